Background: an optimization exercise with open tools, aiming at a short achievable clock period and few clock cycles. Do not read the settings as production practice. RTL that was checked went through simulation tests only; none was proved equivalent to the original. The runs stand in the order in which they began. Some may have run side by side, so a run need not build on the results above it, and the first need not be the original design. Not every run is shown, and edits may drop behaviour that the tests do not exercise. The RTL of runs 3, 7 to 10 and 12 to 14 was laid out without a check of its function. Power and IR drop assume default switching activity.

==> flow/design.v <==
module fp_add (
  input logic         clk,
  input logic         rst,
  input logic         in_vld,
  input logic [31:0]  a,
  input logic [31:0]  b,
  output logic        sum_vld,
  output logic [31:0] sum
);
  localparam OVFL_BIT_POS     = 24;
  localparam IMPLICIT_BIT_POS = 23;
  localparam PIPELINE_DLY     = 7;
  logic a_sign_q;
  logic a_sign_q2;
  logic b_sign_q;
  logic b_sign_q2;
  logic [7:0] a_exp;
  logic [7:0] b_exp;
  logic [7:0] exp_norm;
  logic [7:0] exp_norm_q;
  logic [7:0] exp_norm_q2;
  logic [7:0] exp_norm_q3;
  logic [7:0] exp_norm_q4;
  logic [7:0] exp_norm_adj;
  logic a_exp_larger;
  logic [7:0] exp_diff;
  logic [22:0] a_mant_q;
  logic [22:0] b_mant_q;
  logic [23:0] a_mant_norm;
  logic [23:0] b_mant_norm;
  logic [22:0] sum_mant_adj;
  logic signed [24:0] a_mant_norm_signed;
  logic signed [24:0] b_mant_norm_signed;
  logic signed [25:0] sum_mant_signed;
  logic        [24:0] sum_mant_unsigned;
  logic [PIPELINE_DLY-1:0] sum_vld_sr;
  logic final_sign;
  logic final_sign_q;
  logic imp_bit;
  logic [4:0] mant_msb;
  assign a_exp = a[30:23];
  assign b_exp = b[30:23];
  always_ff @(posedge clk) begin
    if (rst) begin
      sum_vld_sr <= '0;
    end else begin
      sum_vld_sr <= {sum_vld_sr[$size(sum_vld_sr)-2:0], in_vld};
    end
  end
  assign sum_vld = sum_vld_sr[$size(sum_vld_sr)-1];
  always_ff @(posedge clk) begin
    a_sign_q <= a[31];
    b_sign_q <= b[31];
    a_mant_q <= a[22:0];
    b_mant_q <= b[22:0];
    if (a_exp >= b_exp) begin
      a_exp_larger <= 1;
      exp_norm     <= a_exp;
      exp_diff     <= a_exp - b_exp;
    end else begin
      a_exp_larger <= 0;
      exp_norm     <= b_exp;
      exp_diff     <= b_exp - a_exp;
    end
    a_sign_q2   <= a_sign_q;
    b_sign_q2   <= b_sign_q;
    exp_norm_q  <= exp_norm;
    a_mant_norm <= (a_exp_larger ) ? {1'b1, a_mant_q} : {1'b1, a_mant_q} >> exp_diff;
    b_mant_norm <= (!a_exp_larger) ? {1'b1, b_mant_q} : {1'b1, b_mant_q} >> exp_diff;
    exp_norm_q2        <= exp_norm_q;
    a_mant_norm_signed <= a_sign_q2 ? -a_mant_norm : a_mant_norm;
    b_mant_norm_signed <= b_sign_q2 ? -b_mant_norm : b_mant_norm;
    exp_norm_q3     <= exp_norm_q2;
    final_sign      <= sum_mant_signed[$size(sum_mant_signed)-1];
    sum_mant_signed <= a_mant_norm_signed + b_mant_norm_signed;
    final_sign_q      <= final_sign;
    exp_norm_q4       <= exp_norm_q3;
    sum_mant_unsigned <= sum_mant_signed[$size(sum_mant_signed)-1] ? -sum_mant_signed : sum_mant_signed[$size(sum_mant_signed)-2:0];
    if (!sum_mant_unsigned[OVFL_BIT_POS] && !sum_mant_unsigned[IMPLICIT_BIT_POS]) begin
      if (sum_mant_unsigned[$size(sum_mant_adj)-1:0] == '0) begin
        sum_mant_adj <= '0;
        exp_norm_adj <= '0;
      end else begin
        sum_mant_adj <= sum_mant_unsigned[$size(sum_mant_adj)-1:0] << ($size(sum_mant_adj) - mant_msb);
        exp_norm_adj <= exp_norm_q4 - ($size(sum_mant_adj) - mant_msb);
      end
    end else if (sum_mant_unsigned[OVFL_BIT_POS]) begin
      exp_norm_adj <= exp_norm_q4 + 1;
      sum_mant_adj <= sum_mant_unsigned[OVFL_BIT_POS-1:1];
    end else begin
      exp_norm_adj <= exp_norm_q4;
      sum_mant_adj <= sum_mant_unsigned[$size(sum_mant_adj)-1:0];
    end
    sum <= {final_sign_q, exp_norm_adj, sum_mant_adj};
  end
  always_comb begin
    mant_msb = 0;
    for (int i = 0; i < $size(sum_mant_adj); i++) begin
      if (sum_mant_unsigned[i]) begin
        mant_msb = i;
      end
    end
  end
endmodule
==> flow/run.sh <==
#!/bin/bash
# synth_recipe.tcl (not shown) runs the flow's synth.tcl, then flattens the netlist and writes it again
# the make line also repeats each setting of config.mk as NAME=value (left out here)
make -C /OpenROAD-flow-scripts/flow DESIGN_CONFIG=/design/flow/config.mk WORK_HOME=/design/flow/orfs CLKGATE_MAP_FILE= SYNTH_SCRIPT=/design/flow/synth_recipe.tcl finish
==> flow/config.mk <==
export PLATFORM = sky130hd
export DESIGN_NAME = fp_add
export DESIGN_NICKNAME = fp_add
export VERILOG_FILES = /design/flow/design.v
export SDC_FILE = /design/flow/constraint.sdc
export NUM_CORES = 4
export LEC_CHECK = 0
export CAP_MARGIN = 20
export CORE_MARGIN = 2
export CORE_UTILIZATION = 40
export PLACE_DENSITY = 0.6
export SLEW_MARGIN = 20
==> flow/constraint.sdc <==
create_clock -name core_clock -period 10.0 [get_ports {clk}]
set_input_delay 2.0000 -clock core_clock [delete_from_list [all_inputs] [get_ports {clk}]]
set_output_delay 2.0000 -clock core_clock [all_outputs]
set_load 0.01 [all_outputs]
==> impl_summary.log, run 1 <==
[metrics] status: complete, no violations
[metrics] Critical R2R Capture: sum_mant_adj[10]
[metrics] worst slack at placement: 4570 ps
[metrics] number of primary I/O pins: 100
[metrics] Critical path buffers and inverters: 2
[metrics] Required @ worst endpoint: 10470 ps
[metrics] number of clock buffers inserted by TritonCTS: 35
[metrics] Max Clk Rate: 0.205 GHz
[metrics] sequential fraction of design power: 35.1%
[metrics] detailed-routing iteration count for the pre-antenna-repair pass: 7
[metrics] fraction of final layout cells sized beyond drive strength 1: 8.93%
[metrics] part of the power in combinational logic: 39.7%
[metrics] sum of negative setup slack: 0 ps
[metrics] Site Rows: 70
[metrics] number of buffers on the longest clock path: 3
[metrics] crit path capture: exp_diff[7]
[metrics] path category of the worst min-delay check: register to register
[metrics] Reg2Reg Launch Point: sum_mant_unsigned[16]
[metrics] remaining global-route overflow: 0
[metrics] cell count after synthesis: 1573
[metrics] number of nets with antenna violations after routing: 0
[metrics] post-DR vias/cell: 5.49
[metrics] floorplan die area: 38500 sq um
[metrics] area share of and/or/nand/nor cells after synthesis: 13.4%
[metrics] post-DP HPWL: 27.1 mm
[metrics] die width: 196 um
[metrics] number of flops mapped to enable cells by yosys: 0
[metrics] number of antenna diodes: 0
[metrics] initial cell density of the core: 40.5%
[metrics] biggest fanout along the worst timing path: 26
[metrics] number of violations of the max-capacitance limit: 0
[metrics] number of setup buffers added after CTS: 0
[metrics] async set or reset register ratio after synthesis: 0%
[metrics] area grow syn2layout: 17.5%
[metrics] kind of critical path: input port to register
[metrics] number of synthesized register bits: 320
[metrics] wire length of the first global-routing pass: 58.8 mm
[metrics] endpoint kind of the worst setup timing path: register
[metrics] Cell Pwr Density: 323 nW/um^2
[metrics] Synth Area in Compound Gates: 19.7%
[metrics] proportion of synthesized area in mux cells: 8.13%
[metrics] sequential-to-total area share from yosys stat: 43.3%
[metrics] clock insertion delay at the later pin of the skew report: 550 ps
[metrics] Post-Route Skew: 30.7 ps
[metrics] primary flip-flop cell chosen by synthesis mapping: dfxtp_1
[metrics] count of cell types in the netlist: 76
[metrics] R2R cell count: 10
[metrics] Leak Pwr: 6.82 nW
[metrics] CTS root buffer: clkbuf_16
[metrics] number of violations reported at the end of detailed-routing iteration 0: 1123
[metrics] layout net count: 1755
[metrics] detail-routed net length per standard cell: 17.2 um
[metrics] arithmetic-cell share of the synthesized area counting full adders, half adders and majority gates: 5.02%
[metrics] net switching share of the total power: 37.8%
[metrics] Placed Cells incl. Taps: 2062
[metrics] total of buffers placed on input and output ports: 99
[metrics] average footprint of a synthesized cell: 9.41 sq um
[metrics] final cell count without fillers: 2125
[metrics] Floorplan Core Area: 36500 sq um
[metrics] slew at the pin closest to its max-slew limit: 1030 ps
[metrics] cell type contributing the most total cell area after synthesis: dfxtp_1
[metrics] Final Max Slew Viols: 0
[metrics] minimum setup slack in the final design: 5130 ps
[metrics] post-route clock period utilization: 48.7%
[metrics] Worst path max stage delay: 550 ps
[metrics] GP Congestion: 0.931
[metrics] largest family of logic cells by synthesized area: compound AO/OA/AOI/OAI gates
[metrics] area share of the leading cell type in the synthesized netlist: 43.3%
[metrics] Via Count: 11700
[metrics] endpoints failing hold: 0
[metrics] sw power: 2.13 mW
[metrics] internal power: 3.50 mW
[metrics] final critical path time including I/O delays and setup: 4870 ps
[metrics] clock-pin slew reported for the worst setup and hold paths after clock tree synthesis: 60 ps
[metrics] source of the critical timing path: a[23]
[metrics] H-tree levels: 2
[metrics] standard cell with the maximum stage delay on the critical path: a31o_2
[metrics] RSZ-0062 raised after global routing: false
[metrics] total track usage: 18.8%
[metrics] initial antenna violation count: 0
[metrics] reg2reg setup slack: 5970 ps
[metrics] Resized Gates After CTS: 0
[metrics] number of hold-repair buffers added at the cts stage: 0
[metrics] total setup violations reported at the end of the flow: 0
[metrics] cell family contributing the most delay on the critical path: compound AO/OA/AOI/OAI gates
[metrics] XOR/XNOR Fraction of Synth Area: 6.04%
[metrics] Filler Cells Inserted: 3483
[metrics] number of global-route vias before repair: 11200
[metrics] number of cells on the critical path: 12
[metrics] TritonCTS clock tree: built
[metrics] cell types with the largest area share after synthesis: dfxtp_1, mux4_2, xnor2_1, ha_1, nand2_1
[metrics] largest net degree at the start of global routing: 58
[metrics] number of warnings issued by yosys: 1
[metrics] DRC violation count after routing: 0
[metrics] critical path arrival: 5340 ps
[metrics] Slew headroom: 31.5%
[metrics] vertical die dimension: 196 um
[metrics] netlist area before placement: 14800 sq um
[metrics] ordered cell list for the critical path: clkdlybuf4s50_1, inv_1, ha_1, fa_1, o31ai_1, o22a_1, a31o_2, mux2_2, a2bb2oi_1, nand3b_1, a21oi_1, xnor2_1
[metrics] clock network power share: 25.2%
[metrics] Final Routed Wirelength: 36.6 mm
[metrics] kind of start point of the critical path: input port
[metrics] number of clock sinks seen by CTS: 320
[metrics] worst voltage drop across the vdd grid: 0.132 mV
## metrics by stage
step	utilization [%]	total power [mW]	cell area [sq um]	hold WS [ps]
final	47.6	5.62	17400	315
after CTS	47.6	5.65	17400	322
after global routing	47.6	5.98	17400	327
after floorplan	-	3.54	14800	310
after global placement	44.1	4.21	16100	310
after detailed placement	44.1	4.20	16100	312
## cells in the mapped netlist, drive strengths merged, types with 30 or more instances
master	number
mux4	36
inv	75
o21ai	120
nor2	97
xnor2	87
ha	53
clkbuf	63
nand2	157
dfxtp	320
a21oi	65
nand3	50
o22ai	30
## state kept, by name, indices dropped and copies added, names as in the netlist, 23 cells and up
signal,flops
sum,32
sum_mant_signed,26
a_mant_norm_signed,25
b_mant_norm_signed,25
sum_mant_unsigned,25
a_mant_norm,24
b_mant_norm,24
a_mant_q,23
b_mant_q,23
sum_mant_adj,23
## power by group through the flow
stage	Combinational (mW)	Clock (mW)	Sequential, mW
2_1_floorplan	1.68	0	1.86
3_3_place_gp	2.20	0	2.00
3_5_place_dp	2.20	0	2.00
4_1_cts	2.21	1.46	1.98
5_1_grt	2.45	1.51	2.02
6_report	2.23	1.42	1.98
## worst register-to-register path: stages (launching register included)
cell,delay (ps)
dfxtp_1,410
nor4_2,500
nand2_1,180
a21oi_1,610
ha_1,270
buf_4,260
clkinv_1,380
nand4_1,470
nor2_1,220
a222oi_1,480
o21ai_1,130
## placed cells by master (no fill, tap or decap), drive strengths merged, types with 18 or more instances in the layout
| cell | instances |
|---|---|
| dfxtp | 320 |
| clkbuf | 47 |
| o31ai | 25 |
| nor2 | 97 |
| xnor2 | 87 |
| inv | 78 |
| nor2b | 18 |
| nor3 | 19 |
| nand3 | 50 |
| a21oi | 65 |
| o22ai | 30 |
| mux4 | 36 |
| mux2i | 28 |
| a211oi | 19 |
| nand2 | 157 |
| clkdlybuf4s50 | 99 |
| o21ai | 120 |
| a22oi | 20 |
| ha | 53 |
## final cells by class
cell class	instances	area, sq um	share of cell area (%)
clock inverters	16	330	1.90
clock buffers	47	961	5.53
well taps	468	586	3.37
flip-flops and latches	320	6410	36.9
inverters	76	285	1.64
multi-input cells	1087	7730	44.5
repair buffers	111	1080	6.22
## cells by family after synthesis
family,count (synthesis)
multiplexers,74
XOR/XNOR,102
AND/OR/NAND/NOR,426
buffers and inverters,166
AO/OA/AOI/OAI,428
adder cells (fa/ha/maj),57
flip-flops,320
## routing by layer
metal / vias up / wire (um) / GRT usage [%] / part of all wire (%)
li1: 5790 / - / - / -
met1: 5429 / 16500 / 25.5 / 45
met2: 370 / 16700 / 29.8 / 46
met3: 79 / 2180 / 3.34 / 6.0
met4: 0 / 1140 / 7.63 / 3.1
met5: - / 0 / 0 / 0
## worst min-delay path by stage
| stage | startpoint | end | depth (start not counted) | slack [ps] |
|---|---|---|---|---|
| after floorplan | a_sign_q | a_sign_q2 | 0 | 310 |
| after global placement | exp_norm_q3[3] | exp_norm_q4[3] | 0 | 310 |
| after detailed placement | b_sign_q | b_sign_q2 | 0 | 310 |
| after CTS | b_sign_q | b_sign_q2 | 0 | 320 |
| after global routing | exp_norm_adj[0] | sum[23] | 0 | 330 |
| final | exp_norm_adj[1] | sum[24] | 0 | 320 |
==> run 2: changes to the inputs <==
==> flow/design.v (replaced) <==
module fp_add (
  input  logic        clk,
  input  logic        rst,
  input  logic        in_vld,
  input  logic [31:0] a,
  input  logic [31:0] b,
  output logic        sum_vld,
  output logic [31:0] sum
);
  function automatic logic [4:0] lzc24(input logic [23:0] x);
    logic [31:0] p;
    logic [15:0] c1, v1;
    logic [15:0] c2;
    logic [7:0]  v2;
    logic [11:0] c3;
    logic [3:0]  v3;
    logic [7:0]  c4;
    logic [1:0]  v4;
    p = {x, 8'h80};
    for (int i = 0; i < 16; i++) begin
      v1[i] = p[2*i+1] | p[2*i];
      c1[i] = ~p[2*i+1];
    end
    for (int i = 0; i < 8; i++) begin
      v2[i] = v1[2*i+1] | v1[2*i];
      c2[2*i +: 2] = v1[2*i+1] ? {1'b0, c1[2*i+1]} : {1'b1, c1[2*i]};
    end
    for (int i = 0; i < 4; i++) begin
      v3[i] = v2[2*i+1] | v2[2*i];
      c3[3*i +: 3] = v2[2*i+1] ? {1'b0, c2[2*(2*i+1) +: 2]} : {1'b1, c2[2*(2*i) +: 2]};
    end
    for (int i = 0; i < 2; i++) begin
      v4[i] = v3[2*i+1] | v3[2*i];
      c4[4*i +: 4] = v3[2*i+1] ? {1'b0, c3[3*(2*i+1) +: 3]} : {1'b1, c3[3*(2*i) +: 3]};
    end
    lzc24 = v4[1] ? {1'b0, c4[7:4]} : {1'b1, c4[3:0]};
  endfunction
  logic        sa, sb, eff_sub;
  logic [7:0]  ea, eb;
  logic [23:0] ma, mb;
  logic [8:0]  dab, dba;
  logic        a_ge;
  assign sa = a[31];
  assign sb = b[31];
  assign ea = a[30:23];
  assign eb = b[30:23];
  assign ma = {1'b1, a[22:0]};
  assign mb = {1'b1, b[22:0]};
  assign eff_sub = sa ^ sb;
  assign dab = {1'b0, ea} - {1'b0, eb};
  assign dba = {1'b0, eb} - {1'b0, ea};
  assign a_ge = ~dab[8];
  logic [23:0] b_sh, a_sh;
  assign b_sh = (dab[7:5] != 3'd0 || dab[4:3] == 2'b11) ? 24'd0 : (mb >> dab[4:0]);
  assign a_sh = (dba[7:5] != 3'd0 || dba[4:3] == 2'b11) ? 24'd0 : (ma >> dba[4:0]);
  logic        e_eq, a_p1, b_p1, close;
  logic [24:0] d_ab, d_ba;
  logic [23:0] d1a, d1b;
  logic [4:0]  lz_ab, lz_ba, lz_1a, lz_1b;
  assign e_eq = (ea == eb);
  assign a_p1 = (dab == 9'd1);
  assign b_p1 = (dba == 9'd1);
  assign close = eff_sub & (e_eq | a_p1 | b_p1);
  assign d_ab = {1'b0, ma} - {1'b0, mb};
  assign d_ba = {1'b0, mb} - {1'b0, ma};
  assign d1a  = ma - {1'b0, mb[23:1]};
  assign d1b  = mb - {1'b0, ma[23:1]};
  assign lz_ab = lzc24(d_ab[23:0]);
  assign lz_ba = lzc24(d_ba[23:0]);
  assign lz_1a = lzc24(d1a);
  assign lz_1b = lzc24(d1b);
  logic        vld_q, close_q, eff_sub_q, f_s_q, c_s_q, c_zero_q;
  logic [23:0] f_big_q, f_sml_q, c_u_q;
  logic [7:0]  f_e_q, f_ep_q, f_em_q, c_e_q;
  logic [4:0]  c_lz_q;
  always_ff @(posedge clk) begin
    vld_q     <= in_vld & ~rst;
    close_q   <= close;
    eff_sub_q <= eff_sub;
    f_big_q   <= a_ge ? ma : mb;
    f_sml_q   <= a_ge ? b_sh : a_sh;
    f_s_q     <= a_ge ? sa : sb;
    f_e_q     <= a_ge ? ea : eb;
    f_ep_q    <= a_ge ? ea + 8'd1 : eb + 8'd1;
    f_em_q    <= a_ge ? ea - 8'd1 : eb - 8'd1;
    if (a_p1) begin
      c_u_q <= d1a;  c_lz_q <= lz_1a; c_e_q <= ea; c_s_q <= sa; c_zero_q <= 1'b0;
    end else if (b_p1) begin
      c_u_q <= d1b;  c_lz_q <= lz_1b; c_e_q <= eb; c_s_q <= sb; c_zero_q <= 1'b0;
    end else if (!d_ab[24]) begin
      c_u_q <= d_ab[23:0]; c_lz_q <= lz_ab; c_e_q <= ea; c_s_q <= sa; c_zero_q <= (d_ab[23:0] == 24'd0);
    end else begin
      c_u_q <= d_ba[23:0]; c_lz_q <= lz_ba; c_e_q <= ea; c_s_q <= sb; c_zero_q <= 1'b0;
    end
  end
  assign sum_vld = vld_q;
  logic [24:0] f_add;
  logic [23:0] f_sub;
  logic [22:0] f_mant;
  logic [7:0]  f_exp;
  assign f_add = {1'b0, f_big_q} + {1'b0, f_sml_q};
  assign f_sub = f_big_q - f_sml_q;
  always_comb begin
    if (!eff_sub_q) begin
      if (f_add[24]) begin f_mant = f_add[23:1]; f_exp = f_ep_q; end
      else           begin f_mant = f_add[22:0]; f_exp = f_e_q;  end
    end else begin
      if (f_sub[23]) begin f_mant = f_sub[22:0];         f_exp = f_e_q;  end
      else           begin f_mant = {f_sub[21:0], 1'b0}; f_exp = f_em_q; end
    end
  end
  logic [23:0] c_n;
  logic [31:0] c_res, f_res;
  assign c_n   = c_u_q << c_lz_q;
  assign c_res = c_zero_q ? 32'd0 : {c_s_q, c_e_q - {3'd0, c_lz_q}, c_n[22:0]};
  assign f_res = {f_s_q, f_exp, f_mant};
  assign sum = close_q ? c_res : f_res;
endmodule
--- a/flow/config.mk
+++ b/flow/config.mk
@@ -10,3 +10,4 @@
 export CORE_UTILIZATION = 40
 export PLACE_DENSITY = 0.6
+export SETUP_SLACK_MARGIN = 5
 export SLEW_MARGIN = 20
==> run 2 against run 1 <==
Net effect:
- still clean on timing, DRC and antenna
- wire length is 130% higher
- cell area is 36% higher
- non-clock buffer count is 217 higher
- first-iteration DRC count is 81% higher
- utilization is 7.1 points higher
- power is 42% lower
- synthesized cell count is 57% higher
- area after synthesis is 18% higher
- sequential share of layout area is 27 points lower
- fmax is 16% lower
- clock power is 75% lower
==> impl_summary.log, run 2 <==
[metrics] status: complete, no violations
[metrics] slew at the pin closest to its max-slew limit: 1200 ps
[metrics] number of flops mapped to enable cells by yosys: 0
[metrics] H-tree levels: 3
[metrics] number of buffers on the longest clock path: 2
[metrics] Floorplan Core Area: 43200 sq um
[metrics] final core utilization: 54.7%
[metrics] vertical die dimension: 213 um
[metrics] number of violations of the max-capacitance limit: 0
[metrics] Max Clk Rate: 0.173 GHz
[metrics] FF/Latch Area: 2260 sq um
[metrics] path category of the worst min-delay check: input port to register
[metrics] kind of start point of the critical path: register
[metrics] net switching share of the total power: 50.4%
[metrics] standard cell with the maximum stage delay on the critical path: or3_4
[metrics] RSZ-0062 raised after global routing: true
[metrics] count of cell types in the netlist: 92
[metrics] Final Max Slew Viols: 0
[metrics] cell types with the largest area share after synthesis: dfxtp_1, ha_1, mux2i_1, a21oi_1, nand2_1
[metrics] number of synthesized register bits: 112
[metrics] biggest fanout along the worst timing path: 3
[metrics] crit path capture: sum[17]
[metrics] number of global-route vias before repair: 19600
[metrics] ordered cell list for the critical path: inv_2, ha_4, or3_4, or3_4, o31ai_4, o41ai_4, buf_4, o31ai_4, a21oi_1, o21bai_1, xor2_2, nor3_4, a311oi_2, o21ai_1, buf_2
[metrics] part of the power in combinational logic: 71.7%
[metrics] detail-routed net length per standard cell: 25.9 um
[metrics] DRC violation count after routing: 0
[metrics] number of hold-repair buffers added at the cts stage: 0
[metrics] Filler Cells Inserted: 4146
[metrics] primary flip-flop cell chosen by synthesis mapping: dfxtp_1
[metrics] Cell Pwr Density: 138 nW/um^2
[metrics] internal power: 1.61 mW
[metrics] largest net degree at the start of global routing: 65
[metrics] number of antenna diodes: 0
[metrics] number of primary I/O pins: 100
[metrics] remaining global-route overflow: 0
[metrics] largest register by flop count: f_sml_q
[metrics] clock-pin slew reported for the worst setup and hold paths after clock tree synthesis: 80 ps
[metrics] worst slack at placement: 2910 ps
[metrics] endpoint kind of the worst setup timing path: primary output
[metrics] average footprint of a synthesized cell: 7.09 sq um
[metrics] total of buffers placed on input and output ports: 99
[metrics] Slew headroom: 20.3%
[metrics] most used cells in the layout excluding fill and tap cells: nand2_1, buf_4, nor2_1
[metrics] cell type contributing the most total cell area after synthesis: dfxtp_1
[metrics] number of clock buffers inserted by TritonCTS: 9
[metrics] sequential fraction of design power: 17.4%
[metrics] total track usage: 35.3%
[metrics] number of clock sinks seen by CTS: 112
[metrics] worst voltage drop across the vdd grid: 0.0907 mV
[metrics] critical path arrival: 3780 ps
[metrics] Leak Pwr: 9.63 nW
[metrics] endpoints failing hold: 0
[metrics] Via Count: 20700
[metrics] area share of the leading cell type in the synthesized netlist: 12.8%
[metrics] minimum setup slack in the final design: 4220 ps
[metrics] kind of critical path: register to primary output
[metrics] detailed-routing iteration count for the pre-antenna-repair pass: 9
[metrics] GP Congestion: 1.08
[metrics] sequential-to-total area share from yosys stat: 12.8%
[metrics] total setup violations reported at the end of the flow: 0
[metrics] number of nets with antenna violations after routing: 0
[metrics] largest registers in the final layout: f_sml_q: 24 flops, c_u_q: 23 flops, f_big_q: 23 flops
[metrics] area grow syn2layout: 35.1%
[metrics] floorplan die area: 45400 sq um
[metrics] post-DP HPWL: 63.1 mm
[metrics] clock network power share: 10.9%
[metrics] Required @ worst endpoint: 8000 ps
[metrics] number of violations reported at the end of detailed-routing iteration 0: 2037
[metrics] flip-flop count of the largest register, all copies and words added: 24
[metrics] fraction of final layout cells sized beyond drive strength 1: 28.4%
[metrics] most common library cell in the layout ignoring fill and taps: nand2_1
[metrics] number of warnings issued by yosys: 1
[metrics] die width: 213 um
[metrics] initial antenna violation count: 0
[metrics] source of the critical timing path: f_sml_q[9]
[metrics] sum of negative setup slack: 0 ps
[metrics] post-route clock period utilization: 57.8%
[metrics] multi-input logic area: 16800 sq um
[metrics] Final Routed Wirelength: 84.6 mm
[metrics] netlist area before placement: 17500 sq um
[metrics] post-DR vias/cell: 6.34
[metrics] cell count after synthesis: 2468
[metrics] TritonCTS clock tree: built
[metrics] final critical path time including I/O delays and setup: 5780 ps
[metrics] Site Rows: 76
[metrics] CTS root buffer: clkbuf_16
[metrics] async set or reset register ratio after synthesis: 0%
[metrics] Worst path max stage delay: 380 ps
[metrics] initial cell density of the core: 40.5%
[metrics] most common cell in the synthesized netlist: nand2_1
[metrics] layout net count: 2908
[metrics] wire length of the first global-routing pass: 121 mm
[metrics] most numerous cell types in the synthesized netlist: nand2_1, a21oi_1, o21ai_0, nor2_1, ha_1
[metrics] sw power: 1.64 mW
==> run 2: cell types whose count changed after synthesis, sizes merged, moves of 81 or more <==
cell / change
nor2: +99
a21oi: +143
o21ai: +90
dfxtp: -208
nand2: +120
ha: +106
mux2i: +81
==> run 2: how the worst min path moves through the flow <==
| stage | startpoint | slack, ps | depth (start not counted) | end |
|---|---|---|---|---|
| after global routing | b[2] | 1950 | 3 | f_big_q[2] |
| after detailed placement | rst | 2550 | 2 | vld_q |
| final | a[23] | 1940 | 3 | c_e_q[0] |
| after CTS | b[0] | 1910 | 3 | f_big_q[0] |
| after global placement | rst | 2540 | 2 | vld_q |
| after floorplan | rst | 2070 | 1 | vld_q |
==> run 2: critical path, delay by kind of cell, from the launching register on <==
kind	cells	cell delay [ps]
buffers and inverters	3	440
adders and majority gates	1	230
DFF	1	330
AOI/OAI and AO/OA	7	1360
and+or+nand+nor	3	790
xor gates and xnor gates	1	270
==> run 2: repair_timing <==
| item | in CTS | in global routing |
|---|---|---|
| endpoints found under the setup margin | 107 | 79 |
| setup buffers | 128 | 71 |
| endpoints found under the hold margin | 0 | 0 |
| pin swaps | 120 | 107 |
| gates cloned | 9 | 5 |
| gates resized for setup | 707 | 227 |
==> run 2: area by class of cell <==
type	count	area share, %
clock inverter	6	0.228
sequential	112	9.58
inverter	154	2.70
clock buffer	9	0.953
tap	585	3.10
timing repair buffer	328	12.5
multi-input combinational	2068	70.9
==> run 2: per-stage QoR <==
| step | hold slack [ps] | cell area [sq um] | power [mW] | instances |
|---|---|---|---|---|
| after floorplan | 2070 | 17700 | 1.81 | 2468 |
| after global placement | 2540 | 19100 | 2.44 | 3034 |
| after detailed placement | 2550 | 19100 | 2.45 | 3034 |
| after CTS | 1910 | 22100 | 3.01 | 3186 |
| after global routing | 1950 | 23600 | 3.40 | 3262 |
| final | 1940 | 23600 | 3.25 | 3262 |
==> run 2: power by group through the flow <==
stage / clock [mW] / combinational [mW] / sequential (mW)
global placement: 0 / 1.87 / 0.566
CTS: 0.358 / 2.09 / 0.562
global route: 0.377 / 2.45 / 0.573
finish: 0.354 / 2.33 / 0.566
detailed placement: 0 / 1.88 / 0.569
floorplan: 0 / 1.26 / 0.549
==> run 2: kinds of logic (layout without fill, tap and decap cells) <==
| group | count (synthesis) | in the layout | share of synthesized area, % |
|---|---|---|---|
| flops | 112 | 112 | 12.8 |
| fa+ha+maj | 168 | 168 | 12.4 |
| mux | 142 | 142 | 9.54 |
| buf+inv | 290 | 497 | 6.39 |
| xor+xnor | 150 | 150 | 7.51 |
| simple gates | 797 | 797 | 21.6 |
| compound gates | 809 | 811 | 29.8 |
==> run 2: metal layers <==
layer | track usage [%] | share of wire [%] | vias up
li1 | - | - | 9397
met1 | 42.1 | 39 | 9884
met2 | 61.0 | 47 | 1052
met3 | 3.16 | 5.6 | 337
met4 | 22.4 | 7.7 | 0
met5 | 0 | 0 | -
Testbench counts for the RTL of run 2, summed over its fixed seeds: cycles 80,000.
==> run 3: changes to the inputs <==
==> flow/design.v (replaced) <==
module fp_add (
  input  logic        clk,
  input  logic        rst,
  input  logic        in_vld,
  input  logic [31:0] a,
  input  logic [31:0] b,
  output logic        sum_vld,
  output logic [31:0] sum
);
  localparam int K = 2;
  function automatic logic [4:0] lzc24(input logic [23:0] x);
    logic [31:0] p;
    logic [15:0] c1, v1;
    logic [15:0] c2;
    logic [7:0]  v2;
    logic [11:0] c3;
    logic [3:0]  v3;
    logic [7:0]  c4;
    logic [1:0]  v4;
    p = {x, 8'h80};
    for (int i = 0; i < 16; i++) begin
      v1[i] = p[2*i+1] | p[2*i];
      c1[i] = ~p[2*i+1];
    end
    for (int i = 0; i < 8; i++) begin
      v2[i] = v1[2*i+1] | v1[2*i];
      c2[2*i +: 2] = v1[2*i+1] ? {1'b0, c1[2*i+1]} : {1'b1, c1[2*i]};
    end
    for (int i = 0; i < 4; i++) begin
      v3[i] = v2[2*i+1] | v2[2*i];
      c3[3*i +: 3] = v2[2*i+1] ? {1'b0, c2[2*(2*i+1) +: 2]} : {1'b1, c2[2*(2*i) +: 2]};
    end
    for (int i = 0; i < 2; i++) begin
      v4[i] = v3[2*i+1] | v3[2*i];
      c4[4*i +: 4] = v3[2*i+1] ? {1'b0, c3[3*(2*i+1) +: 3]} : {1'b1, c3[3*(2*i) +: 3]};
    end
    lzc24 = v4[1] ? {1'b0, c4[7:4]} : {1'b1, c4[3:0]};
  endfunction
  function automatic logic [23:0] lza(input logic [23:0] x, input logic [23:0] y);
    lza = (x ^ y) & ~({~x[22:0], 1'b0} & {y[22:0], 1'b0});
  endfunction
  function automatic logic [47:0] ks(input logic [23:0] g, input logic [23:0] p,
                                     input int lo, input int hi);
    logic [23:0] gn, pn;
    for (int l = 0; l < 5; l++) begin
      if (l >= lo && l < hi) begin
        for (int i = 0; i < 24; i++) begin
          if (i >= (1 << l)) begin
            gn[i] = g[i] | (p[i] & g[i - (1 << l)]);
            pn[i] = p[i] & p[i - (1 << l)];
          end else begin
            gn[i] = g[i];
            pn[i] = p[i];
          end
        end
        g = gn;
        p = pn;
      end
    end
    ks = {g, p};
  endfunction
  logic        sa, sb, eff_sub;
  logic [7:0]  ea, eb;
  logic [23:0] ma, mb, ma1, mb1;
  logic [8:0]  dab, dba;
  logic        a_ge;
  assign sa  = a[31];
  assign sb  = b[31];
  assign ea  = a[30:23];
  assign eb  = b[30:23];
  assign ma  = {1'b1, a[22:0]};
  assign mb  = {1'b1, b[22:0]};
  assign ma1 = {1'b0, ma[23:1]};
  assign mb1 = {1'b0, mb[23:1]};
  assign eff_sub = sa ^ sb;
  assign dab = {1'b0, ea} - {1'b0, eb};
  assign dba = {1'b0, eb} - {1'b0, ea};
  assign a_ge = ~dab[8];
  logic [7:0] nea, neb;
  logic       e_eq, a_p1, b_p1, close;
  assign nea  = ~ea;
  assign neb  = ~eb;
  assign e_eq = (ea == eb);
  assign a_p1 = ((ea[7:1] ^ neb[7:1]) == (ea[6:0] | neb[6:0])) & ~(ea[0] ^ neb[0]) & (eb != 8'hff);
  assign b_p1 = ((eb[7:1] ^ nea[7:1]) == (eb[6:0] | nea[6:0])) & ~(eb[0] ^ nea[0]) & (ea != 8'hff);
  assign close = eff_sub & (e_eq | a_p1 | b_p1);
  logic [23:0] b_sh, a_sh, f_b, f_s;
  assign b_sh = (dab[7:5] != 3'd0 || dab[4:3] == 2'b11) ? 24'd0 : (mb >> dab[4:0]);
  assign a_sh = (dba[7:5] != 3'd0 || dba[4:3] == 2'b11) ? 24'd0 : (ma >> dba[4:0]);
  assign f_b  = a_ge ? ma : mb;
  assign f_s  = a_ge ? b_sh : a_sh;
  logic [23:0] ap, ag, sp, sg;
  logic [47:0] ak, sk;
  assign ap = f_b ^ f_s;
  assign ag = f_b & f_s;
  assign sp = ~(f_b ^ f_s);
  assign sg = {f_b[23:1] & ~f_s[23:1], f_b[0] | ~f_s[0]};
  assign ak = ks(ag, ap, 0, K);
  assign sk = ks(sg, {sp[23:1], 1'b0}, 0, K);
  logic        m_eq;
  logic [24:0] d_ab;
  logic [23:0] d_ba, d1a, d1b;
  logic [4:0]  lz_ab, lz_ba, lz_1a, lz_1b;
  assign m_eq  = (a[22:0] == b[22:0]);
  assign d_ab  = {1'b0, ma} - {1'b0, mb};
  assign d_ba  = mb - ma;
  assign d1a   = ma - mb1;
  assign d1b   = mb - ma1;
  assign lz_ab = lzc24(lza(ma, mb));
  assign lz_ba = lzc24(lza(mb, ma));
  assign lz_1a = lzc24(lza(ma, mb1));
  assign lz_1b = lzc24(lza(mb, ma1));
  logic [23:0] c_u;
  logic [4:0]  c_lz;
  logic [7:0]  c_e;
  logic        c_s;
  always_comb begin
    if (a_p1) begin
      c_u = d1a;        c_lz = lz_1a; c_e = ea; c_s = sa;
    end else if (b_p1) begin
      c_u = d1b;        c_lz = lz_1b; c_e = eb; c_s = sb;
    end else if (!d_ab[24]) begin
      c_u = d_ab[23:0]; c_lz = lz_ab; c_e = ea; c_s = sa;
    end else begin
      c_u = d_ba;       c_lz = lz_ba; c_e = ea; c_s = sb;
    end
  end
  logic        vld_q, close_q, eff_sub_q, f_s_q, c_s_q, c_zero_q;
  logic [23:0] ap_q, ag_q, a0_q, sp_q, sg_q, s0_q, c_u_q;
  logic [7:0]  f_e_q, f_ep_q, f_em_q, c_e0_q, c_e1_q;
  logic [2:0]  c_lz_q;
  always_ff @(posedge clk) begin
    vld_q     <= in_vld & ~rst;
    close_q   <= close;
    eff_sub_q <= eff_sub;
    {ag_q, ap_q} <= ak;
    {sg_q, sp_q} <= sk;
    a0_q      <= ap;
    s0_q      <= sp;
    f_s_q     <= a_ge ? sa : sb;
    f_e_q     <= a_ge ? ea : eb;
    f_ep_q    <= a_ge ? ea + 8'd1 : eb + 8'd1;
    f_em_q    <= a_ge ? ea - 8'd1 : eb - 8'd1;
    c_zero_q  <= e_eq & m_eq;
    c_s_q     <= c_s;
    c_u_q     <= c_u << {c_lz[4:3], 3'd0};
    c_lz_q    <= c_lz[2:0];
    c_e0_q    <= c_e - {3'd0, c_lz};
    c_e1_q    <= c_e - {3'd0, c_lz} - 8'd1;
  end
  assign sum_vld = vld_q;
  logic [47:0] af, sf;
  logic [24:0] f_add;
  logic [23:0] f_sub;
  assign af    = ks(ag_q, ap_q, K, 5);
  assign sf    = ks(sg_q, sp_q, K, 5);
  assign f_add = {af[47], a0_q ^ {af[46:24], 1'b0}};
  assign f_sub = s0_q ^ {sf[46:24], 1'b1};
  logic [22:0] f_mant;
  logic [7:0]  f_exp;
  always_comb begin
    if (!eff_sub_q) begin
      if (f_add[24]) begin f_mant = f_add[23:1]; f_exp = f_ep_q; end
      else           begin f_mant = f_add[22:0]; f_exp = f_e_q;  end
    end else begin
      if (f_sub[23]) begin f_mant = f_sub[22:0];         f_exp = f_e_q;  end
      else           begin f_mant = {f_sub[21:0], 1'b0}; f_exp = f_em_q; end
    end
  end
  logic [23:0] c_n;
  logic [31:0] c_res, f_res;
  assign c_n   = c_u_q << c_lz_q;
  assign c_res = c_zero_q ? 32'd0 :
                 c_n[23]  ? {c_s_q, c_e0_q, c_n[22:0]} : {c_s_q, c_e1_q, c_n[21:0], 1'b0};
  assign f_res = {f_s_q, f_exp, f_mant};
  assign sum = close_q ? c_res : f_res;
endmodule
==> run 3 against run 2 <==
Net effect:
- critical path depth up 2
- clock power rose to 2.6 times the previous value
- power up 47%
- fmax up 3.8%
- first-iteration DRC count up 32%
- wire length up 12%
- sequential power up 87%
==> impl_summary.log, run 3 <==
[metrics] status: complete, no violations
[metrics] Slew headroom: 20.3%
[metrics] number of nets with antenna violations after routing: 0
[metrics] die width: 227 um
[metrics] initial antenna violation count: 5
[metrics] clock-pin slew reported for the worst setup and hold paths after clock tree synthesis: 50 ps
[metrics] Worst path max stage delay: 470 ps
[metrics] Via Count: 21900
[metrics] global routing met2 resource utilization: 55.0%
[metrics] slew at the pin closest to its max-slew limit: 1190 ps
[metrics] area of placed instances: 21700 sq um
[metrics] RSZ-0062 raised after global routing: true
[metrics] number of violations of the max-capacitance limit: 0
[metrics] primary flip-flop cell chosen by synthesis mapping: dfxtp_1
[metrics] vertical die dimension: 227 um
[metrics] Filler Cells Inserted: 4591
[metrics] post-route clock period utilization: 55.7%
[metrics] internal power: 2.64 mW
[metrics] wire length of the first global-routing pass: 135 mm
[metrics] path category of the worst min-delay check: input port to register
[metrics] remaining global-route overflow: 0
[metrics] kind of start point of the critical path: input port
[metrics] count of cell types in the netlist: 86
[metrics] area grow syn2layout: 36.0%
[metrics] worst voltage drop across the vdd grid: 0.146 mV
[metrics] number of flops mapped to enable cells by yosys: 0
[metrics] endpoints failing hold: 0
[metrics] most used cells in the layout excluding fill and tap cells: nand2_1, nor2_1, a21oi_1
[metrics] net switching share of the total power: 44.6%
[metrics] Required @ worst endpoint: 10470 ps
[metrics] met1 track utilization from global routing: 48.0%
[metrics] average footprint of a synthesized cell: 7.55 sq um
[metrics] detail-routed net length per standard cell: 26.9 um
[metrics] kind of critical path: input port to register
[metrics] most numerous cell types in the synthesized netlist: a21oi_1, nand2_1, nor2_1, dfxtp_1, ha_1
[metrics] critical path arrival: 6040 ps
[metrics] cell count after synthesis: 2640
[metrics] biggest fanout along the worst timing path: 8
[metrics] minimum setup slack in the final design: 4430 ps
[metrics] number of synthesized register bits: 206
[metrics] Placed Cells incl. Taps: 3270
[metrics] worst slack at placement: 2450 ps
[metrics] netlist area before placement: 19900 sq um
[metrics] Final Routed Wirelength: 94.3 mm
[metrics] Final Max Slew Viols: 0
[metrics] endpoint of the worst hold path: f_em_q[0]
[metrics] detailed-routing iteration count for the pre-antenna-repair pass: 8
[metrics] cell types with the largest area share after synthesis: dfxtp_1, ha_1, a21oi_1, mux2i_1, o21ai_0
[metrics] standard cell with the maximum stage delay on the critical path: ha_1
[metrics] number of buffers on the longest clock path: 3
[metrics] total of buffers placed on input and output ports: 99
[metrics] ordered cell list for the critical path: buf_4, inv_4, ha_1, o22ai_1, nor2_1, o211ai_1, a31oi_1, a21o_1, ha_2, fa_2, inv_2, a21o_1, maj3_2, xor2_4, nor3b_2, nor3b_2, xor2_1
[metrics] final core utilization: 55.3%
[metrics] largest net degree at the start of global routing: 64
[metrics] sequential-to-total area share from yosys stat: 20.7%
[metrics] final cell count without fillers: 3512
[metrics] number of global-route vias before repair: 20400
[metrics] Site Rows: 81
[metrics] Critical path buffers and inverters: 3
[metrics] initial cell density of the core: 40.6%
[metrics] total setup violations reported at the end of the flow: 0
[metrics] fraction of final layout cells sized beyond drive strength 1: 31.4%
[metrics] sw power: 2.13 mW
[metrics] cell family contributing the most delay on the critical path: adder cells
[metrics] clock network power share: 19.2%
[metrics] floorplan die area: 51600 sq um
[metrics] area share of the leading cell type in the synthesized netlist: 20.7%
[metrics] post-DR vias/cell: 6.24
[metrics] Leak Pwr: 11.1 nW
[metrics] number of warnings issued by yosys: 1
[metrics] Post-Layout Inst Area: 27100 sq um
[metrics] layout net count: 3113
[metrics] GP Congestion: 1.03
[metrics] startpoint of the lowest-slack hold path: a[23]
[metrics] H-tree levels: 1
[metrics] number of clock sinks seen by CTS: 206
[metrics] post-DP HPWL: 70.2 mm
[metrics] cell type contributing the most total cell area after synthesis: dfxtp_1
[metrics] Floorplan Core Area: 49100 sq um
[metrics] busiest grt layer: met2
[metrics] sequential fraction of design power: 22.2%
[metrics] number of violations reported at the end of detailed-routing iteration 0: 2696
[metrics] number of hold-repair buffers added at the cts stage: 0
[metrics] endpoint kind of the worst setup timing path: register
[metrics] Cell Pwr Density: 176 nW/um^2
[metrics] fraction of met3 tracks used by global routing: 5.99%
[metrics] DRC violation count after routing: 0
[metrics] part of the power in combinational logic: 58.6%
[metrics] sum of negative setup slack: 0 ps
[metrics] Max Clk Rate: 0.180 GHz
[metrics] number of clock buffers inserted by TritonCTS: 24
[metrics] final critical path time including I/O delays and setup: 5570 ps
[metrics] CTS root buffer: clkbuf_16
[metrics] number of primary I/O pins: 100
[metrics] async set or reset register ratio after synthesis: 0%
[metrics] TritonCTS clock tree: built
[metrics] worst hold path depth: 2
[metrics] total track usage: 35.1%
[metrics] most common cell in the synthesized netlist: a21oi_1
## run 3: cell type report
| class | count | area, sq um | share of cell area, % |
|---|---|---|---|
| diodes | 3 | 7.51 | 0.0277 |
| clock buffers | 35 | 702 | 2.59 |
| clock inverters | 8 | 111 | 0.411 |
| inverters | 177 | 741 | 2.73 |
| multi-input cells | 2108 | 17600 | 65.0 |
| flip-flops and latches | 206 | 4130 | 15.2 |
| well taps | 664 | 831 | 3.06 |
| repair buffers | 311 | 2960 | 10.9 |
## run 3: kinds of logic after synthesis
kind of cell / share of synthesized area (%)
fa+ha+maj: 14.5
flops: 20.7
buf+inv: 6.45
simple gates: 17.4
mux: 8.64
xor+xnor: 6.22
compound gates: 26.2
## run 3: repair_timing
item | CTS | global route
pin swaps | 134 | 118
endpoints found under the setup margin | 224 | 129
setup buffers | 113 | 68
gates resized for setup | 945 | 257
cloned | 12 | 3
## run 3: worst max-delay path by stage
stage | cells past startpoint | to | slack [ps] | start
floorplan | 24 | c_e1_q[7] | 4190 | a[0]
global placement | 19 | c_e1_q[7] | 2530 | a[3]
detailed placement | 19 | c_e1_q[7] | 2450 | a[3]
CTS | 23 | c_e1_q[7] | 4610 | a[3]
global route | 24 | c_e1_q[7] | 4370 | a[0]
finish | 17 | c_e1_q[7] | 4430 | a[7]
## run 3: power by group through the flow
stage | combinational, mW | sequential (mW) | clock [mW]
after global placement | 2.12 | 1.06 | 0
after detailed placement | 2.11 | 1.07 | 0
after global routing | 2.93 | 1.07 | 0.954
final | 2.79 | 1.06 | 0.917
after CTS | 2.47 | 1.05 | 0.922
after floorplan | 1.39 | 1.04 | 0
## run 3: per-stage QoR
step                      hold slack (ps)  power (mW)
after CTS                            1780        4.44
after global placement               2540        3.18
final                                1790        4.77
after floorplan                      2070        2.43
after detailed placement             2550        3.18
after global routing                 1800        4.95
## run 3: layer usage
metal / up-vias / part of all wire, %
met5: - / 0
met4: 0 / 4.6
met3: 239 / 9.3
met2: 1214 / 44
met1: 10600 / 43
li1: 9844 / -
==> run 4: changes to the inputs <==
--- a/flow/design.v
+++ b/flow/design.v
@@ -9,4 +9,61 @@
 );
   localparam int K = 2;
+  logic        close, eff_sub, f_s, c_zero, c_s;
+  logic [23:0] ap, ag, a0, sp, sg, s0, c_u;
+  logic [7:0]  f_e, f_ep, f_em, c_e;
+  logic [4:0]  c_lz;
+  fp_add_s1 #(.K(K)) s1 (
+    .a(a), .b(b), .close(close), .eff_sub(eff_sub),
+    .ap(ap), .ag(ag), .a0(a0), .sp(sp), .sg(sg), .s0(s0),
+    .f_s(f_s), .f_e(f_e), .f_ep(f_ep), .f_em(f_em),
+    .c_zero(c_zero), .c_s(c_s), .c_u(c_u), .c_lz(c_lz), .c_e(c_e)
+  );
+  logic        vld_q, close_q, eff_sub_q, f_s_q, c_s_q, c_zero_q;
+  logic [23:0] ap_q, ag_q, a0_q, sp_q, sg_q, s0_q, c_u_q;
+  logic [7:0]  f_e_q, f_ep_q, f_em_q, c_e_q;
+  logic [4:0]  c_lz_q;
+  always_ff @(posedge clk) begin
+    vld_q     <= in_vld & ~rst;
+    close_q   <= close;
+    eff_sub_q <= eff_sub;
+    ap_q      <= ap;
+    ag_q      <= ag;
+    a0_q      <= a0;
+    sp_q      <= sp;
+    sg_q      <= sg;
+    s0_q      <= s0;
+    f_s_q     <= f_s;
+    f_e_q     <= f_e;
+    f_ep_q    <= f_ep;
+    f_em_q    <= f_em;
+    c_zero_q  <= c_zero;
+    c_s_q     <= c_s;
+    c_u_q     <= c_u;
+    c_lz_q    <= c_lz;
+    c_e_q     <= c_e;
+  end
+  assign sum_vld = vld_q;
+  fp_add_s2 #(.K(K)) s2 (
+    .close(close_q), .eff_sub(eff_sub_q),
+    .ap(ap_q), .ag(ag_q), .a0(a0_q), .sp(sp_q), .sg(sg_q), .s0(s0_q),
+    .f_s(f_s_q), .f_e(f_e_q), .f_ep(f_ep_q), .f_em(f_em_q),
+    .c_zero(c_zero_q), .c_s(c_s_q), .c_u(c_u_q), .c_lz(c_lz_q), .c_e(c_e_q),
+    .sum(sum)
+  );
+endmodule
+module fp_add_s1 #(parameter int K = 2) (
+  input  logic [31:0] a,
+  input  logic [31:0] b,
+  output logic        close,
+  output logic        eff_sub,
+  output logic [23:0] ap, ag, a0, sp, sg, s0,
+  output logic        f_s,
+  output logic [7:0]  f_e, f_ep, f_em,
+  output logic        c_zero,
+  output logic        c_s,
+  output logic [23:0] c_u,
+  output logic [4:0]  c_lz,
+  output logic [7:0]  c_e
+);
   function automatic logic [4:0] lzc24(input logic [23:0] x);
     logic [31:0] p;
@@ -60,5 +117,5 @@
     ks = {g, p};
   endfunction
-  logic        sa, sb, eff_sub;
+  logic        sa, sb;
   logic [7:0]  ea, eb;
   logic [23:0] ma, mb, ma1, mb1;
@@ -78,5 +135,5 @@
   assign a_ge = ~dab[8];
   logic [7:0] nea, neb;
-  logic       e_eq, a_p1, b_p1, close;
+  logic       e_eq, a_p1, b_p1;
   assign nea  = ~ea;
   assign neb  = ~eb;
@@ -85,17 +142,22 @@
   assign b_p1 = ((eb[7:1] ^ nea[7:1]) == (eb[6:0] | nea[6:0])) & ~(eb[0] ^ nea[0]) & (ea != 8'hff);
   assign close = eff_sub & (e_eq | a_p1 | b_p1);
-  logic [23:0] b_sh, a_sh, f_b, f_s;
+  logic [23:0] b_sh, a_sh, f_b, f_m;
   assign b_sh = (dab[7:5] != 3'd0 || dab[4:3] == 2'b11) ? 24'd0 : (mb >> dab[4:0]);
   assign a_sh = (dba[7:5] != 3'd0 || dba[4:3] == 2'b11) ? 24'd0 : (ma >> dba[4:0]);
   assign f_b  = a_ge ? ma : mb;
-  assign f_s  = a_ge ? b_sh : a_sh;
-  logic [23:0] ap, ag, sp, sg;
-  logic [47:0] ak, sk;
-  assign ap = f_b ^ f_s;
-  assign ag = f_b & f_s;
-  assign sp = ~(f_b ^ f_s);
-  assign sg = {f_b[23:1] & ~f_s[23:1], f_b[0] | ~f_s[0]};
-  assign ak = ks(ag, ap, 0, K);
-  assign sk = ks(sg, {sp[23:1], 1'b0}, 0, K);
+  assign f_m  = a_ge ? b_sh : a_sh;
+  logic [23:0] pa, ga, ps, gs;
+  assign pa = f_b ^ f_m;
+  assign ga = f_b & f_m;
+  assign ps = ~(f_b ^ f_m);
+  assign gs = {f_b[23:1] & ~f_m[23:1], f_b[0] | ~f_m[0]};
+  assign {ag, ap} = ks(ga, pa, 0, K);
+  assign {sg, sp} = ks(gs, {ps[23:1], 1'b0}, 0, K);
+  assign a0 = pa;
+  assign s0 = ps;
+  assign f_s  = a_ge ? sa : sb;
+  assign f_e  = a_ge ? ea : eb;
+  assign f_ep = a_ge ? ea + 8'd1 : eb + 8'd1;
+  assign f_em = a_ge ? ea - 8'd1 : eb - 8'd1;
   logic        m_eq;
   logic [24:0] d_ab;
@@ -111,8 +173,5 @@
   assign lz_1a = lzc24(lza(ma, mb1));
   assign lz_1b = lzc24(lza(mb, ma1));
-  logic [23:0] c_u;
-  logic [4:0]  c_lz;
-  logic [7:0]  c_e;
-  logic        c_s;
+  assign c_zero = e_eq & m_eq;
   always_comb begin
     if (a_p1) begin
@@ -126,52 +185,65 @@
     end
   end
-  logic        vld_q, close_q, eff_sub_q, f_s_q, c_s_q, c_zero_q;
-  logic [23:0] ap_q, ag_q, a0_q, sp_q, sg_q, s0_q, c_u_q;
-  logic [7:0]  f_e_q, f_ep_q, f_em_q, c_e0_q, c_e1_q;
-  logic [2:0]  c_lz_q;
-  always_ff @(posedge clk) begin
-    vld_q     <= in_vld & ~rst;
-    close_q   <= close;
-    eff_sub_q <= eff_sub;
-    {ag_q, ap_q} <= ak;
-    {sg_q, sp_q} <= sk;
-    a0_q      <= ap;
-    s0_q      <= sp;
-    f_s_q     <= a_ge ? sa : sb;
-    f_e_q     <= a_ge ? ea : eb;
-    f_ep_q    <= a_ge ? ea + 8'd1 : eb + 8'd1;
-    f_em_q    <= a_ge ? ea - 8'd1 : eb - 8'd1;
-    c_zero_q  <= e_eq & m_eq;
-    c_s_q     <= c_s;
-    c_u_q     <= c_u << {c_lz[4:3], 3'd0};
-    c_lz_q    <= c_lz[2:0];
-    c_e0_q    <= c_e - {3'd0, c_lz};
-    c_e1_q    <= c_e - {3'd0, c_lz} - 8'd1;
-  end
-  assign sum_vld = vld_q;
+endmodule
+module fp_add_s2 #(parameter int K = 2) (
+  input  logic        close,
+  input  logic        eff_sub,
+  input  logic [23:0] ap, ag, a0, sp, sg, s0,
+  input  logic        f_s,
+  input  logic [7:0]  f_e, f_ep, f_em,
+  input  logic        c_zero,
+  input  logic        c_s,
+  input  logic [23:0] c_u,
+  input  logic [4:0]  c_lz,
+  input  logic [7:0]  c_e,
+  output logic [31:0] sum
+);
+  function automatic logic [47:0] ks(input logic [23:0] g, input logic [23:0] p,
+                                     input int lo, input int hi);
+    logic [23:0] gn, pn;
+    for (int l = 0; l < 5; l++) begin
+      if (l >= lo && l < hi) begin
+        for (int i = 0; i < 24; i++) begin
+          if (i >= (1 << l)) begin
+            gn[i] = g[i] | (p[i] & g[i - (1 << l)]);
+            pn[i] = p[i] & p[i - (1 << l)];
+          end else begin
+            gn[i] = g[i];
+            pn[i] = p[i];
+          end
+        end
+        g = gn;
+        p = pn;
+      end
+    end
+    ks = {g, p};
+  endfunction
   logic [47:0] af, sf;
   logic [24:0] f_add;
   logic [23:0] f_sub;
-  assign af    = ks(ag_q, ap_q, K, 5);
-  assign sf    = ks(sg_q, sp_q, K, 5);
-  assign f_add = {af[47], a0_q ^ {af[46:24], 1'b0}};
-  assign f_sub = s0_q ^ {sf[46:24], 1'b1};
+  assign af    = ks(ag, ap, K, 5);
+  assign sf    = ks(sg, sp, K, 5);
+  assign f_add = {af[47], a0 ^ {af[46:24], 1'b0}};
+  assign f_sub = s0 ^ {sf[46:24], 1'b1};
   logic [22:0] f_mant;
   logic [7:0]  f_exp;
   always_comb begin
-    if (!eff_sub_q) begin
-      if (f_add[24]) begin f_mant = f_add[23:1]; f_exp = f_ep_q; end
-      else           begin f_mant = f_add[22:0]; f_exp = f_e_q;  end
+    if (!eff_sub) begin
+      if (f_add[24]) begin f_mant = f_add[23:1]; f_exp = f_ep; end
+      else           begin f_mant = f_add[22:0]; f_exp = f_e;  end
     end else begin
-      if (f_sub[23]) begin f_mant = f_sub[22:0];         f_exp = f_e_q;  end
-      else           begin f_mant = {f_sub[21:0], 1'b0}; f_exp = f_em_q; end
+      if (f_sub[23]) begin f_mant = f_sub[22:0];         f_exp = f_e;  end
+      else           begin f_mant = {f_sub[21:0], 1'b0}; f_exp = f_em; end
     end
   end
   logic [23:0] c_n;
+  logic [7:0]  c_e0, c_e1;
   logic [31:0] c_res, f_res;
-  assign c_n   = c_u_q << c_lz_q;
-  assign c_res = c_zero_q ? 32'd0 :
-                 c_n[23]  ? {c_s_q, c_e0_q, c_n[22:0]} : {c_s_q, c_e1_q, c_n[21:0], 1'b0};
-  assign f_res = {f_s_q, f_exp, f_mant};
-  assign sum = close_q ? c_res : f_res;
+  assign c_n   = c_u << c_lz;
+  assign c_e0  = c_e - {3'd0, c_lz};
+  assign c_e1  = c_e - {3'd0, c_lz} - 8'd1;
+  assign c_res = c_zero ? 32'd0 :
+                 c_n[23] ? {c_s, c_e0, c_n[22:0]} : {c_s, c_e1, c_n[21:0], 1'b0};
+  assign f_res = {f_s, f_exp, f_mant};
+  assign sum = close ? c_res : f_res;
 endmodule
==> run 4 against run 3 <==
Net effect:
- clock-buffer cell count down 16
- wire length decreased by 12%
- area after synthesis shrank 1.8%
- via count shrank 5.7%
- largest power group unchanged
==> impl_summary.log, run 4 <==
[metrics] final critical path time including I/O delays and setup: 5460 ps
[metrics] number of clock buffers inserted by TritonCTS: 17
[metrics] CTS root buffer: clkbuf_16
[metrics] critical path arrival: 3460 ps
[metrics] GP Congestion: 0.985
[metrics] post-route clock period utilization: 54.6%
[metrics] most common library cell in the layout ignoring fill and taps: nand2_1
[metrics] number of buffers on the longest clock path: 2
[metrics] count of cell types in the netlist: 75
[metrics] detailed-routing iteration count for the pre-antenna-repair pass: 5
[metrics] Final Routed Wirelength: 83.2 mm
[metrics] TritonCTS clock tree: built
[metrics] vertical die dimension: 225 um
[metrics] detail-routed net length per standard cell: 25.0 um
[metrics] most numerous cell types in the synthesized netlist: nand2_1, a21oi_1, nor2_1, ha_1, dfxtp_1
[metrics] Cell Pwr Density: 173 nW/um^2
[metrics] H-tree levels: 4
[metrics] number of synthesized register bits: 200
[metrics] initial antenna violation count: 0
[metrics] worst voltage drop across the vdd grid: 0.150 mV
[metrics] Max Clk Rate: 0.183 GHz
[metrics] initial cell density of the core: 40.2%
[metrics] Floorplan Core Area: 48600 sq um
[metrics] sequential-to-total area share from yosys stat: 20.5%
[metrics] RSZ-0062 raised after global routing: true
[metrics] number of clock sinks seen by CTS: 200
[metrics] endpoints failing hold: 0
[metrics] largest net degree at the start of global routing: 40
[metrics] cell type contributing the most total cell area after synthesis: dfxtp_1
[metrics] area share of the leading cell type in the synthesized netlist: 20.5%
[metrics] clock-pin slew reported for the worst setup and hold paths after clock tree synthesis: 70 ps
[metrics] post-DR vias/cell: 6.20
[metrics] sum of negative setup slack: 0 ps
[metrics] layout net count: 2984
[metrics] path category of the worst min-delay check: input port to register
[metrics] post-DP HPWL: 61.0 mm
[metrics] Site Rows: 81
[metrics] slew at the pin closest to its max-slew limit: 978 ps
[metrics] kind of critical path: register to primary output
[metrics] cell types with the largest area share after synthesis: dfxtp_1, ha_1, a21oi_1, nand2_1, mux4_2
[metrics] die width: 225 um
[metrics] status: complete, no violations
[metrics] number of primary I/O pins: 100
[metrics] primary flip-flop cell chosen by synthesis mapping: dfxtp_1
[metrics] most used cells in the layout excluding fill and tap cells: nand2_1, nor2_1, dfxtp_1
[metrics] area grow syn2layout: 26.5%
[metrics] total of buffers placed on input and output ports: 99
[metrics] DRC violation count after routing: 0
[metrics] worst hold path depth: 3
[metrics] worst slack at placement: 2800 ps
[metrics] Via Count: 20700
[metrics] floorplan die area: 50700 sq um
[metrics] Required @ worst endpoint: 8000 ps
[metrics] Final Max Slew Viols: 0
[metrics] total setup violations reported at the end of the flow: 0
[metrics] kind of start point of the critical path: register
[metrics] Leak Pwr: 10.5 nW
[metrics] biggest fanout along the worst timing path: 7
[metrics] average footprint of a synthesized cell: 7.74 sq um
[metrics] cell count after synthesis: 2528
[metrics] crit path capture: sum[27]
[metrics] minimum setup slack in the final design: 4540 ps
[metrics] netlist area before placement: 19600 sq um
[metrics] endpoint kind of the worst setup timing path: primary output
[metrics] async set or reset register ratio after synthesis: 0%
[metrics] number of violations reported at the end of detailed-routing iteration 0: 1639
[metrics] number of nets with antenna violations after routing: 0
[metrics] total track usage: 31.8%
[metrics] number of violations of the max-capacitance limit: 0
[metrics] fraction of final layout cells sized beyond drive strength 1: 23.3%
[metrics] remaining global-route overflow: 0
[metrics] Slew headroom: 34.3%
[metrics] wire length of the first global-routing pass: 122 mm
[metrics] number of flops mapped to enable cells by yosys: 0
[metrics] most common cell in the synthesized netlist: nand2_1
[metrics] source of the critical timing path: c_lz_q[0]
[metrics] number of warnings issued by yosys: 3
[metrics] number of global-route vias before repair: 20100
[metrics] final-layout worst hold slack: 1830 ps
run 4: cell count changes after synthesis, sizes merged, moves of 14 or more:
| cell | change |
|---|---|
| a21oi | -35 |
| buf | -15 |
| clkbuf | +14 |
| inv | -23 |
| mux2 | -16 |
| mux4 | +26 |
| nand2 | +14 |
| nor2 | -21 |
| o21ai | -20 |
run 4: final cells by class:
type	count	area [sq um]
Tap cell	622	778
Multi-Input combinational cell	2024	16000
Fill cell	4657	23900
Clock buffer	19	443
Inverter	151	601
Timing Repair Buffer	302	2710
Sequential cell	200	4010
Clock inverter	13	155
Antenna cell	2	5.00
run 4: metal layers:
metal	wire length, um	global-route usage [%]
met5	0	0
met4	5160	17.4
met3	6010	3.29
met2	38400	52.6
met1	33600	40.6
run 4: logic make-up after synthesis:
family / count (synthesis) / synth area share, %
fa+ha+maj: 221 / 14.8
simple gates: 717 / 16.5
buf+inv: 304 / 6.05
compound gates: 800 / 25.5
mux: 148 / 10.4
xor+xnor: 138 / 6.21
flops: 200 / 20.5
run 4: what timing repair did:
item,CTS,global route
hold buffers,0,0
resized for setup,485,211
pin swaps,69,42
setup endpoints to repair,208,129
setup buffers,121,38
gates cloned,9,2
endpoints found under the hold margin,0,0
run 4: how the worst min path moves through the flow:
stage | startpoint | to | slack (ps)
CTS | b[23] | c_e_q[0] | 1810
floorplan | rst | vld_q | 2070
global placement | rst | vld_q | 2550
global route | b[23] | c_e_q[0] | 1860
finish | b[23] | c_e_q[0] | 1830
detailed placement | rst | vld_q | 2550
run 4: power by group:
group          switching (mW)  total, mW  internal, mW  leakage, nW
combinational            1.49       2.59          1.10         8.56
clock                   0.323      0.705         0.382        0.289
sequential             0.0733      0.999         0.926         1.66
total                    1.89       4.29          2.40         10.5
run 4: metrics by stage:
stage / util (%) / instances / total power [mW] / instance area (sq um)
3_5_place_dp: 43.4 / 3129 / 3.00 / 21100
3_3_place_gp: 43.4 / 3129 / 2.98 / 21100
6_report: 50.9 / 3333 / 4.29 / 24700
5_1_grt: 50.9 / 3331 / 4.48 / 24700
4_1_cts: 49.3 / 3291 / 4.10 / 24000
2_1_floorplan: - / 2528 / 2.33 / 19700
run 4: critical path, cell delays in order (launching register included):
cell	delay [ps]
dfxtp_2	350
buf_12	130
mux4_2	540
mux4_2	550
nand2_1	100
o31a_1	190
buf_4	150
buf_6	100
nand3_4	80
or3_4	370
a21oi_4	180
a21o_1	140
buf_2	130
Testbench counts for the RTL of run 4, summed over its fixed seeds: cycles 80,000.
==> run 5: changes to the inputs <==
==> flow/flow/run.sh (new file) <==
#!/bin/bash
# Standard layout with two changes: the port buffers are a plain buffer cell
# (sky130_fd_sc_hd__buf_4) instead of the delay cell buffer_ports picks by
# default, and synthesis leaves adders to abc as plain gates instead of
# mapping them to the library's half- and full-adder cells. The make output
# is kept in flow.log.
set -euo pipefail
export BUFFER_PORTS_ARGS="-buffer_cell sky130_fd_sc_hd__buf_4"
export ADDER_MAP_FILE=
bash standard.sh > flow.log 2>&1
==> flow/standard.sh (new file) <==
#!/bin/bash
# synth_recipe.tcl (not shown) runs the flow's synth.tcl, then flattens the netlist and writes it again
# the make line also repeats each setting of config.mk as NAME=value (left out here)
make -C /OpenROAD-flow-scripts/flow DESIGN_CONFIG=/design/flow/config.mk WORK_HOME=/design/flow/orfs CLKGATE_MAP_FILE= SYNTH_SCRIPT=/design/flow/synth_recipe.tcl "${@:-finish}"
--- a/flow/config.mk
+++ b/flow/config.mk
@@ -12,2 +12,3 @@
 export SETUP_SLACK_MARGIN = 5
 export SLEW_MARGIN = 20
+export SYNTH_HIERARCHICAL = 1
removed: flow/run.sh
==> run 5 against run 4 <==
Net effect:
- clock-buffer cell count increased by 6
- clock power increased by 28%
- area after synthesis increased by 5.3%
- non-clock buffer count decreased by 38
- synthesized cell count increased by 8.4%
- wire length increased by 10%
- sequential power about the same
- via count increased by 10%
- sequential share of layout area decreased by 0.64 points
- still clean
==> impl_summary.log, run 5 <==
[metrics] status: complete, no violations
[metrics] number of hold-repair buffers added at the cts stage: 0
[metrics] most used cells in the layout excluding fill and tap cells: nand2_1, nor2_1, buf_4
[metrics] vertical die dimension: 231 um
[metrics] sum of negative setup slack: 0 ps
[metrics] worst hold path depth: 2
[metrics] total track usage: 32.4%
[metrics] endpoint kind of the worst setup timing path: primary output
[metrics] Leak Pwr: 10.1 nW
[metrics] wire length of the first global-routing pass: 133 mm
[metrics] initial antenna violation count: 0
[metrics] cell count after synthesis: 2741
[metrics] Max Clk Rate: 0.189 GHz
[metrics] startpoint of the lowest-slack hold path: rst
[metrics] post-DR vias/cell: 6.41
[metrics] GP Congestion: 0.976
[metrics] Cell Pwr Density: 167 nW/um^2
[metrics] layout net count: 2922
[metrics] path category of the worst min-delay check: input port to register
[metrics] number of clock buffers inserted by TritonCTS: 23
[metrics] number of buffers on the longest clock path: 3
[metrics] post-route clock period utilization: 53.0%
[metrics] CTS root buffer: clkbuf_16
[metrics] number of violations of the max-capacitance limit: 0
[metrics] number of warnings issued by yosys: 9
[metrics] detail-routed net length per standard cell: 25.8 um
[metrics] number of global-route vias before repair: 20700
[metrics] TritonCTS clock tree: built
[metrics] endpoints failing hold: 0
[metrics] source of the critical timing path: c_lz_q[0]
[metrics] kind of critical path: register to primary output
[metrics] endpoint of the worst hold path: vld_q
[metrics] slew at the pin closest to its max-slew limit: 1080 ps
[metrics] RSZ-0062 raised after global routing: true
[metrics] Final Max Slew Viols: 0
[metrics] post-DP HPWL: 68.1 mm
[metrics] most common library cell in the layout ignoring fill and taps: nand2_1
[metrics] average footprint of a synthesized cell: 7.52 sq um
[metrics] initial cell density of the core: 40.3%
[metrics] netlist area before placement: 20600 sq um
[metrics] Floorplan Core Area: 51100 sq um
[metrics] clock-pin slew reported for the worst setup and hold paths after clock tree synthesis: 70 ps
[metrics] kind of start point of the critical path: register
[metrics] number of violations reported at the end of detailed-routing iteration 0: 2765
[metrics] H-tree levels: 1
[metrics] Required @ worst endpoint: 8000 ps
[metrics] final-layout worst hold slack: 1620 ps
[metrics] fraction of final layout cells sized beyond drive strength 1: 25.7%
[metrics] final critical path time including I/O delays and setup: 5300 ps
[metrics] number of primary I/O pins: 100
[metrics] number of nets with antenna violations after routing: 0
[metrics] area grow syn2layout: 25.8%
[metrics] Site Rows: 83
[metrics] total setup violations reported at the end of the flow: 0
[metrics] worst voltage drop across the vdd grid: 0.111 mV
[metrics] number of clock sinks seen by CTS: 201
[metrics] critical path arrival: 3300 ps
[metrics] biggest fanout along the worst timing path: 6
[metrics] floorplan die area: 53300 sq um
[metrics] DRC violation count after routing: 0
[metrics] Final Routed Wirelength: 91.6 mm
[metrics] Via Count: 22800
[metrics] largest net degree at the start of global routing: 66
[metrics] detailed-routing iteration count for the pre-antenna-repair pass: 5
[metrics] total of buffers placed on input and output ports: 99
[metrics] Slew headroom: 27.4%
[metrics] die width: 231 um
[metrics] remaining global-route overflow: 0
[metrics] Design Power: 4.31 mW
[run 5: stage by stage]
stage               utilization [%]  instances  worst slack (ps)  instance area [sq um]
finish                         50.7       3553              4700                  25900
global route                   50.7       3552              4650                  25900
CTS                            47.5       3473              4710                  24300
detailed placement             42.4       3356              3710                  21600
global placement               42.4       3356              3650                  21600
floorplan                         -       2741              4980                  20700
[run 5: worst max-delay path, cell delays in order (launching register included)]
cell and delay [ps]:
dfxtp_4 410, mux4_2 560, mux4_2 540, a22oi_4 190
buf_12 160, a221oi_4 80, nor3_2 230, xor2_2 250
a22o_1 200, buf_4 140
[run 5: power breakdown]
| part | internal (mW) | switching, mW | total, mW |
|---|---|---|---|
| logic | 1.02 | 1.39 | 2.41 |
| clock network | 0.520 | 0.383 | 0.903 |
| registers | 0.911 | 0.0865 | 0.998 |
[run 5: final cells by class]
cell class                      instances  area (sq um)
Sequential cell                       201          4030
Clock buffer                           25           593
Timing Repair Buffer                  264          2470
Multi-Input combinational cell       2248         17200
Fill cell                            4888         25200
Inverter                              117           490
Clock inverter                         17           215
Tap cell                              680           851
Antenna cell                            1          2.50
[run 5: how the worst max path moves through the flow]
| stage | slack (ps) | endpoint |
|---|---|---|
| final | 4700 | sum[29] |
| after detailed placement | 3710 | ag_q[3] |
| after floorplan | 4980 | ag_q[16] |
| after global routing | 4650 | sum[30] |
| after CTS | 4710 | sum[29] |
| after global placement | 3650 | c_lz_q[1] |
[run 5: what timing repair did]
action / CTS / global route
resized for setup: 205 / 200
pin swaps: 51 / 89
buffers inserted: 68 / 75
gates cloned: 7 / 4
endpoints found under the setup margin: 186 / 130
[run 5: layer usage]
metal	part of all wire (%)	global-route usage [%]
met1	43	45.4
met2	43	49.2
met3	10	6.47
met4	4.1	11.1
met5	0	0
==> run 6: changes to the inputs <==
==> flow/run.sh (new file) <==
#!/bin/bash
# synth_recipe.tcl (not shown) runs the flow's synth.tcl, then flattens the netlist and writes it again
# the make line also repeats each setting of config.mk as NAME=value (left out here)
make -C /OpenROAD-flow-scripts/flow DESIGN_CONFIG=/design/flow/config.mk WORK_HOME=/design/flow/orfs CLKGATE_MAP_FILE= SYNTH_SCRIPT=/design/flow/synth_recipe.tcl finish
removed: flow/flow/run.sh
removed: flow/standard.sh
==> run 6 against run 5 <==
Net effect:
- still clean on timing, DRC and antenna
- hold slack gained 190 ps
- die area decreased by 0.45%
- clock power grew 6.5%
- largest power group unchanged
==> impl_summary.log, run 6 <==
[metrics] status: complete, no violations
[metrics] total of buffers placed on input and output ports: 99
[metrics] number of warnings issued by yosys: 9
[metrics] number of hold-repair buffers added at the cts stage: 0
[metrics] GP Congestion: 0.976
[metrics] FF/Latch Area: 4040 sq um
[metrics] detail-routed net length per standard cell: 25.2 um
[metrics] Filler Cells Inserted: 4732
[metrics] layout net count: 3094
[metrics] kind of start point of the critical path: register
[metrics] endpoints failing hold: 0
[metrics] critical path arrival: 3240 ps
[metrics] largest net degree at the start of global routing: 38
[metrics] Site Rows: 82
[metrics] wire length of the first global-routing pass: 128 mm
[metrics] post-DR vias/cell: 6.35
[metrics] multi-input logic area: 17000 sq um
[metrics] initial antenna violation count: 1
[metrics] RSZ-0062 raised after global routing: true
[metrics] Via Count: 22200
[metrics] DRC violation count after routing: 0
[metrics] number of primary I/O pins: 100
[metrics] number of buffers on the longest clock path: 3
[metrics] startpoint of the lowest-slack hold path: b[30]
[metrics] area grow syn2layout: 27.4%
[metrics] Leak Pwr: 10.7 nW
[metrics] initial cell density of the core: 40.7%
[metrics] crit path capture: sum[17]
[metrics] final core utilization: 51.9%
[metrics] slew at the pin closest to its max-slew limit: 926 ps
[metrics] floorplan die area: 53100 sq um
[metrics] most used cells in the layout excluding fill and tap cells: nand2_1, nor2_1, dfxtp_1
[metrics] vertical die dimension: 230 um
[metrics] Max Clk Rate: 0.191 GHz
[metrics] Floorplan Core Area: 50400 sq um
[metrics] average footprint of a synthesized cell: 7.76 sq um
[metrics] path category of the worst min-delay check: input port to register
[metrics] total track usage: 31.2%
[metrics] Slew headroom: 38.3%
[metrics] kind of critical path: register to primary output
[metrics] endpoint kind of the worst setup timing path: primary output
[metrics] most common library cell in the layout ignoring fill and taps: nand2_1
[metrics] number of clock buffers inserted by TritonCTS: 23
[metrics] fraction of final layout cells sized beyond drive strength 1: 23.2%
[metrics] number of clock sinks seen by CTS: 201
[metrics] CTS root buffer: clkbuf_16
[metrics] total setup violations reported at the end of the flow: 0
[metrics] netlist area before placement: 20500 sq um
[metrics] TritonCTS clock tree: built
[metrics] Final Routed Wirelength: 88.0 mm
[metrics] detailed-routing iteration count for the pre-antenna-repair pass: 6
[metrics] source of the critical timing path: c_lz_q[0]
[metrics] clock-pin slew reported for the worst setup and hold paths after clock tree synthesis: 70 ps
[metrics] Cell Pwr Density: 182 nW/um^2
[metrics] Final Max Slew Viols: 0
[metrics] number of violations of the max-capacitance limit: 0
[metrics] biggest fanout along the worst timing path: 8
[metrics] Required @ worst endpoint: 8000 ps
[metrics] H-tree levels: 1
[metrics] die width: 230 um
[metrics] number of violations reported at the end of detailed-routing iteration 0: 2503
[metrics] remaining global-route overflow: 0
[metrics] final critical path time including I/O delays and setup: 5240 ps
[metrics] post-DP HPWL: 64.5 mm
[metrics] worst voltage drop across the vdd grid: 0.139 mV
[metrics] sum of negative setup slack: 0 ps
[metrics] number of global-route vias before repair: 20700
[metrics] post-route clock period utilization: 52.4%
[metrics] cell count after synthesis: 2644
[metrics] number of nets with antenna violations after routing: 0
==> run 6: layout make-up <==
cell class | count | area share, %
inverter | 156 | 2.38
tap | 672 | 3.22
antenna | 3 | 0.0287
timing repair buffer | 289 | 10.5
clock inverter | 17 | 0.982
sequential | 201 | 15.5
multi-input combinational | 2133 | 65.0
clock buffer | 25 | 2.31
timing repair inverter | 2 | 0.0479
==> run 6: timing repair <==
action | CTS | global route
setup buffers | 95 | 52
gates resized for setup | 388 | 231
setup endpoints to repair | 203 | 138
endpoints found under the hold margin | 0 | 0
gates cloned | 10 | 3
pin swaps | 54 | 54
==> run 6: worst max-delay path, stage by stage (launching register included) <==
cell and delay [ps]:
dfxtp_4 380, buf_12 140, mux4_2 530, mux2_2 290, a222oi_1 410, o21ai_1 170
buf_4 170, o211ai_1 320, o211ai_1 140, buf_2 170
==> run 6: worst min-delay path by stage <==
stage / to / cells after the start
after global routing: f_em_q[0] / 2
after CTS: c_e_q[1] / 3
after floorplan: vld_q / 1
after detailed placement: vld_q / 2
after global placement: vld_q / 2
final: c_e_q[7] / 3
==> run 6: stage by stage <==
stage	instances	total power, mW	cell area [sq um]	hold WS (ps)	setup WS, ps
2_1_floorplan	2644	2.41	20600	2060	4970
3_3_place_gp	3293	3.06	22100	2560	3100
5_1_grt	3495	4.94	26100	1840	4630
3_5_place_dp	3293	3.08	22100	2570	2980
4_1_cts	3440	4.42	25000	1850	4810
6_report	3498	4.75	26100	1810	4760
==> run 6: routing by layer <==
layer | track usage, % | share of wire [%]
met1 | 43.6 | 43
met2 | 48.3 | 44
met3 | 5.34 | 10
met4 | 10.8 | 3.6
met5 | 0 | 0
==> run 6: where the power goes <==
group	total, mW	switching [mW]	internal [mW]	leakage [nW]
Clock	0.962	0.387	0.575	0.418
Sequential	1.05	0.115	0.935	1.67
Combinational	2.74	1.55	1.19	8.61
==> run 7: changes to the inputs <==
==> flow/design.v (replaced) <==
module fp_add (
  input  logic        clk,
  input  logic        rst,
  input  logic        in_vld,
  input  logic [31:0] a,
  input  logic [31:0] b,
  output logic        sum_vld,
  output logic [31:0] sum
);
  localparam int K = 2;
  logic        sa, sb, eff_sub;
  logic [23:0] ma, mb;
  assign sa = a[31];
  assign sb = b[31];
  assign ma = {1'b1, a[22:0]};
  assign mb = {1'b1, b[22:0]};
  assign eff_sub = sa ^ sb;
  logic [8:0] dab, dba;
  logic       a_ge, e_eq, a_p1, b_p1;
  fp_add_exp ex (.ea(a[30:23]), .eb(b[30:23]), .dab(dab), .dba(dba), .a_ge(a_ge),
                 .e_eq(e_eq), .a_p1(a_p1), .b_p1(b_p1));
  logic [23:0] ap, ag, a0, sp, sg, s0;
  fp_add_far1 #(.K(K)) f1 (.ma(ma), .mb(mb), .dab(dab), .dba(dba), .a_ge(a_ge),
                           .ap(ap), .ag(ag), .a0(a0), .sp(sp), .sg(sg), .s0(s0));
  logic        c_zero, c_s;
  logic [23:0] c_u;
  logic [4:0]  c_lz;
  logic [7:0]  c_e;
  fp_add_close1 c1 (.sa(sa), .sb(sb), .ea(a[30:23]), .eb(b[30:23]), .ma(ma), .mb(mb),
                    .e_eq(e_eq), .a_p1(a_p1), .b_p1(b_p1),
                    .c_zero(c_zero), .c_s(c_s), .c_u(c_u), .c_lz(c_lz), .c_e(c_e));
  logic close;
  assign close = eff_sub & (e_eq | a_p1 | b_p1);
  logic        vld_q, c_sel_q, fa_sel_q, fs_sel_q, f_s_q, c_s_q;
  logic [23:0] ap_q, ag_q, a0_q, sp_q, sg_q, s0_q, c_u_q;
  logic [7:0]  f_e_q, f_ep_q, f_em_q, c_e_q;
  logic [4:0]  c_lz_q;
  always_ff @(posedge clk) begin
    vld_q    <= in_vld & ~rst;
    c_sel_q  <= close & ~c_zero;
    fa_sel_q <= ~close & ~eff_sub;
    fs_sel_q <= ~close & eff_sub;
    ap_q     <= ap;
    ag_q     <= ag;
    a0_q     <= a0;
    sp_q     <= sp;
    sg_q     <= sg;
    s0_q     <= s0;
    f_s_q    <= a_ge ? sa : sb;
    f_e_q    <= a_ge ? a[30:23] : b[30:23];
    f_ep_q   <= a_ge ? a[30:23] + 8'd1 : b[30:23] + 8'd1;
    f_em_q   <= a_ge ? a[30:23] - 8'd1 : b[30:23] - 8'd1;
    c_s_q    <= c_s;
    c_u_q    <= c_u;
    c_lz_q   <= c_lz;
    c_e_q    <= c_e;
  end
  assign sum_vld = vld_q;
  logic [30:0] fa_r, fs_r, c_r;
  fp_add_far2 #(.K(K)) f2 (.ap(ap_q), .ag(ag_q), .a0(a0_q), .sp(sp_q), .sg(sg_q), .s0(s0_q),
                           .f_e(f_e_q), .f_ep(f_ep_q), .f_em(f_em_q), .fa_r(fa_r), .fs_r(fs_r));
  fp_add_close2 c2 (.c_u(c_u_q), .c_lz(c_lz_q), .c_e(c_e_q), .c_r(c_r));
  assign sum = ({32{c_sel_q}}  & {c_s_q, c_r}) |
               ({32{fa_sel_q}} & {f_s_q, fa_r}) |
               ({32{fs_sel_q}} & {f_s_q, fs_r});
endmodule
module fp_add_exp (
  input  logic [7:0] ea,
  input  logic [7:0] eb,
  output logic [8:0] dab,
  output logic [8:0] dba,
  output logic       a_ge,
  output logic       e_eq,
  output logic       a_p1,
  output logic       b_p1
);
  logic [7:0] nea, neb;
  assign nea  = ~ea;
  assign neb  = ~eb;
  assign dab  = {1'b0, ea} - {1'b0, eb};
  assign dba  = {1'b0, eb} - {1'b0, ea};
  assign a_ge = ~dab[8];
  assign e_eq = (ea == eb);
  assign a_p1 = ((ea[7:1] ^ neb[7:1]) == (ea[6:0] | neb[6:0])) & ~(ea[0] ^ neb[0]) & (eb != 8'hff);
  assign b_p1 = ((eb[7:1] ^ nea[7:1]) == (eb[6:0] | nea[6:0])) & ~(eb[0] ^ nea[0]) & (ea != 8'hff);
endmodule
module fp_add_far1 #(parameter int K = 2) (
  input  logic [23:0] ma,
  input  logic [23:0] mb,
  input  logic [8:0]  dab,
  input  logic [8:0]  dba,
  input  logic        a_ge,
  output logic [23:0] ap, ag, a0, sp, sg, s0
);
  function automatic logic [47:0] ks(input logic [23:0] g, input logic [23:0] p,
                                     input int lo, input int hi);
    logic [23:0] gn, pn;
    for (int l = 0; l < 5; l++) begin
      if (l >= lo && l < hi) begin
        for (int i = 0; i < 24; i++) begin
          if (i >= (1 << l)) begin
            gn[i] = g[i] | (p[i] & g[i - (1 << l)]);
            pn[i] = p[i] & p[i - (1 << l)];
          end else begin
            gn[i] = g[i];
            pn[i] = p[i];
          end
        end
        g = gn;
        p = pn;
      end
    end
    ks = {g, p};
  endfunction
  logic [23:0] b_sh, a_sh, f_b, f_m;
  assign b_sh = (dab[7:5] != 3'd0 || dab[4:3] == 2'b11) ? 24'd0 : (mb >> dab[4:0]);
  assign a_sh = (dba[7:5] != 3'd0 || dba[4:3] == 2'b11) ? 24'd0 : (ma >> dba[4:0]);
  assign f_b  = a_ge ? ma : mb;
  assign f_m  = a_ge ? b_sh : a_sh;
  logic [23:0] pa, ga, ps, gs;
  assign pa = f_b ^ f_m;
  assign ga = f_b & f_m;
  assign ps = ~(f_b ^ f_m);
  assign gs = {f_b[23:1] & ~f_m[23:1], f_b[0] | ~f_m[0]};
  assign {ag, ap} = ks(ga, pa, 0, K);
  assign {sg, sp} = ks(gs, {ps[23:1], 1'b0}, 0, K);
  assign a0 = pa;
  assign s0 = ps;
endmodule
module fp_add_far2 #(parameter int K = 2) (
  input  logic [23:0] ap, ag, a0, sp, sg, s0,
  input  logic [7:0]  f_e, f_ep, f_em,
  output logic [30:0] fa_r,
  output logic [30:0] fs_r
);
  function automatic logic [47:0] ks(input logic [23:0] g, input logic [23:0] p,
                                     input int lo, input int hi);
    logic [23:0] gn, pn;
    for (int l = 0; l < 5; l++) begin
      if (l >= lo && l < hi) begin
        for (int i = 0; i < 24; i++) begin
          if (i >= (1 << l)) begin
            gn[i] = g[i] | (p[i] & g[i - (1 << l)]);
            pn[i] = p[i] & p[i - (1 << l)];
          end else begin
            gn[i] = g[i];
            pn[i] = p[i];
          end
        end
        g = gn;
        p = pn;
      end
    end
    ks = {g, p};
  endfunction
  logic [47:0] af, sf;
  logic [24:0] f_add;
  logic [23:0] f_sub;
  assign af    = ks(ag, ap, K, 5);
  assign sf    = ks(sg, sp, K, 5);
  assign f_add = {af[47], a0 ^ {af[46:24], 1'b0}};
  assign f_sub = s0 ^ {sf[46:24], 1'b1};
  assign fa_r  = f_add[24] ? {f_ep, f_add[23:1]} : {f_e, f_add[22:0]};
  assign fs_r  = f_sub[23] ? {f_e, f_sub[22:0]} : {f_em, f_sub[21:0], 1'b0};
endmodule
module fp_add_close1 (
  input  logic        sa,
  input  logic        sb,
  input  logic [7:0]  ea,
  input  logic [7:0]  eb,
  input  logic [23:0] ma,
  input  logic [23:0] mb,
  input  logic        e_eq,
  input  logic        a_p1,
  input  logic        b_p1,
  output logic        c_zero,
  output logic        c_s,
  output logic [23:0] c_u,
  output logic [4:0]  c_lz,
  output logic [7:0]  c_e
);
  function automatic logic [4:0] lzc24(input logic [23:0] x);
    logic [31:0] p;
    logic [15:0] c1, v1;
    logic [15:0] c2;
    logic [7:0]  v2;
    logic [11:0] c3;
    logic [3:0]  v3;
    logic [7:0]  c4;
    logic [1:0]  v4;
    p = {x, 8'h80};
    for (int i = 0; i < 16; i++) begin
      v1[i] = p[2*i+1] | p[2*i];
      c1[i] = ~p[2*i+1];
    end
    for (int i = 0; i < 8; i++) begin
      v2[i] = v1[2*i+1] | v1[2*i];
      c2[2*i +: 2] = v1[2*i+1] ? {1'b0, c1[2*i+1]} : {1'b1, c1[2*i]};
    end
    for (int i = 0; i < 4; i++) begin
      v3[i] = v2[2*i+1] | v2[2*i];
      c3[3*i +: 3] = v2[2*i+1] ? {1'b0, c2[2*(2*i+1) +: 2]} : {1'b1, c2[2*(2*i) +: 2]};
    end
    for (int i = 0; i < 2; i++) begin
      v4[i] = v3[2*i+1] | v3[2*i];
      c4[4*i +: 4] = v3[2*i+1] ? {1'b0, c3[3*(2*i+1) +: 3]} : {1'b1, c3[3*(2*i) +: 3]};
    end
    lzc24 = v4[1] ? {1'b0, c4[7:4]} : {1'b1, c4[3:0]};
  endfunction
  function automatic logic [23:0] lza(input logic [23:0] x, input logic [23:0] y);
    lza = (x ^ y) & ~({~x[22:0], 1'b0} & {y[22:0], 1'b0});
  endfunction
  logic [23:0] ma1, mb1, d_ba, d1a, d1b;
  logic [24:0] d_ab;
  logic [4:0]  lz_ab, lz_ba, lz_1a, lz_1b;
  assign ma1   = {1'b0, ma[23:1]};
  assign mb1   = {1'b0, mb[23:1]};
  assign c_zero = e_eq & (ma == mb);
  assign d_ab  = {1'b0, ma} - {1'b0, mb};
  assign d_ba  = mb - ma;
  assign d1a   = ma - mb1;
  assign d1b   = mb - ma1;
  assign lz_ab = lzc24(lza(ma, mb));
  assign lz_ba = lzc24(lza(mb, ma));
  assign lz_1a = lzc24(lza(ma, mb1));
  assign lz_1b = lzc24(lza(mb, ma1));
  logic [23:0] u;
  logic [4:0]  lz;
  always_comb begin
    if (a_p1) begin
      u = d1a;        lz = lz_1a; c_e = ea; c_s = sa;
    end else if (b_p1) begin
      u = d1b;        lz = lz_1b; c_e = eb; c_s = sb;
    end else if (!d_ab[24]) begin
      u = d_ab[23:0]; lz = lz_ab; c_e = ea; c_s = sa;
    end else begin
      u = d_ba;       lz = lz_ba; c_e = ea; c_s = sb;
    end
  end
  assign c_u  = u << {lz[4:3], 3'd0};
  assign c_lz = lz;
endmodule
module fp_add_close2 (
  input  logic [23:0] c_u,
  input  logic [4:0]  c_lz,
  input  logic [7:0]  c_e,
  output logic [30:0] c_r
);
  logic [23:0] n;
  logic [7:0]  e0, e1;
  assign n   = c_u << c_lz[2:0];
  assign e0  = c_e - {3'd0, c_lz};
  assign e1  = c_e - {3'd0, c_lz} - 8'd1;
  assign c_r = n[23] ? {e0, n[22:0]} : {e1, n[21:0], 1'b0};
endmodule
==> run 7 against run 6 <==
Net effect:
- area after synthesis grew 6.4%
- via count grew 4.8%
- sequential power shrank 4%
- combinational power grew 7.7%
- hold slack lost 51 ps
- global-route usage grew 3.1 points
- sequential cell count shrank 1
- wire length grew 16%
- critical path type unchanged
- die area grew 6.3%
==> impl_summary.log, run 7 <==
[metrics] endpoints failing hold: 0
[metrics] layout net count: 3226
[metrics] number of nets with antenna violations after routing: 0
[metrics] DRC violation count after routing: 0
[metrics] post-DP HPWL: 76.0 mm
[metrics] kind of start point of the critical path: register
[metrics] total of buffers placed on input and output ports: 99
[metrics] worst hold path depth: 3
[metrics] sw power: 2.11 mW
[metrics] ordered cell list for the critical path: buf_12, ha_4, fa_2, nand2b_4, a21oi_4, buf_4, xor2_2, nor2_2, buf_6, buf_6, nand2_2, xor2_1, a222oi_1, inv_1, buf_2
[metrics] number of violations of the max-capacitance limit: 0
[metrics] number of warnings issued by yosys: 10
[metrics] detail-routed net length per standard cell: 28.2 um
[metrics] Cell Pwr Density: 164 nW/um^2
[metrics] total setup violations reported at the end of the flow: 0
[metrics] vertical die dimension: 238 um
[metrics] number of buffers on the longest clock path: 2
[metrics] worst slack at placement: 2660 ps
[metrics] number of global-route vias before repair: 22500
[metrics] cell family contributing the most delay on the critical path: buffers and inverters
[metrics] kind of critical path: register to primary output
[metrics] Max Clk Rate: 0.190 GHz
[metrics] part of the power in combinational logic: 63.1%
[metrics] internal power: 2.56 mW
[metrics] netlist area before placement: 21800 sq um
[metrics] Slew headroom: 23.6%
[metrics] number of clock sinks seen by CTS: 200
[metrics] die width: 238 um
[metrics] standard cell with the maximum stage delay on the critical path: a222oi_1
[metrics] H-tree levels: 4
[metrics] Final Routed Wirelength: 102 mm
[metrics] wire length of the first global-routing pass: 145 mm
[metrics] initial cell density of the core: 40.5%
[metrics] sequential fraction of design power: 21.6%
[metrics] clock-pin slew reported for the worst setup and hold paths after clock tree synthesis: 90 ps
[metrics] minimum setup slack in the final design: 4740 ps
[metrics] Site Rows: 85
[metrics] most common library cell in the layout ignoring fill and taps: dfxtp_1
[metrics] endpoint kind of the worst setup timing path: primary output
[metrics] area grow syn2layout: 30.7%
[metrics] RSZ-0062 raised after global routing: true
[metrics] net switching share of the total power: 45.2%
[metrics] Design Power: 4.68 mW
[metrics] worst voltage drop across the vdd grid: 0.129 mV
[metrics] Leak Pwr: 11.5 nW
[metrics] CTS root buffer: clkbuf_16
[metrics] initial antenna violation count: 3
[metrics] status: complete, no violations
[metrics] Critical path buffers and inverters: 6
[metrics] Via Count: 23300
[metrics] post-DR vias/cell: 6.43
[metrics] Worst path max stage delay: 470 ps
[metrics] number of cells on the critical path: 15
[metrics] post-route clock period utilization: 52.6%
[metrics] biggest fanout along the worst timing path: 4
[metrics] path category of the worst min-delay check: input port to register
[metrics] remaining global-route overflow: 0
[metrics] critical path arrival: 3260 ps
[metrics] Floorplan Core Area: 53900 sq um
[metrics] Final Max Slew Viols: 0
[metrics] cell count after synthesis: 2687
[metrics] endpoint of the worst hold path: c_e_q[2]
[metrics] fraction of final layout cells sized beyond drive strength 1: 30.7%
[metrics] number of clock buffers inserted by TritonCTS: 17
[metrics] startpoint of the lowest-slack hold path: a[25]
[metrics] slew at the pin closest to its max-slew limit: 1130 ps
[metrics] number of violations reported at the end of detailed-routing iteration 0: 2321
[metrics] Filler Cells Inserted: 4925
[metrics] GP Congestion: 1.05
[metrics] detailed-routing iteration count for the pre-antenna-repair pass: 8
[metrics] sum of negative setup slack: 0 ps
[metrics] total track usage: 34.3%
[metrics] final critical path time including I/O delays and setup: 5260 ps
[metrics] number of primary I/O pins: 100
[metrics] number of hold-repair buffers added at the cts stage: 0
[metrics] floorplan die area: 56400 sq um
[metrics] Placed Cells incl. Taps: 3390
[metrics] average footprint of a synthesized cell: 8.12 sq um
[metrics] TritonCTS clock tree: built
[metrics] clock network power share: 15.3%
[metrics] largest net degree at the start of global routing: 65
[metrics] final cell count without fillers: 3624
[metrics] most used cells in the layout excluding fill and tap cells: dfxtp_1, nand2_1, a21oi_1
[metrics] Required @ worst endpoint: 8000 ps
[metrics] Critical Path Most Common Cell: buf_6
==> run 7: layout make-up <==
type | count | area, sq um | area share [%]
clock buffer | 17 | 425 | 1.49
inverter | 183 | 774 | 2.71
antenna | 2 | 5.00 | 0.0175
clock inverter | 14 | 175 | 0.614
timing repair buffer | 331 | 3220 | 11.3
multi-input combinational | 2181 | 19100 | 66.8
tap | 696 | 871 | 3.05
sequential | 200 | 4020 | 14.1
==> run 7: repair_timing <==
| item | 4_1_cts | 5_1_grt |
|---|---|---|
| resized for setup | 571 | 323 |
| endpoints found under the hold margin | 0 | 0 |
| pin swaps | 86 | 134 |
| setup buffers | 84 | 105 |
| cloned | 8 | 4 |
| setup endpoints to repair | 205 | 112 |
==> run 7: tightest hold or removal path, cell delays in order <==
cell	delay (ps)
buf_12	100
nand2_1	50
nand2_1	50
==> run 7: routing by layer <==
metal  routed length (um)  global-route usage (%)  share of wire [%]
met4                 6360                    18.1                6.2
met3                 7240                    4.73                7.1
met5                    0                       0                  0
met2                49400                    60.7                 48
met1                39300                    40.1                 38
==> run 7: power groups by stage <==
stage | combinational (mW) | clock [mW] | sequential (mW)
5_1_grt | 3.09 | 0.749 | 1.02
3_5_place_dp | 2.15 | 0 | 1.01
4_1_cts | 2.63 | 0.714 | 1.00
2_1_floorplan | 1.44 | 0 | 0.992
6_report | 2.95 | 0.716 | 1.01
3_3_place_gp | 2.15 | 0 | 1.01
==> run 7: stage by stage <==
step	area (sq um)	utilization, %	hold slack, ps
6_report	28500	52.9	1760
5_1_grt	28500	52.9	1770
4_1_cts	26600	49.4	1770
3_5_place_dp	23600	43.8	2540
3_3_place_gp	23600	43.8	2530
2_1_floorplan	22200	-	2070
==> run 7: worst max path at each step <==
stage,end,slack (ps),start
final,sum[28],4740,c_lz_q[0]
after global routing,sum[28],4600,c_lz_q[0]
after CTS,sum[30],4840,c_lz_q[0]
after detailed placement,c_u_q[21],2660,b[23]
after global placement,c_u_q[21],2720,b[23]
after floorplan,ag_q[6],4840,a[23]
==> run 8: changes to the inputs <==
--- a/flow/design.v
+++ b/flow/design.v
@@ -8,5 +8,5 @@
   output logic [31:0] sum
 );
-  localparam int K = 2;
+  localparam int K = 3;
   logic        sa, sb, eff_sub;
   logic [23:0] ma, mb;
==> run 8 against run 7 <==
Net effect:
- sequential share of layout area down 1.1 points
- largest cell class unchanged
- sequential cell count down 8
- synthesized cell count about the same
- die area up 1.2%
- area after synthesis up 1.3%
- highest routed layer is now met5
- still clean on timing, DRC and antenna
- critical path type is now input port to register
- hold slack better by 12 ps
- utilization up 1.1 points
==> impl_summary.log, run 8 <==
[metrics] Leak Pwr: 12.2 nW
[metrics] multi-input logic area: 19900 sq um
[metrics] total track usage: 34.1%
[metrics] Max Clk Rate: 0.188 GHz
[metrics] worst slack at placement: 2600 ps
[metrics] post-route clock period utilization: 53.3%
[metrics] Required @ worst endpoint: 10380 ps
[metrics] wire length of the first global-routing pass: 148 mm
[metrics] Site Rows: 86
[metrics] area grow syn2layout: 34.0%
[metrics] most used cells in the layout excluding fill and tap cells: buf_4, dfxtp_1, nand2_1
[metrics] critical path arrival: 5700 ps
[metrics] worst voltage drop across the vdd grid: 0.153 mV
[metrics] number of violations reported at the end of detailed-routing iteration 0: 2628
[metrics] highest metal layer with signal wires: met5
[metrics] metal3 WL: 8.26 mm
[metrics] status: complete, no violations
[metrics] post-DP HPWL: 75.9 mm
[metrics] total setup violations reported at the end of the flow: 0
[metrics] vertical die dimension: 239 um
[metrics] die width: 239 um
[metrics] FF/Latch Area: 3850 sq um
[metrics] GP Congestion: 1.05
[metrics] Filler Cells Inserted: 4971
[metrics] endpoint kind of the worst setup timing path: register
[metrics] average footprint of a synthesized cell: 8.22 sq um
[metrics] floorplan die area: 57100 sq um
[metrics] sum of negative setup slack: 0 ps
[metrics] clock-pin slew reported for the worst setup and hold paths after clock tree synthesis: 70 ps
[metrics] minimum setup slack in the final design: 4670 ps
[metrics] initial antenna violation count: 2
[metrics] Floorplan Core Area: 54900 sq um
[metrics] fraction of final layout cells sized beyond drive strength 1: 34.0%
[metrics] Cell Pwr Density: 162 nW/um^2
[metrics] Via Count: 23800
[metrics] number of clock sinks seen by CTS: 192
[metrics] number of buffers on the longest clock path: 2
[metrics] kind of critical path: input port to register
[metrics] H-tree levels: 4
[metrics] layout net count: 3258
[metrics] post-DR vias/cell: 6.50
[metrics] number of nets with antenna violations after routing: 0
[metrics] netlist area before placement: 22100 sq um
[metrics] detailed-routing iteration count for the pre-antenna-repair pass: 6
[metrics] total of buffers placed on input and output ports: 99
[metrics] number of clock buffers inserted by TritonCTS: 17
[metrics] Slew headroom: 19.8%
[metrics] path category of the worst min-delay check: input port to register
[metrics] number of warnings issued by yosys: 10
[metrics] routed wire length on met2: 46.5 mm
[metrics] number of violations of the max-capacitance limit: 0
[metrics] endpoints failing hold: 0
[metrics] number of primary I/O pins: 100
[metrics] CTS root buffer: clkbuf_16
[metrics] number of global-route vias before repair: 23100
[metrics] remaining global-route overflow: 0
[metrics] most common library cell in the layout ignoring fill and taps: buf_4
[metrics] initial cell density of the core: 40.3%
[metrics] final core utilization: 54.0%
[metrics] number of antenna diodes: 0
[metrics] detailed-route wire length on metal 1: 40.2 mm
[metrics] TritonCTS clock tree: built
[metrics] cell count after synthesis: 2688
[metrics] kind of start point of the critical path: input port
[metrics] slew at the pin closest to its max-slew limit: 1190 ps
[metrics] detail-routed net length per standard cell: 27.7 um
[metrics] Final Routed Wirelength: 102 mm
[metrics] DRC violation count after routing: 0
[metrics] final critical path time including I/O delays and setup: 5330 ps
[metrics] Final Max Slew Viols: 0
[metrics] biggest fanout along the worst timing path: 7
[metrics] RSZ-0062 raised after global routing: true
[metrics] largest net degree at the start of global routing: 49
[run 8: metal layers]
layer  global-route usage (%)  up-vias
li1                         -    10500
met1                     42.4    11600
met2                     56.3     1401
met3                     5.21      372
met4                     19.3        4
met5                        0        -
[run 8: cell type report]
type,instances,share of cell area [%]
clock buffer,20,1.54
clock inverter,12,0.414
tap,704,2.97
inverter,189,2.82
timing repair buffer,361,11.9
sequential,192,13.0
multi-input combinational,2187,67.3
timing repair inverter,1,0.0253
[run 8: stage by stage]
stage                     instance area [sq um]  power (mW)  hold slack, ps  std cells
after floorplan                           22700        2.49            2070       2706
after global placement                    24000        3.19            2540       3398
after detailed placement                  24000        3.20            2540       3398
after CTS                                 28400        4.47            1780       3597
after global routing                      29600        4.97            1800       3666
final                                     29600        4.81            1770       3666
[run 8: path summary, 6_finish.rpt]
kind                  startpoint       end  slack, ps  cells after the start
worst max-delay path       a[23]  ag_q[19]       4670                     14
worst min-delay path       a[27]  c_e_q[4]       1770                      3
[run 8: critical path, stage by stage]
cell and delay (ps):
buf_12 120, ha_4 160, fa_2 570, clkinvlp_4 100, buf_12 150, buf_12 140, mux2_4 320, mux4_2 490
o211ai_1 270, o221ai_4 200, ha_4 380, inv_4 60, o31ai_2 420, a41o_1 310
[run 8: power by group]
| group | leakage (nW) | total, mW | switching [mW] | internal (mW) |
|---|---|---|---|---|
| sequential | 1.60 | 0.960 | 0.0756 | 0.884 |
| clock | 0.274 | 0.679 | 0.317 | 0.362 |
| combinational | 10.3 | 3.17 | 1.75 | 1.42 |
| total | 12.2 | 4.81 | 2.14 | 2.66 |
[run 8: timing repair]
action                     in CTS  in global routing
pin swaps                     140                 97
hold buffers                    0                  0
cloned                         12                  2
setup endpoints to repair     209                127
buffers inserted              155                 67
resized for setup             695                256
==> run 9: changes to the inputs <==
==> flow/design.v (replaced) <==
module fp_add (
  input  logic        clk,
  input  logic        rst,
  input  logic        in_vld,
  input  logic [31:0] a,
  input  logic [31:0] b,
  output logic        sum_vld,
  output logic [31:0] sum
);
  localparam int K = 2;
  logic [23:0] ap, ag, a0, sp, sg, s0;
  for (genvar i = 0; i < 4; i++) begin : g_far1
    fp_add_far1 #(.K(K), .LO(6*i), .HI(6*i+5)) f1 (
      .a(a[30:0]), .b(b[30:0]),
      .ap(ap[6*i +: 6]), .ag(ag[6*i +: 6]), .a0(a0[6*i +: 6]),
      .sp(sp[6*i +: 6]), .sg(sg[6*i +: 6]), .s0(s0[6*i +: 6]));
  end
  logic [23:0] c_u;
  for (genvar i = 0; i < 2; i++) begin : g_close1
    fp_add_close1 #(.LO(12*i), .HI(12*i+11)) c1 (
      .a(a[30:0]), .b(b[30:0]), .c_u(c_u[12*i +: 12]));
  end
  logic       c_s, c_zero, close, eff_sub, f_s;
  logic [4:0] c_lz;
  logic [7:0] c_e, f_e, f_ep, f_em;
  fp_add_ctl1 ct (.a(a), .b(b), .c_s(c_s), .c_zero(c_zero), .c_lz(c_lz), .c_e(c_e),
                  .close(close), .eff_sub(eff_sub), .f_s(f_s), .f_e(f_e), .f_ep(f_ep),
                  .f_em(f_em));
  logic        vld_q, c_sel_q, fa_sel_q, fs_sel_q, f_s_q, c_s_q;
  logic [23:0] ap_q, ag_q, a0_q, sp_q, sg_q, s0_q, c_u_q;
  logic [7:0]  f_e_q, f_ep_q, f_em_q, c_e_q;
  logic [4:0]  c_lz_q;
  always_ff @(posedge clk) begin
    vld_q    <= in_vld & ~rst;
    c_sel_q  <= close & ~c_zero;
    fa_sel_q <= ~close & ~eff_sub;
    fs_sel_q <= ~close & eff_sub;
    ap_q     <= ap;
    ag_q     <= ag;
    a0_q     <= a0;
    sp_q     <= sp;
    sg_q     <= sg;
    s0_q     <= s0;
    f_s_q    <= f_s;
    f_e_q    <= f_e;
    f_ep_q   <= f_ep;
    f_em_q   <= f_em;
    c_s_q    <= c_s;
    c_u_q    <= c_u;
    c_lz_q   <= c_lz;
    c_e_q    <= c_e;
  end
  assign sum_vld = vld_q;
  logic [30:0] fa_r, fs_r, c_r;
  for (genvar i = 0; i < 4; i++) begin : g_st2
    localparam int LO = 8 * i;
    localparam int HI = (i == 3) ? 30 : 8 * i + 7;
    fp_add_far2 #(.K(K), .LO(LO), .HI(HI)) f2 (
      .ap(ap_q), .ag(ag_q), .a0(a0_q), .sp(sp_q), .sg(sg_q), .s0(s0_q),
      .f_e(f_e_q), .f_ep(f_ep_q), .f_em(f_em_q),
      .fa_r(fa_r[HI:LO]), .fs_r(fs_r[HI:LO]));
    fp_add_close2 #(.LO(LO), .HI(HI)) c2 (
      .c_u(c_u_q), .c_lz(c_lz_q), .c_e(c_e_q), .c_r(c_r[HI:LO]));
  end
  assign sum = ({32{c_sel_q}}  & {c_s_q, c_r}) |
               ({32{fa_sel_q}} & {f_s_q, fa_r}) |
               ({32{fs_sel_q}} & {f_s_q, fs_r});
endmodule
module fp_add_exp (
  input  logic [7:0] ea,
  input  logic [7:0] eb,
  output logic [8:0] dab,
  output logic [8:0] dba,
  output logic       a_ge,
  output logic       e_eq,
  output logic       a_p1,
  output logic       b_p1
);
  logic [7:0] nea, neb;
  assign nea  = ~ea;
  assign neb  = ~eb;
  assign dab  = {1'b0, ea} - {1'b0, eb};
  assign dba  = {1'b0, eb} - {1'b0, ea};
  assign a_ge = ~dab[8];
  assign e_eq = (ea == eb);
  assign a_p1 = ((ea[7:1] ^ neb[7:1]) == (ea[6:0] | neb[6:0])) & ~(ea[0] ^ neb[0]) & (eb != 8'hff);
  assign b_p1 = ((eb[7:1] ^ nea[7:1]) == (eb[6:0] | nea[6:0])) & ~(eb[0] ^ nea[0]) & (ea != 8'hff);
endmodule
module fp_add_far1 #(parameter int K = 2, parameter int LO = 0, parameter int HI = 23) (
  input  logic [30:0]      a,
  input  logic [30:0]      b,
  output logic [HI-LO:0]   ap, ag, a0, sp, sg, s0
);
  function automatic logic [47:0] ks(input logic [23:0] g, input logic [23:0] p,
                                     input int lo, input int hi);
    logic [23:0] gn, pn;
    for (int l = 0; l < 5; l++) begin
      if (l >= lo && l < hi) begin
        for (int i = 0; i < 24; i++) begin
          if (i >= (1 << l)) begin
            gn[i] = g[i] | (p[i] & g[i - (1 << l)]);
            pn[i] = p[i] & p[i - (1 << l)];
          end else begin
            gn[i] = g[i];
            pn[i] = p[i];
          end
        end
        g = gn;
        p = pn;
      end
    end
    ks = {g, p};
  endfunction
  logic [23:0] ma, mb;
  logic [8:0]  dab, dba;
  logic        a_ge, e_eq, a_p1, b_p1;
  assign ma = {1'b1, a[22:0]};
  assign mb = {1'b1, b[22:0]};
  fp_add_exp ex (.ea(a[30:23]), .eb(b[30:23]), .dab(dab), .dba(dba), .a_ge(a_ge),
                 .e_eq(e_eq), .a_p1(a_p1), .b_p1(b_p1));
  logic [23:0] b_sh, a_sh, f_b, f_m;
  assign b_sh = (dab[7:5] != 3'd0 || dab[4:3] == 2'b11) ? 24'd0 : (mb >> dab[4:0]);
  assign a_sh = (dba[7:5] != 3'd0 || dba[4:3] == 2'b11) ? 24'd0 : (ma >> dba[4:0]);
  assign f_b  = a_ge ? ma : mb;
  assign f_m  = a_ge ? b_sh : a_sh;
  logic [23:0] pa, ga, ps, gs, apf, agf, spf, sgf;
  assign pa = f_b ^ f_m;
  assign ga = f_b & f_m;
  assign ps = ~(f_b ^ f_m);
  assign gs = {f_b[23:1] & ~f_m[23:1], f_b[0] | ~f_m[0]};
  assign {agf, apf} = ks(ga, pa, 0, K);
  assign {sgf, spf} = ks(gs, {ps[23:1], 1'b0}, 0, K);
  assign ap = apf[HI:LO];
  assign ag = agf[HI:LO];
  assign sp = spf[HI:LO];
  assign sg = sgf[HI:LO];
  assign a0 = pa[HI:LO];
  assign s0 = ps[HI:LO];
endmodule
module fp_add_far2 #(parameter int K = 2, parameter int LO = 0, parameter int HI = 30) (
  input  logic [23:0]    ap, ag, a0, sp, sg, s0,
  input  logic [7:0]     f_e, f_ep, f_em,
  output logic [HI-LO:0] fa_r,
  output logic [HI-LO:0] fs_r
);
  function automatic logic [47:0] ks(input logic [23:0] g, input logic [23:0] p,
                                     input int lo, input int hi);
    logic [23:0] gn, pn;
    for (int l = 0; l < 5; l++) begin
      if (l >= lo && l < hi) begin
        for (int i = 0; i < 24; i++) begin
          if (i >= (1 << l)) begin
            gn[i] = g[i] | (p[i] & g[i - (1 << l)]);
            pn[i] = p[i] & p[i - (1 << l)];
          end else begin
            gn[i] = g[i];
            pn[i] = p[i];
          end
        end
        g = gn;
        p = pn;
      end
    end
    ks = {g, p};
  endfunction
  logic [47:0] af, sf;
  logic [24:0] f_add;
  logic [23:0] f_sub;
  logic [30:0] fa, fs;
  assign af    = ks(ag, ap, K, 5);
  assign sf    = ks(sg, sp, K, 5);
  assign f_add = {af[47], a0 ^ {af[46:24], 1'b0}};
  assign f_sub = s0 ^ {sf[46:24], 1'b1};
  assign fa    = f_add[24] ? {f_ep, f_add[23:1]} : {f_e, f_add[22:0]};
  assign fs    = f_sub[23] ? {f_e, f_sub[22:0]} : {f_em, f_sub[21:0], 1'b0};
  assign fa_r  = fa[HI:LO];
  assign fs_r  = fs[HI:LO];
endmodule
module fp_add_close1_core (
  input  logic [30:0] a,
  input  logic [30:0] b,
  output logic [23:0] u,
  output logic [4:0]  lz,
  output logic        use_b,
  output logic        use_eb
);
  function automatic logic [4:0] lzc24(input logic [23:0] x);
    logic [31:0] p;
    logic [15:0] c1, v1;
    logic [15:0] c2;
    logic [7:0]  v2;
    logic [11:0] c3;
    logic [3:0]  v3;
    logic [7:0]  c4;
    logic [1:0]  v4;
    p = {x, 8'h80};
    for (int i = 0; i < 16; i++) begin
      v1[i] = p[2*i+1] | p[2*i];
      c1[i] = ~p[2*i+1];
    end
    for (int i = 0; i < 8; i++) begin
      v2[i] = v1[2*i+1] | v1[2*i];
      c2[2*i +: 2] = v1[2*i+1] ? {1'b0, c1[2*i+1]} : {1'b1, c1[2*i]};
    end
    for (int i = 0; i < 4; i++) begin
      v3[i] = v2[2*i+1] | v2[2*i];
      c3[3*i +: 3] = v2[2*i+1] ? {1'b0, c2[2*(2*i+1) +: 2]} : {1'b1, c2[2*(2*i) +: 2]};
    end
    for (int i = 0; i < 2; i++) begin
      v4[i] = v3[2*i+1] | v3[2*i];
      c4[4*i +: 4] = v3[2*i+1] ? {1'b0, c3[3*(2*i+1) +: 3]} : {1'b1, c3[3*(2*i) +: 3]};
    end
    lzc24 = v4[1] ? {1'b0, c4[7:4]} : {1'b1, c4[3:0]};
  endfunction
  function automatic logic [23:0] lza(input logic [23:0] x, input logic [23:0] y);
    lza = (x ^ y) & ~({~x[22:0], 1'b0} & {y[22:0], 1'b0});
  endfunction
  logic [7:0]  ea, eb;
  logic [23:0] ma, mb;
  logic [8:0]  dab, dba;
  logic        a_ge, e_eq, a_p1, b_p1;
  assign ea = a[30:23];
  assign eb = b[30:23];
  assign ma = {1'b1, a[22:0]};
  assign mb = {1'b1, b[22:0]};
  fp_add_exp ex (.ea(ea), .eb(eb), .dab(dab), .dba(dba), .a_ge(a_ge),
                 .e_eq(e_eq), .a_p1(a_p1), .b_p1(b_p1));
  logic [23:0] ma1, mb1, d_ba, d1a, d1b;
  logic [24:0] d_ab;
  logic [4:0]  lz_ab, lz_ba, lz_1a, lz_1b;
  assign ma1   = {1'b0, ma[23:1]};
  assign mb1   = {1'b0, mb[23:1]};
  assign d_ab  = {1'b0, ma} - {1'b0, mb};
  assign d_ba  = mb - ma;
  assign d1a   = ma - mb1;
  assign d1b   = mb - ma1;
  assign lz_ab = lzc24(lza(ma, mb));
  assign lz_ba = lzc24(lza(mb, ma));
  assign lz_1a = lzc24(lza(ma, mb1));
  assign lz_1b = lzc24(lza(mb, ma1));
  always_comb begin
    if (a_p1) begin
      u = d1a;        lz = lz_1a; use_b = 1'b0; use_eb = 1'b0;
    end else if (b_p1) begin
      u = d1b;        lz = lz_1b; use_b = 1'b1; use_eb = 1'b1;
    end else if (!d_ab[24]) begin
      u = d_ab[23:0]; lz = lz_ab; use_b = 1'b0; use_eb = 1'b0;
    end else begin
      u = d_ba;       lz = lz_ba; use_b = 1'b1; use_eb = 1'b0;
    end
  end
endmodule
module fp_add_close1 #(parameter int LO = 0, parameter int HI = 23) (
  input  logic [30:0]    a,
  input  logic [30:0]    b,
  output logic [HI-LO:0] c_u
);
  logic [23:0] u, us;
  logic [4:0]  lz;
  logic        use_b, use_eb;
  fp_add_close1_core co (.a(a), .b(b), .u(u), .lz(lz), .use_b(use_b), .use_eb(use_eb));
  assign us  = u << {lz[4:3], 3'd0};
  assign c_u = us[HI:LO];
endmodule
module fp_add_ctl1 (
  input  logic [31:0] a,
  input  logic [31:0] b,
  output logic        c_s,
  output logic        c_zero,
  output logic [4:0]  c_lz,
  output logic [7:0]  c_e,
  output logic        close,
  output logic        eff_sub,
  output logic        f_s,
  output logic [7:0]  f_e,
  output logic [7:0]  f_ep,
  output logic [7:0]  f_em
);
  logic [23:0] u;
  logic        use_b, use_eb;
  fp_add_close1_core co (.a(a[30:0]), .b(b[30:0]), .u(u), .lz(c_lz), .use_b(use_b),
                         .use_eb(use_eb));
  logic [7:0] ea, eb;
  logic [8:0] dab, dba;
  logic       a_ge, e_eq, a_p1, b_p1;
  assign ea = a[30:23];
  assign eb = b[30:23];
  fp_add_exp ex (.ea(ea), .eb(eb), .dab(dab), .dba(dba), .a_ge(a_ge),
                 .e_eq(e_eq), .a_p1(a_p1), .b_p1(b_p1));
  assign eff_sub = a[31] ^ b[31];
  assign close   = eff_sub & (e_eq | a_p1 | b_p1);
  assign c_zero  = e_eq & (a[22:0] == b[22:0]);
  assign c_s     = use_b ? b[31] : a[31];
  assign c_e     = use_eb ? eb : ea;
  assign f_s     = a_ge ? a[31] : b[31];
  assign f_e     = a_ge ? ea : eb;
  assign f_ep    = a_ge ? ea + 8'd1 : eb + 8'd1;
  assign f_em    = a_ge ? ea - 8'd1 : eb - 8'd1;
endmodule
module fp_add_close2 #(parameter int LO = 0, parameter int HI = 30) (
  input  logic [23:0]    c_u,
  input  logic [4:0]     c_lz,
  input  logic [7:0]     c_e,
  output logic [HI-LO:0] c_r
);
  logic [23:0] n;
  logic [7:0]  e0, e1;
  logic [30:0] r;
  assign n   = c_u << c_lz[2:0];
  assign e0  = c_e - {3'd0, c_lz};
  assign e1  = c_e - {3'd0, c_lz} - 8'd1;
  assign r   = n[23] ? {e0, n[22:0]} : {e1, n[21:0], 1'b0};
  assign c_r = r[HI:LO];
endmodule
==> flow/flow/run.sh (new file) <==
#!/bin/bash
# Standard layout, with the port buffers made from a plain buffer cell
# (sky130_fd_sc_hd__buf_4) instead of the delay cell buffer_ports picks by
# default. The make output is kept in flow.log.
set -euo pipefail
export BUFFER_PORTS_ARGS="-buffer_cell sky130_fd_sc_hd__buf_4"
bash standard.sh > flow.log 2>&1
==> flow/standard.sh (new file) <==
#!/bin/bash
# synth_recipe.tcl (not shown) runs the flow's synth.tcl, then flattens the netlist and writes it again
# the make line also repeats each setting of config.mk as NAME=value (left out here)
make -C /OpenROAD-flow-scripts/flow DESIGN_CONFIG=/design/flow/config.mk WORK_HOME=/design/flow/orfs CLKGATE_MAP_FILE= SYNTH_SCRIPT=/design/flow/synth_recipe.tcl "${@:-finish}"
removed: flow/run.sh
==> run 9 against run 8 <==
Net effect:
- still clean on timing, DRC and antenna
- clock power is 43% higher
- combinational power up 18%
- synthesized cell count increased by 66%
- critical path depth down 5
- hold slack worse by 170 ps
- critical path type is now register to primary output
- largest cell class unchanged
==> impl_summary.log, run 9 <==
[metrics] critical path arrival: 3220 ps
[metrics] die width: 313 um
[metrics] endpoints failing hold: 0
[metrics] sum of negative setup slack: 0 ps
[metrics] wire length of the first global-routing pass: 205 mm
[metrics] slew at the pin closest to its max-slew limit: 1170 ps
[metrics] RSZ-0062 raised after global routing: true
[metrics] remaining global-route overflow: 0
[metrics] Required @ worst endpoint: 8000 ps
[metrics] most used cells in the layout excluding fill and tap cells: ha_1, inv_1, nor2_1
[metrics] Leak Pwr: 19.7 nW
[metrics] number of nets with antenna violations after routing: 0
[metrics] endpoint kind of the worst setup timing path: primary output
[metrics] number of buffers on the longest clock path: 3
[metrics] average footprint of a synthesized cell: 8.52 sq um
[metrics] initial cell density of the core: 40.2%
[metrics] final critical path time including I/O delays and setup: 5220 ps
[metrics] detailed-routing iteration count for the pre-antenna-repair pass: 8
[metrics] number of violations reported at the end of detailed-routing iteration 0: 3899
[metrics] path category of the worst min-delay check: input port to register
[metrics] total setup violations reported at the end of the flow: 0
[metrics] Slew headroom: 21.3%
[metrics] Design Power: 5.81 mW
[metrics] worst voltage drop across the vdd grid: 0.138 mV
[metrics] number of warnings issued by yosys: 16
[metrics] total track usage: 26.8%
[metrics] post-DR vias/cell: 6.07
[metrics] Worst path max stage delay: 700 ps
[metrics] Critical Path Most Common Cell: buf_6
[metrics] final core utilization: 47.4%
[metrics] Placed Cells incl. Taps: 5599
[metrics] startpoint of the lowest-slack hold path: rst
[metrics] final cell count without fillers: 5830
[metrics] TritonCTS clock tree: built
[metrics] Site Rows: 113
[metrics] number of violations of the max-capacitance limit: 0
[metrics] number of clock buffers inserted by TritonCTS: 23
[metrics] number of hold-repair buffers added at the cts stage: 0
[metrics] Max Clk Rate: 0.192 GHz
[metrics] layout net count: 5306
[metrics] Via Count: 35400
[metrics] Cell Pwr Density: 129 nW/um^2
[metrics] floorplan die area: 97700 sq um
[metrics] CTS root buffer: clkbuf_16
[metrics] number of primary I/O pins: 100
[metrics] area grow syn2layout: 18.0%
[metrics] Final Max Slew Viols: 0
[metrics] kind of critical path: register to primary output
[metrics] fraction of final layout cells sized beyond drive strength 1: 23.2%
[metrics] detail-routed net length per standard cell: 24.2 um
[metrics] vertical die dimension: 313 um
[metrics] DRC violation count after routing: 0
[metrics] post-DP HPWL: 98.7 mm
[metrics] H-tree levels: 1
[metrics] Floorplan Core Area: 94700 sq um
[metrics] GP Congestion: 0.965
[metrics] biggest fanout along the worst timing path: 5
[metrics] cell count after synthesis: 4473
[metrics] number of clock sinks seen by CTS: 201
[metrics] worst hold path depth: 2
[metrics] standard cell with the maximum stage delay on the critical path: a222oi_1
[metrics] largest net degree at the start of global routing: 54
[metrics] netlist area before placement: 38100 sq um
[metrics] number of global-route vias before repair: 33200
[metrics] endpoint of the worst hold path: vld_q
[metrics] clock-pin slew reported for the worst setup and hold paths after clock tree synthesis: 70 ps
[metrics] most common library cell in the layout ignoring fill and taps: ha_1
[metrics] status: complete, no violations
[metrics] kind of start point of the critical path: register
[metrics] worst slack at placement: 3500 ps
[metrics] Final Routed Wirelength: 141 mm
[metrics] ordered cell list for the critical path: buf_12, buf_4, buf_6, mux4_2, mux2_4, nor3_2, a222oi_1, inv_1, buf_6
[metrics] post-route clock period utilization: 52.2%
[metrics] total of buffers placed on input and output ports: 99
[metrics] initial antenna violation count: 3
[metrics] minimum setup slack in the final design: 4780 ps
## run 9: timing repair
item                                    4_1_cts  5_1_grt
setup buffers                                44      116
endpoints found under the setup margin      185      114
gates resized for setup                     210      331
pin swaps                                    41      125
gates cloned                                 19        9
## run 9: worst max path at each step
stage / start / to / slack, ps / cells past startpoint
final: c_lz_q[0] / sum[1] / 4780 / 9
after global placement: a[26] / ag_q[3] / 3550 / 15
after global routing: c_lz_q[0] / sum[29] / 4760 / 11
after detailed placement: a[23] / ag_q[3] / 3500 / 16
after CTS: c_lz_q[1] / sum[30] / 4850 / 12
after floorplan: a[23] / sg_q[16] / 4940 / 15
## run 9: critical path, delay by kind of cell, from the launching register on
kind	cells	cell delay (ps)
mux	2	780
buf+inv	5	730
compound gates	1	700
flops	1	420
simple gates	1	40
## run 9: area by class of cell
class / instances / area, sq um
inverter: 411 / 1610
antenna: 1 / 2.50
timing repair buffer: 331 / 3790
sequential: 201 / 4040
multi-input combinational: 3576 / 33000
timing repair inverter: 3 / 22.5
fill: 8930 / 49800
tap: 1265 / 1580
clock inverter: 15 / 262
clock buffer: 27 / 621
## run 9: metal layers
layer	up-vias	global-route usage, %	wire [um]
met4	0	8.37	4770
li1	16300	-	-
met5	-	0	0
met3	292	4.53	12300
met1	17200	37.4	61700
met2	1683	42.1	62200
## run 9: report_power, final
group,internal (mW),total [mW],switching [mW]
sequential,0.945,1.10,0.157
combinational,1.66,3.74,2.08
clock,0.606,0.972,0.367
## run 9: stage by stage
step | cell area, sq um | hold slack, ps
finish | 44900 | 1600
global route | 44900 | 1600
CTS | 42400 | 1580
detailed placement | 39600 | 2160
global placement | 39600 | 2160
floorplan | 38400 | 2070
==> run 10: changes to the inputs <==
==> flow/run.sh (new file) <==
#!/bin/bash
# synth_recipe.tcl (not shown) runs the flow's synth.tcl, then flattens the netlist and writes it again
# the make line also repeats each setting of config.mk as NAME=value (left out here)
make -C /OpenROAD-flow-scripts/flow DESIGN_CONFIG=/design/flow/config.mk WORK_HOME=/design/flow/orfs CLKGATE_MAP_FILE= SYNTH_SCRIPT=/design/flow/synth_recipe.tcl finish
removed: flow/flow/run.sh
removed: flow/standard.sh
==> run 10 against run 9 <==
Net effect:
- still clean on timing, DRC and antenna
- clock-buffer cell count rose by 2
- clock power rose by 5%
- die area unchanged
- hold slack improved by 220 ps
- power grew 7.8%
- synthesized cell count did not move
- combinational power up about 10%
- global-route usage up 2.0 points
- sequential power about the same
- sequential share of layout area decreased by 0.74 points
- non-clock buffer count is 261 higher
- worst setup slack got worse by 16 ps
- largest cell class unchanged
==> impl_summary.log, run 10 <==
[metrics] status: complete, no violations
[metrics] Site Rows: 113
[metrics] total setup violations reported at the end of the flow: 0
[metrics] netlist area before placement: 38100 sq um
[metrics] final cell count without fillers: 6097
[metrics] number of nets with antenna violations after routing: 0
[metrics] path category of the worst min-delay check: input port to register
[metrics] average footprint of a synthesized cell: 8.52 sq um
[metrics] number of clock buffers inserted by TritonCTS: 25
[metrics] Critical path buffers and inverters: 3
[metrics] critical path arrival: 3230 ps
[metrics] TritonCTS clock tree: built
[metrics] cell count after synthesis: 4473
[metrics] layout net count: 5573
[metrics] fraction of final layout cells sized beyond drive strength 1: 30.3%
[metrics] part of the power in combinational logic: 65.9%
[metrics] Slew headroom: 25.4%
[metrics] largest net degree at the start of global routing: 54
[metrics] final core utilization: 51.9%
[metrics] global routing met2 resource utilization: 45.6%
[metrics] total track usage: 28.8%
[metrics] cell family contributing the most delay on the critical path: compound AO/OA/AOI/OAI gates
[metrics] number of clock sinks seen by CTS: 201
[metrics] die width: 313 um
[metrics] Worst path max stage delay: 530 ps
[metrics] final critical path time including I/O delays and setup: 5230 ps
[metrics] minimum setup slack in the final design: 4770 ps
[metrics] number of antenna diodes: 0
[metrics] Floorplan Core Area: 94700 sq um
[metrics] Required @ worst endpoint: 8000 ps
[metrics] area grow syn2layout: 29.2%
[metrics] number of global-route vias before repair: 35100
[metrics] detail-routed net length per standard cell: 25.2 um
[metrics] sum of negative setup slack: 0 ps
[metrics] number of violations reported at the end of detailed-routing iteration 0: 3772
[metrics] clock-pin slew reported for the worst setup and hold paths after clock tree synthesis: 80 ps
[metrics] number of cells on the critical path: 11
[metrics] worst slack at placement: 2850 ps
[metrics] Final Routed Wirelength: 154 mm
[metrics] DRC violation count after routing: 0
[metrics] Filler Cells Inserted: 8571
[metrics] Max Clk Rate: 0.191 GHz
[metrics] kind of start point of the critical path: register
[metrics] post-route clock period utilization: 52.3%
[metrics] number of hold-repair buffers added at the cts stage: 0
[metrics] most common library cell in the layout ignoring fill and taps: ha_1
[metrics] fraction of met3 tracks used by global routing: 4.60%
[metrics] final-layout worst hold slack: 1820 ps
[metrics] crit path capture: sum[30]
[metrics] net switching share of the total power: 45.0%
[metrics] RSZ-0062 raised after global routing: true
[metrics] busiest grt layer: met2
[metrics] post-DP HPWL: 100 mm
[metrics] number of violations of the max-capacitance limit: 0
[metrics] total of buffers placed on input and output ports: 99
[metrics] Cell Pwr Density: 127 nW/um^2
[metrics] ordered cell list for the critical path: inv_1, ha_1, nor2_1, a21oi_4, a211oi_2, xor2_2, nor4_4, xnor2_1, a222oi_1, inv_1, buf_2
[metrics] post-DR vias/cell: 6.06
[metrics] sequential fraction of design power: 17.8%
[metrics] floorplan die area: 97700 sq um
[metrics] number of primary I/O pins: 100
[metrics] Leak Pwr: 21.5 nW
[metrics] met1 track utilization from global routing: 39.9%
[metrics] endpoints failing hold: 0
[metrics] initial cell density of the core: 40.2%
[metrics] Critical Path Most Common Cell: inv_1
[metrics] source of the critical timing path: c_lz_q[3]
[metrics] remaining global-route overflow: 0
[metrics] vertical die dimension: 313 um
[metrics] Final Max Slew Viols: 0
[metrics] wire length of the first global-routing pass: 219 mm
[metrics] H-tree levels: 1
[metrics] detailed-routing iteration count for the pre-antenna-repair pass: 7
[metrics] initial antenna violation count: 2
[metrics] CTS root buffer: clkbuf_16
[metrics] standard cell with the maximum stage delay on the critical path: dfxtp_1
[metrics] number of buffers on the longest clock path: 3
[metrics] biggest fanout along the worst timing path: 5
[metrics] slew at the pin closest to its max-slew limit: 1110 ps
[metrics] Via Count: 37000
[metrics] internal power: 3.45 mW
[metrics] worst voltage drop across the vdd grid: 0.122 mV
[metrics] GP Congestion: 0.972
[metrics] clock network power share: 16.2%
[metrics] number of warnings issued by yosys: 16
[metrics] sw power: 2.82 mW
[metrics] endpoint kind of the worst setup timing path: primary output
[metrics] kind of critical path: register to primary output
[metrics] Placed Cells incl. Taps: 5655
[metrics] most used cells in the layout excluding fill and tap cells: ha_1, inv_1, buf_4
-- run 10: power by group through the flow --
stage          Clock, mW  Sequential (mW)  Combinational (mW)
3_5_place_dp           0             1.12                3.16
3_3_place_gp           0             1.11                3.15
2_1_floorplan          0             1.05                2.29
5_1_grt             1.06             1.13                4.39
4_1_cts             1.02             1.11                3.68
6_report            1.02             1.12                4.13
-- run 10: area by class of cell --
| type | count | area, sq um | share of cell area [%] |
|---|---|---|---|
| Clock inverter | 16 | 224 | 0.455 |
| Timing Repair Buffer | 592 | 6700 | 13.6 |
| Timing Repair inverter | 6 | 40.0 | 0.0814 |
| Sequential cell | 201 | 4060 | 8.26 |
| Inverter | 411 | 1650 | 3.35 |
| Multi-Input combinational cell | 3577 | 34300 | 69.6 |
| Tap cell | 1265 | 1580 | 3.22 |
| Clock buffer | 29 | 681 | 1.38 |
-- run 10: metrics by stage --
stage               power (mW)  area [sq um]
global placement          4.27         40200
detailed placement        4.28         40200
global route              6.57         49200
CTS                       5.81         45900
finish                    6.27         49200
floorplan                 3.33         38400
-- run 10: worst min-delay path by stage --
stage,from,endpoint,slack [ps],depth (start not counted)
final,b[29],c_e_q[6],1820,2
after global placement,b[25],c_e_q[2],2500,2
after detailed placement,a[26],c_e_q[3],2500,2
after floorplan,rst,vld_q,2070,1
after global routing,b[29],c_e_q[6],1810,2
after CTS,b[25],c_e_q[2],1750,2
-- run 10: repair_timing --
item,in CTS,in global routing
cloned,36,12
endpoints found under the setup margin,228,149
pin swaps,143,225
buffers inserted,182,167
hold endpoints to repair,0,0
gates resized for setup,659,512
-- run 10: per-layer routing --
metal | wire length (um) | share of wire [%]
met1 | 63900 | 42
met2 | 67700 | 44
met3 | 15000 | 9.8
met4 | 6850 | 4.5
met5 | 0 | 0
==> run 11: changes to the inputs <==
==> flow/design.v: back to that of run 4 <==
==> flow/flow/run.sh (new file) <==
#!/bin/bash
# Standard layout, with the port buffers made from a plain buffer cell
# (sky130_fd_sc_hd__buf_4) instead of the delay cell buffer_ports picks by
# default. The make output is kept in flow.log.
set -euo pipefail
export BUFFER_PORTS_ARGS="-buffer_cell sky130_fd_sc_hd__buf_4"
bash standard.sh > flow.log 2>&1
==> flow/standard.sh (new file) <==
#!/bin/bash
# synth_recipe.tcl (not shown) runs the flow's synth.tcl, then flattens the netlist and writes it again
# the make line also repeats each setting of config.mk as NAME=value (left out here)
make -C /OpenROAD-flow-scripts/flow DESIGN_CONFIG=/design/flow/config.mk WORK_HOME=/design/flow/orfs CLKGATE_MAP_FILE= SYNTH_SCRIPT=/design/flow/synth_recipe.tcl "${@:-finish}"
removed: flow/run.sh
==> run 11 against run 10 <==
Net effect:
- sequential cell count unchanged
- sequential power shrank 7%
- largest cell class unchanged
- area after synthesis fell by 46%
- critical path depth down 3
- worst setup slack gained 120 ps
- highest routed layer is now met5
- combinational power shrank about 40%
- global-route usage grew 1.1 points
- critical path type unchanged
- die area fell by 46%
- non-clock buffer count shrank 383
- utilization decreased by 3.3 points
==> impl_summary.log, run 11 <==
[metrics] source of the critical timing path: c_lz_q[0]
[metrics] worst slack at placement: 3450 ps
[metrics] GP Congestion: 0.972
[metrics] total of buffers placed on input and output ports: 99
[metrics] Required @ worst endpoint: 8000 ps
[metrics] slew at the pin closest to its max-slew limit: 816 ps
[metrics] detailed-routing iteration count for the pre-antenna-repair pass: 8
[metrics] detail-routed net length per standard cell: 24.4 um
[metrics] Slew headroom: 45.0%
[metrics] most common library cell in the layout ignoring fill and taps: nand2_1
[metrics] vertical die dimension: 230 um
[metrics] area grow syn2layout: 19.4%
[metrics] DRC violation count after routing: 0
[metrics] kind of critical path: register to primary output
[metrics] number of violations of the max-capacitance limit: 0
[metrics] minimum setup slack in the final design: 4890 ps
[metrics] total setup violations reported at the end of the flow: 0
[metrics] die width: 230 um
[metrics] fraction of final layout cells sized beyond drive strength 1: 19.3%
[metrics] kind of start point of the critical path: register
[metrics] path category of the worst min-delay check: input port to register
[metrics] biggest fanout along the worst timing path: 9
[metrics] floorplan die area: 53100 sq um
[metrics] Site Rows: 82
[metrics] Leak Pwr: 10.1 nW
[metrics] Final Routed Wirelength: 83.3 mm
[metrics] CTS root buffer: clkbuf_16
[metrics] crit path capture: sum[17]
[metrics] busiest grt layer: met2
[metrics] post-route clock period utilization: 51.1%
[metrics] fraction of met3 tracks used by global routing: 4.95%
[metrics] number of violations reported at the end of detailed-routing iteration 0: 2217
[metrics] total track usage: 29.9%
[metrics] area of placed instances: 21700 sq um
[metrics] remaining global-route overflow: 0
[metrics] initial antenna violation count: 5
[metrics] layout net count: 3015
[metrics] number of hold-repair buffers added at the cts stage: 0
[metrics] Cell Pwr Density: 178 nW/um^2
[metrics] Final Max Slew Viols: 0
[metrics] number of global-route vias before repair: 20100
[metrics] Design Power: 4.36 mW
[metrics] number of clock sinks seen by CTS: 201
[metrics] largest net degree at the start of global routing: 41
[metrics] Floorplan Core Area: 50400 sq um
[metrics] Filler Cells Inserted: 4913
[metrics] RSZ-0062 raised after global routing: true
[metrics] Post-Layout Inst Area: 24500 sq um
[metrics] status: complete, no violations
[metrics] post-DP HPWL: 63.4 mm
[metrics] TritonCTS clock tree: built
[metrics] average footprint of a synthesized cell: 7.76 sq um
[metrics] clock-pin slew reported for the worst setup and hold paths after clock tree synthesis: 60 ps
[metrics] endpoint kind of the worst setup timing path: primary output
[metrics] number of primary I/O pins: 100
[metrics] met1 track utilization from global routing: 41.8%
[metrics] netlist area before placement: 20500 sq um
[metrics] cell count after synthesis: 2644
[metrics] most used cells in the layout excluding fill and tap cells: nand2_1, nor2_1, a21oi_1
[metrics] number of clock buffers inserted by TritonCTS: 23
[metrics] Via Count: 21400
[metrics] post-DR vias/cell: 6.27
[metrics] initial cell density of the core: 40.7%
[metrics] final critical path time including I/O delays and setup: 5110 ps
[metrics] worst voltage drop across the vdd grid: 0.171 mV
[metrics] number of warnings issued by yosys: 9
[metrics] sum of negative setup slack: 0 ps
[metrics] final-layout worst hold slack: 1640 ps
[metrics] critical path arrival: 3110 ps
[metrics] global routing met2 resource utilization: 46.7%
[metrics] number of buffers on the longest clock path: 3
[metrics] endpoints failing hold: 0
[metrics] number of nets with antenna violations after routing: 0
[metrics] Max Clk Rate: 0.196 GHz
[metrics] H-tree levels: 1
[metrics] wire length of the first global-routing pass: 124 mm
==> run 11: routing by layer <==
metal / share of wire, % / routed length, um / up-vias
li1: - / - / 9875
met1: 43 / 35800 / 10300
met2: 44 / 36400 / 1062
met3: 9.3 / 7770 / 187
met4: 3.9 / 3220 / 6
met5: 0.054 / 45 / -
==> run 11: area by class of cell <==
| cell class | instances | area, sq um | area share (%) |
|---|---|---|---|
| Inverter | 156 | 604 | 2.47 |
| Antenna cell | 1 | 2.50 | 0.0102 |
| Sequential cell | 201 | 4040 | 16.5 |
| Timing Repair inverter | 2 | 12.5 | 0.0511 |
| Multi-Input combinational cell | 2134 | 16400 | 66.9 |
| Clock inverter | 7 | 98.8 | 0.404 |
| Clock buffer | 33 | 683 | 2.79 |
| Tap cell | 672 | 841 | 3.43 |
| Timing Repair Buffer | 209 | 1830 | 7.47 |
==> run 11: per-stage QoR <==
step,utilization [%],cells
3_5_place_dp,43.1,3279
3_3_place_gp,43.1,3279
6_report,48.6,3415
2_1_floorplan,-,2644
5_1_grt,48.6,3414
4_1_cts,46.7,3369
==> run 11: worst min path at each step <==
stage | start | end | slack (ps) | depth (start not counted)
floorplan | rst | vld_q | 2060 | 1
global placement | rst | vld_q | 2170 | 2
detailed placement | rst | vld_q | 2170 | 2
CTS | rst | vld_q | 1630 | 2
global route | rst | vld_q | 1630 | 2
finish | rst | vld_q | 1640 | 2
==> run 11: power breakdown <==
| group | internal [mW] | switching (mW) | total [mW] |
|---|---|---|---|
| clock network | 0.506 | 0.351 | 0.857 |
| logic | 1.02 | 1.44 | 2.46 |
| registers | 0.935 | 0.109 | 1.04 |
==> run 11: worst max-delay path, cell delays in order, from the launching register on <==
cell and delay, ps:
dfxtp_4 380, buf_12 150, mux4_2 540, mux2_2 290, a222oi_1 350, o21ai_1 160, o211ai_1 380, o211ai_1 160
buf_4 170
==> run 11: what timing repair did <==
action | in CTS | in global routing
endpoints found under the hold margin | 0 | 0
cloned | 7 | 3
gates resized for setup | 119 | 123
pin swaps | 26 | 26
endpoints found under the setup margin | 177 | 128
buffers inserted | 43 | 42
Testbench counts for the RTL of run 11, summed over its fixed seeds: cycles 80,000.
==> run 12: changes to the inputs <==
==> flow/design.v (replaced) <==
module fp_add (
  input  logic        clk,
  input  logic        rst,
  input  logic        in_vld,
  input  logic [31:0] a,
  input  logic [31:0] b,
  output logic        sum_vld,
  output logic [31:0] sum
);
  localparam int K = 2;
  logic        sa, sb, eff_sub;
  logic [23:0] ma, mb;
  assign sa = a[31];
  assign sb = b[31];
  assign ma = {1'b1, a[22:0]};
  assign mb = {1'b1, b[22:0]};
  assign eff_sub = sa ^ sb;
  logic [8:0] dab, dba;
  logic       a_ge, e_eq, a_p1, b_p1;
  fp_add_exp ex (.ea(a[30:23]), .eb(b[30:23]), .dab(dab), .dba(dba), .a_ge(a_ge),
                 .e_eq(e_eq), .a_p1(a_p1), .b_p1(b_p1));
  logic [23:0] ap, ag, a0, sp, sg, s0;
  fp_add_far1 #(.K(K)) f1 (.ea(a[30:23]), .eb(b[30:23]), .ma(ma), .mb(mb), .dab(dab), .dba(dba), .a_ge(a_ge),
                           .ap(ap), .ag(ag), .a0(a0), .sp(sp), .sg(sg), .s0(s0));
  logic        c_zero, c_neg, cx_s;
  logic [23:0] cx_u, cy_u;
  logic [4:0]  cx_lz, cy_lz;
  logic [7:0]  cx_e;
  fp_add_close1 c1 (.sa(sa), .sb(sb), .ea(a[30:23]), .eb(b[30:23]), .ma(ma), .mb(mb),
                    .e_eq(e_eq), .a_p1(a_p1), .b_p1(b_p1),
                    .c_zero(c_zero), .c_neg(c_neg), .cx_s(cx_s), .cx_u(cx_u), .cx_lz(cx_lz),
                    .cx_e(cx_e), .cy_u(cy_u), .cy_lz(cy_lz));
  logic close;
  assign close = eff_sub & (e_eq | a_p1 | b_p1);
  logic        vld_q, cx_sel_q, cy_sel_q, fa_sel_q, fs_sel_q, f_s_q, cx_s_q, sb_q;
  logic [23:0] ap_q, ag_q, a0_q, sp_q, sg_q, s0_q, cx_u_q, cy_u_q;
  logic [7:0]  f_e_q, f_ep_q, f_em_q;
  logic [4:0]  cx_lz_q, cy_lz_q;
  logic [4:0]  cx_el_q, cy_el_q;
  logic [2:0]  cx_eh_q, cx_ehm_q, cy_eh_q, cy_ehm_q;
  always_ff @(posedge clk) begin
    vld_q    <= in_vld & ~rst;
    cx_sel_q <= close & ~c_zero & ~c_neg;
    cy_sel_q <= close & c_neg;
    fa_sel_q <= ~close & ~eff_sub;
    fs_sel_q <= ~close & eff_sub;
    ap_q     <= ap;
    ag_q     <= ag;
    a0_q     <= a0;
    sp_q     <= sp;
    sg_q     <= sg;
    s0_q     <= s0;
    f_s_q    <= a_ge ? sa : sb;
    f_e_q    <= a_ge ? a[30:23] : b[30:23];
    f_ep_q   <= a_ge ? a[30:23] + 8'd1 : b[30:23] + 8'd1;
    f_em_q   <= a_ge ? a[30:23] - 8'd1 : b[30:23] - 8'd1;
    cx_s_q   <= cx_s;
    sb_q     <= sb;
    cx_u_q   <= cx_u;
    cy_u_q   <= cy_u;
    cx_lz_q  <= cx_lz;
    cy_lz_q  <= cy_lz;
    cx_el_q  <= cx_e[4:0];
    cx_eh_q  <= cx_e[7:5];
    cx_ehm_q <= cx_e[7:5] - 3'd1;
    cy_el_q  <= a[27:23];
    cy_eh_q  <= a[30:28];
    cy_ehm_q <= a[30:28] - 3'd1;
  end
  assign sum_vld = vld_q;
  logic [30:0] fa_r, fs_r, cx_r, cy_r;
  fp_add_far2 #(.K(K)) f2 (.ap(ap_q), .ag(ag_q), .a0(a0_q), .sp(sp_q), .sg(sg_q), .s0(s0_q),
                           .f_e(f_e_q), .f_ep(f_ep_q), .f_em(f_em_q), .fa_r(fa_r), .fs_r(fs_r));
  fp_add_close2 c2x (.c_u(cx_u_q), .c_lz(cx_lz_q), .c_el(cx_el_q), .c_eh(cx_eh_q),
                     .c_ehm(cx_ehm_q), .c_r(cx_r));
  fp_add_close2 c2y (.c_u(cy_u_q), .c_lz(cy_lz_q), .c_el(cy_el_q), .c_eh(cy_eh_q),
                     .c_ehm(cy_ehm_q), .c_r(cy_r));
  assign sum = ({32{cx_sel_q}} & {cx_s_q, cx_r}) |
               ({32{cy_sel_q}} & {sb_q, cy_r}) |
               ({32{fa_sel_q}} & {f_s_q, fa_r}) |
               ({32{fs_sel_q}} & {f_s_q, fs_r});
endmodule
module fp_add_exp (
  input  logic [7:0] ea,
  input  logic [7:0] eb,
  output logic [8:0] dab,
  output logic [8:0] dba,
  output logic       a_ge,
  output logic       e_eq,
  output logic       a_p1,
  output logic       b_p1
);
  logic [7:0] nea, neb;
  assign nea  = ~ea;
  assign neb  = ~eb;
  assign dab  = {1'b0, ea} - {1'b0, eb};
  assign dba  = {1'b0, eb} - {1'b0, ea};
  assign a_ge = ~dab[8];
  assign e_eq = (ea == eb);
  assign a_p1 = ((ea[7:1] ^ neb[7:1]) == (ea[6:0] | neb[6:0])) & ~(ea[0] ^ neb[0]) & (eb != 8'hff);
  assign b_p1 = ((eb[7:1] ^ nea[7:1]) == (eb[6:0] | nea[6:0])) & ~(eb[0] ^ nea[0]) & (ea != 8'hff);
endmodule
module fp_add_far1 #(parameter int K = 2) (
  input  logic [7:0]  ea,
  input  logic [7:0]  eb,
  input  logic [23:0] ma,
  input  logic [23:0] mb,
  input  logic [8:0]  dab,
  input  logic [8:0]  dba,
  input  logic        a_ge,
  output logic [23:0] ap, ag, a0, sp, sg, s0
);
  function automatic logic [47:0] ks(input logic [23:0] g, input logic [23:0] p,
                                     input int lo, input int hi);
    logic [23:0] gn, pn;
    for (int l = 0; l < 5; l++) begin
      if (l >= lo && l < hi) begin
        for (int i = 0; i < 24; i++) begin
          if (i >= (1 << l)) begin
            gn[i] = g[i] | (p[i] & g[i - (1 << l)]);
            pn[i] = p[i] & p[i - (1 << l)];
          end else begin
            gn[i] = g[i];
            pn[i] = p[i];
          end
        end
        g = gn;
        p = pn;
      end
    end
    ks = {g, p};
  endfunction
  function automatic logic sum_is(input logic [7:0] x, input logic [7:0] y, input logic [7:0] k);
    logic ok;
    ok = ((x[0] ^ y[0]) == k[0]);
    for (int i = 0; i < 7; i++)
      ok = ok & ((x[i+1] ^ y[i+1] ^ k[i+1]) == (k[i] ? (x[i] & y[i]) : (x[i] | y[i])));
    sum_is = ok;
  endfunction
  logic [23:0] da, db, b_sh, a_sh, f_b, f_m;
  always_comb begin
    for (int k = 0; k < 24; k++) begin
      da[k] = sum_is(ea, ~eb, 8'(k - 1));
      db[k] = sum_is(eb, ~ea, 8'(k - 1));
    end
    for (int j = 0; j < 24; j++) begin
      b_sh[j] = 1'b0;
      a_sh[j] = 1'b0;
      for (int k = 0; k < 24; k++) begin
        if (j + k < 24) begin
          b_sh[j] = b_sh[j] | (da[k] & mb[j+k]);
          a_sh[j] = a_sh[j] | (db[k] & ma[j+k]);
        end
      end
    end
  end
  assign f_b  = a_ge ? ma : mb;
  assign f_m  = a_ge ? b_sh : a_sh;
  logic [23:0] pa, ga, ps, gs;
  assign pa = f_b ^ f_m;
  assign ga = f_b & f_m;
  assign ps = ~(f_b ^ f_m);
  assign gs = {f_b[23:1] & ~f_m[23:1], f_b[0] | ~f_m[0]};
  assign {ag, ap} = ks(ga, pa, 0, K);
  assign {sg, sp} = ks(gs, {ps[23:1], 1'b0}, 0, K);
  assign a0 = pa;
  assign s0 = ps;
endmodule
module fp_add_far2 #(parameter int K = 2) (
  input  logic [23:0] ap, ag, a0, sp, sg, s0,
  input  logic [7:0]  f_e, f_ep, f_em,
  output logic [30:0] fa_r,
  output logic [30:0] fs_r
);
  function automatic logic [47:0] ks(input logic [23:0] g, input logic [23:0] p,
                                     input int lo, input int hi);
    logic [23:0] gn, pn;
    for (int l = 0; l < 5; l++) begin
      if (l >= lo && l < hi) begin
        for (int i = 0; i < 24; i++) begin
          if (i >= (1 << l)) begin
            gn[i] = g[i] | (p[i] & g[i - (1 << l)]);
            pn[i] = p[i] & p[i - (1 << l)];
          end else begin
            gn[i] = g[i];
            pn[i] = p[i];
          end
        end
        g = gn;
        p = pn;
      end
    end
    ks = {g, p};
  endfunction
  logic [47:0] af, sf;
  logic [24:0] f_add;
  logic [23:0] f_sub;
  assign af    = ks(ag, ap, K, 5);
  assign sf    = ks(sg, sp, K, 5);
  assign f_add = {af[47], a0 ^ {af[46:24], 1'b0}};
  assign f_sub = s0 ^ {sf[46:24], 1'b1};
  assign fa_r  = f_add[24] ? {f_ep, f_add[23:1]} : {f_e, f_add[22:0]};
  assign fs_r  = f_sub[23] ? {f_e, f_sub[22:0]} : {f_em, f_sub[21:0], 1'b0};
endmodule
module fp_add_close1 (
  input  logic        sa,
  input  logic        sb,
  input  logic [7:0]  ea,
  input  logic [7:0]  eb,
  input  logic [23:0] ma,
  input  logic [23:0] mb,
  input  logic        e_eq,
  input  logic        a_p1,
  input  logic        b_p1,
  output logic        c_zero,
  output logic        c_neg,
  output logic        cx_s,
  output logic [23:0] cx_u,
  output logic [4:0]  cx_lz,
  output logic [7:0]  cx_e,
  output logic [23:0] cy_u,
  output logic [4:0]  cy_lz
);
  function automatic logic [4:0] lzc24(input logic [23:0] x);
    logic [31:0] p;
    logic [15:0] c1, v1;
    logic [15:0] c2;
    logic [7:0]  v2;
    logic [11:0] c3;
    logic [3:0]  v3;
    logic [7:0]  c4;
    logic [1:0]  v4;
    p = {x, 8'h80};
    for (int i = 0; i < 16; i++) begin
      v1[i] = p[2*i+1] | p[2*i];
      c1[i] = ~p[2*i+1];
    end
    for (int i = 0; i < 8; i++) begin
      v2[i] = v1[2*i+1] | v1[2*i];
      c2[2*i +: 2] = v1[2*i+1] ? {1'b0, c1[2*i+1]} : {1'b1, c1[2*i]};
    end
    for (int i = 0; i < 4; i++) begin
      v3[i] = v2[2*i+1] | v2[2*i];
      c3[3*i +: 3] = v2[2*i+1] ? {1'b0, c2[2*(2*i+1) +: 2]} : {1'b1, c2[2*(2*i) +: 2]};
    end
    for (int i = 0; i < 2; i++) begin
      v4[i] = v3[2*i+1] | v3[2*i];
      c4[4*i +: 4] = v3[2*i+1] ? {1'b0, c3[3*(2*i+1) +: 3]} : {1'b1, c3[3*(2*i) +: 3]};
    end
    lzc24 = v4[1] ? {1'b0, c4[7:4]} : {1'b1, c4[3:0]};
  endfunction
  function automatic logic [23:0] lza(input logic [23:0] x, input logic [23:0] y);
    lza = (x ^ y) & ~({~x[22:0], 1'b0} & {y[22:0], 1'b0});
  endfunction
  logic [23:0] ma1, mb1, d_ba, d1a, d1b;
  logic [24:0] d_ab;
  logic [4:0]  lz_ab, lz_ba, lz_1a, lz_1b;
  assign ma1   = {1'b0, ma[23:1]};
  assign mb1   = {1'b0, mb[23:1]};
  assign c_zero = e_eq & (ma == mb);
  assign d_ab  = {1'b0, ma} - {1'b0, mb};
  assign d_ba  = mb - ma;
  assign d1a   = ma - mb1;
  assign d1b   = mb - ma1;
  assign lz_ab = lzc24(lza(ma, mb));
  assign lz_ba = lzc24(lza(mb, ma));
  assign lz_1a = lzc24(lza(ma, mb1));
  assign lz_1b = lzc24(lza(mb, ma1));
  logic [23:0] u;
  logic [4:0]  lz;
  always_comb begin
    if (a_p1) begin
      u = d1a;        lz = lz_1a; cx_e = ea; cx_s = sa;
    end else if (b_p1) begin
      u = d1b;        lz = lz_1b; cx_e = eb; cx_s = sb;
    end else begin
      u = d_ab[23:0]; lz = lz_ab; cx_e = ea; cx_s = sa;
    end
  end
  assign c_neg = e_eq & d_ab[24];
  assign cx_u  = u << {lz[4:3], 3'd0};
  assign cx_lz = lz;
  assign cy_u  = d_ba << {lz_ba[4:3], 3'd0};
  assign cy_lz = lz_ba;
endmodule
module fp_add_close2 (
  input  logic [23:0] c_u,
  input  logic [4:0]  c_lz,
  input  logic [4:0]  c_el,
  input  logic [2:0]  c_eh,
  input  logic [2:0]  c_ehm,
  output logic [30:0] c_r
);
  logic [23:0] n;
  logic [5:0]  l0, l1;
  logic [7:0]  e0, e1;
  assign n   = c_u << c_lz[2:0];
  assign l0  = {1'b0, c_el} - {1'b0, c_lz};
  assign l1  = {1'b0, c_el} + {1'b0, ~c_lz};
  assign e0  = {l0[5] ? c_ehm : c_eh, l0[4:0]};
  assign e1  = {l1[5] ? c_eh : c_ehm, l1[4:0]};
  assign c_r = n[23] ? {e0, n[22:0]} : {e1, n[21:0], 1'b0};
endmodule
==> run 12 against run 11 <==
Net effect:
- still clean
- area after synthesis increased by 27%
- worst setup slack better by 82 ps
- via count is 29% higher
- wire length is 36% higher
- largest cell class unchanged
- largest power group unchanged
==> impl_summary.log, run 12 <==
[metrics] status: complete, no violations
[metrics] most common library cell in the layout ignoring fill and taps: nand2_1
[metrics] worst slack at placement: 3180 ps
[metrics] clock-pin slew reported for the worst setup and hold paths after clock tree synthesis: 60 ps
[metrics] initial antenna violation count: 2
[metrics] final critical path time including I/O delays and setup: 5030 ps
[metrics] TritonCTS clock tree: built
[metrics] Leak Pwr: 12.6 nW
[metrics] path category of the worst min-delay check: input port to register
[metrics] layout net count: 3657
[metrics] ordered cell list for the critical path: buf_4, inv_1, ha_1, fa_1, nand4_1, nor3_4, clkbuf_16, clkinvlp_4, buf_4, a2111oi_0, o21ai_0, a31oi_1, a221o_1
[metrics] endpoints failing hold: 0
[metrics] Worst path max stage delay: 590 ps
[metrics] Max Clk Rate: 0.199 GHz
[metrics] Via Count: 27700
[metrics] Site Rows: 93
[metrics] number of violations of the max-capacitance limit: 0
[metrics] slew at the pin closest to its max-slew limit: 1010 ps
[metrics] multi-input logic area: 21100 sq um
[metrics] number of clock buffers inserted by TritonCTS: 25
[metrics] Placed Cells incl. Taps: 4043
[metrics] cell family contributing the most delay on the critical path: compound AO/OA/AOI/OAI gates
[metrics] Final Max Slew Viols: 0
[metrics] fraction of final layout cells sized beyond drive strength 1: 20.1%
[metrics] netlist area before placement: 26100 sq um
[metrics] number of nets with antenna violations after routing: 0
[metrics] area grow syn2layout: 19.2%
[metrics] sum of negative setup slack: 0 ps
[metrics] most used cells in the layout excluding fill and tap cells: nand2_1, dfxtp_1, buf_4
[metrics] total of buffers placed on input and output ports: 99
[metrics] average footprint of a synthesized cell: 7.97 sq um
[metrics] Critical Path Most Common Cell: buf_4
[metrics] total setup violations reported at the end of the flow: 0
[metrics] number of hold-repair buffers added at the cts stage: 0
[metrics] vertical die dimension: 260 um
[metrics] minimum setup slack in the final design: 4970 ps
[metrics] Critical path buffers and inverters: 5
[metrics] final cell count without fillers: 4211
[metrics] largest net degree at the start of global routing: 38
[metrics] RSZ-0062 raised after global routing: true
[metrics] biggest fanout along the worst timing path: 19
[metrics] kind of critical path: input port to register
[metrics] post-route clock period utilization: 50.3%
[metrics] cell count after synthesis: 3276
[metrics] GP Congestion: 1.00
[metrics] detail-routed net length per standard cell: 26.9 um
[metrics] Floorplan Core Area: 64500 sq um
[metrics] DRC violation count after routing: 0
[metrics] number of primary I/O pins: 100
[metrics] initial cell density of the core: 40.5%
[metrics] worst voltage drop across the vdd grid: 0.123 mV
[metrics] CTS root buffer: clkbuf_16
[metrics] final core utilization: 48.3%
[metrics] number of global-route vias before repair: 26200
[metrics] total track usage: 31.9%
[metrics] Slew headroom: 31.9%
[metrics] Required @ worst endpoint: 10460 ps
[metrics] post-DR vias/cell: 6.58
[metrics] endpoint kind of the worst setup timing path: register
[metrics] kind of start point of the critical path: input port
[metrics] number of clock sinks seen by CTS: 245
[metrics] number of violations reported at the end of detailed-routing iteration 0: 4027
[metrics] final-layout worst hold slack: 1610 ps
[metrics] detailed-routing iteration count for the pre-antenna-repair pass: 12
[metrics] number of buffers on the longest clock path: 3
[metrics] H-tree levels: 1
[metrics] die width: 260 um
[metrics] Cell Pwr Density: 170 nW/um^2
[metrics] critical path arrival: 5490 ps
[metrics] standard cell with the maximum stage delay on the critical path: a2111oi_0
[metrics] post-DP HPWL: 83.2 mm
[metrics] FF/Latch Area: 4910 sq um
[metrics] floorplan die area: 67300 sq um
[metrics] number of warnings issued by yosys: 10
[metrics] wire length of the first global-routing pass: 166 mm
[metrics] remaining global-route overflow: 0
[metrics] Filler Cells Inserted: 6262
[metrics] Final Routed Wirelength: 113 mm
-- run 12: area by class of cell --
cell class / count / area share (%)
Tap cell: 855 / 3.44
Clock buffer: 30 / 2.20
Multi-Input combinational cell: 2628 / 67.8
Clock inverter: 16 / 0.579
Sequential cell: 245 / 15.8
Timing Repair Buffer: 259 / 8.03
Antenna cell: 1 / 0.00804
Inverter: 175 / 2.17
Timing Repair inverter: 2 / 0.0402
-- run 12: path summary, 6_finish.rpt --
path,from,end,depth (start not counted)
worst max-delay path,a[27],cx_lz_q[0],13
worst min-delay path,b[31],sb_q,1
-- run 12: metal layers --
layer  vias up  global-route usage [%]  wire [um]
met2      1849                    46.0      46700
met4         2                    15.5       6190
li1      12300                       -          -
met5         -                       0         12
met3       400                    6.98      12300
met1     13100                    44.7      48000
-- run 12: power breakdown --
group	switching, mW	total [mW]	internal [mW]
Combinational	1.76	3.01	1.25
Clock	0.404	0.974	0.570
Sequential	0.144	1.32	1.18
Total	2.30	5.31	3.00
-- run 12: metrics by stage --
stage                     total power, mW  cell area, sq um
after floorplan                      3.01             26300
after global placement               3.86             27400
after detailed placement             3.87             27500
after CTS                            5.07             29900
after global routing                 5.55             31100
final                                5.31             31100
-- run 12: what timing repair did --
item	4_1_cts	5_1_grt
gates cloned	9	6
setup buffers	61	45
gates resized for setup	161	157
pin swaps	23	55
endpoints found under the setup margin	183	127
==> run 13: changes to the inputs <==
--- a/flow/design.v
+++ b/flow/design.v
@@ -25,10 +25,12 @@
   logic        c_zero, c_neg, cx_s;
   logic [23:0] cx_u, cy_u;
-  logic [4:0]  cx_lz, cy_lz;
-  logic [7:0]  cx_e;
+  logic [4:0]  cx_fs, cy_fs;
+  logic [7:0]  cx_x0, cx_x1, cy_x0, cy_x1;
+  logic        cx_m1, cy_m1;
   fp_add_close1 c1 (.sa(sa), .sb(sb), .ea(a[30:23]), .eb(b[30:23]), .ma(ma), .mb(mb),
                     .e_eq(e_eq), .a_p1(a_p1), .b_p1(b_p1),
-                    .c_zero(c_zero), .c_neg(c_neg), .cx_s(cx_s), .cx_u(cx_u), .cx_lz(cx_lz),
-                    .cx_e(cx_e), .cy_u(cy_u), .cy_lz(cy_lz));
+                    .c_zero(c_zero), .c_neg(c_neg), .cx_s(cx_s), .cx_u(cx_u), .cx_sel(cx_fs),
+                    .cx_x0(cx_x0), .cx_x1(cx_x1), .cx_m1(cx_m1), .cy_u(cy_u), .cy_sel(cy_fs),
+                    .cy_x0(cy_x0), .cy_x1(cy_x1), .cy_m1(cy_m1));
   logic close;
   assign close = eff_sub & (e_eq | a_p1 | b_p1);
@@ -36,7 +38,7 @@
   logic [23:0] ap_q, ag_q, a0_q, sp_q, sg_q, s0_q, cx_u_q, cy_u_q;
   logic [7:0]  f_e_q, f_ep_q, f_em_q;
-  logic [4:0]  cx_lz_q, cy_lz_q;
-  logic [4:0]  cx_el_q, cy_el_q;
-  logic [2:0]  cx_eh_q, cx_ehm_q, cy_eh_q, cy_ehm_q;
+  logic [4:0]  cx_fs_q, cy_fs_q;
+  logic [7:0]  cx_x0_q, cx_x1_q, cy_x0_q, cy_x1_q;
+  logic        cx_m1_q, cy_m1_q;
   always_ff @(posedge clk) begin
     vld_q    <= in_vld & ~rst;
@@ -59,12 +61,12 @@
     cx_u_q   <= cx_u;
     cy_u_q   <= cy_u;
-    cx_lz_q  <= cx_lz;
-    cy_lz_q  <= cy_lz;
-    cx_el_q  <= cx_e[4:0];
-    cx_eh_q  <= cx_e[7:5];
-    cx_ehm_q <= cx_e[7:5] - 3'd1;
-    cy_el_q  <= a[27:23];
-    cy_eh_q  <= a[30:28];
-    cy_ehm_q <= a[30:28] - 3'd1;
+    cx_fs_q  <= cx_fs;
+    cy_fs_q  <= cy_fs;
+    cx_x0_q  <= cx_x0;
+    cx_x1_q  <= cx_x1;
+    cx_m1_q  <= cx_m1;
+    cy_x0_q  <= cy_x0;
+    cy_x1_q  <= cy_x1;
+    cy_m1_q  <= cy_m1;
   end
   assign sum_vld = vld_q;
@@ -72,8 +74,8 @@
   fp_add_far2 #(.K(K)) f2 (.ap(ap_q), .ag(ag_q), .a0(a0_q), .sp(sp_q), .sg(sg_q), .s0(s0_q),
                            .f_e(f_e_q), .f_ep(f_ep_q), .f_em(f_em_q), .fa_r(fa_r), .fs_r(fs_r));
-  fp_add_close2 c2x (.c_u(cx_u_q), .c_lz(cx_lz_q), .c_el(cx_el_q), .c_eh(cx_eh_q),
-                     .c_ehm(cx_ehm_q), .c_r(cx_r));
-  fp_add_close2 c2y (.c_u(cy_u_q), .c_lz(cy_lz_q), .c_el(cy_el_q), .c_eh(cy_eh_q),
-                     .c_ehm(cy_ehm_q), .c_r(cy_r));
+  fp_add_close2 c2x (.c_u(cx_u_q), .c_sel(cx_fs_q), .c_x0(cx_x0_q), .c_x1(cx_x1_q), .c_m1(cx_m1_q),
+                     .c_r(cx_r));
+  fp_add_close2 c2y (.c_u(cy_u_q), .c_sel(cy_fs_q), .c_x0(cy_x0_q), .c_x1(cy_x1_q), .c_m1(cy_m1_q),
+                     .c_r(cy_r));
   assign sum = ({32{cx_sel_q}} & {cx_s_q, cx_r}) |
                ({32{cy_sel_q}} & {sb_q, cy_r}) |
@@ -217,8 +219,13 @@
   output logic        cx_s,
   output logic [23:0] cx_u,
-  output logic [4:0]  cx_lz,
-  output logic [7:0]  cx_e,
+  output logic [4:0]  cx_sel,
+  output logic [7:0]  cx_x0,
+  output logic [7:0]  cx_x1,
+  output logic        cx_m1,
   output logic [23:0] cy_u,
-  output logic [4:0]  cy_lz
+  output logic [4:0]  cy_sel,
+  output logic [7:0]  cy_x0,
+  output logic [7:0]  cy_x1,
+  output logic        cy_m1
 );
   function automatic logic [4:0] lzc24(input logic [23:0] x);
@@ -250,4 +257,22 @@
     lzc24 = v4[1] ? {1'b0, c4[7:4]} : {1'b1, c4[3:0]};
   endfunction
+  function automatic logic [4:0] fine_sel(input logic [1:0] lo, input logic err);
+    logic [3:0] oh;
+    for (int t = 0; t < 4; t++) oh[t] = (lo == 2'(t));
+    fine_sel = err ? {oh, 1'b0} : {1'b0, oh};
+  endfunction
+  function automatic logic [23:0] lead1(input logic [23:0] f);
+    logic [23:0] above;
+    above[23] = 1'b0;
+    for (int i = 22; i >= 0; i--) above[i] = above[i+1] | f[i+1];
+    lead1 = f & ~above;
+  endfunction
+  function automatic logic [7:0] exp_at(input logic [7:0] e, input logic [23:0] h,
+                                        input logic m1);
+    logic [7:0] r;
+    r = 8'd0;
+    for (int i = 0; i < 24; i++) r = r | ({8{h[i]}} & (e - 8'(23 - i) - {7'd0, m1}));
+    exp_at = r;
+  endfunction
   function automatic logic [23:0] lza(input logic [23:0] x, input logic [23:0] y);
     lza = (x ^ y) & ~({~x[22:0], 1'b0} & {y[22:0], 1'b0});
@@ -267,37 +292,54 @@
   assign lz_1a = lzc24(lza(ma, mb1));
   assign lz_1b = lzc24(lza(mb, ma1));
+  logic [23:0] h_ab, h_ba, h_1a, h_1b;
+  logic        er_ab, er_1a, er_1b, cy_err, cx_err;
+  logic [7:0]  cx_e;
+  assign h_ab   = lead1(lza(ma, mb));
+  assign h_ba   = lead1(lza(mb, ma));
+  assign h_1a   = lead1(lza(ma, mb1));
+  assign h_1b   = lead1(lza(mb, ma1));
+  assign er_ab  = ~|(h_ab & d_ab[23:0]);
+  assign er_1a  = ~|(h_1a & d1a);
+  assign er_1b  = ~|(h_1b & d1b);
+  assign cy_err = ~|(h_ba & d_ba);
   logic [23:0] u;
   logic [4:0]  lz;
   always_comb begin
     if (a_p1) begin
-      u = d1a;        lz = lz_1a; cx_e = ea; cx_s = sa;
+      u = d1a;        lz = lz_1a; cx_err = er_1a; cx_e = ea; cx_s = sa;
     end else if (b_p1) begin
-      u = d1b;        lz = lz_1b; cx_e = eb; cx_s = sb;
+      u = d1b;        lz = lz_1b; cx_err = er_1b; cx_e = eb; cx_s = sb;
     end else begin
-      u = d_ab[23:0]; lz = lz_ab; cx_e = ea; cx_s = sa;
+      u = d_ab[23:0]; lz = lz_ab; cx_err = er_ab; cx_e = ea; cx_s = sa;
     end
   end
   assign c_neg = e_eq & d_ab[24];
-  assign cx_u  = u << {lz[4:3], 3'd0};
-  assign cx_lz = lz;
-  assign cy_u  = d_ba << {lz_ba[4:3], 3'd0};
-  assign cy_lz = lz_ba;
+  assign cx_u   = u << {lz[4:2], 2'd0};
+  assign cx_sel = fine_sel(lz[1:0], cx_err);
+  logic [23:0] hx_a, hx_b;
+  assign hx_a   = a_p1 ? h_1a : (b_p1 ? 24'd0 : h_ab);
+  assign hx_b   = b_p1 ? h_1b : 24'd0;
+  assign cx_x0  = exp_at(ea, hx_a, 1'b0) | exp_at(eb, hx_b, 1'b0);
+  assign cx_x1  = exp_at(ea, hx_a, 1'b1) | exp_at(eb, hx_b, 1'b1);
+  assign cx_m1  = cx_err;
+  assign cy_u   = d_ba << {lz_ba[4:2], 2'd0};
+  assign cy_sel = fine_sel(lz_ba[1:0], cy_err);
+  assign cy_x0  = exp_at(ea, h_ba, 1'b0);
+  assign cy_x1  = exp_at(ea, h_ba, 1'b1);
+  assign cy_m1  = cy_err;
 endmodule
 module fp_add_close2 (
   input  logic [23:0] c_u,
-  input  logic [4:0]  c_lz,
-  input  logic [4:0]  c_el,
-  input  logic [2:0]  c_eh,
-  input  logic [2:0]  c_ehm,
+  input  logic [4:0]  c_sel,
+  input  logic [7:0]  c_x0,
+  input  logic [7:0]  c_x1,
+  input  logic        c_m1,
   output logic [30:0] c_r
 );
   logic [23:0] n;
-  logic [5:0]  l0, l1;
-  logic [7:0]  e0, e1;
-  assign n   = c_u << c_lz[2:0];
-  assign l0  = {1'b0, c_el} - {1'b0, c_lz};
-  assign l1  = {1'b0, c_el} + {1'b0, ~c_lz};
-  assign e0  = {l0[5] ? c_ehm : c_eh, l0[4:0]};
-  assign e1  = {l1[5] ? c_eh : c_ehm, l1[4:0]};
-  assign c_r = n[23] ? {e0, n[22:0]} : {e1, n[21:0], 1'b0};
+  always_comb begin
+    n = 24'd0;
+    for (int t = 0; t < 5; t++) n = n | ({24{c_sel[t]}} & (c_u << t));
+  end
+  assign c_r = {c_m1 ? c_x1 : c_x0, n[22:0]};
 endmodule
==> run 13 against run 12 <==
Net effect:
- utilization up 2.9 points
- area after synthesis rose by 52%
- cell area rose by 62%
- still clean on timing, DRC and antenna
- sequential power increased by 14%
- synthesized cell count increased by 68%
==> impl_summary.log, run 13 <==
[metrics] area grow syn2layout: 26.7%
[metrics] number of buffers on the longest clock path: 3
[metrics] CTS root buffer: clkbuf_16
[metrics] sum of negative setup slack: 0 ps
[metrics] Floorplan Core Area: 98400 sq um
[metrics] RSZ-0062 raised after global routing: true
[metrics] initial cell density of the core: 40.3%
[metrics] critical path arrival: 5780 ps
[metrics] TritonCTS clock tree: built
[metrics] total of buffers placed on input and output ports: 99
[metrics] largest registers in the final layout: a0_q: 24 flops, ag_q: 24 flops, s0_q: 24 flops
[metrics] Filler Cells Inserted: 9700
[metrics] most used cells in the layout excluding fill and tap cells: nand2_1, buf_4, nor2_1
[metrics] slew at the pin closest to its max-slew limit: 1370 ps
[metrics] Max Clk Rate: 0.189 GHz
[metrics] detailed-routing iteration count for the pre-antenna-repair pass: 17
[metrics] final critical path time including I/O delays and setup: 5300 ps
[metrics] die width: 319 um
[metrics] clock-pin slew reported for the worst setup and hold paths after clock tree synthesis: 80 ps
[metrics] Design Power: 6.84 mW
[metrics] minimum setup slack in the final design: 4700 ps
[metrics] biggest fanout along the worst timing path: 8
[metrics] ordered cell list for the critical path: buf_16, clkinvlp_4, buf_4, buf_4, ha_1, clkinvlp_4, buf_4, xnor2_1, buf_4, a21oi_1, a2111oi_0, o2111ai_1, a2111oi_0, o211ai_1
[metrics] number of primary I/O pins: 100
[metrics] total setup violations reported at the end of the flow: 0
[metrics] endpoints failing hold: 0
[metrics] detail-routed net length per standard cell: 39.8 um
[metrics] FF/Latch Area: 5110 sq um
[metrics] Site Rows: 115
[metrics] post-DP HPWL: 201 mm
[metrics] most common library cell in the layout ignoring fill and taps: nand2_1
[metrics] wire length of the first global-routing pass: 376 mm
[metrics] Critical Path Most Common Cell: buf_4
[metrics] total track usage: 51.2%
[metrics] post-route clock period utilization: 53.0%
[metrics] cell count after synthesis: 5512
[metrics] Final Max Slew Viols: 0
[metrics] remaining global-route overflow: 0
[metrics] number of warnings issued by yosys: 11
[metrics] final core utilization: 51.1%
[metrics] Final Routed Wirelength: 280 mm
[metrics] status: complete, no violations
[metrics] path category of the worst min-delay check: input port to register
[metrics] endpoint kind of the worst setup timing path: register
[metrics] Leak Pwr: 19.2 nW
[metrics] kind of start point of the critical path: input port
[metrics] netlist area before placement: 39700 sq um
[metrics] Worst path max stage delay: 700 ps
[metrics] worst voltage drop across the vdd grid: 0.136 mV
[metrics] fraction of final layout cells sized beyond drive strength 1: 24.3%
[metrics] Required @ worst endpoint: 10480 ps
[metrics] number of clock buffers inserted by TritonCTS: 30
[metrics] floorplan die area: 102000 sq um
[metrics] Via Count: 52600
[metrics] layout net count: 6083
[metrics] largest net degree at the start of global routing: 47
[metrics] DRC violation count after routing: 0
[metrics] number of violations reported at the end of detailed-routing iteration 0: 9324
[metrics] Slew headroom: 8.09%
[metrics] GP Congestion: 1.13
[metrics] vertical die dimension: 319 um
[metrics] number of violations of the max-capacitance limit: 0
[metrics] multi-input logic area: 35800 sq um
[metrics] worst slack at placement: 2710 ps
[metrics] Critical path buffers and inverters: 7
[metrics] standard cell with the maximum stage delay on the critical path: ha_1
[metrics] average footprint of a synthesized cell: 7.20 sq um
[metrics] cell family contributing the most delay on the critical path: buffers and inverters
[metrics] number of hold-repair buffers added at the cts stage: 0
[metrics] number of nets with antenna violations after routing: 0
[metrics] initial antenna violation count: 15
[metrics] kind of critical path: input port to register
[metrics] H-tree levels: 1
[metrics] number of global-route vias before repair: 47800
[metrics] post-DR vias/cell: 7.46
[metrics] Cell Pwr Density: 136 nW/um^2
[metrics] number of clock sinks seen by CTS: 255
-- run 13: path summary, 6_finish.rpt --
kind | slack, ps | depth (start not counted) | startpoint | endpoint
worst max-delay path | 4700 | 14 | a[26] | cy_x1_q[3]
worst min-delay path | 1510 | 1 | b[31] | sb_q
-- run 13: cell type report --
type                       instances  share of cell area, %
multi-input combinational       4649                   71.2
inverter                         204                   1.76
antenna                           13                 0.0646
timing repair inverter             1                 0.0224
tap                             1287                   3.20
sequential                       255                   10.2
clock buffer                      34                   1.56
clock inverter                    22                  0.614
timing repair buffer             580                   11.4
-- run 13: per-layer routing --
layer / share of wire [%] / track usage, % / up-vias / routed length, um
met1: 34 / 58.6 / 24800 / 94200
met4: 12 / 45.5 / 8 / 33800
li1: - / - / 21200 / -
met2: 40 / 75.4 / 4850 / 113000
met5: 0.023 / 0.0473 / - / 64
met3: 14 / 17.8 / 1709 / 39200
-- run 13: what timing repair did --
item,in CTS,in global routing
setup endpoints to repair,267,188
gates cloned,13,17
setup buffers,159,144
resized for setup,498,356
pin swaps,66,100
-- run 13: metrics by stage --
stage / instances / hold slack [ps] / instance area (sq um)
2_1_floorplan: 5521 / 2030 / 39900
4_1_cts: 6868 / 1490 / 46900
3_3_place_gp: 6638 / 2150 / 41600
6_report: 7045 / 1510 / 50300
5_1_grt: 7037 / 1530 / 50300
3_5_place_dp: 6640 / 2160 / 41600
-- run 13: where the power goes --
| part | switching (mW) | total [mW] | internal (mW) |
|---|---|---|---|
| combinational | 2.59 | 4.09 | 1.49 |
| clock | 0.531 | 1.24 | 0.710 |
| sequential | 0.255 | 1.51 | 1.26 |
| total | 3.38 | 6.84 | 3.46 |
==> run 14: changes to the inputs <==
--- a/flow/design.v
+++ b/flow/design.v
@@ -8,5 +8,5 @@
   output logic [31:0] sum
 );
-  localparam int K = 2;
+  localparam int K = 3;
   logic        sa, sb, eff_sub;
   logic [23:0] ma, mb;
@@ -26,11 +26,9 @@
   logic [23:0] cx_u, cy_u;
   logic [4:0]  cx_fs, cy_fs;
-  logic [7:0]  cx_x0, cx_x1, cy_x0, cy_x1;
-  logic        cx_m1, cy_m1;
+  logic [7:0]  cx_x, cy_x;
   fp_add_close1 c1 (.sa(sa), .sb(sb), .ea(a[30:23]), .eb(b[30:23]), .ma(ma), .mb(mb),
                     .e_eq(e_eq), .a_p1(a_p1), .b_p1(b_p1),
                     .c_zero(c_zero), .c_neg(c_neg), .cx_s(cx_s), .cx_u(cx_u), .cx_sel(cx_fs),
-                    .cx_x0(cx_x0), .cx_x1(cx_x1), .cx_m1(cx_m1), .cy_u(cy_u), .cy_sel(cy_fs),
-                    .cy_x0(cy_x0), .cy_x1(cy_x1), .cy_m1(cy_m1));
+                    .cx_x(cx_x), .cy_u(cy_u), .cy_sel(cy_fs), .cy_x(cy_x));
   logic close;
   assign close = eff_sub & (e_eq | a_p1 | b_p1);
@@ -39,6 +37,5 @@
   logic [7:0]  f_e_q, f_ep_q, f_em_q;
   logic [4:0]  cx_fs_q, cy_fs_q;
-  logic [7:0]  cx_x0_q, cx_x1_q, cy_x0_q, cy_x1_q;
-  logic        cx_m1_q, cy_m1_q;
+  logic [7:0]  cx_x_q, cy_x_q;
   always_ff @(posedge clk) begin
     vld_q    <= in_vld & ~rst;
@@ -63,10 +60,6 @@
     cx_fs_q  <= cx_fs;
     cy_fs_q  <= cy_fs;
-    cx_x0_q  <= cx_x0;
-    cx_x1_q  <= cx_x1;
-    cx_m1_q  <= cx_m1;
-    cy_x0_q  <= cy_x0;
-    cy_x1_q  <= cy_x1;
-    cy_m1_q  <= cy_m1;
+    cx_x_q   <= cx_x;
+    cy_x_q   <= cy_x;
   end
   assign sum_vld = vld_q;
@@ -74,8 +67,6 @@
   fp_add_far2 #(.K(K)) f2 (.ap(ap_q), .ag(ag_q), .a0(a0_q), .sp(sp_q), .sg(sg_q), .s0(s0_q),
                            .f_e(f_e_q), .f_ep(f_ep_q), .f_em(f_em_q), .fa_r(fa_r), .fs_r(fs_r));
-  fp_add_close2 c2x (.c_u(cx_u_q), .c_sel(cx_fs_q), .c_x0(cx_x0_q), .c_x1(cx_x1_q), .c_m1(cx_m1_q),
-                     .c_r(cx_r));
-  fp_add_close2 c2y (.c_u(cy_u_q), .c_sel(cy_fs_q), .c_x0(cy_x0_q), .c_x1(cy_x1_q), .c_m1(cy_m1_q),
-                     .c_r(cy_r));
+  fp_add_close2 c2x (.c_u(cx_u_q), .c_sel(cx_fs_q), .c_x(cx_x_q), .c_r(cx_r));
+  fp_add_close2 c2y (.c_u(cy_u_q), .c_sel(cy_fs_q), .c_x(cy_x_q), .c_r(cy_r));
   assign sum = ({32{cx_sel_q}} & {cx_s_q, cx_r}) |
                ({32{cy_sel_q}} & {sb_q, cy_r}) |
@@ -220,12 +211,8 @@
   output logic [23:0] cx_u,
   output logic [4:0]  cx_sel,
-  output logic [7:0]  cx_x0,
-  output logic [7:0]  cx_x1,
-  output logic        cx_m1,
+  output logic [7:0]  cx_x,
   output logic [23:0] cy_u,
   output logic [4:0]  cy_sel,
-  output logic [7:0]  cy_x0,
-  output logic [7:0]  cy_x1,
-  output logic        cy_m1
+  output logic [7:0]  cy_x
 );
   function automatic logic [4:0] lzc24(input logic [23:0] x);
@@ -262,16 +249,20 @@
     fine_sel = err ? {oh, 1'b0} : {1'b0, oh};
   endfunction
-  function automatic logic [23:0] lead1(input logic [23:0] f);
-    logic [23:0] above;
+  function automatic logic [7:0] exp_less(input logic [7:0] e, input logic [4:0] lz,
+                                          input logic err);
+    logic [5:0] l0, l1;
+    logic [7:0] e0, e1;
+    l0 = {1'b0, e[4:0]} - {1'b0, lz};
+    l1 = {1'b0, e[4:0]} + {1'b0, ~lz};
+    e0 = {l0[5] ? e[7:5] - 3'd1 : e[7:5], l0[4:0]};
+    e1 = {l1[5] ? e[7:5] : e[7:5] - 3'd1, l1[4:0]};
+    exp_less = err ? e1 : e0;
+  endfunction
+  function automatic logic lza_err(input logic [23:0] f, input logic [23:0] d);
+    logic [23:0] above, h;
     above[23] = 1'b0;
     for (int i = 22; i >= 0; i--) above[i] = above[i+1] | f[i+1];
-    lead1 = f & ~above;
-  endfunction
-  function automatic logic [7:0] exp_at(input logic [7:0] e, input logic [23:0] h,
-                                        input logic m1);
-    logic [7:0] r;
-    r = 8'd0;
-    for (int i = 0; i < 24; i++) r = r | ({8{h[i]}} & (e - 8'(23 - i) - {7'd0, m1}));
-    exp_at = r;
+    h = f & ~above;
+    lza_err = ~|(h & d);
   endfunction
   function automatic logic [23:0] lza(input logic [23:0] x, input logic [23:0] y);
@@ -292,15 +283,11 @@
   assign lz_1a = lzc24(lza(ma, mb1));
   assign lz_1b = lzc24(lza(mb, ma1));
-  logic [23:0] h_ab, h_ba, h_1a, h_1b;
-  logic        er_ab, er_1a, er_1b, cy_err, cx_err;
-  logic [7:0]  cx_e;
-  assign h_ab   = lead1(lza(ma, mb));
-  assign h_ba   = lead1(lza(mb, ma));
-  assign h_1a   = lead1(lza(ma, mb1));
-  assign h_1b   = lead1(lza(mb, ma1));
-  assign er_ab  = ~|(h_ab & d_ab[23:0]);
-  assign er_1a  = ~|(h_1a & d1a);
-  assign er_1b  = ~|(h_1b & d1b);
-  assign cy_err = ~|(h_ba & d_ba);
+  logic er_ab, er_1a, er_1b;
+  assign er_ab  = lza_err(lza(ma, mb), d_ab[23:0]);
+  assign er_1a  = lza_err(lza(ma, mb1), d1a);
+  assign er_1b  = lza_err(lza(mb, ma1), d1b);
+  logic       cy_err, cx_err;
+  logic [7:0] cx_e;
+  assign cy_err = lza_err(lza(mb, ma), d_ba);
   logic [23:0] u;
   logic [4:0]  lz;
@@ -317,22 +304,13 @@
   assign cx_u   = u << {lz[4:2], 2'd0};
   assign cx_sel = fine_sel(lz[1:0], cx_err);
-  logic [23:0] hx_a, hx_b;
-  assign hx_a   = a_p1 ? h_1a : (b_p1 ? 24'd0 : h_ab);
-  assign hx_b   = b_p1 ? h_1b : 24'd0;
-  assign cx_x0  = exp_at(ea, hx_a, 1'b0) | exp_at(eb, hx_b, 1'b0);
-  assign cx_x1  = exp_at(ea, hx_a, 1'b1) | exp_at(eb, hx_b, 1'b1);
-  assign cx_m1  = cx_err;
+  assign cx_x   = exp_less(cx_e, lz, cx_err);
   assign cy_u   = d_ba << {lz_ba[4:2], 2'd0};
   assign cy_sel = fine_sel(lz_ba[1:0], cy_err);
-  assign cy_x0  = exp_at(ea, h_ba, 1'b0);
-  assign cy_x1  = exp_at(ea, h_ba, 1'b1);
-  assign cy_m1  = cy_err;
+  assign cy_x   = exp_less(ea, lz_ba, cy_err);
 endmodule
 module fp_add_close2 (
   input  logic [23:0] c_u,
   input  logic [4:0]  c_sel,
-  input  logic [7:0]  c_x0,
-  input  logic [7:0]  c_x1,
-  input  logic        c_m1,
+  input  logic [7:0]  c_x,
   output logic [30:0] c_r
 );
@@ -342,4 +320,4 @@
     for (int t = 0; t < 5; t++) n = n | ({24{c_sel[t]}} & (c_u << t));
   end
-  assign c_r = {c_m1 ? c_x1 : c_x0, n[22:0]};
+  assign c_r = {c_x, n[22:0]};
 endmodule
==> run 14 against run 13 <==
Net effect:
- critical path type unchanged
- utilization increased by 3.5 points
- synthesized cell count decreased by 36%
- via count decreased by 39%
- power decreased by 20%
- largest cell class unchanged
- still clean
- die area decreased by 31%
- sequential power decreased by 12%
- largest power group unchanged
- non-clock buffer count decreased by 59
- fmax increased by 3.1%
- critical path depth increased by 2
- global-route usage decreased by 16 points
- sequential share of layout area increased by 2.4 points
==> impl_summary.log, run 14 <==
[metrics] endpoint of the worst hold path: sb_q
[metrics] endpoint kind of the worst setup timing path: register
[metrics] kind of start point of the critical path: input port
[metrics] RSZ-0062 raised after global routing: true
[metrics] Final Routed Wirelength: 136 mm
[metrics] number of violations of the max-capacitance limit: 0
[metrics] Required @ worst endpoint: 10470 ps
[metrics] netlist area before placement: 27100 sq um
[metrics] most common library cell in the layout ignoring fill and taps: buf_4
[metrics] sw power: 2.50 mW
[metrics] Critical path buffers and inverters: 3
[metrics] standard cell with the maximum stage delay on the critical path: o31ai_1
[metrics] clock network power share: 14.8%
[metrics] post-DP HPWL: 90.5 mm
[metrics] initial antenna violation count: 0
[metrics] critical path arrival: 5620 ps
[metrics] number of cells on the critical path: 16
[metrics] sequential fraction of design power: 24.3%
[metrics] H-tree levels: 1
[metrics] internal power: 2.98 mW
[metrics] net switching share of the total power: 45.7%
[metrics] Post-Layout Inst Area: 36600 sq um
[metrics] number of hold-repair buffers added at the cts stage: 0
[metrics] detailed-routing iteration count for the pre-antenna-repair pass: 15
[metrics] worst hold path depth: 1
[metrics] most used cells in the layout excluding fill and tap cells: buf_4, a22oi_1, nand2_1
[metrics] worst slack at placement: 2880 ps
[metrics] minimum setup slack in the final design: 4860 ps
[metrics] Leak Pwr: 14.5 nW
[metrics] GP Congestion: 0.994
[metrics] fraction of final layout cells sized beyond drive strength 1: 32.5%
[metrics] post-DR vias/cell: 6.84
[metrics] initial cell density of the core: 40.4%
[metrics] number of clock buffers inserted by TritonCTS: 21
[metrics] post-route clock period utilization: 51.4%
[metrics] number of clock sinks seen by CTS: 229
[metrics] number of global-route vias before repair: 28300
[metrics] area of placed instances: 28500 sq um
[metrics] startpoint of the lowest-slack hold path: b[31]
[metrics] slew at the pin closest to its max-slew limit: 888 ps
[metrics] TritonCTS clock tree: built
[metrics] area grow syn2layout: 35.4%
[metrics] worst voltage drop across the vdd grid: 0.108 mV
[metrics] path category of the worst min-delay check: input port to register
[metrics] largest net degree at the start of global routing: 56
[metrics] Max Clk Rate: 0.195 GHz
[metrics] Site Rows: 95
[metrics] number of nets with antenna violations after routing: 0
[metrics] cell count after synthesis: 3502
[metrics] detail-routed net length per standard cell: 29.0 um
[metrics] number of primary I/O pins: 100
[metrics] layout net count: 4110
[metrics] average footprint of a synthesized cell: 7.73 sq um
[metrics] number of warnings issued by yosys: 11
[metrics] remaining global-route overflow: 0
[metrics] clock-pin slew reported for the worst setup and hold paths after clock tree synthesis: 70 ps
[metrics] biggest fanout along the worst timing path: 10
[metrics] largest registers in the final layout: a0_q: 24 flops, ag_q: 24 flops, s0_q: 24 flops
[metrics] endpoints failing hold: 0
[metrics] sum of negative setup slack: 0 ps
[metrics] number of violations reported at the end of detailed-routing iteration 0: 5327
[metrics] Via Count: 32000
[metrics] CTS root buffer: clkbuf_16
[metrics] part of the power in combinational logic: 60.9%
[metrics] total track usage: 34.8%
[metrics] DRC violation count after routing: 0
[metrics] wire length of the first global-routing pass: 187 mm
[metrics] Final Max Slew Viols: 0
[metrics] Slew headroom: 40.8%
[metrics] kind of critical path: input port to register
[metrics] Cell Pwr Density: 150 nW/um^2
[metrics] number of buffers on the longest clock path: 3
[metrics] Worst path max stage delay: 560 ps
[metrics] final critical path time including I/O delays and setup: 5140 ps
[metrics] Floorplan Core Area: 67000 sq um
[metrics] vertical die dimension: 264 um
[metrics] die width: 264 um
[metrics] cell family contributing the most delay on the critical path: compound AO/OA/AOI/OAI gates
[metrics] total setup violations reported at the end of the flow: 0
[metrics] floorplan die area: 69700 sq um
[metrics] status: complete, no violations
[metrics] total of buffers placed on input and output ports: 99
[metrics] ordered cell list for the critical path: buf_16, inv_4, ha_4, xor2_4, buf_12, nor3_4, a22oi_1, o21ai_0, a221oi_2, nand3_1, o31ai_1, ha_1, o21bai_4, nand2_1, o21ai_2, a31o_2
-- run 14: per-layer routing --
| metal | share of wire, % | global-route usage, % | up-vias | wire (um) |
|---|---|---|---|---|
| li1 | - | - | 13700 | - |
| met1 | 39 | 47.7 | 15100 | 53500 |
| met2 | 41 | 51.4 | 2482 | 56000 |
| met3 | 13 | 8.89 | 652 | 17200 |
| met4 | 6.4 | 15.0 | 8 | 8720 |
| met5 | 0.18 | 0.970 | - | 241 |
-- run 14: worst max-delay path by stage --
stage	startpoint	to	slack, ps
final	a[24]	sg_q[7]	4860
after floorplan	a[22]	cx_x_q[5]	4880
after global routing	a[26]	sg_q[20]	4810
after detailed placement	b[25]	cx_x_q[5]	2880
after global placement	b[25]	cx_x_q[5]	2950
after CTS	a[7]	cx_x_q[5]	4900
-- run 14: cell type report --
type                    instances  area (sq um)
repair buffers                521          5310
clock buffers                  28           592
inverters                     173           808
multi-input cells            2845         24100
repair inverters                1          3.75
well taps                     873          1090
clock inverters                10          90.1
fillers                      6177         30400
flip-flops and latches        229          4590
diodes                          1          2.50
-- run 14: power by group through the flow --
stage,Combinational [mW],Sequential [mW],Clock (mW)
floorplan,1.84,1.24,0
global placement,2.57,1.34,0
detailed placement,2.57,1.34,0
CTS,2.89,1.32,0.821
global route,3.49,1.35,0.859
finish,3.34,1.33,0.813
-- run 14: per-stage QoR --
stage	util, %	total power, mW	std cells	hold WS (ps)
2_1_floorplan	-	3.08	3522	2030
3_3_place_gp	42.4	3.91	4241	2140
3_5_place_dp	42.5	3.91	4242	2140
4_1_cts	48.7	5.03	4441	1610
5_1_grt	54.6	5.70	4680	1620
6_report	54.6	5.48	4681	1630
-- run 14: what timing repair did --
| action | CTS | global route |
|---|---|---|
| buffers inserted | 147 | 217 |
| setup endpoints to repair | 199 | 106 |
| pin swaps | 105 | 208 |
| cloned | 14 | 22 |
| gates resized for setup | 419 | 381 |
==> run 15: changes to the inputs <==
--- a/flow/design.v
+++ b/flow/design.v
@@ -8,5 +8,5 @@
   output logic [31:0] sum
 );
-  localparam int K = 3;
+  localparam int K = 2;
   logic        sa, sb, eff_sub;
   logic [23:0] ma, mb;
@@ -23,23 +23,20 @@
   fp_add_far1 #(.K(K)) f1 (.ea(a[30:23]), .eb(b[30:23]), .ma(ma), .mb(mb), .dab(dab), .dba(dba), .a_ge(a_ge),
                            .ap(ap), .ag(ag), .a0(a0), .sp(sp), .sg(sg), .s0(s0));
-  logic        c_zero, c_neg, cx_s;
-  logic [23:0] cx_u, cy_u;
-  logic [4:0]  cx_fs, cy_fs;
-  logic [7:0]  cx_x, cy_x;
+  logic        c_zero, c_s;
+  logic [23:0] c_u;
+  logic [4:0]  c_lz;
+  logic [7:0]  c_e;
   fp_add_close1 c1 (.sa(sa), .sb(sb), .ea(a[30:23]), .eb(b[30:23]), .ma(ma), .mb(mb),
                     .e_eq(e_eq), .a_p1(a_p1), .b_p1(b_p1),
-                    .c_zero(c_zero), .c_neg(c_neg), .cx_s(cx_s), .cx_u(cx_u), .cx_sel(cx_fs),
-                    .cx_x(cx_x), .cy_u(cy_u), .cy_sel(cy_fs), .cy_x(cy_x));
+                    .c_zero(c_zero), .c_s(c_s), .c_u(c_u), .c_lz(c_lz), .c_e(c_e));
   logic close;
   assign close = eff_sub & (e_eq | a_p1 | b_p1);
-  logic        vld_q, cx_sel_q, cy_sel_q, fa_sel_q, fs_sel_q, f_s_q, cx_s_q, sb_q;
-  logic [23:0] ap_q, ag_q, a0_q, sp_q, sg_q, s0_q, cx_u_q, cy_u_q;
-  logic [7:0]  f_e_q, f_ep_q, f_em_q;
-  logic [4:0]  cx_fs_q, cy_fs_q;
-  logic [7:0]  cx_x_q, cy_x_q;
+  logic        vld_q, c_sel_q, fa_sel_q, fs_sel_q, f_s_q, c_s_q;
+  logic [23:0] ap_q, ag_q, a0_q, sp_q, sg_q, s0_q, c_u_q;
+  logic [7:0]  f_e_q, f_ep_q, f_em_q, c_e_q;
+  logic [4:0]  c_lz_q;
   always_ff @(posedge clk) begin
     vld_q    <= in_vld & ~rst;
-    cx_sel_q <= close & ~c_zero & ~c_neg;
-    cy_sel_q <= close & c_neg;
+    c_sel_q  <= close & ~c_zero;
     fa_sel_q <= ~close & ~eff_sub;
     fs_sel_q <= ~close & eff_sub;
@@ -54,21 +51,15 @@
     f_ep_q   <= a_ge ? a[30:23] + 8'd1 : b[30:23] + 8'd1;
     f_em_q   <= a_ge ? a[30:23] - 8'd1 : b[30:23] - 8'd1;
-    cx_s_q   <= cx_s;
-    sb_q     <= sb;
-    cx_u_q   <= cx_u;
-    cy_u_q   <= cy_u;
-    cx_fs_q  <= cx_fs;
-    cy_fs_q  <= cy_fs;
-    cx_x_q   <= cx_x;
-    cy_x_q   <= cy_x;
+    c_s_q    <= c_s;
+    c_u_q    <= c_u;
+    c_lz_q   <= c_lz;
+    c_e_q    <= c_e;
   end
   assign sum_vld = vld_q;
-  logic [30:0] fa_r, fs_r, cx_r, cy_r;
+  logic [30:0] fa_r, fs_r, c_r;
   fp_add_far2 #(.K(K)) f2 (.ap(ap_q), .ag(ag_q), .a0(a0_q), .sp(sp_q), .sg(sg_q), .s0(s0_q),
                            .f_e(f_e_q), .f_ep(f_ep_q), .f_em(f_em_q), .fa_r(fa_r), .fs_r(fs_r));
-  fp_add_close2 c2x (.c_u(cx_u_q), .c_sel(cx_fs_q), .c_x(cx_x_q), .c_r(cx_r));
-  fp_add_close2 c2y (.c_u(cy_u_q), .c_sel(cy_fs_q), .c_x(cy_x_q), .c_r(cy_r));
-  assign sum = ({32{cx_sel_q}} & {cx_s_q, cx_r}) |
-               ({32{cy_sel_q}} & {sb_q, cy_r}) |
+  fp_add_close2 c2 (.c_u(c_u_q), .c_lz(c_lz_q), .c_e(c_e_q), .c_r(c_r));
+  assign sum = ({32{c_sel_q}}  & {c_s_q, c_r}) |
                ({32{fa_sel_q}} & {f_s_q, fa_r}) |
                ({32{fs_sel_q}} & {f_s_q, fs_r});
@@ -207,12 +198,8 @@
   input  logic        b_p1,
   output logic        c_zero,
-  output logic        c_neg,
-  output logic        cx_s,
-  output logic [23:0] cx_u,
-  output logic [4:0]  cx_sel,
-  output logic [7:0]  cx_x,
-  output logic [23:0] cy_u,
-  output logic [4:0]  cy_sel,
-  output logic [7:0]  cy_x
+  output logic        c_s,
+  output logic [23:0] c_u,
+  output logic [4:0]  c_lz,
+  output logic [7:0]  c_e
 );
   function automatic logic [4:0] lzc24(input logic [23:0] x);
@@ -244,26 +231,4 @@
     lzc24 = v4[1] ? {1'b0, c4[7:4]} : {1'b1, c4[3:0]};
   endfunction
-  function automatic logic [4:0] fine_sel(input logic [1:0] lo, input logic err);
-    logic [3:0] oh;
-    for (int t = 0; t < 4; t++) oh[t] = (lo == 2'(t));
-    fine_sel = err ? {oh, 1'b0} : {1'b0, oh};
-  endfunction
-  function automatic logic [7:0] exp_less(input logic [7:0] e, input logic [4:0] lz,
-                                          input logic err);
-    logic [5:0] l0, l1;
-    logic [7:0] e0, e1;
-    l0 = {1'b0, e[4:0]} - {1'b0, lz};
-    l1 = {1'b0, e[4:0]} + {1'b0, ~lz};
-    e0 = {l0[5] ? e[7:5] - 3'd1 : e[7:5], l0[4:0]};
-    e1 = {l1[5] ? e[7:5] : e[7:5] - 3'd1, l1[4:0]};
-    exp_less = err ? e1 : e0;
-  endfunction
-  function automatic logic lza_err(input logic [23:0] f, input logic [23:0] d);
-    logic [23:0] above, h;
-    above[23] = 1'b0;
-    for (int i = 22; i >= 0; i--) above[i] = above[i+1] | f[i+1];
-    h = f & ~above;
-    lza_err = ~|(h & d);
-  endfunction
   function automatic logic [23:0] lza(input logic [23:0] x, input logic [23:0] y);
     lza = (x ^ y) & ~({~x[22:0], 1'b0} & {y[22:0], 1'b0});
@@ -283,41 +248,31 @@
   assign lz_1a = lzc24(lza(ma, mb1));
   assign lz_1b = lzc24(lza(mb, ma1));
-  logic er_ab, er_1a, er_1b;
-  assign er_ab  = lza_err(lza(ma, mb), d_ab[23:0]);
-  assign er_1a  = lza_err(lza(ma, mb1), d1a);
-  assign er_1b  = lza_err(lza(mb, ma1), d1b);
-  logic       cy_err, cx_err;
-  logic [7:0] cx_e;
-  assign cy_err = lza_err(lza(mb, ma), d_ba);
   logic [23:0] u;
   logic [4:0]  lz;
   always_comb begin
     if (a_p1) begin
-      u = d1a;        lz = lz_1a; cx_err = er_1a; cx_e = ea; cx_s = sa;
+      u = d1a;        lz = lz_1a; c_e = ea; c_s = sa;
     end else if (b_p1) begin
-      u = d1b;        lz = lz_1b; cx_err = er_1b; cx_e = eb; cx_s = sb;
+      u = d1b;        lz = lz_1b; c_e = eb; c_s = sb;
+    end else if (!d_ab[24]) begin
+      u = d_ab[23:0]; lz = lz_ab; c_e = ea; c_s = sa;
     end else begin
-      u = d_ab[23:0]; lz = lz_ab; cx_err = er_ab; cx_e = ea; cx_s = sa;
+      u = d_ba;       lz = lz_ba; c_e = ea; c_s = sb;
     end
   end
-  assign c_neg = e_eq & d_ab[24];
-  assign cx_u   = u << {lz[4:2], 2'd0};
-  assign cx_sel = fine_sel(lz[1:0], cx_err);
-  assign cx_x   = exp_less(cx_e, lz, cx_err);
-  assign cy_u   = d_ba << {lz_ba[4:2], 2'd0};
-  assign cy_sel = fine_sel(lz_ba[1:0], cy_err);
-  assign cy_x   = exp_less(ea, lz_ba, cy_err);
+  assign c_u  = u << {lz[4:3], 3'd0};
+  assign c_lz = lz;
 endmodule
 module fp_add_close2 (
   input  logic [23:0] c_u,
-  input  logic [4:0]  c_sel,
-  input  logic [7:0]  c_x,
+  input  logic [4:0]  c_lz,
+  input  logic [7:0]  c_e,
   output logic [30:0] c_r
 );
   logic [23:0] n;
-  always_comb begin
-    n = 24'd0;
-    for (int t = 0; t < 5; t++) n = n | ({24{c_sel[t]}} & (c_u << t));
-  end
-  assign c_r = {c_x, n[22:0]};
+  logic [7:0]  e0, e1;
+  assign n   = c_u << c_lz[2:0];
+  assign e0  = c_e - {3'd0, c_lz};
+  assign e1  = c_e - {3'd0, c_lz} - 8'd1;
+  assign c_r = n[23] ? {e0, n[22:0]} : {e1, n[21:0], 1'b0};
 endmodule
==> flow/flow/run.sh (replaced) <==
#!/bin/bash
# Standard layout with two changes: the port buffers are a plain buffer cell
# (sky130_fd_sc_hd__buf_4) instead of the delay cell buffer_ports picks by
# default, and timing repair may resize a cell to one of another width
# (MATCH_CELL_FOOTPRINT=0; the platform sets 1). The make output is kept in
# flow.log.
set -euo pipefail
export BUFFER_PORTS_ARGS="-buffer_cell sky130_fd_sc_hd__buf_4"
bash standard.sh MATCH_CELL_FOOTPRINT=0 finish > flow.log 2>&1
==> run 15 against run 14 <==
Net effect:
- still clean on timing, DRC and antenna
- via count decreased by 14%
- combinational power is 14% lower
- cell area is 20% lower
- utilization shrank 4.8 points
==> impl_summary.log, run 15 <==
[metrics] path category of the worst min-delay check: input port to register
[metrics] GP Congestion: 1.04
[metrics] routed wire length on met2: 48.8 mm
[metrics] number of nets with antenna violations after routing: 0
[metrics] RSZ-0062 raised after global routing: true
[metrics] clock-pin slew reported for the worst setup and hold paths after clock tree synthesis: 80 ps
[metrics] kind of critical path: input port to register
[metrics] area grow syn2layout: 23.7%
[metrics] clock network power share: 15.6%
[metrics] vertical die dimension: 248 um
[metrics] Cell Pwr Density: 159 nW/um^2
[metrics] total track usage: 37.3%
[metrics] number of global-route vias before repair: 25500
[metrics] TritonCTS clock tree: built
[metrics] net switching share of the total power: 46.2%
[metrics] total of buffers placed on input and output ports: 99
[metrics] detail-routed net length per standard cell: 30.0 um
[metrics] internal power: 2.52 mW
[metrics] CTS root buffer: clkbuf_16
[metrics] Via Count: 27500
[metrics] detailed-routing iteration count for the pre-antenna-repair pass: 7
[metrics] post-DP HPWL: 85.7 mm
[metrics] sum of negative setup slack: 0 ps
[metrics] die width: 248 um
[metrics] Final Max Slew Viols: 0
[metrics] Site Rows: 89
[metrics] Post-Layout Inst Area: 29400 sq um
[metrics] H-tree levels: 4
[metrics] total setup violations reported at the end of the flow: 0
[metrics] layout net count: 3499
[metrics] kind of start point of the critical path: input port
[metrics] netlist area before placement: 23800 sq um
[metrics] highest metal layer with signal wires: met5
[metrics] Leak Pwr: 11.6 nW
[metrics] number of primary I/O pins: 100
[metrics] post-route clock period utilization: 50.4%
[metrics] wire length of the first global-routing pass: 171 mm
[metrics] number of violations of the max-capacitance limit: 0
[metrics] fraction of final layout cells sized beyond drive strength 1: 23.2%
[metrics] minimum setup slack in the final design: 4960 ps
[metrics] Filler Cells Inserted: 5733
[metrics] most used cells in the layout excluding fill and tap cells: buf_4, nand2_1, a21oi_1
[metrics] floorplan die area: 61400 sq um
[metrics] biggest fanout along the worst timing path: 17
[metrics] endpoints failing hold: 0
[metrics] critical path arrival: 5390 ps
[metrics] initial antenna violation count: 5
[metrics] worst slack at placement: 3050 ps
[metrics] Max Clk Rate: 0.198 GHz
[metrics] remaining global-route overflow: 0
[metrics] final critical path time including I/O delays and setup: 5040 ps
[metrics] endpoint kind of the worst setup timing path: register
[metrics] post-DR vias/cell: 6.92
[metrics] part of the power in combinational logic: 61.1%
[metrics] detailed-route wire length on metal 1: 49.9 mm
[metrics] number of violations reported at the end of detailed-routing iteration 0: 3986
[metrics] worst voltage drop across the vdd grid: 0.133 mV
[metrics] initial cell density of the core: 40.3%
[metrics] Required @ worst endpoint: 10350 ps
[metrics] sw power: 2.17 mW
[metrics] number of buffers on the longest clock path: 2
[metrics] sequential fraction of design power: 23.4%
[metrics] slew at the pin closest to its max-slew limit: 1090 ps
[metrics] number of clock sinks seen by CTS: 200
[metrics] Final Routed Wirelength: 119 mm
[metrics] area of placed instances: 24900 sq um
[metrics] most common library cell in the layout ignoring fill and taps: buf_4
[metrics] metal3 WL: 14.7 mm
[metrics] Slew headroom: 26.8%
[metrics] cell count after synthesis: 3076
[metrics] DRC violation count after routing: 0
[metrics] Floorplan Core Area: 58900 sq um
[metrics] average footprint of a synthesized cell: 7.72 sq um
[metrics] number of clock buffers inserted by TritonCTS: 17
[metrics] number of warnings issued by yosys: 10
[metrics] status: complete, no violations
[metrics] largest net degree at the start of global routing: 49
[run 15: worst paths after layout]
check,end,from,depth (start not counted),slack (ps)
setup / recovery,c_u_q[8],a[11],13,4960
hold / removal,vld_q,rst,2,1700
[run 15: power groups by stage]
stage / logic, mW / clock network, mW / registers, mW
detailed placement: 2.34 / 0 / 1.12
floorplan: 1.61 / 0 / 1.06
CTS: 2.61 / 0.738 / 1.09
finish: 2.86 / 0.730 / 1.09
global placement: 2.33 / 0 / 1.11
global route: 3.02 / 0.766 / 1.11
[run 15: layer usage]
| layer | GRT usage, % | vias to the layer above |
|---|---|---|
| met4 | 15.4 | 6 |
| met2 | 54.1 | 1994 |
| met3 | 8.99 | 472 |
| li1 | - | 11800 |
| met1 | 52.4 | 13300 |
| met5 | 0 | - |
[run 15: what timing repair did]
action | CTS | global route
endpoints found under the setup margin | 197 | 129
pin swaps | 48 | 73
buffers inserted | 100 | 66
hold buffers | 0 | 0
gates resized for setup | 244 | 214
cloned | 5 | 2
[run 15: final cells by class]
| cell class | count | area (sq um) | area share [%] |
|---|---|---|---|
| repair inverters | 1 | 7.51 | 0.0255 |
| multi-input cells | 2466 | 20100 | 68.3 |
| repair buffers | 315 | 2910 | 9.92 |
| flip-flops and latches | 200 | 4020 | 13.7 |
| clock buffers | 17 | 425 | 1.45 |
| diodes | 2 | 5.00 | 0.0170 |
| well taps | 773 | 967 | 3.29 |
| clock inverters | 15 | 206 | 0.703 |
| inverters | 191 | 776 | 2.64 |
[run 15: stage by stage]
stage	utilization [%]	cells	power, mW	hold slack [ps]
3_5_place_dp	42.3	3773	3.46	2170
2_1_floorplan	-	3089	2.67	2070
3_3_place_gp	42.3	3773	3.45	2160
6_report	49.9	3980	4.69	1700
5_1_grt	49.9	3978	4.89	1690
4_1_cts	47.2	3910	4.43	1680
[run 15: worst max-delay path, cell delays in order]
cell        delay (ps)
buf_6              240
clkinvlp_4         300
ha_4               460
nand4_1            210
a21oi_2            260
and2_4             220
o21a_4             230
nor2_4              70
buf_4              200
a211oi_1           300
mux2i_1            370
o221ai_2           270
o22ai_1            210
Testbench counts for the RTL of run 15, summed over its fixed seeds: cycles 80,000.
==> run 16: changes to the inputs <==
==> flow/flow/run.sh (replaced) <==
#!/bin/bash
# Standard layout, with the port buffers made from a plain buffer cell
# (sky130_fd_sc_hd__buf_4) instead of the delay cell buffer_ports picks by
# default. The make output is kept in flow.log.
set -euo pipefail
export BUFFER_PORTS_ARGS="-buffer_cell sky130_fd_sc_hd__buf_4"
bash standard.sh > flow.log 2>&1
==> run 16 against run 15 <==
Net effect:
- hold slack improved by 3.4 ps
- clock-buffer cell count increased by 1
- fmax increased by 0.54%
- die area unchanged
- power increased by 0.50%
- global-route usage increased by 0.66 points
- sequential power about the same
- clock power decreased by 3.8%
- sequential share of layout area decreased by 0.21 points
- sequential cell count unchanged
- via count increased by 1.5%
- first-iteration DRC count increased by 3.0%
- critical endpoint is now c_u_q[23]
- largest power group unchanged
==> impl_summary.log, run 16 <==
[metrics] slew at the pin closest to its max-slew limit: 1030 ps
[metrics] worst voltage drop across the vdd grid: 0.135 mV
[metrics] Floorplan Core Area: 58900 sq um
[metrics] largest net degree at the start of global routing: 48
[metrics] source of the critical timing path: a[8]
[metrics] path category of the worst min-delay check: input port to register
[metrics] total setup violations reported at the end of the flow: 0
[metrics] number of violations reported at the end of detailed-routing iteration 0: 4104
[metrics] Slew headroom: 30.5%
[metrics] netlist area before placement: 23800 sq um
[metrics] number of nets with antenna violations after routing: 0
[metrics] detail-routed net length per standard cell: 30.5 um
[metrics] Max Clk Rate: 0.199 GHz
[metrics] most common library cell in the layout ignoring fill and taps: buf_4
[metrics] Site Rows: 89
[metrics] number of primary I/O pins: 100
[metrics] area of placed instances: 25000 sq um
[metrics] detailed-route wire length on metal 1: 50.9 mm
[metrics] Final Routed Wirelength: 122 mm
[metrics] post-route clock period utilization: 50.1%
[metrics] sum of negative setup slack: 0 ps
[metrics] biggest fanout along the worst timing path: 14
[metrics] endpoint kind of the worst setup timing path: register
[metrics] number of buffers on the longest clock path: 2
[metrics] number of warnings issued by yosys: 10
[metrics] number of clock sinks seen by CTS: 200
[metrics] final critical path time including I/O delays and setup: 5010 ps
[metrics] DRC violation count after routing: 0
[metrics] initial cell density of the core: 40.3%
[metrics] routed wire length on met2: 48.5 mm
[metrics] cell count after synthesis: 3076
[metrics] GP Congestion: 1.01
[metrics] startpoint of the lowest-slack hold path: rst
[metrics] remaining global-route overflow: 0
[metrics] detailed-routing iteration count for the pre-antenna-repair pass: 10
[metrics] Via Count: 28000
[metrics] CTS root buffer: clkbuf_16
[metrics] highest metal layer with signal wires: met5
[metrics] post-DP HPWL: 86.3 mm
[metrics] number of clock buffers inserted by TritonCTS: 17
[metrics] Final Max Slew Viols: 0
[metrics] RSZ-0062 raised after global routing: true
[metrics] initial antenna violation count: 5
[metrics] critical path arrival: 5300 ps
[metrics] floorplan die area: 61400 sq um
[metrics] fraction of final layout cells sized beyond drive strength 1: 25.0%
[metrics] Cell Pwr Density: 158 nW/um^2
[metrics] number of violations of the max-capacitance limit: 0
[metrics] endpoints failing hold: 0
[metrics] total track usage: 38.0%
[metrics] kind of critical path: input port to register
[metrics] status: complete, no violations
[metrics] post-DR vias/cell: 6.97
[metrics] die width: 248 um
[metrics] area grow syn2layout: 25.5%
[metrics] average footprint of a synthesized cell: 7.72 sq um
[metrics] number of global-route vias before repair: 25700
[metrics] Post-Layout Inst Area: 29800 sq um
[metrics] vertical die dimension: 248 um
[metrics] TritonCTS clock tree: built
[metrics] worst hold path depth: 2
[metrics] kind of start point of the critical path: input port
[metrics] layout net count: 3530
[metrics] total of buffers placed on input and output ports: 99
[metrics] wire length of the first global-routing pass: 174 mm
[metrics] metal3 WL: 16.0 mm
[metrics] most used cells in the layout excluding fill and tap cells: buf_4, nand2_1, a21oi_1
[metrics] number of hold-repair buffers added at the cts stage: 0
[metrics] clock-pin slew reported for the worst setup and hold paths after clock tree synthesis: 70 ps
[metrics] H-tree levels: 4
[metrics] Leak Pwr: 11.8 nW
[metrics] Required @ worst endpoint: 10290 ps
==> run 16: path summary, 6_finish.rpt <==
check	end
setup / recovery	c_u_q[23]
hold / removal	vld_q
==> run 16: final cells by class <==
cell class                 count  area [sq um]
inverter                     191           788
antenna                        4          10.0
timing repair buffer         342          3160
multi-input combinational   2470         20300
clock inverter                14           166
tap                          773           967
timing repair inverter         1          7.51
fill                        5636         29100
sequential                   200          4020
clock buffer                  18           439
==> run 16: per-stage QoR <==
step           hold WS (ps)  setup slack, ps  std cells  util, %  total power, mW
4_1_cts                1690             4950       3927     47.9             4.45
5_1_grt                1700             4880       4009     50.6             4.92
3_5_place_dp           2160             3070       3771     42.4             3.47
6_report               1700             4990       4013     50.6             4.71
3_3_place_gp           2160             3200       3771     42.4             3.45
2_1_floorplan          2070             4960       3089        -             2.67
==> run 16: per-layer routing <==
| metal | up-vias | track usage, % |
|---|---|---|
| met3 | 506 | 9.54 |
| met1 | 13400 | 53.7 |
| met5 | - | 0 |
| li1 | 11900 | - |
| met2 | 2234 | 53.5 |
| met4 | 6 | 17.4 |
==> run 16: repair_timing <==
item	CTS	global route
cloned	9	5
hold endpoints to repair	0	0
pin swaps	63	81
resized for setup	294	200
buffers inserted	115	77
setup endpoints to repair	192	133
==> run 16: worst max-delay path, cell delays in order <==
cell and delay [ps]:
buf_6 220, clkinvlp_4 300, ha_1 470, nand3_1 120
a21boi_0 120, o311a_1 420, or3_1 430, o221ai_1 370
o211ai_1 240, mux2i_1 280, a221o_1 180, o221ai_1 130
==> run 16: power breakdown <==
part           leakage (nW)  switching [mW]  total (mW)  internal [mW]
Combinational          9.86            1.73        2.92           1.19
Clock                 0.293           0.355       0.702          0.347
Sequential             1.67           0.113        1.09          0.976
==> run 17: changes to the inputs <==
==> flow/flow/run.sh (replaced) <==
#!/bin/bash
# Standard layout with two changes:
# - the port buffers are a plain buffer cell (sky130_fd_sc_hd__buf_4)
#   instead of the delay cell buffer_ports picks by default;
# - synthesis maps with abc_speed.script here (delay-targeted mapping and
#   sizing) in place of ORFS's; every other ORFS script is used unchanged,
#   from a copy of ORFS's scripts folder.
# The make output is kept in flow.log.
set -euo pipefail
here=$(pwd)
rm -rf "$here/scripts"
cp -r "$FLOW_HOME/scripts" "$here/scripts"
cp "$here/flow/abc_speed.script" "$here/scripts/abc_speed.script"
export SCRIPTS_DIR="$here/scripts"
export BUFFER_PORTS_ARGS="-buffer_cell sky130_fd_sc_hd__buf_4"
bash standard.sh > flow.log 2>&1
==> flow/flow/abc_speed.script (new file) <==
strash
dch -f
map -p -D 1000
buffer -c
topo
stime -c
upsize -c -D 1000
dnsize -c -D 1000
==> run 17 against run 16 <==
Net effect:
- critical endpoint is now c_u_q[21]
- global-route usage shrank 0.38 points
- largest power group unchanged
- combinational power grew 2%
- still clean on timing, DRC and antenna
- largest cell class unchanged
- critical path type unchanged
- area after synthesis grew 11%
==> impl_summary.log, run 17 <==
[metrics] status: complete, no violations
[metrics] Site Rows: 93
[metrics] DRC violation count after routing: 0
[metrics] Max Clk Rate: 0.193 GHz
[metrics] largest net degree at the start of global routing: 110
[metrics] sum of negative setup slack: 0 ps
[metrics] remaining global-route overflow: 0
[metrics] cell count after synthesis: 3447
[metrics] total setup violations reported at the end of the flow: 0
[metrics] floorplan die area: 67800 sq um
[metrics] most common library cell in the layout ignoring fill and taps: nand4_1
[metrics] path category of the worst min-delay check: input port to register
[metrics] H-tree levels: 4
[metrics] source of the critical timing path: a[13]
[metrics] number of nets with antenna violations after routing: 0
[metrics] detailed-routing iteration count for the pre-antenna-repair pass: 10
[metrics] slew at the pin closest to its max-slew limit: 971 ps
[metrics] fraction of final layout cells sized beyond drive strength 1: 19.5%
[metrics] final critical path time including I/O delays and setup: 5170 ps
[metrics] kind of start point of the critical path: input port
[metrics] Filler Cells Inserted: 6360
[metrics] number of hold-repair buffers added at the cts stage: 0
[metrics] Leak Pwr: 12.2 nW
[metrics] multi-input logic area: 21700 sq um
[metrics] Final Max Slew Viols: 0
[metrics] TritonCTS clock tree: built
[metrics] worst slack at placement: 3260 ps
[metrics] RSZ-0062 raised after global routing: true
[metrics] initial antenna violation count: 6
[metrics] Post-Layout Inst Area: 31100 sq um
[metrics] minimum setup slack in the final design: 4830 ps
[metrics] Required @ worst endpoint: 10360 ps
[metrics] biggest fanout along the worst timing path: 23
[metrics] number of warnings issued by yosys: 10
[metrics] number of buffers on the longest clock path: 2
[metrics] number of clock buffers inserted by TritonCTS: 17
[metrics] netlist area before placement: 26300 sq um
[metrics] kind of critical path: input port to register
[metrics] Slew headroom: 35.0%
[metrics] Via Count: 31100
[metrics] number of violations reported at the end of detailed-routing iteration 0: 5509
[metrics] critical path arrival: 5530 ps
[metrics] total of buffers placed on input and output ports: 99
[metrics] worst voltage drop across the vdd grid: 0.127 mV
[metrics] number of global-route vias before repair: 28500
[metrics] number of violations of the max-capacitance limit: 0
[metrics] Floorplan Core Area: 64700 sq um
[metrics] Final Routed Wirelength: 134 mm
[metrics] Cell Pwr Density: 153 nW/um^2
[metrics] GP Congestion: 1.05
[metrics] final cell count without fillers: 4372
[metrics] number of primary I/O pins: 100
[metrics] die width: 260 um
[metrics] clock-pin slew reported for the worst setup and hold paths after clock tree synthesis: 70 ps
[metrics] layout net count: 3810
[metrics] area grow syn2layout: 18.4%
[metrics] post-route clock period utilization: 51.7%
[metrics] number of clock sinks seen by CTS: 200
[metrics] wire length of the first global-routing pass: 191 mm
[metrics] crit path capture: c_u_q[21]
[metrics] total track usage: 37.6%
[metrics] endpoint kind of the worst setup timing path: register
[metrics] area of placed instances: 27400 sq um
[metrics] most used cells in the layout excluding fill and tap cells: nand4_1, inv_1, buf_4
[metrics] detail-routed net length per standard cell: 30.6 um
[metrics] post-DP HPWL: 96.5 mm
[metrics] initial cell density of the core: 40.6%
[metrics] Placed Cells incl. Taps: 4192
[metrics] endpoints failing hold: 0
[metrics] CTS root buffer: clkbuf_16
[metrics] post-DR vias/cell: 7.10
[metrics] average footprint of a synthesized cell: 7.62 sq um
[metrics] FF/Latch Area: 4020 sq um
[metrics] vertical die dimension: 260 um
-- run 17: cell types whose count changed in the layout (fill, tap and decap cells not counted), moves of 31 or more --
cell	previous run	this run
xnor2_1	70	37
a222oi_1	37	0
and2_1	18	51
nand4_1	34	472
a22oi_1	143	10
o2111a_1	1	40
a22o_1	54	4
buf_6	44	8
mux2i_1	72	41
nand2_1	214	168
o2111ai_1	6	55
a221oi_1	36	3
inv_1	165	265
nand3b_1	10	55
-- run 17: power breakdown --
| group | total [mW] | switching [mW] | internal (mW) |
|---|---|---|---|
| Sequential | 1.09 | 0.122 | 0.971 |
| Clock | 0.670 | 0.316 | 0.354 |
| Combinational | 2.99 | 1.81 | 1.18 |
| Total | 4.75 | 2.25 | 2.50 |
-- run 17: per-stage QoR --
step / total power [mW] / hold slack [ps] / util [%]
4_1_cts: 4.48 / 1690 / 46.2
3_5_place_dp: 3.60 / 2160 / 42.4
5_1_grt: 4.93 / 1700 / 48.1
6_report: 4.75 / 1700 / 48.1
2_1_floorplan: 2.74 / 2070 / -
3_3_place_gp: 3.61 / 2160 / 42.4
-- run 17: routing by layer --
metal | wire length, um | GRT usage, % | vias to the layer above
li1 | - | - | 13400
met1 | 54600 | 51.4 | 14600
met2 | 51800 | 52.8 | 2434
met3 | 18600 | 12.2 | 646
met4 | 8760 | 17.5 | 4
met5 | 68 | 0.641 | -
-- run 17: what timing repair did --
action | in CTS | in global routing
buffers inserted | 77 | 54
cloned | 12 | 4
gates resized for setup | 198 | 131
endpoints found under the setup margin | 193 | 134
pin swaps | 36 | 35
-- run 17: how the worst min path moves through the flow --
| stage | cells past startpoint | startpoint | slack [ps] | endpoint |
|---|---|---|---|---|
| 6_report | 2 | rst | 1700 | vld_q |
| 5_1_grt | 2 | rst | 1700 | vld_q |
| 4_1_cts | 2 | rst | 1690 | vld_q |
| 3_5_place_dp | 2 | rst | 2160 | vld_q |
| 3_3_place_gp | 2 | rst | 2160 | vld_q |
| 2_1_floorplan | 1 | rst | 2070 | vld_q |
-- run 17: layout make-up --
class	count	area share [%]
diodes	3	0.0241
well taps	855	3.44
flip-flops and latches	200	12.9
inverters	296	3.85
repair inverters	4	0.0845
clock buffers	20	1.44
repair buffers	276	8.03
multi-input cells	2708	69.9
clock inverters	10	0.370
-- run 17: critical path, stage by stage --
cell and delay [ps]:
buf_4 290, inv_1 220, ha_4 420, a21oi_1 160, o21ai_0 620, a21oi_4 150, o211ai_4 220, buf_12 210
o21ai_0 140, nand3_1 100, nand3_1 310, o311ai_4 240, nand3_1 190, a22oi_1 200

## what the ideal ports hide
The results above use ideal ports. As a check the final layouts listed here were re-extracted and re-timed, cells and wires unchanged.
Step 1 sets driving cells, clkbuf_16 on the clock port and buf_2 on the other inputs (assumed; they add their load-dependent delay and slew).
Step 2 times the ports against the registers' clock, not the clock port: input delays grow and output delays shrink by t, the midpoint of the rising clock arrivals with the driver on.
a / b / c = no drivers / after step 1 / after step 2; a / b = the first two.
run	shift t [ns]	setup slack, ns	worst data-port slew with drivers (ns)	cell pins on the clock port's net
run 1	0.587	5.131 / 5.143 / 4.556	0.04	1
run 2	0.410	4.221 / 4.171 / 4.364	0.10	1
run 3	0.606	4.431 / 4.430 / 3.824	0.14	1
run 4	0.495	4.537 / 4.485 / 4.440	0.05	1
run 5	0.598	4.696 / 4.642 / 4.271	0.14	1
run 6	0.589	4.759 / 4.705 / 4.360	0.04	1
run 7	0.517	4.742 / 4.686 / 4.318	0.07	1
run 8	0.506	4.673 / 4.645 / 4.140	0.08	1
run 9	0.609	4.781 / 4.709 / 4.179	0.21	1
run 10	0.621	4.766 / 4.700 / 4.194	0.10	1
run 11	0.572	4.886 / 4.836 / 4.510	0.05	1
run 12	0.583	4.968 / 4.989 / 4.406	0.08	1
run 13	0.700	4.702 / 4.628 / 3.928	0.33	1
run 14	0.574	4.859 / 4.801 / 4.228	0.22	1
run 15	0.496	4.960 / 4.974 / 4.478	0.06	1
run 16	0.496	4.987 / 4.955 / 4.500	0.06	1
run 17	0.493	4.828 / 4.839 / 4.346	0.05	1
After both steps every run listed still meets setup and hold. For run 13, which loses most, drivers alone change the setup slack by -0.074 ns; drivers and shift together by -0.774 ns.
